This design comes from an exercise in tuning for small area and a short achievable clock period on the open sky130 flow, not from production work. At most, simulation tests tie the RTL to the original design; equivalence was not proved. The runs stand in the order in which they began. Some may have run side by side, so a run need not build on the results above it, and the first need not be the original design. The series may have gaps, and a smaller design here may also do less where the tests do not look. No functional check of the RTL was part of runs 2 to 7 and 19. The clock port is modelled as an ideal driver; clocking choices that lean on that would not hold on a real chip. Power figures rest on the tool's default switching activity, not on a simulated workload.

File: flow/run.sh
#!/bin/bash
# synth_recipe.tcl (not shown) runs the flow's synth.tcl, then flattens the netlist and writes it again
# the make line also repeats each setting of config.mk as NAME=value (left out here)
make -C /OpenROAD-flow-scripts/flow DESIGN_CONFIG=/design/flow/config.mk WORK_HOME=/design/flow/orfs CLKGATE_MAP_FILE= SYNTH_SCRIPT=/design/flow/synth_recipe.tcl finish
File: flow/config.mk
export PLATFORM = sky130hd
export DESIGN_NAME = adder64
export DESIGN_NICKNAME = adder64
export VERILOG_FILES = /design/flow/design.v
export SDC_FILE = /design/flow/constraint.sdc
export NUM_CORES = 4
export LEC_CHECK = 0
export CAP_MARGIN = 20
export CORE_MARGIN = 2
export CORE_UTILIZATION = 40
export SLEW_MARGIN = 20
File: flow/constraint.sdc
create_clock -name core_clock -period 28.0 [get_ports {clk}]
set_input_delay 5.6000 -clock core_clock [delete_from_list [all_inputs] [get_ports {clk}]]
set_output_delay 5.6000 -clock core_clock [all_outputs]
set_load 0.01 [all_outputs]
File: flow/design.v
module carry_lookahead_adder(x, y, result);
	parameter n = 64;
	input [n-1:0] x, y;
	output [n:0] result;
	wire [n-1:0] p, g;
	wire [n:0] c;
	assign c[0] = 1'b0;
	assign result[n] = c[n];
	genvar i;
    genvar j;
	generate
		for(i = 0; i < n; i=i+1)
		begin
			assign p[i] = x[i]|y[i];
			assign g[i] = x[i]&y[i];
			assign c[i+1] = g[i] | (p[i]&c[i]);
		end
	endgenerate
	generate
		for(j = 0; j < n; j=j+1)
		begin
			assign result[j] = x[j] ^ y[j] ^ c[j];
		end
	endgenerate
endmodule
module adder64 (clk, x, y, result);
    input clk;
    input [63:0] x, y;
    output [64:0] result;
    reg [63:0] x_r, y_r;
    reg [64:0] result_r;
    wire [64:0] sum;
    carry_lookahead_adder #(64) add (.x(x_r), .y(y_r), .result(sum));
    always @(posedge clk) begin
        x_r <= x;
        y_r <= y;
        result_r <= sum;
    end
    assign result = result_r;
endmodule
==> results of run 1 <==
-- worst max-delay path, delay by kind of cell (launching register included) --
family,cells,cell delay [ns]
adders and majority gates,64,26.54
buffers and inverters,2,0.14
DFF,1,0.30
-- cells in the mapped netlist --
cell / count / share of area
dfxtp_1: 193 / 0.75
fa_1: 63 / 0.24
inv_1: 5 / 0.0036
ha_1: 1 / 0.0024
-- cell families (layout without fill, tap and decap cells) --
family,after synthesis,count (layout),synth area share
adders and majority gates,64,64,0.247
DFF,193,193,0.749
buffers and inverters,5,229,0.00364
-- what timing repair did --
item | 4_1_cts | 5_1_grt
hold buffers | 0 | 0
endpoints found under the hold margin | 0 | 0
setup endpoints to repair | 4 | 3
resized for setup | 17 | 11
pin swaps | 0 | 0
-- flip-flops by register name, indices dropped and copies added (netlist names) --
register / count
y_r: 64
x_r: 64
result_r: 65
-- per-stage QoR --
| step | std cells | util | instance area [um^2] | setup WS, ns | setup TNS, ns |
|---|---|---|---|---|---|
| floorplan | 262 | - | 5210 | 0.00380 | 0 |
| global placement | 627 | 0.583 | 7360 | -0.777 | -1.76 |
| detailed placement | 627 | 0.583 | 7360 | -0.958 | -2.45 |
| CTS | 658 | 0.635 | 8010 | 0.0304 | 0 |
| global route | 658 | 0.637 | 8040 | 0.0605 | 0 |
| finish | 658 | 0.637 | 8040 | 0.932 | 0 |
-- worst paths after layout --
check	end	cells past startpoint	slack, ns
worst max-delay path	result_r[63]	66	0.93
worst min-delay path	result_r[0]	1	0.47
worst max register to register	result_r[63]	66	0.93
worst min register to register	result_r[0]	1	0.47
-- layer usage --
layer | GRT usage | vias to the layer above | wire, um
met4 | 0.0715 | 0 | 157
met3 | 0.0848 | 12 | 1030
met5 | 0 | - | 0
met2 | 0.218 | 125 | 4340
met1 | 0.153 | 1211 | 3270
li1 | - | 1220 | -
-- area by class of cell --
| cell class | count | share of cell area |
|---|---|---|
| clock inverter | 9 | 0.0162 |
| sequential | 193 | 0.481 |
| inverter | 5 | 0.00233 |
| clock buffer | 22 | 0.0602 |
| timing repair buffer | 193 | 0.240 |
| tap | 172 | 0.0268 |
| multi-input combinational | 64 | 0.174 |
-- power groups by stage --
stage / Combinational [W] / Clock [W] / Sequential, W
floorplan: 0.0000168 / 0 / 0.000330
global placement: 0.0000890 / 0 / 0.000320
detailed placement: 0.0000899 / 0 / 0.000320
CTS: 0.0000914 / 0.000249 / 0.000315
global route: 0.0000992 / 0.000262 / 0.000317
finish: 0.0000896 / 0.000242 / 0.000314
-- cells in the final DEF (no fill, tap or decap) --
cell type,count
clkinv_2,2
clkdlybuf4s50_1,193
clkbuf_8,4
dfxtp_1,193
bufinv_16,3
clkinvlp_4,4
fa_1,14
inv_1,5
fa_2,49
clkbuf_1,1
ha_1,1
clkbuf_16,17
==> summary.md, run 1 <==
| Metric | Value |
|---|---|
| Area of the multi-input gates | 0.00140 mm^2 |
| Vias in the first global route | slightly below 3000 |
| Drt pass-1 iters | 4 |
| RSZ-0062 raised after global routing | false |
| Root buf cell | clkbuf_16 |
| Setup Skew | 0.00697 ns |
| Net Sw Power | approximately 0.00013 W |
| Clock buffer depth | 2 |
| Per-cell routed wire length | roughly 13 um |
| CTS sink count | about 190 |
| Worst-Skew Late Latency | around 0.42 ns |
| Pwr per Cell Area | 80.4 mW/mm^2 |
| Mean Syn Cell Area | slightly below 20 um^2 |
| Slew Limit Fails | 0 |
| All-Layer GR Usage | 0.141 |
| Status | timing/DRC/antenna clean |
| Crit Path Class | flop to flop |
| Synth Cell Area | a little over 0.005 mm^2 |
| Hold Path Class | flop to flop |
| Element type at the critical path start | flop |
| Yosys warnings | 1 |
| Site row count | 41 |
| Worst slew pin tran | around 0.19 ns |
| Number of synthesized register bits | about 190 |
| Antenna violations before repair | 0 |
| Worst EP required | between 20 and 30 ns |
| Die extent in x | between 100 and 150 um |
| Internal Power | between 0.0005 and 0.0006 W |
| Worst-path clk slew | 0.06 ns |
| Hold Vio Cnt, Final | 0 |
| Chip height | 118 um |
| # H-tree levels | 4 |
| Critical path arrival | 27.43 ns |
| TritonCTS clock tree | yes |
| Post-DP HPWL | between 6 and 7 mm |
| Final period demand of the worst path | roughly 27 ns |
| Post-synth cell types | 4 |
| Total design power | ~0.00065 W |
| Most frequent CP cell | fa_2 |
| Clk pwr share | 0.375 |
| Hold path startpoint | x_r[0] |
| Slowest cell on the critical path | fa_1 |
| Crit Path Max Fanout | 1 |
| FMAX | roughly 37 MHz |
| # diodes | 0 |
| Share of layout cells above drive strength 1 | 0.163 |
| Final hold slack | roughly 0.47 ns |
| Slew margin rel. | 0.875 |
| FF/Latch Area | slightly below 0.004 mm^2 |
| Endpoint class of the critical path | flop |
| IO Pins | about 190 |
| Total gr overflow | 0 |
| CP Launch Point | y_r[0] |
| Fill cells | approximately 950 |
| Nets | 667 |
| Via density | roughly 3.9 |
| Starting DRT DRC Count | 96 |
| Placer Congestion | a little over 0.7 |
| Worst r2r src | y_r[0] |
| Tcrit/Tclk final | 0.967 |
| Comb power frac | 0.139 |
| Die area | about 0.014 mm^2 |
| DRC viols | 0 |
| Pleak | about 3.1 nW |
| Flop pwr share | 0.486 |
| Max-cap violation count | 0 |
| Core area | approximately 0.013 mm^2 |
| Final setup fails | 0 |
| Total CTS buffers | 17 |
| Peak supply drop | about 0.046 mV |
| Largest net degree at the start of global routing | 17 |
| Synthesized instance count | roughly 260 |
| IO buf count | roughly 190 |
| Starting Density | 0.409 |
| Global-route wire length before repair | 14.4 mm |
| Final ANT Viol Nets | 0 |
| Area grow syn2layout | 55.9% |
| CP max stage delay | between 0.4 and 0.5 ns |
| Sequential-to-total area share from yosys stat | 0.749 |
| Via count | 2568 |
| Mapped Nets | approximately 460 |
| Switching Share | 0.208 |
| Setup bufs post-CTS | 0 |
| Final WL | about 8.8 mm |
==> run 2: changes to the inputs <==
==> flow/design.v (replaced) <==
module block_sum2(x, y, s, c);
	parameter n = 64;
	input  [n-1:0] x, y;
	output [n-1:0] s;
	output [n/2-1:0] c;
	genvar j;
	generate
		for (j = 0; j < n/2; j = j + 1)
		begin : blk
			wire c0 = x[2*j] & y[2*j];
			assign s[2*j]   = x[2*j] ^ y[2*j];
			assign s[2*j+1] = x[2*j+1] ^ y[2*j+1] ^ c0;
			assign c[j]     = (x[2*j+1] & y[2*j+1]) | ((x[2*j+1] ^ y[2*j+1]) & c0);
		end
	endgenerate
endmodule
module carry_lookahead_adder(s, c, result);
	parameter n = 64;
	input  [n-1:0] s;
	input  [n/2-1:0] c;
	output [n:0] result;
	wire [n/2:0] ci;    
	assign ci[0] = 1'b0;
	assign result[n] = ci[n/2];
	genvar j;
	generate
		for (j = 0; j < n/2; j = j + 1)
		begin : blk
			assign ci[j+1] = c[j] | (s[2*j] & s[2*j+1] & ci[j]);
			assign result[2*j]   = s[2*j] ^ ci[j];
			assign result[2*j+1] = s[2*j+1] ^ (s[2*j] & ci[j]);
		end
	endgenerate
endmodule
module adder64 (clk, x, y, result);
    input clk;
    input [63:0] x, y;
    output [64:0] result;
    wire [63:0] s;
    wire [31:0] c;
    reg [63:0] s_r;
    reg [31:0] c_r;
    reg [64:0] result_r;
    wire [64:0] sum;
    block_sum2 #(64) pre (.x(x), .y(y), .s(s), .c(c));
    carry_lookahead_adder #(64) add (.s(s_r), .c(c_r), .result(sum));
    always @(posedge clk) begin
        s_r <= s;
        c_r <= c;
        result_r <= sum;
    end
    assign result = result_r;
endmodule
==> summary.md, run 2 <==
| Metric | Value |
|---|---|
| Worst EP required | 22.40 ns (-5.96 ns) |
| Crit Path Class | flop to output pin |
| Slew Limit Fails | 0 (unchanged) |
| Worst-Skew Late Latency | 0.42 ns (about the same) |
| Total CTS buffers | 17 (unchanged) |
| Hold Vio Cnt, Final | 0 (unchanged) |
| Flop pwr share | 0.447 (-0.039) |
| Post-synth top area cell | dfxtp_1 |
| Pleak | 3.58 nW (+14%) |
| Hold Buf Count CTS | 0 (unchanged) |
| Post-synthesis async set-or-reset flop share | 0 (unchanged) |
| Worst slew pin tran | 0.341 ns (+0.154 ns) |
| Number of synthesized register bits | 161 (-17%) |
| Via density | 4.55 (+17%) |
| Mean Syn Cell Area | 14.9 um^2 (-24%) |
| Internal Power | 0.000491 W (-4.0%) |
| All-Layer GR Usage | 0.159 (+0.0173) |
| Synth top area share | 0.572 (-0.178) |
| Top Registers | result_r: 65 flops, s_r: 64 flops, c_r: 32 flops |
| Synth Cell Area | 0.00564 mm^2 (+9.3%) |
| CTS sink count | 161 (-17%) |
| Placed Cells | 752 (+20%) |
| Top reg by flops | result_r |
| Peak supply drop | 0.0431 mV (-7.1%) |
| Nets | 815 (+22%) |
| TritonCTS clock tree | yes |
| Worst-path clk slew | 0.06 ns (about the same) |
| Fill cells | 1098 (+15%) |
| Via count | 3563 (+39%) |
| IO buf count | 193 (unchanged) |
| Share of layout cells above drive strength 1 | 0.0846 (-0.0780) |
| Sequential-to-total area share from yosys stat | 0.572 (-0.178) |
| Chip height | 123 um (+4.4%) |
| Switching Share | 0.238 (+0.0298) |
| Per-cell routed wire length | 14.5 um (+8.6%) |
| Drt pass-1 iters | 3 (-1) |
| Final ANT Viol Nets | 0 (unchanged) |
| Yosys warnings | 1 (unchanged) |
| Most frequent cells in the layout | 193 x clkdlybuf4s50_1, 161 x dfxtp_1, 63 x ha_1, 32 x fa_1, 31 x xor2_1 |
| Setup_tns | 0 ns (unchanged) |
| Synthesized instance count | 379 (+45%) |
| Post-DP HPWL | 9.39 mm (+36%) |
| Global-route wire length before repair | 17.5 mm (+21%) |
| FMAX | 145 MHz (+290%) |
| Site row count | 43 (+4.9%) |
| Largest register FFs | 65 (unchanged) |
| Area grow syn2layout | 48.9% |
| Largest net degree at the start of global routing | 17 (unchanged) |
| # diodes | 0 (unchanged) |
| Most frequent cell after synthesis | dfxtp_1 |
| Die extent in x | 123 um (+4.4%) |
| # H-tree levels | 4 (unchanged) |
| Final period demand of the worst path | 6.90 ns (-20.17 ns) |
| Most common cell after layout, fill and taps aside | clkdlybuf4s50_1 |
| Slew margin rel. | 0.772 (-0.103) |
| Starting Density | 0.408 (-0.000840) |
| Clk pwr share | 0.364 (-0.011) |
| Placer Congestion | 0.732 (+3.1%) |
| Mapped Nets | 603 (+33%) |
| Synth top cells by count | 161 x dfxtp_1, 63 x ha_1, 32 x fa_1 |
| Net Sw Power | 0.000153 W (+14%) |
| Status | timing/DRC/antenna clean |
| Antenna violations before repair | 0 (unchanged) |
| Die area | 0.0151 mm^2 (+9.0%) |
| Crit Path Max Fanout | 1 (unchanged) |
| Root buf cell | clkbuf_16 |
| Critical path buffers and inverters | 1 (-1) |
| Final setup fails | 0 (unchanged) |
| Total gr overflow | 0 (unchanged) |
| Critical path arrival | 1.30 ns (-26.13 ns) |
| Core area | 0.0138 mm^2 (+9.6%) |
| Setup Skew | 0.00668 ns (-0.000287 ns) |
| Pwr per Cell Area | 76.8 mW/mm^2 (-4.4%) |
| Post_cts resized | 0 (-17) |
| Post-synth cell types | 42 (+38) |
| Synth top area cells | dfxtp_1 57%, ha_1 14%, fa_1 11%, xor2_1 4.8%, a31o_1 1.7% |
| DRC viols | 0 (unchanged) |
| Vias in the first global route | 3763 (+30%) |
| RSZ-0062 raised after global routing | false |
| IO Pins | 194 (unchanged) |
| Family with the most delay on the worst path | buffers and inverters |
| Slowest cell on the critical path | clkdlybuf4s50_1 |
| Max-cap violation count | 0 (unchanged) |
| Setup bufs post-CTS | 0 (unchanged) |
| Clock buffer depth | 2 (unchanged) |
| Tcrit/Tclk final | 0.246 (-0.720) |
| Post-synth top flop | dfxtp_1 |
| Number of synthesized flops with an enable pin | 0 (unchanged) |
| Comb power frac | 0.189 (+0.050) |
| Finished Layout Cells | 783 (+19%) |
| Hold Path Class | flop to flop |
| Starting DRT DRC Count | 110 (+15%) |
| Critical path, cell by cell | clkdlybuf4s50_1 |
| Final WL | 11.4 mm (+29%) |
| CP max stage delay | 0.57 ns (+0.10 ns) |
| Element type at the critical path start | flop |
| Endpoint class of the critical path | output pin |
-- run 2: changes by cell type in the layout (fill, tap and decap cells not counted), moves of 9 or more --
cell and delta:
nor2_1 +9, a31o_1 +11, fa_1 +18, fa_2 -49, nand2_1 +9, xor2_1 +31, dfxtp_1 -32, ha_1 +62
-- run 2: metal layers --
metal	vias up	routed length, um	GRT usage
met1	1672	4160	0.153
met3	17	944	0.0776
met4	0	166	0.0575
li1	1763	-	-
met5	-	0	0
met2	111	6090	0.290
-- run 2: kinds of logic (layout without fill, tap and decap cells) --
family          count (synthesis)  after routing  synth area share
fa+ha+maj                      95             95             0.253
compound gates                 55             55            0.0930
simple gates                   36             36            0.0331
flops                         161            161             0.572
xor+xnor                       31             31            0.0482
buf+inv                         1            225          0.000665
-- run 2: final timing paths --
kind	start	to	slack, ns	cells past startpoint
worst max-delay path	result_r[54]	result[54]	21.10	1
worst min-delay path	s_r[1]	result_r[1]	0.33	0
worst max register to register	s_r[20]	result_r[63]	25.45	10
worst min register to register	s_r[1]	result_r[1]	0.33	0
-- run 2: area by class of cell --
type	instances	area [um^2]	area share
repair buffers	193	1930	0.230
clock buffers	19	433	0.0516
clock inverters	12	166	0.0198
multi-input cells	217	2410	0.287
well taps	180	225	0.0268
flip-flops and latches	161	3220	0.384
inverters	1	3.75	0.000447
-- run 2: power groups by stage --
stage	clock, W	combinational [W]	sequential (W)
2_1_floorplan	0	0.0000328	0.000302
3_3_place_gp	0	0.000123	0.000293
3_5_place_dp	0	0.000124	0.000294
4_1_cts	0.000240	0.000125	0.000289
5_1_grt	0.000249	0.000135	0.000293
6_report	0.000235	0.000122	0.000288
-- run 2: stage by stage --
stage          power [W]  hold slack, ns  cell area [um^2]   util  worst slack [ns]
6_report        0.000645           0.325              8390  0.607             21.10
5_1_grt         0.000677           0.335              8390  0.607             21.03
4_1_cts         0.000654           0.327              8390  0.607             21.07
3_5_place_dp    0.000418           0.313              7790  0.564             21.20
3_3_place_gp    0.000416           0.312              7790  0.564             21.19
2_1_floorplan   0.000335           0.310              5640      -             21.68
==> run 3: changes to the inputs <==
==> flow/design.v (replaced) <==
module carry_lookahead_adder(x, y, result);
	parameter n = 64;
	input [n-1:0] x, y;
	output [n:0] result;
	assign result = {1'b0, x} + {1'b0, y};
endmodule
module adder64 (clk, x, y, result);
    input clk;
    input [63:0] x, y;
    output [64:0] result;
    reg [63:0] x_r, y_r;
    reg [64:0] result_r;
    wire [64:0] sum;
    carry_lookahead_adder #(64) add (.x(x_r), .y(y_r), .result(sum));
    always @(posedge clk) begin
        x_r <= x;
        y_r <= y;
        result_r <= sum;
    end
    assign result = result_r;
endmodule
==> summary.md, run 3 <==
| Metric | Value |
|---|---|
| Worst-Skew Late Latency | 0.44 ns (+0.02 ns) |
| Pwr per Cell Area | 67.7 mW/mm^2 (-12%) |
| Chip height | 144 um (+17%) |
| RSZ-0062 raised after global routing | false |
| FMAX | 145 MHz (-0.30%) |
| Site row count | 51 (+19%) |
| Worst slew pin tran | 0.579 ns (+0.238 ns) |
| DP Worst Slack | 21.56 ns (+0.365 ns) |
| Hold Vio Cnt, Final | 0 (unchanged) |
| Core area | 0.0193 mm^2 (+40%) |
| Die extent in x | 144 um (+17%) |
| All-Layer GR Usage | 0.191 (+0.0321) |
| Top Registers | result_r: 65 flops, x_r: 64 flops, y_r: 64 flops |
| Post-synth top flop | dfxtp_1 |
| Tcrit/Tclk final | 0.247 (+0.000750) |
| Final ANT Viol Nets | 0 (unchanged) |
| Peak supply drop | 0.0474 mV (+9.9%) |
| # H-tree levels | 4 (unchanged) |
| Final period demand of the worst path | 6.92 ns (+0.0210 ns) |
| # diodes | 0 (unchanged) |
| Total gr overflow | 0 (unchanged) |
| Post_cts resized | 0 (unchanged) |
| Crit Path Max Fanout | 1 (unchanged) |
| Final WL | 19.5 mm (+71%) |
| IO buf count | 193 (unchanged) |
| Number of synthesized flops with an enable pin | 0 (unchanged) |
| Setup_tns | 0 ns (unchanged) |
| Yosys warnings | 1 (unchanged) |
| CP Launch Point | result_r[30] |
| Area grow syn2layout | 34.0% |
| Per-cell routed wire length | 15.7 um (+8.4%) |
| Hold Path Class | flop to flop |
| Synthesized instance count | 777 (+110%) |
| Mean Syn Cell Area | 10.1 um^2 (-32%) |
| Vias in the first global route | 5997 (+59%) |
| Via density | 5.04 (+11%) |
| Die area | 0.0207 mm^2 (+38%) |
| Clock buffer depth | 2 (unchanged) |
| DRC viols | 0 (unchanged) |
| Drt pass-1 iters | 7 (+4) |
| Largest register FFs | 65 (unchanged) |
| Pleak | 4.37 nW (+22%) |
| Antenna violations before repair | 0 (unchanged) |
| Critical path buffers and inverters | 1 (unchanged) |
| Worst r2r src | y_r[13] |
| Internal Power | 0.000513 W (+4.5%) |
| Worst EP required | 22.40 ns (about the same) |
| Nets | 1154 (+42%) |
| Family with the most delay on the worst path | buffers and inverters |
| Final WS setup | 21.08 ns (-0.0210 ns) |
| Net Sw Power | 0.000198 W (+29%) |
| Hold path startpoint | x_r[0] |
| Final setup fails | 0 (unchanged) |
| Slowest cell on the critical path | clkdlybuf4s50_1 |
| Top reg by flops | result_r |
| Status | timing/DRC/antenna clean |
| Number of synthesized register bits | 193 (+20%) |
| TritonCTS clock tree | yes |
| CTS sink count | 193 (+20%) |
| Most frequent cells in the layout | 193 x clkdlybuf4s50_1, 193 x dfxtp_1, 70 x a21oi_1, 64 x ha_1, 54 x nand2_1 |
| Slew Limit Fails | 0 (unchanged) |
| Placed Instance Area | 0.00996 mm^2 (+28%) |
| Element type at the critical path start | flop |
| Starting DRT DRC Count | 355 (+220%) |
| Critical path, cell by cell | clkdlybuf4s50_1 |
| Starting Density | 0.405 (-0.00226) |
| Synth top area cells | dfxtp_1 49%, ha_1 10%, a21oi_1 4.5%, xnor2_1 3.9%, a21o_1 3.4% |
| Clk pwr share | 0.317 (-0.047) |
| Slew margin rel. | 0.610 (-0.162) |
| Setup Skew | 0.0115 ns (+0.00483 ns) |
| Max-cap violation count | 0 (unchanged) |
| Post-route cell area | 0.0105 mm^2 (+25%) |
| Endpoint class of the critical path | output pin |
| Most frequent cell after synthesis | dfxtp_1 |
| Synth Cell Area | 0.00784 mm^2 (+39%) |
| Comb power frac | 0.241 (+0.052) |
| Post-DP HPWL | 15.4 mm (+64%) |
| Root buf cell | clkbuf_16 |
| Critical path arrival | 1.32 ns (+0.02 ns) |
| Share of layout cells above drive strength 1 | 0.0545 (-0.0301) |
| Mapped Nets | 971 (+61%) |
| Total CTS buffers | 17 (unchanged) |
| CP max stage delay | 0.54 ns (-0.03 ns) |
| Sequential-to-total area share from yosys stat | 0.493 (-0.0789) |
| Hold Buf Count CTS | 0 (unchanged) |
| Global-route wire length before repair | 30.4 mm (+74%) |
| Crit Path Class | flop to output pin |
| Post-synth cell types | 70 (+67%) |
| Post-synth top area cell | dfxtp_1 |
| Largest net degree at the start of global routing | 18 (+1) |
| Flop pwr share | 0.442 (-0.005) |
| Synth top cells by count | 193 x dfxtp_1, 70 x a21oi_1, 64 x ha_1 |
| Final hold slack | 0.452 ns (+0.127 ns) |
| IO Pins | 194 (unchanged) |
| Switching Share | 0.278 (+0.0400) |
| Via count | 6235 (+75%) |
| Placer Congestion | 0.869 (+19%) |
| Synth top area share | 0.493 (-0.0789) |
| Post-synthesis async set-or-reset flop share | 0 (unchanged) |
| Setup bufs post-CTS | 0 (unchanged) |
| Worst-path clk slew | 0.07 ns (about the same) |
| Fill cells | 1724 (+57%) |
==> run 3: cell count changes in the layout (fill, tap and decap cells not counted), moves of 21 or more <==
cell	change
a21oi_1	+66
o21ai_0	+46
nand2_1	+45
nor2_1	+36
xnor2_1	+35
a21o_1	+32
dfxtp_1	+32
fa_1	-31
nand4_1	+21
==> run 3: power by group through the flow <==
| stage | Combinational, W | Sequential [W] | Clock (W) |
|---|---|---|---|
| 6_report | 0.000171 | 0.000314 | 0.000225 |
| 3_3_place_gp | 0.000172 | 0.000320 | 0 |
| 4_1_cts | 0.000172 | 0.000315 | 0.000232 |
| 2_1_floorplan | 0.0000780 | 0.000332 | 0 |
| 3_5_place_dp | 0.000171 | 0.000321 | 0 |
| 5_1_grt | 0.000186 | 0.000318 | 0.000243 |
==> run 3: cell families (layout without fill, tap and decap cells) <==
family	Yosys count	in the layout	share of synthesized area
fa+ha+maj	65	65	0.105
xor+xnor	58	58	0.0648
simple gates	192	192	0.122
compound gates	225	225	0.189
mux	1	1	0.00128
buf+inv	43	239	0.0246
flops	193	193	0.493
==> run 3: final timing paths <==
path | endpoint | slack [ns] | cells past startpoint
setup reg to reg | result_r[63] | 24.88 | 10
setup / recovery | result[30] | 21.08 | 1
hold reg to reg | result_r[0] | 0.45 | 1
hold / removal | result_r[0] | 0.45 | 1
==> run 3: metrics by stage <==
stage          power [W]   util  instances
2_1_floorplan   0.000410      -        777
6_report        0.000711  0.543       1238
4_1_cts         0.000719  0.543       1238
5_1_grt         0.000746  0.543       1238
3_5_place_dp    0.000491  0.515       1206
3_3_place_gp    0.000492  0.515       1206
==> run 3: area by class of cell <==
class	count	area, um^2	area share
repair buffers	193	1930	0.184
multi-input cells	541	3780	0.360
clock buffers	20	447	0.0425
flip-flops and latches	193	3860	0.368
clock inverters	12	97.6	0.00929
well taps	265	332	0.0316
inverters	14	52.6	0.00500
==> run 3: layer usage <==
layer / vias to the layer above / GRT usage / wire length, um
met2: 210 / 0.301 / 8850
met1: 2837 / 0.259 / 9160
met3: 25 / 0.0407 / 1080
li1: 3163 / - / -
met4: 0 / 0.0681 / 384
met5: - / 0 / 0
==> run 4: changes to the inputs <==
==> flow/design.v (replaced) <==
module block_sum2(x, y, s, c);
	parameter n = 64;
	input  [n-1:0] x, y;
	output [n-1:0] s;
	output [n/2-1:0] c;
	genvar j;
	generate
		for (j = 0; j < n/2; j = j + 1)
		begin : blk
			wire c0 = x[2*j] & y[2*j];
			assign s[2*j]   = x[2*j] ^ y[2*j];
			assign s[2*j+1] = x[2*j+1] ^ y[2*j+1] ^ c0;
			assign c[j]     = (x[2*j+1] & y[2*j+1]) | ((x[2*j+1] ^ y[2*j+1]) & c0);
		end
	endgenerate
endmodule
module carry_lookahead_adder(s, c, result);
	parameter n = 64;
	input  [n-1:0] s;
	input  [n/2-1:0] c;
	output [n:0] result;
	wire [n/2:0] ci;    
	assign ci[0] = 1'b0;
	assign result[n] = ci[n/2];
	genvar j;
	generate
		for (j = 0; j < n/2; j = j + 1)
		begin : blk
			assign ci[j+1] = c[j] | (s[2*j] & s[2*j+1] & ci[j]);
			assign result[2*j]   = s[2*j] ^ ci[j];
			assign result[2*j+1] = s[2*j+1] ^ (s[2*j] & ci[j]);
		end
	endgenerate
endmodule
module adder64 (clk, x, y, result);
    input clk;
    input [63:0] x, y;
    output [64:0] result;
    wire [63:0] s;
    wire [31:0] c;
    reg [63:0] s_r;
    reg [31:0] c_r;
    reg [64:0] result_r;
    wire [64:0] sum;
    block_sum2 #(64) pre (.x(x), .y(y), .s(s), .c(c));
    carry_lookahead_adder #(64) add (.s(s_r), .c(c_r), .result(sum));
    always @(posedge clk) begin
        s_r <= s;
        c_r <= c;
        result_r <= sum;
    end
    assign result = result_r;
endmodule
==> flow/flow/run.sh (new file) <==
#!/bin/bash
# Standard layout, with the smallest buffer on every port and no dummy
# clock-tree loads. Full tool output goes to standard.log.
export BUFFER_PORTS_ARGS="-buffer_cell sky130_fd_sc_hd__buf_1"
export CTS_ARGS="-sink_clustering_enable -repair_clock_nets -dont_use_dummy_load"
bash standard.sh > standard.log 2>&1
==> flow/standard.sh (new file) <==
#!/bin/bash
# synth_recipe.tcl (not shown) runs the flow's synth.tcl, then flattens the netlist and writes it again
# the make line also repeats each setting of config.mk as NAME=value (left out here)
make -C /OpenROAD-flow-scripts/flow DESIGN_CONFIG=/design/flow/config.mk WORK_HOME=/design/flow/orfs CLKGATE_MAP_FILE= SYNTH_SCRIPT=/design/flow/synth_recipe.tcl "${@:-finish}"
removed: flow/run.sh
==> summary.md, run 4 <==
| Metric | Value |
|---|---|
| # diodes | 0 (unchanged) |
| Pleak | 2.97 nW (-32%) |
| Crit Path Class | flop to output pin |
| Die extent in x | 123 um (-15%) |
| Synth top area cells | dfxtp_1 57%, ha_1 14%, fa_1 11%, xor2_1 4.8%, a31o_1 1.7% |
| Top Registers | result_r: 65 flops, s_r: 64 flops, c_r: 32 flops |
| Die area | 0.0151 mm^2 (-27%) |
| Share of layout cells above drive strength 1 | 0.0662 (+0.0117) |
| Top reg by flops | result_r |
| Most frequent cells in the layout | 193 x buf_1, 161 x dfxtp_1, 63 x ha_1, 32 x fa_1, 31 x xor2_1 |
| Family with the most delay on the worst path | flip-flops |
| Starting Density | 0.408 (+0.00226) |
| Critical path buffers and inverters | 1 (unchanged) |
| Number of synthesized flops with an enable pin | 0 (unchanged) |
| All-Layer GR Usage | 0.139 (-0.0517) |
| Crit Path Max Fanout | 1 (unchanged) |
| Most frequent cell after synthesis | dfxtp_1 |
| Final hold slack | 0.329 ns (-0.124 ns) |
| Critical path arrival | 0.90 ns (-0.42 ns) |
| RSZ-0062 raised after global routing | false |
| FMAX | 154 MHz (+6.4%) |
| Slew Limit Fails | 0 (unchanged) |
| Via density | 4.55 (-9.7%) |
| Via count | 3499 (-44%) |
| Final WL | 10.0 mm (-49%) |
| TritonCTS clock tree | yes |
| Hold Vio Cnt, Final | 0 (unchanged) |
| Global route hottest layer | met2 |
| Hold Buf Count CTS | 0 (unchanged) |
| Net Sw Power | 0.000141 W (-29%) |
| Worst EP required | 22.40 ns (about the same) |
| Synth top area share | 0.572 (+0.0789) |
| Worst-Skew Late Latency | 0.42 ns (-0.02 ns) |
| Global-route wire length before repair | 15.6 mm (-49%) |
| Chip height | 123 um (-15%) |
| CTS sink count | 161 (-17%) |
| Met1 GRT Util | 0.152 (-0.107) |
| Mapped Nets | 603 (-38%) |
| Worst-path clk slew | 0.06 ns (about the same) |
| Total CTS buffers | 17 (unchanged) |
| Flop pwr share | 0.524 (+0.082) |
| Final ANT Viol Nets | 0 (unchanged) |
| Setup bufs post-CTS | 0 (unchanged) |
| Most common cell after layout, fill and taps aside | buf_1 |
| Post_cts resized | 0 (unchanged) |
| GRT met3 Usage | 0.0576 (+0.0169) |
| Pwr per Cell Area | 78.5 mW/mm^2 (+16%) |
| Setup_tns | 0 ns (unchanged) |
| Setup Skew | 0.0146 ns (+0.00311 ns) |
| Slew margin rel. | 0.774 (+0.164) |
| Clk pwr share | 0.328 (+0.011) |
| Worst path depth | 1 (unchanged) |
| IO Pins | 194 (unchanged) |
| Sequential-to-total area share from yosys stat | 0.572 (+0.0789) |
| Yosys warnings | 1 (unchanged) |
| Placer Congestion | 0.788 (-9.4%) |
| Peak supply drop | 0.0422 mV (-11%) |
| Total gr overflow | 0 (unchanged) |
| IO buf count | 193 (unchanged) |
| Largest register FFs | 65 (unchanged) |
| Starting DRT DRC Count | 106 (-70%) |
| Per-cell routed wire length | 13.0 um (-17%) |
| Post-synth top area cell | dfxtp_1 |
| Comb power frac | 0.147 (-0.094) |
| Worst Reg-to-Reg Cells | 10 (unchanged) |
| Largest net degree at the start of global routing | 17 (-1) |
| Element type at the critical path start | flop |
| Number of synthesized register bits | 161 (-17%) |
| Synth Cell Area | 0.00564 mm^2 (-28%) |
| Core area | 0.0138 mm^2 (-28%) |
| Site row count | 43 (-16%) |
| Root buf cell | clkbuf_16 |
| Slowest cell on the critical path | dfxtp_1 |
| Post-DP HPWL | 8.18 mm (-47%) |
| R2r endpoint | result_r[63] |
| Antenna violations before repair | 0 (unchanged) |
| Worst r2r src | s_r[11] |
| Final setup fails | 0 (unchanged) |
| Synthesized instance count | 379 (-51%) |
| Grt met2 use | 0.230 (-0.0702) |
| CP max stage delay | 0.31 ns (-0.23 ns) |
| Drt pass-1 iters | 4 (-3) |
| Area grow syn2layout | 24.4% |
| # H-tree levels | 4 (unchanged) |
| Switching Share | 0.256 (-0.0219) |
| Post-synth cell types | 42 (-40%) |
| Endpoint class of the critical path | output pin |
| Critical path, cell by cell | buf_1 |
| Max-cap violation count | 0 (unchanged) |
| Worst Hold End | result_r[1] |
| Nets | 815 (-29%) |
| Hold Path Class | flop to flop |
| Clock buffer depth | 2 (unchanged) |
| Internal Power | 0.000409 W (-20%) |
| Final period demand of the worst path | 6.50 ns (-0.417 ns) |
| Setup slack, reg-to-reg | 25.48 ns (+0.60 ns) |
| Worst slew pin tran | 0.336 ns (-0.243 ns) |
| Vias in the first global route | 3551 (-41%) |
| Post-synthesis async set-or-reset flop share | 0 (unchanged) |
| DRC viols | 0 (unchanged) |
| Status | timing/DRC/antenna clean |
| Synth top cells by count | 161 x dfxtp_1, 63 x ha_1, 32 x fa_1 |
| Hold path startpoint | s_r[1] |
| Tcrit/Tclk final | 0.232 (-0.0149) |
| Worst Hold Path Cells | 0 (-1) |
| Post-synth top flop | dfxtp_1 |
| Mean Syn Cell Area | 14.9 um^2 (+47%) |
run 4: through the flow:
stage | cells | worst slack [ns] | util | power [W] | cell area, um^2
3_5_place_dp | 752 | 21.54 | 0.476 | 0.000376 | 6590
6_report | 769 | 21.50 | 0.507 | 0.000550 | 7010
4_1_cts | 769 | 21.45 | 0.507 | 0.000559 | 7010
5_1_grt | 769 | 21.43 | 0.507 | 0.000582 | 7010
2_1_floorplan | 379 | 21.68 | - | 0.000335 | 5640
3_3_place_gp | 752 | 21.54 | 0.476 | 0.000374 | 6590
run 4: cell type report:
class | count | area, um^2
Clock buffer | 17 | 425
Sequential cell | 161 | 3220
Tap cell | 180 | 225
Multi-Input combinational cell | 217 | 2410
Fill cell | 1212 | 6810
Inverter | 1 | 3.75
Timing Repair Buffer | 193 | 724
run 4: power groups by stage:
stage | Combinational, W | Clock (W) | Sequential (W)
global placement | 0.0000810 | 0 | 0.000293
global route | 0.0000927 | 0.000196 | 0.000293
detailed placement | 0.0000826 | 0 | 0.000294
floorplan | 0.0000328 | 0 | 0.000302
CTS | 0.0000836 | 0.000186 | 0.000289
finish | 0.0000810 | 0.000181 | 0.000289
run 4: metal layers:
layer	part of all wire	up-vias
met4	0.023	0
met2	0.51	107
met3	0.066	16
met1	0.41	1632
met5	0	-
li1	-	1744
run 4: cells by family (layout without fill, tap and decap cells):
| logic type | after synthesis | after routing | synth area share |
|---|---|---|---|
| AOI/OAI and AO/OA | 55 | 55 | 0.0930 |
| xor gates and xnor gates | 31 | 31 | 0.0482 |
| adders and majority gates | 95 | 95 | 0.253 |
| buffers and inverters | 1 | 211 | 0.000665 |
| DFF | 161 | 161 | 0.572 |
| and+or+nand+nor | 36 | 36 | 0.0331 |
run 4: how the worst max path moves through the flow:
stage | from | end | slack (ns)
2_1_floorplan | y[10] | s_r[11] | 21.68
3_3_place_gp | y[38] | s_r[39] | 21.54
3_5_place_dp | y[14] | s_r[15] | 21.54
4_1_cts | result_r[5] | result[5] | 21.45
5_1_grt | result_r[5] | result[5] | 21.43
6_report | result_r[5] | result[5] | 21.50
==> run 5: changes to the inputs <==
==> flow/flow/run.sh (replaced) <==
#!/bin/bash
# Standard layout, with the smallest buffer on every port and a lighter
# clock tree. Full tool output goes to standard.log.
export BUFFER_PORTS_ARGS="-buffer_cell sky130_fd_sc_hd__buf_1"
export CTS_ARGS="-sink_clustering_enable -repair_clock_nets -dont_use_dummy_load -buf_list sky130_fd_sc_hd__clkbuf_4 -sink_clustering_size 20"
bash standard.sh > standard.log 2>&1
==> summary.md, run 5 <==
| Metric | Value |
|---|---|
| Slew Limit Fails | 0 (unchanged) |
| Hold Vio Cnt, Final | 0 (unchanged) |
| Hold Path Class | flop to flop |
| Post-synth top flop | dfxtp_1 |
| Synth top area cells | dfxtp_1 57%, ha_1 14%, fa_1 11%, xor2_1 4.8%, a31o_1 1.7% |
| Share of layout cells above drive strength 1 | 0.0662 (unchanged) |
| Root buf cell | clkbuf_4 |
| Pwr per Cell Area | 68.6 mW/mm^2 (-13%) |
| Status | timing/DRC/antenna clean |
| Element type at the critical path start | flop |
| Top Registers | result_r: 65 flops, s_r: 64 flops, c_r: 32 flops |
| Die extent in x | 123 um (unchanged) |
| Worst-Skew Late Latency | 0.54 ns (+0.12 ns) |
| Mean Syn Cell Area | 14.9 um^2 (unchanged) |
| Area grow syn2layout | 19.2% |
| Worst Hold Path Cells | 0 (unchanged) |
| Total CTS buffers | 17 (unchanged) |
| R2r endpoint | result_r[33] |
| Number of synthesized register bits | 161 (unchanged) |
| Top reg by flops | result_r |
| Worst-path clk slew | 0.12 ns (+0.06 ns) |
| Post-synth top area cell | dfxtp_1 |
| Post-synthesis async set-or-reset flop share | 0 (unchanged) |
| Core area | 0.0138 mm^2 (unchanged) |
| Synthesized instance count | 379 (unchanged) |
| Synth top cells by count | 161 x dfxtp_1, 63 x ha_1, 32 x fa_1 |
| Yosys warnings | 1 (unchanged) |
| Hold path startpoint | s_r[1] |
| Vias in the first global route | 3536 (-0.42%) |
| Most frequent cell after synthesis | dfxtp_1 |
| Endpoint class of the critical path | output pin |
| Starting Density | 0.408 (unchanged) |
| Per-cell routed wire length | 12.9 um (-1.1%) |
| Synth top area share | 0.572 (unchanged) |
| Post-synth cell types | 42 (unchanged) |
| Finished Layout Cells | 770 (+0.13%) |
| Critical path arrival | 1.04 ns (+0.14 ns) |
| Crit Path Max Fanout | 1 (unchanged) |
| Family with the most delay on the worst path | flip-flops |
| # H-tree levels | 4 (unchanged) |
| Critical path buffers and inverters | 1 (unchanged) |
| Worst EP required | 22.40 ns (about the same) |
| Synth Cell Area | 0.00564 mm^2 (unchanged) |
| Setup slack, reg-to-reg | 25.48 ns (about the same) |
| Worst r2r src | s_r[4] |
| Largest net degree at the start of global routing | 17 (unchanged) |
| DRC viols | 0 (unchanged) |
| Largest register FFs | 65 (unchanged) |
| IO Pins | 194 (unchanged) |
| Final WL | 9.90 mm (-0.96%) |
| Setup_tns | 0 ns (unchanged) |
| Total gr overflow | 0 (unchanged) |
| Setup bufs post-CTS | 0 (unchanged) |
| Final ANT Viol Nets | 0 (unchanged) |
| Drt pass-1 iters | 4 (unchanged) |
| Die area | 0.0151 mm^2 (unchanged) |
| All-Layer GR Usage | 0.137 (-0.00178) |
| Via density | 4.56 (+0.16%) |
| Clock buffer depth | 2 (unchanged) |
| Utilization after layout | 0.486 (-0.0214) |
| Nets | 815 (unchanged) |
| Setup Skew | 0.0325 ns (+0.0179 ns) |
| Pleak | 2.84 nW (-4.4%) |
| Antenna violations before repair | 1 (+1) |
| IO buf count | 193 (unchanged) |
| Placer Congestion | 0.788 (unchanged) |
| FMAX | 151 MHz (-2.1%) |
| Final period demand of the worst path | 6.64 ns (+0.143 ns) |
| Slew margin rel. | 0.775 (+0.00169) |
| Worst Reg-to-Reg Cells | 10 (unchanged) |
| Hold Buf Count CTS | 0 (unchanged) |
| Tcrit/Tclk final | 0.237 (+0.00509) |
| Sequential-to-total area share from yosys stat | 0.572 (unchanged) |
| Slowest cell on the critical path | dfxtp_1 |
| Site row count | 43 (unchanged) |
| Via count | 3509 (+0.29%) |
| Critical path, cell by cell | buf_1 |
| Post_cts resized | 0 (unchanged) |
| CTS sink count | 161 (unchanged) |
| Post-DP HPWL | 8.18 mm (unchanged) |
| Crit Path Class | flop to output pin |
| CP max stage delay | 0.33 ns (+0.02 ns) |
| Most common cell after layout, fill and taps aside | buf_1 |
| TritonCTS clock tree | yes |
| Mapped Nets | 603 (unchanged) |
| Chip height | 123 um (unchanged) |
| Final setup fails | 0 (unchanged) |
| Peak supply drop | 0.0401 mV (-4.9%) |
| Global-route wire length before repair | 15.5 mm (-0.70%) |
| Most frequent cells in the layout | 193 x buf_1, 161 x dfxtp_1, 63 x ha_1, 32 x fa_1, 31 x xor2_1 |
| Max-cap violation count | 0 (unchanged) |
| Placed Cells | 752 (unchanged) |
| Worst Hold End | result_r[1] |
| Number of synthesized flops with an enable pin | 0 (unchanged) |
| RSZ-0062 raised after global routing | false |
| Worst slew pin tran | 0.334 ns (-0.00250 ns) |
| Starting DRT DRC Count | 107 (+0.94%) |
==> run 5: cell counts after synthesis <==
Identical to the previous run, type by type.
==> run 5: area by class of cell <==
class / count / area [um^2]
diodes: 1 / 2.50
clock buffers: 17 / 128
fillers: 1250 / 7110
inverters: 1 / 3.75
multi-input cells: 217 / 2410
flip-flops and latches: 161 / 3220
well taps: 180 / 225
repair buffers: 193 / 724
==> run 5: worst max path at each step <==
stage	from	end	slack, ns	cells past startpoint
floorplan	y[10]	s_r[11]	21.68	2
global route	result_r[4]	result[4]	21.23	1
CTS	result_r[5]	result[5]	21.28	1
detailed placement	y[14]	s_r[15]	21.54	3
global placement	y[38]	s_r[39]	21.54	3
finish	result_r[4]	result[4]	21.36	1
==> run 5: cells by family (layout without fill, tap and decap cells) <==
group	Yosys count	count (layout)	synth area share
flops	161	161	0.572
fa+ha+maj	95	95	0.253
compound gates	55	55	0.0930
simple gates	36	36	0.0331
xor+xnor	31	31	0.0482
buf+inv	1	211	0.000665
other cells	0	1	0
==> run 5: power breakdown <==
part           switching [W]  internal [W]
Combinational      0.0000457     0.0000351
Clock              0.0000645     0.0000278
Sequential         0.0000193      0.000269
==> run 5: metrics by stage <==
step           hold WS [ns]  total power (W)  worst slack (ns)  instance area [um^2]
5_1_grt               0.349         0.000492             21.23                  6720
3_3_place_gp          0.312         0.000374             21.54                  6590
3_5_place_dp          0.320         0.000376             21.54                  6590
2_1_floorplan         0.310         0.000335             21.68                  5640
6_report              0.344         0.000461             21.36                  6720
4_1_cts               0.344         0.000469             21.28                  6720
==> run 5: layer usage <==
layer	global-route usage	vias up	part of all wire
met5	0	-	0
met4	0.0704	0	0.019
met3	0.0548	15	0.070
met2	0.226	109	0.50
met1	0.153	1638	0.41
li1	-	1747	-
==> run 6: changes to the inputs <==
==> flow/flow/run.sh (replaced) <==
#!/bin/bash
# Standard layout, with the smallest buffer on every port and a lighter
# clock tree. Full tool output goes to standard.log.
export BUFFER_PORTS_ARGS="-buffer_cell sky130_fd_sc_hd__buf_1"
export CTS_ARGS="-sink_clustering_enable -repair_clock_nets -dont_use_dummy_load -buf_list sky130_fd_sc_hd__clkbuf_8 -root_buf sky130_fd_sc_hd__clkbuf_16 -sink_clustering_size 25 -sink_clustering_max_diameter 80"
bash standard.sh > standard.log 2>&1
--- a/flow/config.mk
+++ b/flow/config.mk
@@ -7,5 +7,5 @@
 export LEC_CHECK = 0
 export CAP_MARGIN = 20
 export CORE_MARGIN = 2
-export CORE_UTILIZATION = 40
+export CORE_UTILIZATION = 60
 export SLEW_MARGIN = 20
==> summary.md, run 6 <==
| Metric | Value |
|---|---|
| Clock buffer depth | 2 (unchanged) |
| Synth top area cells | dfxtp_1 57%, ha_1 14%, fa_1 11%, xor2_1 4.8%, a31o_1 1.7% |
| Chip height | 101 um (-18%) |
| Synth Area in Simple Gates | 0.0331 (unchanged) |
| Via density | 5.00 (+9.7%) |
| Synth Area in XOR/XNOR | 0.0482 (unchanged) |
| Largest net degree at the start of global routing | 17 (unchanged) |
| Final WL | 9.52 mm (-3.8%) |
| Total CTS buffers | 17 (unchanged) |
| Final ANT Viol Nets | 0 (unchanged) |
| Pleak | 2.89 nW (+1.7%) |
| # diodes | 0 (-1) |
| Mapped Nets | 603 (unchanged) |
| Placer Congestion | 0.796 (+1.1%) |
| Critical path buffers and inverters | 1 (unchanged) |
| Sequential-to-total area share from yosys stat | 0.572 (unchanged) |
| Worst r2r src | s_r[4] |
| FMAX | 155 MHz (+3.0%) |
| Critical path arrival | 0.85 ns (-0.19 ns) |
| Site row count | 35 (-19%) |
| Crit Path Class | flop to output pin |
| CP max stage delay | 0.33 ns (about the same) |
| Crit Path Max Fanout | 1 (unchanged) |
| Yosys warnings | 1 (unchanged) |
| # H-tree levels | 4 (unchanged) |
| Vias in the first global route | 3540 (+0.11%) |
| Die area | 0.0102 mm^2 (-32%) |
| Nets | 815 (unchanged) |
| Synth top area share | 0.572 (unchanged) |
| Antenna violations before repair | 0 (-1) |
| IO Pins | 194 (unchanged) |
| Setup slack, reg-to-reg | 25.53 ns (+0.05 ns) |
| Hold Path Class | flop to flop |
| Post-synthesis async set-or-reset flop share | 0 (unchanged) |
| Per-cell routed wire length | 13.6 um (+5.8%) |
| Endpoint class of the critical path | output pin |
| Tcrit/Tclk final | 0.230 (-0.00689) |
| Worst-path clk slew | 0.09 ns (-0.03 ns) |
| Area grow syn2layout | 19.7% |
| Most frequent cells in the layout | 193 x buf_1, 161 x dfxtp_1, 63 x ha_1, 32 x fa_1, 31 x xor2_1 |
| R2r endpoint | result_r[33] |
| Number of synthesized flops with an enable pin | 0 (unchanged) |
| Slew Limit Fails | 0 (unchanged) |
| Mean Syn Cell Area | 14.9 um^2 (unchanged) |
| Setup bufs post-CTS | 0 (unchanged) |
| Top Registers | result_r: 65 flops, s_r: 64 flops, c_r: 32 flops |
| Post-synth top flop | dfxtp_1 |
| DRC viols | 0 (unchanged) |
| Worst-Skew Late Latency | 0.37 ns (-0.17 ns) |
| Hold Buf Count CTS | 0 (unchanged) |
| CTS sink count | 161 (unchanged) |
| Adder-cell share of the synthesized area | 0.253 (unchanged) |
| Worst Hold Path Cells | 0 (unchanged) |
| Family with the most delay on the worst path | flip-flops |
| Most frequent cell after synthesis | dfxtp_1 |
| Max-cap violation count | 0 (unchanged) |
| Post-synthesis mux area share | 0 (unchanged) |
| Final hold slack | 0.335 ns (-0.00889 ns) |
| Setup_tns | 0 ns (unchanged) |
| Drt pass-1 iters | 4 (unchanged) |
| Synth top cells by count | 161 x dfxtp_1, 63 x ha_1, 32 x fa_1 |
| Starting DRT DRC Count | 49 (-54%) |
| Hold Vio Cnt, Final | 0 (unchanged) |
| Slowest cell on the critical path | dfxtp_1 |
| Root buf cell | clkbuf_16 |
| Worst EP required | 22.40 ns (about the same) |
| Fill cells | 702 (-44%) |
| Element type at the critical path start | flop |
| Worst Hold End | result_r[1] |
| Most common cell after layout, fill and taps aside | buf_1 |
| Post-synth top area cell | dfxtp_1 |
| Pwr per Cell Area | 73.0 mW/mm^2 (+6.4%) |
| Final period demand of the worst path | 6.45 ns (-0.193 ns) |
| Via count | 3501 (-0.23%) |
| Top reg by flops | result_r |
| Share of layout cells above drive strength 1 | 0.0662 (unchanged) |
| Final setup fails | 0 (unchanged) |
| Post_cts resized | 0 (unchanged) |
| Core area | 0.00920 mm^2 (-33%) |
| All-Layer GR Usage | 0.196 (+0.0591) |
| Worst slew pin tran | 0.334 ns (+0.000212 ns) |
| Largest family of logic cells by synthesized area | adder cells |
| Total gr overflow | 0 (unchanged) |
| Setup Skew | 0.0356 ns (+0.00310 ns) |
| IO buf count | 193 (unchanged) |
| Compound-Gate Fraction of Synth Area | 0.0930 (unchanged) |
| Hold path startpoint | s_r[1] |
| Synthesized instance count | 379 (unchanged) |
| Worst Reg-to-Reg Cells | 10 (unchanged) |
| Die extent in x | 101 um (-18%) |
| Synth Cell Area | 0.00564 mm^2 (unchanged) |
| Starting Density | 0.613 (+0.205) |
| Peak supply drop | 0.0466 mV (+16%) |
| TritonCTS clock tree | yes |
| Global-route wire length before repair | 15.2 mm (-1.8%) |
| Utilization after layout | 0.734 (+0.248) |
| Largest register FFs | 65 (unchanged) |
| Post-synth cell types | 42 (unchanged) |
| Post-DP HPWL | 7.88 mm (-3.7%) |
| Slew margin rel. | 0.775 (about the same) |
| RSZ-0062 raised after global routing | false |
| Critical path, cell by cell | buf_1 |
| Number of synthesized register bits | 161 (unchanged) |
| Status | timing/DRC/antenna clean |
==> run 6: changes by cell type in the layout (fill, tap and decap cells not counted), sizes merged <==
cell and delta:
diode -1
==> run 6: per-layer routing <==
layer / part of all wire / GRT usage / vias to the layer above
met1: 0.39 / 0.214 / 1635
met4: 0.016 / 0.0634 / 0
met2: 0.52 / 0.352 / 116
li1: - / - / 1737
met3: 0.074 / 0.0742 / 13
met5: 0 / 0 / -
==> run 6: worst max path at each step <==
stage / cells after the start / end / slack, ns / startpoint
6_report: 1 / result[63] / 21.55 / result_r[63]
5_1_grt: 1 / result[11] / 21.50 / result_r[11]
4_1_cts: 1 / result[63] / 21.53 / result_r[63]
3_5_place_dp: 3 / s_r[41] / 21.54 / y[40]
3_3_place_gp: 3 / s_r[35] / 21.54 / y[34]
2_1_floorplan: 2 / s_r[11] / 21.68 / y[10]
==> run 6: cell families after synthesis <==
kind of cell	Yosys count
flops	161
compound gates	55
xor+xnor	31
simple gates	36
buf+inv	1
fa+ha+maj	95
==> run 6: layout make-up <==
type                    instances  area, um^2  area share
multi-input cells             217        2410       0.357
flip-flops and latches        161        3220       0.478
inverters                       1        3.75    0.000556
well taps                     111         139      0.0206
repair buffers                193         724       0.107
clock buffers                  17         245      0.0364
==> run 6: stage by stage <==
stage	std cells	worst slack (ns)	power [W]	cell area (um^2)
floorplan	379	21.68	0.000335	5640
global placement	683	21.54	0.000372	6500
detailed placement	683	21.54	0.000376	6500
CTS	700	21.53	0.000499	6750
global route	700	21.50	0.000522	6750
finish	700	21.55	0.000492	6750
==> run 6: report_power, final <==
group	internal [W]	leakage [nW]	total (W)	switching [W]
sequential	0.000269	1.36	0.000288	0.0000193
combinational	0.0000352	1.40	0.0000809	0.0000457
clock	0.0000573	0.127	0.000123	0.0000661
==> run 7: changes to the inputs <==
==> flow/flow/run.sh (replaced) <==
#!/bin/bash
# Standard layout, with the smallest buffer on every port and a lighter
# clock tree. Full tool output goes to standard.log.
export BUFFER_PORTS_ARGS="-buffer_cell sky130_fd_sc_hd__buf_1"
export CTS_ARGS="-sink_clustering_enable -repair_clock_nets -dont_use_dummy_load -buf_list sky130_fd_sc_hd__clkbuf_8 -root_buf sky130_fd_sc_hd__clkbuf_16 -sink_clustering_size 40 -sink_clustering_max_diameter 150"
bash standard.sh > standard.log 2>&1
==> summary.md, run 7 <==
| Metric | Value |
|---|---|
| Status | timing/DRC/antenna clean |
| IO buf count | 193 (unchanged) |
| Most frequent cells in the layout | 193 x buf_1, 161 x dfxtp_1, 63 x ha_1, 32 x fa_1, 31 x xor2_1 |
| Adder-cell share of the synthesized area | 0.253 (unchanged) |
| Chip height | 101 um (unchanged) |
| Top Registers | result_r: 65 flops, s_r: 64 flops, c_r: 32 flops |
| Most frequent cell after synthesis | dfxtp_1 |
| Slowest cell on the critical path | dfxtp_1 |
| Total CTS buffers | 17 (unchanged) |
| Antenna violations before repair | 0 (unchanged) |
| FMAX | 155 MHz (unchanged) |
| Internal Power | 0.000361 W (unchanged) |
| Synth top area share | 0.572 (unchanged) |
| Post-synth cell types | 42 (unchanged) |
| Slew Limit Fails | 0 (unchanged) |
| Final WL | 9.52 mm (unchanged) |
| Net Sw Power | 0.000131 W (unchanged) |
| Yosys warnings | 1 (unchanged) |
| Post-synthesis async set-or-reset flop share | 0 (unchanged) |
| Worst slew pin tran | 0.334 ns (unchanged) |
| Setup slack, reg-to-reg | 25.53 ns (about the same) |
| Post-synth top area cell | dfxtp_1 |
| Family with the most delay on the worst path | flip-flops |
| Worst-Skew Late Latency | 0.37 ns (about the same) |
| Utilization after layout | 0.734 (unchanged) |
| Synth Area in XOR/XNOR | 0.0482 (unchanged) |
| Post-DP HPWL | 7.88 mm (unchanged) |
| Starting DRT DRC Count | 49 (unchanged) |
| Sequential-to-total area share from yosys stat | 0.572 (unchanged) |
| Worst-path clk slew | 0.09 ns (about the same) |
| CP max stage delay | 0.33 ns (about the same) |
| Crit Path Max Fanout | 1 (unchanged) |
| Mapped Nets | 603 (unchanged) |
| Synth Cell Area | 0.00564 mm^2 (unchanged) |
| Worst EP required | 22.40 ns (about the same) |
| Nets | 815 (unchanged) |
| Total design power | 0.000492 W (unchanged) |
| Via density | 5.00 (unchanged) |
| Switching Share | 0.266 (unchanged) |
| Comb power frac | 0.164 (about the same) |
| Number of synthesized flops with an enable pin | 0 (unchanged) |
| Total gr overflow | 0 (unchanged) |
| All-Layer GR Usage | 0.196 (unchanged) |
| Final setup fails | 0 (unchanged) |
| Setup Skew | 0.0356 ns (unchanged) |
| Pwr per Cell Area | 73.0 mW/mm^2 (unchanged) |
| Clock buffer depth | 2 (unchanged) |
| Slew margin rel. | 0.775 (unchanged) |
| CTS sink count | 161 (unchanged) |
| DRC viols | 0 (unchanged) |
| Via count | 3501 (unchanged) |
| Compound-Gate Fraction of Synth Area | 0.0930 (unchanged) |
| Critical path, cell by cell | buf_1 |
| Final period demand of the worst path | 6.45 ns (unchanged) |
| Post-synthesis mux area share | 0 (unchanged) |
| Element type at the critical path start | flop |
| Number of synthesized register bits | 161 (unchanged) |
| Hold Vio Cnt, Final | 0 (unchanged) |
| Clk pwr share | 0.251 (about the same) |
| Area grow syn2layout | 19.7% (unchanged) |
| Root buf cell | clkbuf_16 |
| Hold Path Class | flop to flop |
| Max-cap violation count | 0 (unchanged) |
| Synth Area in Simple Gates | 0.0331 (unchanged) |
| Placer Congestion | 0.796 (unchanged) |
| Flop pwr share | 0.585 (about the same) |
| Post-route cell area | 0.00675 mm^2 (unchanged) |
| Pleak | 2.89 nW (unchanged) |
| Synth top cells by count | 161 x dfxtp_1, 63 x ha_1, 32 x fa_1 |
| Peak supply drop | 0.0466 mV (unchanged) |
| Final ANT Viol Nets | 0 (unchanged) |
| Largest register FFs | 65 (unchanged) |
| Share of layout cells above drive strength 1 | 0.0662 (unchanged) |
| TritonCTS clock tree | yes |
| Final WS setup | 21.55 ns (unchanged) |
| Mean Syn Cell Area | 14.9 um^2 (unchanged) |
| Post-synth top flop | dfxtp_1 |
| RSZ-0062 raised after global routing | false |
| Critical path buffers and inverters | 1 (unchanged) |
| Starting Density | 0.613 (unchanged) |
| Setup bufs post-CTS | 0 (unchanged) |
| Die extent in x | 101 um (unchanged) |
| # H-tree levels | 4 (unchanged) |
| Post_cts resized | 0 (unchanged) |
| Tcrit/Tclk final | 0.230 (unchanged) |
| # diodes | 0 (unchanged) |
| Vias in the first global route | 3540 (unchanged) |
| Synthesized instance count | 379 (unchanged) |
| Largest family of logic cells by synthesized area | adder cells |
| Global-route wire length before repair | 15.2 mm (unchanged) |
| Critical path arrival | 0.85 ns (about the same) |
| Core area | 0.00920 mm^2 (unchanged) |
| Die area | 0.0102 mm^2 (unchanged) |
| Site row count | 35 (unchanged) |
| Crit Path Class | flop to output pin |
| Top reg by flops | result_r |
| Endpoint class of the critical path | output pin |
| IO Pins | 194 (unchanged) |
| Per-cell routed wire length | 13.6 um (unchanged) |
| Largest net degree at the start of global routing | 17 (unchanged) |
| Synth top area cells | dfxtp_1 57%, ha_1 14%, fa_1 11%, xor2_1 4.8%, a31o_1 1.7% |
| Setup_tns | 0 ns (unchanged) |
| DP Worst Slack | 21.54 ns (unchanged) |
| Most common cell after layout, fill and taps aside | buf_1 |
| Placed Instance Area | 0.00650 mm^2 (unchanged) |
| Drt pass-1 iters | 4 (unchanged) |
| Hold Buf Count CTS | 0 (unchanged) |
## run 7: final cells by class
type                            count  area, um^2
Clock buffer                       17         245
Fill cell                         702        2450
Inverter                            1        3.75
Multi-Input combinational cell    217        2410
Sequential cell                   161        3220
Tap cell                          111         139
Timing Repair Buffer              193         724
## run 7: power by group through the flow
stage                     combinational, W  clock [W]  sequential [W]
after floorplan                  0.0000328          0        0.000302
after global placement           0.0000799          0        0.000292
after detailed placement         0.0000826          0        0.000293
after CTS                        0.0000832   0.000127        0.000288
after global routing             0.0000933   0.000136        0.000292
final                            0.0000809   0.000123        0.000288
## run 7: logic make-up after synthesis
family                   after synthesis
XOR/XNOR                              31
adder cells (fa/ha/maj)               95
AND/OR/NAND/NOR                       36
flip-flops                           161
buffers and inverters                  1
AO/OA/AOI/OAI                         55
## run 7: worst paths after layout
check                                    end          from  cells after the start
worst max-delay path              result[63]  result_r[63]                      1
worst max register to register  result_r[33]        s_r[4]                     10
worst min-delay path             result_r[1]        s_r[1]                      0
worst min register to register   result_r[1]        s_r[1]                      0
## run 7: per-stage QoR
step / std cells / hold slack, ns
4_1_cts: 700 / 0.331
3_3_place_gp: 683 / 0.312
3_5_place_dp: 683 / 0.318
2_1_floorplan: 379 / 0.310
6_report: 700 / 0.335
5_1_grt: 700 / 0.339
## run 7: routing by layer
layer	vias up	wire, um	GRT usage
li1	1737	-	-
met1	1635	3720	0.214
met4	0	150	0.0634
met2	116	4950	0.352
met5	-	0	0
met3	13	700	0.0742
==> run 8: changes to the inputs <==
==> flow/design.v (replaced) <==
module half_adder(a, b, s, co);
	input a, b;
	output s, co;
	assign s = a ^ b;
	assign co = a & b;
endmodule
module full_adder(a, b, ci, s, co);
	input a, b, ci;
	output s, co;
	assign s = a ^ b ^ ci;
	assign co = (a & b) | ((a ^ b) & ci);
endmodule
module block_sum(x, y, s, c);
	parameter n = 64;
	parameter K = 3;
	localparam NB = (n + K - 1) / K;
	input  [n-1:0] x, y;
	output [n-1:0] s;
	output [NB-1:0] c;
	wire [n:0] cc;      
	genvar i;
	generate
		for (i = 0; i < n; i = i + 1)
		begin : bit_
			if (i % K == 0)
			begin : h
				half_adder ha (.a(x[i]), .b(y[i]), .s(s[i]), .co(cc[i+1]));
			end
			else
			begin : f
				full_adder fa (.a(x[i]), .b(y[i]), .ci(cc[i]), .s(s[i]), .co(cc[i+1]));
			end
			if ((i % K == K - 1) || (i == n - 1))
			begin : out_
				assign c[i / K] = cc[i+1];
			end
		end
	endgenerate
endmodule
module carry_lookahead_adder(s, c, result);
	parameter n = 64;
	parameter K = 3;
	localparam NB = (n + K - 1) / K;
	input  [n-1:0] s;
	input  [NB-1:0] c;
	output [n:0] result;
	wire [NB:0] ci;     
	wire [n-1:0] t;     
	assign ci[0] = 1'b0;
	assign result[n] = ci[NB];
	genvar i, b;
	generate
		for (i = 0; i < n; i = i + 1)
		begin : bit_
			if (i % K == 0)
			begin : first
				assign t[i] = ci[i / K];
			end
			else
			begin : rest
				assign t[i] = t[i-1] & s[i-1];
			end
			assign result[i] = s[i] ^ t[i];
		end
		for (b = 0; b < NB; b = b + 1)
		begin : blk
			localparam LO = b * K;
			localparam HI = (b * K + K - 1 < n - 1) ? b * K + K - 1 : n - 1;
			assign ci[b+1] = c[b] | (&s[HI:LO] & ci[b]);
		end
	endgenerate
endmodule
module adder64 (clk, x, y, result);
    input clk;
    input [63:0] x, y;
    output [64:0] result;
    localparam K = 3;
    localparam NB = (64 + K - 1) / K;
    wire [63:0] s;
    wire [NB-1:0] c;
    reg [63:0] s_r;
    reg [NB-1:0] c_r;
    reg [64:0] result_r;
    wire [64:0] sum;
    block_sum #(64, K) pre (.x(x), .y(y), .s(s), .c(c));
    carry_lookahead_adder #(64, K) add (.s(s_r), .c(c_r), .result(sum));
    always @(posedge clk) begin
        s_r <= s;
        c_r <= c;
        result_r <= sum;
    end
    assign result = result_r;
endmodule
==> flow/flow/run.sh (replaced) <==
#!/bin/bash
# Standard layout, with the smallest buffer on every port and a lighter
# clock tree. Full tool output goes to standard.log.
export BUFFER_PORTS_ARGS="-buffer_cell sky130_fd_sc_hd__buf_1"
export CTS_ARGS="-sink_clustering_enable -repair_clock_nets -dont_use_dummy_load -buf_list sky130_fd_sc_hd__clkbuf_8 -root_buf sky130_fd_sc_hd__clkbuf_16 -sink_clustering_size 25 -sink_clustering_max_diameter 80"
bash standard.sh > standard.log 2>&1
--- a/flow/config.mk
+++ b/flow/config.mk
@@ -9,3 +9,5 @@
 export CORE_MARGIN = 2
 export CORE_UTILIZATION = 60
 export SLEW_MARGIN = 20
+export SYNTH_HIERARCHICAL = 1
+export SYNTH_MINIMUM_KEEP_SIZE = 0
==> summary.md, run 8 <==
| Metric | Value |
|---|---|
| Slowest cell on the critical path | fa_1 |
| Hold Buf Count CTS | 0 (unchanged) |
| Worst Hold End | result_r[2] |
| Largest register FFs | 65 (unchanged) |
| Via count | 3204 (-8.5%) |
| Post-synth top flop | dfxtp_1 |
| Switching Share | 0.264 (-0.00217) |
| Post-synth top area cell | dfxtp_1 |
| CP max stage delay | 0.46 ns (+0.13 ns) |
| Synth top area cells | dfxtp_1 55%, fa_1 15%, ha_1 14%, buf_4 3.4%, xor2_1 3.2% |
| Worst r2r src | c_r[0] |
| Post-route cell area | 0.00638 mm^2 (-5.5%) |
| Post-synthesis mux area share | 0 (unchanged) |
| Post_cts resized | 0 (unchanged) |
| Final WL | 9.01 mm (-5.4%) |
| Most frequent cells in the layout | 193 x buf_1, 151 x dfxtp_1, 63 x ha_1, 42 x fa_1, 20 x xor2_1 |
| Post-synth cell types | 29 (-31%) |
| Adder-cell share of the synthesized area | 0.298 (+0.0448) |
| Synth top area share | 0.553 (-0.0182) |
| IO Pins | 194 (unchanged) |
| Post-synthesis async set-or-reset flop share | 0 (unchanged) |
| Hold Vio Cnt, Final | 0 (unchanged) |
| Clk pwr share | 0.253 (+0.002) |
| Internal Power | 0.000346 W (-4.3%) |
| TritonCTS clock tree | yes |
| Flop pwr share | 0.582 (-0.003) |
| Final setup fails | 0 (unchanged) |
| Finished Layout Cells | 660 (-5.7%) |
| Setup slack, reg-to-reg | 25.20 ns (-0.33 ns) |
| Most common cell after layout, fill and taps aside | buf_1 |
| Area grow syn2layout | 16.8% |
| # diodes | 0 (unchanged) |
| Global-route wire length before repair | 14.7 mm (-3.1%) |
| Per-cell routed wire length | 13.7 um (+0.37%) |
| Crit Path Class | primary input to flop |
| Largest family of logic cells by synthesized area | adder cells |
| Placed Instance Area | 0.00613 mm^2 (-5.7%) |
| Worst-path clk slew | 0.06 ns (-0.03 ns) |
| Share of layout cells above drive strength 1 | 0.0399 (-0.0264) |
| Yosys warnings | 7 (+6) |
| Mapped Nets | 601 (-0.33%) |
| Worst-Skew Late Latency | 0.36 ns (about the same) |
| Placer Congestion | 0.722 (-9.4%) |
| Nets | 788 (-3.3%) |
| Placed Cells | 643 (-5.9%) |
| Setup_tns | 0 ns (unchanged) |
| Top Registers | result_r: 65 flops, s_r: 64 flops, c_r: 22 flops |
| Vias in the first global route | 3371 (-4.8%) |
| Drt pass-1 iters | 4 (unchanged) |
| FMAX | 153 MHz (-1.1%) |
| Core area | 0.00876 mm^2 (-4.7%) |
| Sequential-to-total area share from yosys stat | 0.553 (-0.0182) |
| Synth Area in XOR/XNOR | 0.0321 (-0.0161) |
| All-Layer GR Usage | 0.195 (-0.000951) |
| Pleak | 2.77 nW (-4.2%) |
| Worst Reg-to-Reg Cells | 11 (+1) |
| Post-DP HPWL | 7.43 mm (-5.7%) |
| Element type at the critical path start | primary input |
| Chip height | 99.4 um (-1.5%) |
| Worst EP required | 28.20 ns (+5.80 ns) |
| Peak supply drop | 0.0327 mV (-30%) |
| Worst slew pin tran | 0.374 ns (+0.0401 ns) |
| Via density | 4.85 (-2.9%) |
| Site row count | 34 (-2.9%) |
| Max-cap violation count | 0 (unchanged) |
| Largest net degree at the start of global routing | 17 (unchanged) |
| Crit Path Max Fanout | 1 (unchanged) |
| Compound-Gate Fraction of Synth Area | 0.0465 (-0.0465) |
| Clock buffer depth | 2 (unchanged) |
| Starting DRT DRC Count | 43 (-12%) |
| Most frequent CP cell | fa_1 |
| IO buf count | 193 (unchanged) |
| Setup bufs post-CTS | 0 (unchanged) |
| Die extent in x | 99.4 um (-1.5%) |
| Most frequent cell after synthesis | dfxtp_1 |
| Slew margin rel. | 0.748 (-0.0267) |
| CTS sink count | 151 (-6.2%) |
| Total CTS buffers | 17 (unchanged) |
| # H-tree levels | 4 (unchanged) |
| Total gr overflow | 0 (unchanged) |
| Top reg by flops | result_r |
| Critical path arrival | 6.72 ns (+5.87 ns) |
| Synthesized instance count | 367 (-3.2%) |
| Hold path startpoint | s_r[2] |
| Setup Skew | 0.0305 ns (-0.00510 ns) |
| Hold Path Class | flop to flop |
| Starting Density | 0.623 (+0.0102) |
| Status | timing/DRC/antenna clean |
| Die area | 0.00988 mm^2 (-3.0%) |
| Tcrit/Tclk final | 0.233 (+0.00255) |
| Mean Syn Cell Area | 14.9 um^2 (about the same) |
| Synth Area in Simple Gates | 0.0318 (-0.00122) |
| Synth Cell Area | 0.00546 mm^2 (-3.1%) |
| Synth top cells by count | 151 x dfxtp_1, 63 x ha_1, 42 x fa_1 |
| Fill cells | 669 (-4.7%) |
| Slew Limit Fails | 0 (unchanged) |
| Worst Hold Path Cells | 0 (unchanged) |
| Endpoint class of the critical path | flop |
| Final ANT Viol Nets | 0 (unchanged) |
| DRC viols | 0 (unchanged) |
| Critical path, cell by cell | buf_1 -> ha_1 -> fa_1 -> fa_1 |
| Number of synthesized register bits | 151 (-6.2%) |
| Pwr per Cell Area | 73.7 mW/mm^2 (+0.91%) |
| RSZ-0062 raised after global routing | false |
| Net Sw Power | 0.000124 W (-5.4%) |
| Antenna violations before repair | 0 (unchanged) |
| Number of synthesized flops with an enable pin | 0 (unchanged) |
| R2r endpoint | result_r[62] |
| Root buf cell | clkbuf_16 |
| Comb power frac | 0.165 (about the same) |
| Final period demand of the worst path | 6.52 ns (+0.0713 ns) |
[run 8: changes by cell type in the layout (fill, tap and decap cells not counted), moves of 3 or more]
cell / before / now
a31oi_1: 6 / 1
nor2_1: 9 / 4
nand2_1: 9 / 1
a41oi_1: 0 / 4
xor2_1: 31 / 20
nand4_1: 4 / 0
fa_1: 32 / 42
dfxtp_1: 161 / 151
inv_1: 1 / 5
a31o_2: 7 / 0
nand3_1: 0 / 14
a21oi_1: 4 / 1
a31o_1: 11 / 1
a41o_1: 2 / 11
[run 8: power groups by stage]
stage,clock network (W),registers (W),logic [W]
after detailed placement,0,0.000278,0.0000788
final,0.000119,0.000273,0.0000775
after CTS,0.000124,0.000274,0.0000802
after global routing,0.000132,0.000278,0.0000891
after floorplan,0,0.000288,0.0000315
after global placement,0,0.000277,0.0000765
[run 8: layout make-up]
| cell class | instances | area, um^2 | share of cell area |
|---|---|---|---|
| Tap cell | 108 | 135 | 0.0212 |
| Inverter | 5 | 18.8 | 0.00294 |
| Sequential cell | 151 | 3020 | 0.474 |
| Clock buffer | 17 | 245 | 0.0384 |
| Multi-Input combinational cell | 186 | 2230 | 0.350 |
| Timing Repair Buffer | 193 | 724 | 0.114 |
[run 8: worst max-delay path, delay by kind of cell]
family | cells | cell delay (ns)
adder cells (fa/ha/maj) | 3 | 1.05
buffers and inverters | 1 | 0.07
[run 8: kinds of logic after synthesis]
family                   Yosys count
AND/OR/NAND/NOR                   32
flip-flops                       151
adder cells (fa/ha/maj)          105
buffers and inverters             30
AO/OA/AOI/OAI                     29
XOR/XNOR                          20
[run 8: worst max path at each step]
stage | cells after the start | slack (ns) | start | end
after floorplan | 4 | 21.25 | x[0] | c_r[0]
after global routing | 4 | 21.46 | x[6] | s_r[8]
after CTS | 4 | 21.50 | x[36] | s_r[38]
final | 4 | 21.48 | x[36] | s_r[38]
after detailed placement | 4 | 21.12 | x[6] | s_r[8]
after global placement | 4 | 21.15 | x[6] | s_r[8]
[run 8: Yosys stat by module, one instance, submodules excluded, a selection]
module      copies in the design  cells inside  area (um^2)
half_adder                    22             1         12.5
adder64                        1           151         3020
full_adder                    42             1         20.0
[run 8: layer usage]
layer | global-route usage | vias to the layer above | part of all wire
met5 | 0 | - | 0
met1 | 0.227 | 1464 | 0.40
met2 | 0.337 | 127 | 0.51
li1 | - | 1603 | -
met3 | 0.0647 | 10 | 0.081
met4 | 0.0727 | 0 | 0.0091
[run 8: through the flow]
step	power (W)	hold slack, ns	utilization	worst slack (ns)
floorplan	0.000319	0.389	-	21.25
global placement	0.000354	0.313	0.700	21.15
detailed placement	0.000357	0.312	0.700	21.12
CTS	0.000477	0.331	0.728	21.50
global route	0.000500	0.343	0.728	21.46
finish	0.000470	0.330	0.728	21.48
==> run 9: changes to the inputs <==
==> flow/flow/run.sh (replaced) <==
#!/bin/bash
# Standard layout, with the smallest buffer on every port and a lighter
# clock tree. Full tool output goes to standard.log.
export BUFFER_PORTS_ARGS="-buffer_cell sky130_fd_sc_hd__buf_1"
export CTS_ARGS="-sink_clustering_enable -repair_clock_nets -dont_use_dummy_load -buf_list {sky130_fd_sc_hd__clkbuf_4 sky130_fd_sc_hd__clkbuf_8} -root_buf sky130_fd_sc_hd__clkbuf_16"
bash standard.sh > standard.log 2>&1
==> summary.md, run 9 <==
| Metric | Value |
|---|---|
| Status | timing/DRC/antenna clean |
| Placer Congestion | 0.722 (unchanged) |
| Core area | 0.00876 mm^2 (unchanged) |
| Worst-Skew Late Latency | 0.36 ns (about the same) |
| Root buf cell | clkbuf_16 |
| Area of the multi-input gates | 0.00223 mm^2 (unchanged) |
| Critical path, cell by cell | buf_1 -> ha_1 -> fa_1 -> fa_1 |
| Mean Syn Cell Area | 14.9 um^2 (unchanged) |
| Top reg by flops | result_r |
| Number of synthesized register bits | 151 (unchanged) |
| Slew margin rel. | 0.748 (unchanged) |
| Worst EP required | 28.20 ns (about the same) |
| Peak supply drop | 0.0327 mV (unchanged) |
| Post-synth cell types | 29 (unchanged) |
| Largest register FFs | 65 (unchanged) |
| Final ANT Viol Nets | 0 (unchanged) |
| Final WL | 9.01 mm (unchanged) |
| Worst r2r src | c_r[0] |
| RSZ-0062 raised after global routing | false |
| Via density | 4.85 (unchanged) |
| Clock buffer depth | 2 (unchanged) |
| Setup Skew | 0.0305 ns (unchanged) |
| Number of synthesized flops with an enable pin | 0 (unchanged) |
| Slew Limit Fails | 0 (unchanged) |
| Post-synthesis async set-or-reset flop share | 0 (unchanged) |
| DRC viols | 0 (unchanged) |
| Max-cap violation count | 0 (unchanged) |
| Hold Vio Cnt, Final | 0 (unchanged) |
| Crit Path Class | primary input to flop |
| Mapped Nets | 601 (unchanged) |
| # H-tree levels | 4 (unchanged) |
| Most common cell after layout, fill and taps aside | buf_1 |
| Final hold slack | 0.330 ns (unchanged) |
| TritonCTS clock tree | yes |
| FF/Latch Area | 0.00302 mm^2 (unchanged) |
| Top Registers | result_r: 65 flops, s_r: 64 flops, c_r: 22 flops |
| Pleak | 2.77 nW (unchanged) |
| Hold Path Class | flop to flop |
| Vias in the first global route | 3371 (unchanged) |
| Post-synth top area cell | dfxtp_1 |
| Synth top area share | 0.553 (unchanged) |
| Pwr per Cell Area | 73.7 mW/mm^2 (unchanged) |
| Most frequent CP cell | fa_1 |
| # diodes | 0 (unchanged) |
| Total gr overflow | 0 (unchanged) |
| Endpoint class of the critical path | flop |
| Final period demand of the worst path | 6.52 ns (unchanged) |
| Setup_tns | 0 ns (unchanged) |
| CP max stage delay | 0.46 ns (about the same) |
| Synth top area cells | dfxtp_1 55%, fa_1 15%, ha_1 14%, buf_4 3.4%, xor2_1 3.2% |
| Sequential-to-total area share from yosys stat | 0.553 (unchanged) |
| Post-DP HPWL | 7.43 mm (unchanged) |
| IO buf count | 193 (unchanged) |
| Via count | 3204 (unchanged) |
| Worst-path clk slew | 0.06 ns (about the same) |
| Hold path startpoint | s_r[2] |
| Share of layout cells above drive strength 1 | 0.0399 (unchanged) |
| Most frequent cells in the layout | 193 x buf_1, 151 x dfxtp_1, 63 x ha_1, 42 x fa_1, 20 x xor2_1 |
| Synth top cells by count | 151 x dfxtp_1, 63 x ha_1, 42 x fa_1 |
| Largest net degree at the start of global routing | 17 (unchanged) |
| Setup slack, reg-to-reg | 25.20 ns (about the same) |
| All-Layer GR Usage | 0.195 (unchanged) |
| Most frequent cell after synthesis | dfxtp_1 |
| Post-synth top flop | dfxtp_1 |
| Worst slew pin tran | 0.374 ns (unchanged) |
| Tcrit/Tclk final | 0.233 (unchanged) |
| Global-route wire length before repair | 14.7 mm (unchanged) |
| FMAX | 153 MHz (unchanged) |
| Antenna violations before repair | 0 (unchanged) |
| Yosys warnings | 7 (unchanged) |
| Synth Cell Area | 0.00546 mm^2 (unchanged) |
| Drt pass-1 iters | 4 (unchanged) |
| CTS sink count | 151 (unchanged) |
| Worst Reg-to-Reg Cells | 11 (unchanged) |
| Total CTS buffers | 17 (unchanged) |
| Die extent in x | 99.4 um (unchanged) |
| Per-cell routed wire length | 13.7 um (unchanged) |
| Synthesized instance count | 367 (unchanged) |
| Critical path arrival | 6.72 ns (about the same) |
| Starting Density | 0.623 (unchanged) |
| Hold Buf Count CTS | 0 (unchanged) |
| Area grow syn2layout | 16.8% (unchanged) |
| Nets | 788 (unchanged) |
| Final setup fails | 0 (unchanged) |
| R2r endpoint | result_r[62] |
| IO Pins | 194 (unchanged) |
| Crit Path Max Fanout | 1 (unchanged) |
| Chip height | 99.4 um (unchanged) |
| Starting DRT DRC Count | 43 (unchanged) |
| Worst Hold End | result_r[2] |
| Post_cts resized | 0 (unchanged) |
| Worst Hold Path Cells | 0 (unchanged) |
| Site row count | 34 (unchanged) |
| Die area | 0.00988 mm^2 (unchanged) |
| Setup bufs post-CTS | 0 (unchanged) |
| Fill cells | 669 (unchanged) |
| Slowest cell on the critical path | fa_1 |
| Element type at the critical path start | primary input |
==> run 9: cell counts after synthesis <==
Identical to the previous run, type by type.
==> run 9: power by group <==
part	internal, W	total, W	switching, W
sequential	0.000256	0.000273	0.0000174
clock	0.0000571	0.000119	0.0000619
combinational	0.0000327	0.0000775	0.0000448
==> run 9: how the worst max path moves through the flow <==
stage / endpoint / cells after the start / startpoint / slack [ns]
finish: s_r[38] / 4 / x[36] / 21.48
global route: s_r[8] / 4 / x[6] / 21.46
CTS: s_r[38] / 4 / x[36] / 21.50
global placement: s_r[8] / 4 / x[6] / 21.15
detailed placement: s_r[8] / 4 / x[6] / 21.12
floorplan: c_r[0] / 4 / x[0] / 21.25
==> run 9: per-stage QoR <==
| stage | std cells | setup WS [ns] | utilization | area [um^2] | power (W) |
|---|---|---|---|---|---|
| 3_3_place_gp | 643 | 21.15 | 0.700 | 6130 | 0.000354 |
| 3_5_place_dp | 643 | 21.12 | 0.700 | 6130 | 0.000357 |
| 5_1_grt | 660 | 21.46 | 0.728 | 6380 | 0.000500 |
| 6_report | 660 | 21.48 | 0.728 | 6380 | 0.000470 |
| 4_1_cts | 660 | 21.50 | 0.728 | 6380 | 0.000477 |
| 2_1_floorplan | 367 | 21.25 | - | 5460 | 0.000319 |
==> run 9: layout make-up <==
type	instances	share of cell area
clock buffers	17	0.0384
inverters	5	0.00294
multi-input cells	186	0.350
flip-flops and latches	151	0.474
well taps	108	0.0212
repair buffers	193	0.114
==> run 9: metal layers <==
| metal | global-route usage | wire length [um] | share of wire | vias to the layer above |
|---|---|---|---|---|
| li1 | - | - | - | 1603 |
| met1 | 0.227 | 3580 | 0.40 | 1464 |
| met2 | 0.337 | 4620 | 0.51 | 127 |
| met3 | 0.0647 | 731 | 0.081 | 10 |
| met4 | 0.0727 | 82 | 0.0091 | 0 |
| met5 | 0 | 0 | 0 | - |
==> run 9: kinds of logic after synthesis <==
logic type,Yosys count,synth area share
buf+inv,30,0.0378
flops,151,0.553
compound gates,29,0.0465
fa+ha+maj,105,0.298
xor+xnor,20,0.0321
simple gates,32,0.0318
==> run 9: worst max-delay path, delay by kind of cell <==
kind                     cells  cell delay [ns]
adder cells (fa/ha/maj)      3             1.05
buffers and inverters        1             0.07
==> run 9: per-module statistics from Yosys (local to each module, per instance), a selection <==
module      cells inside  times used
adder64              151           1
full_adder             1          42
half_adder             1          22
==> run 10: changes to the inputs <==
==> flow/flow/run.sh (replaced) <==
#!/bin/bash
# Standard layout, with the smallest buffer on every port and a lighter
# clock tree. Full tool output goes to standard.log.
export BUFFER_PORTS_ARGS="-buffer_cell sky130_fd_sc_hd__buf_1"
export CTS_ARGS="-sink_clustering_enable -repair_clock_nets -dont_use_dummy_load -buf_list sky130_fd_sc_hd__clkbuf_4 -root_buf sky130_fd_sc_hd__clkbuf_16"
bash standard.sh > standard.log 2>&1
--- a/flow/config.mk
+++ b/flow/config.mk
@@ -7,7 +7,8 @@
 export LEC_CHECK = 0
 export CAP_MARGIN = 20
 export CORE_MARGIN = 2
-export CORE_UTILIZATION = 60
+export CORE_UTILIZATION = 80
+export PLACE_DENSITY = 0.85
 export SLEW_MARGIN = 20
 export SYNTH_HIERARCHICAL = 1
 export SYNTH_MINIMUM_KEEP_SIZE = 0
==> summary.md, run 10 <==
| Metric | Value |
|---|---|
| Status | timing/DRC/antenna clean |
| Worst-path clk slew | 0.09 ns (+0.03 ns) |
| IO buf count | 193 (unchanged) |
| Area grow syn2layout | 14.3% |
| Mapped Nets | 601 (unchanged) |
| Element type at the critical path start | primary input |
| Synth top area cells | dfxtp_1 55%, fa_1 15%, ha_1 14%, buf_4 3.4%, xor2_1 3.2% |
| Comb power frac | 0.183 (+0.018) |
| Largest register FFs | 65 (unchanged) |
| Tcrit/Tclk final | 0.236 (+0.00286) |
| Net Sw Power | 0.000128 W (+3.4%) |
| Setup Skew | 0.0424 ns (+0.0119 ns) |
| Sequential-to-total area share from yosys stat | 0.553 (unchanged) |
| Die extent in x | 86.6 um (-13%) |
| Placed Instance Area | 0.00610 mm^2 (-0.57%) |
| Number of synthesized register bits | 151 (unchanged) |
| Internal Power | 0.000322 W (-6.7%) |
| Worst EP required | 28.20 ns (about the same) |
| Final setup fails | 0 (unchanged) |
| Crit Path Max Fanout | 1 (unchanged) |
| DRC viols | 0 (unchanged) |
| Post-route cell area | 0.00624 mm^2 (-2.1%) |
| IO Pins | 194 (unchanged) |
| Site row count | 30 (-12%) |
| Setup_tns | 0 ns (unchanged) |
| Hold path startpoint | s_r[2] |
| Via density | 5.63 (+16%) |
| Total CTS buffers | 17 (unchanged) |
| Hold Buf Count CTS | 0 (unchanged) |
| FF/Latch Area | 0.00302 mm^2 (unchanged) |
| Final period demand of the worst path | 6.60 ns (+0.0801 ns) |
| Top reg by flops | result_r |
| Area of the multi-input gates | 0.00223 mm^2 (unchanged) |
| Pleak | 2.72 nW (-1.5%) |
| Nets | 788 (unchanged) |
| Most frequent cell after synthesis | dfxtp_1 |
| Post-synth top flop | dfxtp_1 |
| Post-DP HPWL | 9.11 mm (+23%) |
| RSZ-0062 raised after global routing | false |
| Critical path arrival | 6.81 ns (+0.09 ns) |
| Per-cell routed wire length | 18.4 um (+35%) |
| Synth top cells by count | 151 x dfxtp_1, 63 x ha_1, 42 x fa_1 |
| Share of layout cells above drive strength 1 | 0.0399 (unchanged) |
| Top Registers | result_r: 65 flops, s_r: 64 flops, c_r: 22 flops |
| Worst r2r src | s_r[5] |
| # diodes | 0 (unchanged) |
| Worst slew pin tran | 0.462 ns (+0.0880 ns) |
| Post-synth cell types | 29 (unchanged) |
| Most common cell after layout, fill and taps aside | buf_1 |
| Root buf cell | clkbuf_16 |
| TritonCTS clock tree | yes |
| Flop pwr share | 0.613 (+0.031) |
| Post-synthesis async set-or-reset flop share | 0 (unchanged) |
| Max-cap violation count | 0 (unchanged) |
| Global-route wire length before repair | 17.9 mm (+21%) |
| Switching Share | 0.285 (+0.0205) |
| CTS sink count | 151 (unchanged) |
| CP Launch Point | x[54] |
| Synth Cell Area | 0.00546 mm^2 (unchanged) |
| Starting DRT DRC Count | 150 (+250%) |
| Pwr per Cell Area | 72.2 mW/mm^2 (-2.0%) |
| Hold Path Class | flop to flop |
| Slew Limit Fails | 0 (unchanged) |
| Peak supply drop | 0.0446 mV (+37%) |
| Hold Vio Cnt, Final | 0 (unchanged) |
| FMAX | 151 MHz (-1.2%) |
| Drt pass-1 iters | 4 (unchanged) |
| Post_cts resized | 0 (unchanged) |
| Endpoint class of the critical path | flop |
| Fill cells | 225 (-66%) |
| All-Layer GR Usage | 0.329 (+0.134) |
| Crit Path Class | primary input to flop |
| # H-tree levels | 4 (unchanged) |
| Total gr overflow | 0 (unchanged) |
| Starting Density | 0.817 (+0.194) |
| Most frequent cells in the layout | 193 x buf_1, 151 x dfxtp_1, 63 x ha_1, 42 x fa_1, 20 x xor2_1 |
| Number of synthesized flops with an enable pin | 0 (unchanged) |
| Clock buffer depth | 2 (unchanged) |
| Final WL | 11.6 mm (+29%) |
| Setup bufs post-CTS | 0 (unchanged) |
| Synthesized instance count | 367 (unchanged) |
| Largest net degree at the start of global routing | 17 (unchanged) |
| Chip height | 86.6 um (-13%) |
| Core area | 0.00668 mm^2 (-24%) |
| Yosys warnings | 7 (unchanged) |
| Mean Syn Cell Area | 14.9 um^2 (unchanged) |
| Synth top area share | 0.553 (unchanged) |
| Post-synth top area cell | dfxtp_1 |
| Slew margin rel. | 0.689 (-0.0592) |
| Die area | 0.00750 mm^2 (-24%) |
| Worst-Skew Late Latency | 0.37 ns (about the same) |
| Clk pwr share | 0.204 (-0.049) |
| Placer Congestion | 0.822 (+14%) |
| Via count | 3560 (+11%) |
| Vias in the first global route | 3977 (+18%) |
| Antenna violations before repair | 0 (unchanged) |
| Final ANT Viol Nets | 0 (unchanged) |
-- run 10: kinds of logic (layout without fill, tap and decap cells) --
| logic type | Yosys count | in the layout | synth area share |
|---|---|---|---|
| flops | 151 | 151 | 0.553 |
| fa+ha+maj | 105 | 105 | 0.298 |
| simple gates | 32 | 32 | 0.0318 |
| buf+inv | 30 | 215 | 0.0378 |
| compound gates | 29 | 29 | 0.0465 |
| xor+xnor | 20 | 20 | 0.0321 |
-- run 10: worst max-delay path, cell delays in order --
cell	delay, ns
buf_1	0.08
ha_1	0.22
fa_1	0.42
fa_1	0.49
-- run 10: area by class of cell --
cell class / count / area share
Inverter: 5 / 0.00301
Multi-Input combinational cell: 186 / 0.358
Tap cell: 80 / 0.0160
Clock buffer: 17 / 0.0232
Sequential cell: 151 / 0.484
Timing Repair Buffer: 193 / 0.116
-- run 10: per-module statistics from Yosys (local to each module, per instance), excerpt --
module      flops+latches  cell area [um^2]  copies in the design  cells
half_adder              0              12.5                    22      1
adder64               151              3020                     1    151
full_adder              0              20.0                    42      1
-- run 10: path summary, 6_finish.rpt --
| check | endpoint | slack [ns] | depth (start not counted) |
|---|---|---|---|
| hold reg to reg | result_r[2] | 0.34 | 0 |
| setup / recovery | s_r[56] | 21.40 | 4 |
| setup reg to reg | result_r[62] | 24.99 | 11 |
| hold / removal | result_r[2] | 0.34 | 0 |
-- run 10: routing by layer --
metal / vias to the layer above / wire length (um) / share of wire / GRT usage
met3: 54 / 850 / 0.073 / 0.113
li1: 1609 / - / - / -
met1: 1671 / 3890 / 0.33 / 0.306
met5: - / 0 / 0 / 0
met4: 0 / 647 / 0.056 / 0.212
met2: 226 / 6250 / 0.54 / 0.602
-- run 10: stage by stage --
| stage | hold WS [ns] | power [W] | worst slack [ns] | std cells | util |
|---|---|---|---|---|---|
| after floorplan | 0.389 | 0.000319 | 21.25 | 367 | - |
| after global placement | 0.312 | 0.000351 | 21.17 | 615 | 0.913 |
| after detailed placement | 0.316 | 0.000361 | 21.12 | 615 | 0.913 |
| after CTS | 0.337 | 0.000453 | 21.44 | 632 | 0.934 |
| after global routing | 0.351 | 0.000474 | 21.43 | 632 | 0.934 |
| final | 0.335 | 0.000451 | 21.40 | 632 | 0.934 |
-- run 10: power by group through the flow --
stage | sequential (W) | clock, W | combinational, W
floorplan | 0.000288 | 0 | 0.0000315
global placement | 0.000278 | 0 | 0.0000734
detailed placement | 0.000280 | 0 | 0.0000810
CTS | 0.000276 | 0.0000941 | 0.0000828
global route | 0.000280 | 0.000103 | 0.0000921
finish | 0.000276 | 0.0000920 | 0.0000824
==> run 11: changes to the inputs <==
--- a/flow/design.v
+++ b/flow/design.v
@@ -37,6 +37,13 @@
 		end
 	endgenerate
 endmodule
+module carry_cell(p, g, ci, co);
+	parameter W = 3;
+	input [W-1:0] p;
+	input g, ci;
+	output co;
+	assign co = g | (&p & ci);
+endmodule
 module carry_lookahead_adder(s, c, result);
 	parameter n = 64;
 	parameter K = 3;
@@ -66,7 +73,7 @@
 		begin : blk
 			localparam LO = b * K;
 			localparam HI = (b * K + K - 1 < n - 1) ? b * K + K - 1 : n - 1;
-			assign ci[b+1] = c[b] | (&s[HI:LO] & ci[b]);
+			carry_cell #(HI - LO + 1) cc (.p(s[HI:LO]), .g(c[b]), .ci(ci[b]), .co(ci[b+1]));
 		end
 	endgenerate
 endmodule
==> flow/flow/run.sh (replaced) <==
#!/bin/bash
# Standard layout, with the smallest buffer on every port and a lighter
# clock tree. Full tool output goes to standard.log.
export BUFFER_PORTS_ARGS="-buffer_cell sky130_fd_sc_hd__buf_1"
export CTS_ARGS="-sink_clustering_enable -repair_clock_nets -dont_use_dummy_load -buf_list sky130_fd_sc_hd__clkbuf_8 -root_buf sky130_fd_sc_hd__clkbuf_16"
bash standard.sh > standard.log 2>&1
--- a/flow/config.mk
+++ b/flow/config.mk
@@ -7,8 +7,7 @@
 export LEC_CHECK = 0
 export CAP_MARGIN = 20
 export CORE_MARGIN = 2
-export CORE_UTILIZATION = 80
-export PLACE_DENSITY = 0.85
+export CORE_UTILIZATION = 60
 export SLEW_MARGIN = 20
 export SYNTH_HIERARCHICAL = 1
 export SYNTH_MINIMUM_KEEP_SIZE = 0
==> summary.md, run 11 <==
| Metric | Value |
|---|---|
| Root buf cell | clkbuf_16 |
| TritonCTS clock tree | yes |
| IO Pins | 194 (unchanged) |
| IO buf count | 193 (unchanged) |
| Placed Cells | 600 (-2.4%) |
| Total gr overflow | 0 (unchanged) |
| Sequential-to-total area share from yosys stat | 0.577 (+0.0234) |
| Top reg by flops | result_r |
| Synthesized instance count | 325 (-11%) |
| Die extent in x | 97.5 um (+12%) |
| Net Sw Power | 0.000118 W (-8.0%) |
| DRC viols | 0 (unchanged) |
| Most frequent cells in the layout | 193 x buf_1, 151 x dfxtp_1, 62 x ha_1, 42 x fa_1 |
| Synth Cell Area | 0.00524 mm^2 (-4.1%) |
| Tcrit/Tclk final | 0.233 (-0.00302) |
| Utilization after layout | 0.716 (-0.219) |
| # diodes | 0 (unchanged) |
| R2r endpoint | result_r[62] |
| Switching Share | 0.255 (-0.0292) |
| Largest register FFs | 65 (unchanged) |
| Site row count | 34 (+13%) |
| Nets | 744 (-5.6%) |
| Worst Hold End | result_r[2] |
| Mean Syn Cell Area | 16.1 um^2 (+8.3%) |
| Synth top area cells | dfxtp_1 58%, fa_1 16%, ha_1 15%, a41o_1 4.0%, buf_4 3.7% |
| CP max stage delay | 0.46 ns (-0.03 ns) |
| Number of synthesized register bits | 151 (unchanged) |
| Internal Power | 0.000344 W (+6.6%) |
| Crit Path Class | primary input to flop |
| Status | timing/DRC/antenna clean |
| Mapped Nets | 558 (-7.2%) |
| Core area | 0.00859 mm^2 (+29%) |
| Number of synthesized flops with an enable pin | 0 (unchanged) |
| Most common cell after layout, fill and taps aside | buf_1 |
| Total CTS buffers | 17 (unchanged) |
| RSZ-0062 raised after global routing | false |
| Drt pass-1 iters | 4 (unchanged) |
| Total design power | 0.000462 W (+2.5%) |
| Setup_tns | 0 ns (unchanged) |
| Placer Congestion | 0.737 (-10%) |
| Die area | 0.00950 mm^2 (+27%) |
| Synth top cells by count | 151 x dfxtp_1, 62 x ha_1, 42 x fa_1 |
| Chip height | 97.5 um (+12%) |
| Largest net degree at the start of global routing | 17 (unchanged) |
| Final setup fails | 0 (unchanged) |
| Endpoint class of the critical path | flop |
| Max-cap violation count | 0 (unchanged) |
| Pleak | 2.74 nW (+0.61%) |
| Final period demand of the worst path | 6.52 ns (-0.0846 ns) |
| Antenna violations before repair | 0 (unchanged) |
| Share of layout cells above drive strength 1 | 0.0334 (-0.00646) |
| Worst EP required | 28.20 ns (about the same) |
| Critical path, cell by cell | buf_1 -> ha_1 -> fa_1 -> fa_1 |
| Top Registers | result_r: 65 flops, s_r: 64 flops, c_r: 22 flops |
| Final WS setup | 21.48 ns (+0.0846 ns) |
| Crit Path Max Fanout | 1 (unchanged) |
| Hold Path Class | flop to flop |
| Area grow syn2layout | 17.4% |
| CTS sink count | 151 (unchanged) |
| Starting Density | 0.610 (-0.208) |
| Worst r2r src | c_r[0] |
| Setup bufs post-CTS | 0 (unchanged) |
| Comb power frac | 0.158 (-0.025) |
| Yosys warnings | 7 (unchanged) |
| Synth top area share | 0.577 (+0.0234) |
| Hold Buf Count CTS | 0 (unchanged) |
| All-Layer GR Usage | 0.185 (-0.144) |
| Most frequent cell after synthesis | dfxtp_1 |
| Slowest cell on the critical path | fa_1 |
| Critical path arrival | 6.72 ns (-0.09 ns) |
| Setup Skew | 0.0247 ns (-0.0177 ns) |
| Final WL | 8.06 mm (-31%) |
| Post_cts resized | 0 (unchanged) |
| Post-DP HPWL | 6.81 mm (-25%) |
| Global-route wire length before repair | 13.6 mm (-24%) |
| Worst Hold Path Cells | 0 (unchanged) |
| Most frequent CP cell | fa_1 |
| Setup slack, reg-to-reg | 21.99 ns (-3.00 ns) |
| Critical path buffers and inverters | 1 (unchanged) |
| Element type at the critical path start | primary input |
| Finished Layout Cells | 617 (-2.4%) |
| Family with the most delay on the worst path | adder cells |
| Flop pwr share | 0.586 (-0.027) |
| Post-synth top area cell | dfxtp_1 |
| Per-cell routed wire length | 13.1 um (-29%) |
| DP Worst Slack | 21.15 ns (+0.0256 ns) |
| Slew Limit Fails | 0 (unchanged) |
| Via count | 2905 (-18%) |
| Clock buffer depth | 2 (unchanged) |
| Pwr per Cell Area | 75.1 mW/mm^2 (+4.0%) |
| Post-synth cell types | 8 (-72%) |
| Vias in the first global route | 3169 (-20%) |
| Post-synthesis async set-or-reset flop share | 0 (unchanged) |
| Worst-Skew Late Latency | 0.35 ns (-0.02 ns) |
| # H-tree levels | 4 (unchanged) |
| Post-synth top flop | dfxtp_1 |
| Hold Vio Cnt, Final | 0 (unchanged) |
| Worst Reg-to-Reg Cells | 23 (+12) |
| Worst-path clk slew | 0.07 ns (-0.02 ns) |
| Peak supply drop | 0.0327 mV (-27%) |
| Hold path startpoint | s_r[2] |
| FMAX | 153 MHz (+1.3%) |
| Via density | 4.71 (-16%) |
| Clk pwr share | 0.256 (+0.052) |
| Final ANT Viol Nets | 0 (unchanged) |
| Starting DRT DRC Count | 29 (-81%) |
run 11: changes by cell type after synthesis, moves of 2 or more:
cell      previous run  this run
a41o_1              11        21
a41oi_1              4         0
inv_1                5         0
nand3_1             14         0
nor2_1               4         0
nor3_1               4         0
o21ai_0              2         0
o21bai_1             2         0
o31ai_1              2         0
or3_1                3         0
run 11: how the worst max path moves through the flow:
stage                     startpoint  slack (ns)  endpoint  depth (start not counted)
final                          x[33]       21.48   s_r[35]                          4
after global routing            x[9]       21.47   s_r[11]                          4
after CTS                      x[33]       21.51   s_r[35]                          4
after detailed placement       x[42]       21.15   s_r[44]                          4
after global placement         x[33]       21.16   s_r[35]                          4
after floorplan                 x[0]       21.25    c_r[0]                          4
run 11: kinds of logic after synthesis:
family                     after synthesis  synth area share
DFF                                    151             0.577
adders and majority gates              104             0.309
buffers and inverters                   26            0.0372
AOI/OAI and AO/OA                       22            0.0415
xor gates and xnor gates                21            0.0351
other                                    1          0.000716
run 11: stage by stage:
| stage | area, um^2 | hold WS [ns] |
|---|---|---|
| 2_1_floorplan | 5240 | 0.423 |
| 3_3_place_gp | 5900 | 0.336 |
| 3_5_place_dp | 5900 | 0.343 |
| 4_1_cts | 6150 | 0.356 |
| 5_1_grt | 6150 | 0.361 |
| 6_report | 6150 | 0.354 |
run 11: power groups by stage:
stage	registers, W	logic, W	clock network [W]
2_1_floorplan	0.000286	0.0000286	0
3_3_place_gp	0.000275	0.0000726	0
3_5_place_dp	0.000276	0.0000747	0
4_1_cts	0.000271	0.0000756	0.000123
5_1_grt	0.000275	0.0000845	0.000130
6_report	0.000271	0.0000732	0.000118
run 11: cell type report:
class,count,area (um^2)
multi-input combinational,148,2020
timing repair buffer,193,724
tap,108,135
clock buffer,17,245
fill,654,2440
sequential,151,3020
run 11: worst register-to-register path: stages, from the launching register on:
cell	delay, ns
dfxtp_1	0.30
a41o_1	0.22
a41o_1	0.26
a41o_1	0.25
a41o_1	0.25
a41o_1	0.25
a41o_1	0.26
a41o_1	0.26
a41o_1	0.27
a41o_1	0.26
a41o_1	0.26
a41o_1	0.25
a41o_1	0.25
a41o_1	0.25
a41o_1	0.25
a41o_1	0.26
a41o_1	0.26
a41o_1	0.27
a41o_1	0.26
a41o_1	0.25
a41o_1	0.26
ha_1	0.19
ha_1	0.18
xor2_1	0.15
run 11: metal layers:
layer	track usage	share of wire	up-vias
li1	-	-	1446
met1	0.206	0.40	1324
met2	0.312	0.49	125
met3	0.0770	0.099	10
met4	0.0780	0.010	0
met5	0	0	-
run 11: per-module statistics from Yosys (local to each module, per instance), a selection:
module | area, um^2 | times used | cells inside
half_adder | 12.5 | 22 | 1
adder64 | 3020 | 1 | 151
full_adder | 20.0 | 42 | 1
==> run 12: changes to the inputs <==
==> flow/flow/run.sh (replaced) <==
#!/bin/bash
# Standard layout, with the smallest buffer on every port and a lighter
# clock tree. Full tool output goes to standard.log.
export BUFFER_PORTS_ARGS="-buffer_cell sky130_fd_sc_hd__buf_1"
export CTS_ARGS="-sink_clustering_enable -repair_clock_nets -dont_use_dummy_load -buf_list sky130_fd_sc_hd__clkbuf_8 -root_buf sky130_fd_sc_hd__clkbuf_8"
bash standard.sh > standard.log 2>&1
==> summary.md, run 12 <==
| Metric | Value |
|---|---|
| Pleak | 2.74 nW (-0.19%) |
| Largest register FFs | 65 (unchanged) |
| Hold Buf Count CTS | 0 (unchanged) |
| Most frequent cell after synthesis | dfxtp_1 |
| Hold Path Class | flop to flop |
| Area of the multi-input gates | 0.00202 mm^2 (unchanged) |
| Final hold slack | 0.354 ns (+0.000130 ns) |
| All-Layer GR Usage | 0.185 (unchanged) |
| Critical path, cell by cell | buf_1 |
| Yosys warnings | 7 (unchanged) |
| Chip height | 97.5 um (unchanged) |
| Net Sw Power | 0.000118 W (+0.20%) |
| Most frequent cells in the layout | 193 x buf_1, 151 x dfxtp_1, 62 x ha_1, 42 x fa_1 |
| DRC viols | 0 (unchanged) |
| Mapped Nets | 558 (unchanged) |
| Number of synthesized register bits | 151 (unchanged) |
| Post-synth cell types | 8 (unchanged) |
| Element type at the critical path start | flop |
| Tcrit/Tclk final | 0.232 (-0.00106) |
| Global-route wire length before repair | 13.6 mm (+0.10%) |
| CP max stage delay | 0.31 ns (-0.15 ns) |
| Synth top area cells | dfxtp_1 58%, fa_1 16%, ha_1 15%, a41o_1 4.0%, buf_4 3.7% |
| Switching Share | 0.258 (+0.00241) |
| Family with the most delay on the worst path | flip-flops |
| Clock buffer depth | 2 (unchanged) |
| Via count | 2913 (+0.28%) |
| Starting Density | 0.610 (unchanged) |
| Fill cells | 654 (unchanged) |
| Placer Congestion | 0.737 (unchanged) |
| Worst-path clk slew | 0.07 ns (about the same) |
| # diodes | 0 (unchanged) |
| Critical path buffers and inverters | 1 (unchanged) |
| Internal Power | 0.000340 W (-1.1%) |
| Most common cell after layout, fill and taps aside | buf_1 |
| Final ANT Viol Nets | 0 (unchanged) |
| Synthesized instance count | 325 (unchanged) |
| IO buf count | 193 (unchanged) |
| Synth top area share | 0.577 (unchanged) |
| Total design power | 0.000458 W (-0.74%) |
| Share of layout cells above drive strength 1 | 0.0334 (unchanged) |
| Root buf cell | clkbuf_8 |
| Utilization after layout | 0.714 (-0.00131) |
| Vias in the first global route | 3171 (+0.063%) |
| RSZ-0062 raised after global routing | false |
| Per-cell routed wire length | 13.1 um (+0.20%) |
| Top Registers | result_r: 65 flops, s_r: 64 flops, c_r: 22 flops |
| Top reg by flops | result_r |
| Slew Limit Fails | 0 (unchanged) |
| Area grow syn2layout | 17.1% |
| Antenna violations before repair | 0 (unchanged) |
| Comb power frac | 0.160 (+0.002) |
| Final period demand of the worst path | 6.49 ns (-0.0296 ns) |
| Site row count | 34 (unchanged) |
| Starting DRT DRC Count | 36 (+24%) |
| # H-tree levels | 4 (unchanged) |
| Final setup fails | 0 (unchanged) |
| CTS sink count | 151 (unchanged) |
| Sequential-to-total area share from yosys stat | 0.577 (unchanged) |
| Post-synth top flop | dfxtp_1 |
| Nets | 744 (unchanged) |
| Endpoint class of the critical path | output pin |
| Setup_tns | 0 ns (unchanged) |
| Total CTS buffers | 17 (unchanged) |
| Post-DP HPWL | 6.81 mm (unchanged) |
| Final WL | 8.07 mm (+0.20%) |
| Placed Instance Area | 0.00590 mm^2 (unchanged) |
| Flop pwr share | 0.590 (+0.004) |
| Hold Vio Cnt, Final | 0 (unchanged) |
| Core area | 0.00859 mm^2 (unchanged) |
| Status | timing/DRC/antenna clean |
| Synth top cells by count | 151 x dfxtp_1, 62 x ha_1, 42 x fa_1 |
| Crit Path Max Fanout | 1 (unchanged) |
| Worst EP required | 22.40 ns (-5.80 ns) |
| Slowest cell on the critical path | dfxtp_1 |
| TritonCTS clock tree | yes |
| Pwr per Cell Area | 74.7 mW/mm^2 (-0.56%) |
| Largest net degree at the start of global routing | 17 (unchanged) |
| Total gr overflow | 0 (unchanged) |
| Clk pwr share | 0.250 (-0.006) |
| Post-synth top area cell | dfxtp_1 |
| FF/Latch Area | 0.00302 mm^2 (unchanged) |
| Mean Syn Cell Area | 16.1 um^2 (unchanged) |
| Worst-Skew Late Latency | 0.41 ns (+0.06 ns) |
| Number of synthesized flops with an enable pin | 0 (unchanged) |
| Crit Path Class | flop to output pin |
| Die area | 0.00950 mm^2 (unchanged) |
| Critical path arrival | 0.89 ns (-5.83 ns) |
| Via density | 4.72 (+0.28%) |
| Setup Skew | 0.0241 ns (-0.000672 ns) |
| IO Pins | 194 (unchanged) |
| Peak supply drop | 0.0333 mV (+2.0%) |
| Post-synthesis async set-or-reset flop share | 0 (unchanged) |
| FMAX | 154 MHz (+0.45%) |
| Post-route cell area | 0.00614 mm^2 (-0.18%) |
| Max-cap violation count | 0 (unchanged) |
| Synth Cell Area | 0.00524 mm^2 (unchanged) |
| Drt pass-1 iters | 4 (unchanged) |
| Setup bufs post-CTS | 0 (unchanged) |
| Post_cts resized | 0 (unchanged) |
| Die extent in x | 97.5 um (unchanged) |
==> run 12: through the flow <==
step	setup WS, ns	instances
after detailed placement	21.15	600
after global routing	21.43	617
after CTS	21.46	617
after global placement	21.16	600
after floorplan	21.25	325
final	21.51	617
==> run 12: layout make-up <==
type | instances | share of cell area
clock buffers | 17 | 0.0381
multi-input cells | 148 | 0.329
well taps | 108 | 0.0220
flip-flops and latches | 151 | 0.492
repair buffers | 193 | 0.118
==> run 12: path summary, 6_finish.rpt <==
| path | start | end | slack, ns | cells past startpoint |
|---|---|---|---|---|
| worst max-delay path | result_r[33] | result[33] | 21.51 | 1 |
| worst min-delay path | s_r[2] | result_r[2] | 0.35 | 0 |
| worst max register to register | c_r[0] | result_r[62] | 22.00 | 23 |
| worst min register to register | s_r[2] | result_r[2] | 0.35 | 0 |
==> run 12: metal layers <==
layer	vias up	GRT usage	routed length (um)
met4	0	0.0716	78
li1	1446	-	-
met2	129	0.312	3940
met1	1327	0.206	3250
met3	11	0.0813	805
met5	-	0	0
==> run 12: power groups by stage <==
stage	sequential [W]	clock (W)	combinational, W
after CTS	0.000271	0.000119	0.0000756
after global placement	0.000275	0	0.0000726
final	0.000271	0.000115	0.0000733
after floorplan	0.000286	0	0.0000286
after detailed placement	0.000276	0	0.0000747
after global routing	0.000275	0.000126	0.0000845
==> run 12: kinds of logic after synthesis <==
kind of cell / Yosys count / synth area share
compound gates: 22 / 0.0415
xor+xnor: 21 / 0.0351
fa+ha+maj: 104 / 0.309
buf+inv: 26 / 0.0372
flops: 151 / 0.577
other cells: 1 / 0.000716
==> run 12: modules after synthesis, one instance, submodules excluded, a selection <==
module / flip-flops and latches / area [um^2]
adder64: 151 / 3020
half_adder: 0 / 12.5
full_adder: 0 / 20.0
==> run 13: changes to the inputs <==
--- a/flow/config.mk
+++ b/flow/config.mk
@@ -7,7 +7,8 @@
 export LEC_CHECK = 0
 export CAP_MARGIN = 20
 export CORE_MARGIN = 2
-export CORE_UTILIZATION = 60
+export CORE_UTILIZATION = 75
+export PLACE_DENSITY = 0.8
 export SLEW_MARGIN = 20
 export SYNTH_HIERARCHICAL = 1
 export SYNTH_MINIMUM_KEEP_SIZE = 0
==> summary.md, run 13 <==
| Metric | Value |
|---|---|
| Status | timing/DRC/antenna clean |
| Post-synthesis async set-or-reset flop share | 0 (unchanged) |
| Grt met2 use | 0.520 (+0.208) |
| Most frequent cell after synthesis | dfxtp_1 |
| Core area | 0.00679 mm^2 (-21%) |
| Largest register FFs | 65 (unchanged) |
| Hold Vio Cnt, Final | 0 (unchanged) |
| Via density | 5.17 (+9.4%) |
| Post-synth cell types | 8 (unchanged) |
| FMAX | 153 MHz (-0.78%) |
| Comb power frac | 0.167 (+0.007) |
| Root buf cell | clkbuf_8 |
| Per-cell routed wire length | 16.9 um (+29%) |
| Clk pwr share | 0.248 (-0.002) |
| Post_cts resized | 0 (unchanged) |
| Starting DRT DRC Count | 74 (+110%) |
| Global route hottest layer | met2 |
| Final setup fails | 0 (unchanged) |
| Chip height | 87.6 um (-10%) |
| Slew Limit Fails | 0 (unchanged) |
| Site row count | 30 (-12%) |
| All-Layer GR Usage | 0.282 (+0.0975) |
| Slowest cell on the critical path | dfxtp_1 |
| CP max stage delay | 0.34 ns (+0.03 ns) |
| Vias in the first global route | 3412 (+7.6%) |
| CTS sink count | 151 (unchanged) |
| Global-route wire length before repair | 15.6 mm (+15%) |
| # H-tree levels | 4 (unchanged) |
| Final ANT Viol Nets | 0 (unchanged) |
| Crit Path Class | flop to output pin |
| Synthesized instance count | 325 (unchanged) |
| Worst-Skew Late Latency | 0.43 ns (+0.02 ns) |
| Synth top area share | 0.577 (unchanged) |
| Clock buffer depth | 2 (unchanged) |
| Critical path buffers and inverters | 1 (unchanged) |
| Antenna violations before repair | 0 (unchanged) |
| Top reg by flops | result_r |
| Fill cells | 286 (-56%) |
| Post-route cell area | 0.00612 mm^2 (-0.24%) |
| Post-DP HPWL | 7.74 mm (+14%) |
| Peak supply drop | 0.0488 mV (+46%) |
| Utilization after layout | 0.901 (+0.187) |
| DRC viols | 0 (unchanged) |
| Setup bufs post-CTS | 0 (unchanged) |
| Pleak | 2.74 nW (unchanged) |
| Via count | 3126 (+7.3%) |
| Synth Cell Area | 0.00524 mm^2 (unchanged) |
| Die area | 0.00767 mm^2 (-19%) |
| Top Registers | result_r: 65 flops, s_r: 64 flops, c_r: 22 flops |
| Number of synthesized flops with an enable pin | 0 (unchanged) |
| Hold Buf Count CTS | 0 (unchanged) |
| Family with the most delay on the worst path | flip-flops |
| Setup Skew | 0.0302 ns (+0.00619 ns) |
| Endpoint class of the critical path | output pin |
| Worst-path clk slew | 0.08 ns (about the same) |
| Final period demand of the worst path | 6.54 ns (+0.0510 ns) |
| Total design power | 0.000467 W (+1.8%) |
| Starting Density | 0.771 (+0.161) |
| Flop pwr share | 0.584 (-0.006) |
| Yosys warnings | 7 (unchanged) |
| Final WL | 10.2 mm (+27%) |
| TritonCTS clock tree | yes |
| Placer Congestion | 0.786 (+6.7%) |
| Tcrit/Tclk final | 0.234 (+0.00182) |
| Worst EP required | 22.40 ns (about the same) |
| Critical path arrival | 0.94 ns (+0.05 ns) |
| Drt pass-1 iters | 4 (unchanged) |
| Synth top cells by count | 151 x dfxtp_1, 62 x ha_1, 42 x fa_1 |
| Net Sw Power | 0.000125 W (+6.1%) |
| Element type at the critical path start | flop |
| Placed Instance Area | 0.00589 mm^2 (-0.25%) |
| Largest net degree at the start of global routing | 17 (unchanged) |
| IO Pins | 194 (unchanged) |
| Synth top area cells | dfxtp_1 58%, fa_1 16%, ha_1 15%, a41o_1 4.0%, buf_4 3.7% |
| RSZ-0062 raised after global routing | false |
| Area grow syn2layout | 16.9% |
| IO buf count | 193 (unchanged) |
| Total gr overflow | 0 (unchanged) |
| Nets | 744 (unchanged) |
| # diodes | 0 (unchanged) |
| Max-cap violation count | 0 (unchanged) |
| Internal Power | 0.000341 W (+0.31%) |
| Crit Path Max Fanout | 1 (unchanged) |
| Most frequent cells in the layout | 193 x buf_1, 151 x dfxtp_1, 62 x ha_1, 42 x fa_1 |
| Critical path, cell by cell | buf_1 |
| Sequential-to-total area share from yosys stat | 0.577 (unchanged) |
| Hold Path Class | flop to flop |
| Mapped Nets | 558 (unchanged) |
| Number of synthesized register bits | 151 (unchanged) |
| Met1 GRT Util | 0.277 (+0.0708) |
| Total CTS buffers | 17 (unchanged) |
| Setup_tns | 0 ns (unchanged) |
| Pwr per Cell Area | 76.2 mW/mm^2 (+2.1%) |
| Switching Share | 0.269 (+0.0110) |
| Die extent in x | 87.6 um (-10%) |
| GRT met3 Usage | 0.0905 (+0.00919) |
| Share of layout cells above drive strength 1 | 0.0334 (unchanged) |
| Post-synth top area cell | dfxtp_1 |
| Mean Syn Cell Area | 16.1 um^2 (unchanged) |
| Post-synth top flop | dfxtp_1 |
| Most common cell after layout, fill and taps aside | buf_1 |
==> run 13: cell families (layout without fill, tap and decap cells) <==
family          Yosys count  in the layout  synth area share
other cells               1              1          0.000716
buf+inv                  26            210            0.0372
flops                   151            151             0.577
compound gates           22             22            0.0415
xor+xnor                 21             21            0.0351
fa+ha+maj               104            104             0.309
==> run 13: Yosys stat by module (local to each module, per instance), a selection <==
module | area, um^2 | cells | flip-flops and latches | times used
full_adder | 20.0 | 1 | 0 | 42
adder64 | 3020 | 151 | 151 | 1
half_adder | 12.5 | 1 | 0 | 22
==> run 13: through the flow <==
stage               setup slack (ns)  instances  hold WS (ns)
global placement               21.17        588         0.335
global route                   21.44        605         0.366
CTS                            21.45        605         0.354
finish                         21.46        605         0.353
detailed placement             21.13        588         0.338
floorplan                      21.25        325         0.423
==> run 13: final timing paths <==
kind	start	depth (start not counted)	to	slack (ns)
setup / recovery	result_r[31]	1	result[31]	21.46
hold / removal	s_r[2]	0	result_r[2]	0.35
setup reg to reg	c_r[0]	23	result_r[62]	21.83
hold reg to reg	s_r[2]	0	result_r[2]	0.35
==> run 13: power groups by stage <==
stage	combinational (W)	clock, W	sequential (W)
floorplan	0.0000286	0	0.000286
global placement	0.0000707	0	0.000275
detailed placement	0.0000759	0	0.000277
CTS	0.0000786	0.000117	0.000273
global route	0.0000873	0.000125	0.000276
finish	0.0000781	0.000116	0.000273
==> run 13: area by class of cell <==
cell class | instances | area [um^2] | share of cell area
clock buffer | 17 | 234 | 0.0382
sequential | 151 | 3020 | 0.494
timing repair buffer | 193 | 724 | 0.118
tap | 96 | 120 | 0.0196
multi-input combinational | 148 | 2020 | 0.330
==> run 13: layer usage <==
| metal | part of all wire | vias up |
|---|---|---|
| met4 | 0.037 | 0 |
| met5 | 0 | - |
| li1 | - | 1450 |
| met2 | 0.54 | 160 |
| met3 | 0.075 | 39 |
| met1 | 0.35 | 1477 |
==> run 14: changes to the inputs <==
==> flow/flow/run.sh (replaced) <==
#!/bin/bash
# Standard layout, with the smallest buffer on every port and a lighter
# clock tree. Full tool output goes to standard.log.
export BUFFER_PORTS_ARGS="-buffer_cell sky130_fd_sc_hd__buf_1"
export CTS_ARGS="-sink_clustering_enable -repair_clock_nets -dont_use_dummy_load -buf_list sky130_fd_sc_hd__clkbuf_8 -root_buf sky130_fd_sc_hd__clkbuf_4"
bash standard.sh > standard.log 2>&1
--- a/flow/config.mk
+++ b/flow/config.mk
@@ -7,8 +7,7 @@
 export LEC_CHECK = 0
 export CAP_MARGIN = 20
 export CORE_MARGIN = 2
-export CORE_UTILIZATION = 75
-export PLACE_DENSITY = 0.8
+export CORE_UTILIZATION = 60
 export SLEW_MARGIN = 20
 export SYNTH_HIERARCHICAL = 1
 export SYNTH_MINIMUM_KEEP_SIZE = 0
==> summary.md, run 14 <==
| Metric | Value |
|---|---|
| Synth Cell Area | 0.00524 mm^2 (unchanged) |
| FMAX | 151 MHz (-1.1%) |
| IO buf count | 193 (unchanged) |
| Starting Density | 0.610 (-0.161) |
| Setup bufs post-CTS | 0 (unchanged) |
| Number of synthesized flops with an enable pin | 0 (unchanged) |
| Hold Buf Count CTS | 0 (unchanged) |
| Critical path buffers and inverters | 1 (unchanged) |
| Hold Vio Cnt, Final | 0 (unchanged) |
| Area grow syn2layout | 17.0% |
| Pleak | 2.73 nW (about the same) |
| CP max stage delay | 0.31 ns (-0.03 ns) |
| Per-cell routed wire length | 13.1 um (-23%) |
| IO Pins | 194 (unchanged) |
| Met1 GRT Util | 0.206 (-0.0708) |
| Core area | 0.00859 mm^2 (+26%) |
| Grt met2 use | 0.312 (-0.208) |
| Max-cap violation count | 0 (unchanged) |
| TritonCTS clock tree | yes |
| Global-route wire length before repair | 13.6 mm (-13%) |
| Endpoint class of the critical path | output pin |
| Worst-path clk slew | 0.07 ns (about the same) |
| Worst EP required | 22.40 ns (about the same) |
| Most frequent cell after synthesis | dfxtp_1 |
| All-Layer GR Usage | 0.185 (-0.0975) |
| Pwr per Cell Area | 74.4 mW/mm^2 (-2.4%) |
| Post-synth top flop | dfxtp_1 |
| Final WL | 8.07 mm (-21%) |
| Site row count | 34 (+13%) |
| Worst-Skew Late Latency | 0.54 ns (+0.11 ns) |
| Setup Skew | 0.0258 ns (-0.00446 ns) |
| Post-synth cell types | 8 (unchanged) |
| Nets | 744 (unchanged) |
| GRT met3 Usage | 0.0813 (-0.00919) |
| Total design power | 0.000456 W (-2.3%) |
| DRC viols | 0 (unchanged) |
| Via count | 2910 (-6.9%) |
| Post-route cell area | 0.00613 mm^2 (+0.14%) |
| Crit Path Class | flop to output pin |
| Total CTS buffers | 17 (unchanged) |
| Slew Limit Fails | 0 (unchanged) |
| Root buf cell | clkbuf_4 |
| Critical path, cell by cell | buf_1 |
| Post-synthesis async set-or-reset flop share | 0 (unchanged) |
| Post-synth top area cell | dfxtp_1 |
| Via density | 4.72 (-8.7%) |
| Synth top area cells | dfxtp_1 58%, fa_1 16%, ha_1 15%, a41o_1 4.0%, buf_4 3.7% |
| Final ANT Viol Nets | 0 (unchanged) |
| Tcrit/Tclk final | 0.236 (+0.00268) |
| Placed Cells | 600 (+2.0%) |
| Mean Syn Cell Area | 16.1 um^2 (unchanged) |
| # H-tree levels | 4 (unchanged) |
| Sequential-to-total area share from yosys stat | 0.577 (unchanged) |
| Placer Congestion | 0.737 (-6.3%) |
| # diodes | 0 (unchanged) |
| Top Registers | result_r: 65 flops, s_r: 64 flops, c_r: 22 flops |
| Chip height | 97.5 um (+11%) |
| Synthesized instance count | 325 (unchanged) |
| Drt pass-1 iters | 5 (+1) |
| Crit Path Max Fanout | 1 (unchanged) |
| Most frequent cells in the layout | 193 x buf_1, 151 x dfxtp_1, 62 x ha_1, 42 x fa_1 |
| Element type at the critical path start | flop |
| Mapped Nets | 558 (unchanged) |
| Critical path arrival | 1.01 ns (+0.07 ns) |
| Final period demand of the worst path | 6.61 ns (+0.0750 ns) |
| Finished Layout Cells | 617 (+2.0%) |
| Fill cells | 655 (+130%) |
| Antenna violations before repair | 0 (unchanged) |
| Most common cell after layout, fill and taps aside | buf_1 |
| Synth top cells by count | 151 x dfxtp_1, 62 x ha_1, 42 x fa_1 |
| RSZ-0062 raised after global routing | false |
| Synth top area share | 0.577 (unchanged) |
| Die extent in x | 97.5 um (+11%) |
| Final setup fails | 0 (unchanged) |
| Top reg by flops | result_r |
| Setup_tns | 0 ns (unchanged) |
| Total gr overflow | 0 (unchanged) |
| Global route hottest layer | met2 |
| Share of layout cells above drive strength 1 | 0.0334 (unchanged) |
| Placed Instance Area | 0.00590 mm^2 (+0.25%) |
| Die area | 0.00950 mm^2 (+24%) |
| Hold Path Class | flop to flop |
| Largest register FFs | 65 (unchanged) |
| Number of synthesized register bits | 151 (unchanged) |
| Yosys warnings | 7 (unchanged) |
| Status | timing/DRC/antenna clean |
| Starting DRT DRC Count | 40 (-46%) |
| Peak supply drop | 0.0314 mV (-36%) |
| Slowest cell on the critical path | dfxtp_1 |
| Vias in the first global route | 3168 (-7.2%) |
| Largest net degree at the start of global routing | 17 (unchanged) |
| Post-DP HPWL | 6.81 mm (-12%) |
| CTS sink count | 151 (unchanged) |
| Post_cts resized | 0 (unchanged) |
| Family with the most delay on the worst path | flip-flops |
| Clock buffer depth | 2 (unchanged) |
==> run 14: final cells by class <==
type,instances,area [um^2],share of cell area
flip-flops and latches,151,3020,0.493
multi-input cells,148,2020,0.330
repair buffers,193,724,0.118
clock buffers,17,228,0.0371
well taps,108,135,0.0220
==> run 14: per-stage QoR <==
step	setup slack [ns]	util	hold slack, ns
final	21.39	0.714	0.354
after global routing	21.29	0.714	0.361
after CTS	21.32	0.714	0.357
after detailed placement	21.15	0.687	0.343
after global placement	21.16	0.687	0.336
after floorplan	21.25	-	0.423
==> run 14: logic make-up (layout without fill, tap and decap cells) <==
logic type,Yosys count,count (layout),share of synthesized area
flops,151,151,0.577
buf+inv,26,210,0.0372
other cells,1,1,0.000716
fa+ha+maj,104,104,0.309
xor+xnor,21,21,0.0351
compound gates,22,22,0.0415
==> run 14: per-module statistics from Yosys, one instance, submodules excluded, excerpt <==
module      copies in the design  flip-flops and latches
full_adder                    42                       0
half_adder                    22                       0
adder64                        1                     151
==> run 14: per-layer routing <==
| metal | share of wire | up-vias |
|---|---|---|
| met4 | 0.011 | 0 |
| li1 | - | 1446 |
| met5 | 0 | - |
| met1 | 0.40 | 1325 |
| met2 | 0.49 | 129 |
| met3 | 0.10 | 10 |
==> run 14: worst paths after layout <==
path | startpoint | endpoint | slack [ns] | cells after the start
setup / recovery | result_r[33] | result[33] | 21.39 | 1
hold / removal | s_r[2] | result_r[2] | 0.35 | 0
setup reg to reg | c_r[0] | result_r[62] | 21.99 | 23
hold reg to reg | s_r[2] | result_r[2] | 0.35 | 0
==> run 14: power breakdown <==
| group | internal (W) | total (W) | switching (W) |
|---|---|---|---|
| sequential | 0.000256 | 0.000271 | 0.0000148 |
| clock | 0.0000514 | 0.000112 | 0.0000610 |
| combinational | 0.0000309 | 0.0000732 | 0.0000423 |
==> run 15: changes to the inputs <==
==> flow/flow/run.sh (replaced) <==
#!/bin/bash
# Standard layout, with the smallest buffer on every port and a lighter
# clock tree. Full tool output goes to standard.log.
export BUFFER_PORTS_ARGS="-buffer_cell sky130_fd_sc_hd__buf_1"
export CTS_ARGS="-sink_clustering_enable -repair_clock_nets -dont_use_dummy_load -buf_list sky130_fd_sc_hd__clkbuf_8 -root_buf sky130_fd_sc_hd__clkbuf_8"
export SETUP_SLACK_MARGIN=21.65
bash standard.sh > standard.log 2>&1
==> summary.md, run 15 <==
| Metric | Value |
|---|---|
| Placed Cells | 600 (unchanged) |
| Nets | 744 (unchanged) |
| Number of synthesized register bits | 151 (unchanged) |
| Total gr overflow | 0 (unchanged) |
| Post-synth cell types | 8 (unchanged) |
| Critical path arrival | 0.87 ns (-0.14 ns) |
| Number of synthesized flops with an enable pin | 0 (unchanged) |
| Clk pwr share | 0.235 (-0.011) |
| Via count | 3041 (+4.5%) |
| Total CTS buffers | 17 (unchanged) |
| Site row count | 34 (unchanged) |
| Comb power frac | 0.203 (+0.042) |
| IO Pins | 194 (unchanged) |
| Setup Skew | 0.0262 ns (+0.000391 ns) |
| Final ANT Viol Nets | 0 (unchanged) |
| Switching Share | 0.254 (-0.00493) |
| Mean Syn Cell Area | 16.1 um^2 (unchanged) |
| Clock buffer depth | 2 (unchanged) |
| Hold Path Class | flop to flop |
| Die area | 0.00950 mm^2 (unchanged) |
| Post-synthesis async set-or-reset flop share | 0 (unchanged) |
| Root buf cell | clkbuf_8 |
| Via density | 4.93 (+4.5%) |
| Final WL | 9.36 mm (+16%) |
| Critical path, cell by cell | buf_6 |
| Total design power | 0.000492 W (+7.8%) |
| Final setup fails | 0 (unchanged) |
| Synth Cell Area | 0.00524 mm^2 (unchanged) |
| Synth top area cells | dfxtp_1 58%, fa_1 16%, ha_1 15%, a41o_1 4.0%, buf_4 3.7% |
| Synth top cells by count | 151 x dfxtp_1, 62 x ha_1, 42 x fa_1 |
| Endpoint class of the critical path | output pin |
| Starting Density | 0.610 (unchanged) |
| Final period demand of the worst path | 6.47 ns (-0.142 ns) |
| # H-tree levels | 4 (unchanged) |
| Largest register FFs | 65 (unchanged) |
| Most common cell after layout, fill and taps aside | dfxtp_1 |
| Utilization after layout | 0.817 (+0.104) |
| Post-DP HPWL | 7.08 mm (+4.1%) |
| Area grow syn2layout | 34.0% |
| Most frequent cells in the layout | 121 x dfxtp_1, 96 x buf_1, 57 x buf_6, 42 x fa_2, 41 x ha_1 |
| Max-cap violation count | 0 (unchanged) |
| Net Sw Power | 0.000125 W (+5.7%) |
| Element type at the critical path start | flop |
| Slew Limit Fails | 0 (unchanged) |
| Crit Path Class | flop to output pin |
| RSZ-0062 raised after global routing | true |
| # diodes | 0 (unchanged) |
| Top Registers | result_r: 65 flops, s_r: 64 flops, c_r: 22 flops |
| Global-route wire length before repair | 14.6 mm (+7.9%) |
| Worst-path clk slew | 0.07 ns (about the same) |
| TritonCTS clock tree | yes |
| DRC viols | 0 (unchanged) |
| Slowest cell on the critical path | dfxtp_2 |
| Placer Congestion | 0.729 (-1.0%) |
| Synth top area share | 0.577 (unchanged) |
| Mapped Nets | 558 (unchanged) |
| Internal Power | 0.000367 W (+8.5%) |
| Setup_tns | 0 ns (unchanged) |
| Starting DRT DRC Count | 26 (-35%) |
| Finished Layout Cells | 617 (unchanged) |
| Die extent in x | 97.5 um (unchanged) |
| Tcrit/Tclk final | 0.231 (-0.00508) |
| Post-synth top area cell | dfxtp_1 |
| Share of layout cells above drive strength 1 | 0.407 (+0.373) |
| Hold Vio Cnt, Final | 0 (unchanged) |
| Pwr per Cell Area | 70.0 mW/mm^2 (-5.9%) |
| Crit Path Max Fanout | 1 (unchanged) |
| Most frequent cell after synthesis | dfxtp_1 |
| Critical path buffers and inverters | 1 (unchanged) |
| Drt pass-1 iters | 4 (-1) |
| CP max stage delay | 0.35 ns (+0.04 ns) |
| Chip height | 97.5 um (unchanged) |
| Yosys warnings | 7 (unchanged) |
| CTS sink count | 151 (unchanged) |
| Pleak | 3.08 nW (+13%) |
| FMAX | 154 MHz (+2.2%) |
| Antenna violations before repair | 0 (unchanged) |
| Worst-Skew Late Latency | 0.42 ns (-0.12 ns) |
| Sequential-to-total area share from yosys stat | 0.577 (unchanged) |
| Largest net degree at the start of global routing | 17 (unchanged) |
| Synthesized instance count | 325 (unchanged) |
| Vias in the first global route | 3294 (+4.0%) |
| Per-cell routed wire length | 15.2 um (+16%) |
| Worst EP required | 22.40 ns (about the same) |
| Core area | 0.00859 mm^2 (unchanged) |
| Status | timing/DRC/antenna clean |
| Setup bufs post-CTS | 0 (unchanged) |
| Family with the most delay on the worst path | flip-flops |
| Flop pwr share | 0.561 (-0.032) |
| Top reg by flops | result_r |
| All-Layer GR Usage | 0.202 (+0.0172) |
| IO buf count | 193 (unchanged) |
| Peak supply drop | 0.0385 mV (+23%) |
| Post-synth top flop | dfxtp_1 |
| Hold Buf Count CTS | 0 (unchanged) |
-- run 15: cell count changes in the layout (fill, tap and decap cells not counted), moves of 2 or more --
cell	previous run	this run
buf_1	193	96
buf_6	0	57
fa_1	42	0
fa_2	0	42
buf_2	0	38
dfxtp_1	151	121
dfxtp_2	0	30
ha_1	62	41
ha_4	0	21
clkbuf_2	0	2
-- run 15: layout make-up --
class	count	area, um^2
timing repair buffer	193	1200
clock buffer	17	234
fill	466	1570
multi-input combinational	148	2390
tap	108	135
sequential	151	3060
-- run 15: Yosys stat by module, one instance, submodules excluded, a selection --
module / flops+latches / cells inside / copies in the design
full_adder: 0 / 1 / 42
adder64: 151 / 151 / 1
half_adder: 0 / 1 / 22
-- run 15: worst paths after layout --
kind | end | slack [ns] | startpoint | depth (start not counted)
max reg2reg | result_r[62] | 21.95 | c_r[0] | 23
max | result[52] | 21.53 | result_r[52] | 1
min reg2reg | result_r[0] | 0.35 | s_r[0] | 0
min | result_r[0] | 0.35 | s_r[0] | 0
-- run 15: metrics by stage --
step,hold slack [ns],instance area (um^2),setup slack [ns]
after floorplan,0.423,5670,21.33
after global placement,0.335,6270,21.20
after detailed placement,0.342,6270,21.15
after CTS,0.346,6830,21.50
after global routing,0.353,7020,21.48
final,0.346,7020,21.53
-- run 15: power groups by stage --
| stage | clock network (W) | registers [W] | logic, W |
|---|---|---|---|
| after floorplan | 0 | 0.000286 | 0.0000334 |
| after global placement | 0 | 0.000275 | 0.0000756 |
| after detailed placement | 0 | 0.000276 | 0.0000791 |
| after CTS | 0.000120 | 0.000273 | 0.0000934 |
| after global routing | 0.000128 | 0.000280 | 0.000111 |
| final | 0.000116 | 0.000276 | 0.0000998 |
-- run 15: logic make-up after synthesis --
group | share of synthesized area
compound gates | 0.0415
xor+xnor | 0.0351
fa+ha+maj | 0.309
buf+inv | 0.0372
flops | 0.577
other cells | 0.000716
-- run 15: timing repair --
action / in CTS / in global routing
hold endpoints to repair: 0 / 0
endpoints found under the setup margin: 79 / 79
resized for setup: 128 / 62
pin swaps: 37 / 22
-- run 15: routing by layer --
metal  global-route usage  part of all wire
met1                0.213              0.35
met2                0.352              0.54
met3               0.0813             0.077
met4               0.0940             0.028
met5                    0                 0
==> run 16: changes to the inputs <==
==> flow/flow/run.sh (replaced) <==
#!/bin/bash
# Standard layout, with the smallest buffer on every port and a lighter
# clock tree. Full tool output goes to standard.log.
export BUFFER_PORTS_ARGS="-buffer_cell sky130_fd_sc_hd__buf_1"
export CTS_ARGS="-repair_clock_nets -dont_use_dummy_load -buf_list sky130_fd_sc_hd__clkbuf_4 -root_buf sky130_fd_sc_hd__clkbuf_8"
bash standard.sh > standard.log 2>&1
==> summary.md, run 16 <==
| Metric | Value |
|---|---|
| Synth Area in XOR/XNOR | 0.0351 (unchanged) |
| Worst-path clk slew | 0.12 ns (+0.05 ns) |
| CP max stage delay | 0.34 ns (about the same) |
| Peak supply drop | 0.0368 mV (-4.4%) |
| Final period demand of the worst path | 6.50 ns (+0.0271 ns) |
| Compound-Gate Fraction of Synth Area | 0.0415 (unchanged) |
| Pleak | 2.69 nW (-13%) |
| Final setup fails | 0 (unchanged) |
| Share of layout cells above drive strength 1 | 0.0334 (-0.373) |
| FMAX | 154 MHz (-0.42%) |
| Pwr per Cell Area | 71.5 mW/mm^2 (+2.1%) |
| Post-DP HPWL | 6.81 mm (-3.9%) |
| Setup slack, reg-to-reg | 21.98 ns (+0.03 ns) |
| Hold Vio Cnt, Final | 0 (unchanged) |
| Post-synth cell types | 8 (unchanged) |
| Critical path arrival | 0.90 ns (+0.03 ns) |
| Mapped Nets | 558 (unchanged) |
| Area grow syn2layout | 15.2% |
| Most frequent cell after synthesis | dfxtp_1 |
| All-Layer GR Usage | 0.185 (-0.0168) |
| Chip height | 97.5 um (unchanged) |
| Status | timing/DRC/antenna clean |
| Element type at the critical path start | flop |
| Endpoint class of the critical path | output pin |
| Mean Syn Cell Area | 16.1 um^2 (unchanged) |
| Synth top area cells | dfxtp_1 58%, fa_1 16%, ha_1 15%, a41o_1 4.0%, buf_4 3.7% |
| Final WL | 8.10 mm (-14%) |
| Post-synthesis mux area share | 0 (unchanged) |
| Post-synth top flop | dfxtp_1 |
| Synth Area in Simple Gates | 0 (unchanged) |
| Site row count | 34 (unchanged) |
| Final hold slack | 0.359 ns (+0.0123 ns) |
| Max-cap violation count | 0 (unchanged) |
| Worst-Skew Late Latency | 0.41 ns (about the same) |
| Per-cell routed wire length | 13.1 um (-14%) |
| Root buf cell | clkbuf_8 |
| Slew Limit Fails | 0 (unchanged) |
| Number of synthesized register bits | 151 (unchanged) |
| Tcrit/Tclk final | 0.232 (+0.000968) |
| CTS sink count | 151 (unchanged) |
| Top reg by flops | result_r |
| Synthesized instance count | 325 (unchanged) |
| Most frequent cells in the layout | 193 x buf_1, 151 x dfxtp_1, 62 x ha_1, 42 x fa_1 |
| Post-route cell area | 0.00604 mm^2 (-14%) |
| Final ANT Viol Nets | 0 (unchanged) |
| Placer Congestion | 0.737 (+1.1%) |
| Nets | 744 (unchanged) |
| Adder-cell share of the synthesized area | 0.309 (unchanged) |
| Worst r2r src | c_r[0] |
| Family with the most delay on the worst path | flip-flops |
| Most common cell after layout, fill and taps aside | buf_1 |
| Die area | 0.00950 mm^2 (unchanged) |
| Largest register FFs | 65 (unchanged) |
| Setup Skew | 0.0400 ns (+0.0138 ns) |
| Worst Hold End | result_r[2] |
| TritonCTS clock tree | yes |
| Sequential-to-total area share from yosys stat | 0.577 (unchanged) |
| Hold path startpoint | s_r[2] |
| Hold Path Class | flop to flop |
| IO buf count | 193 (unchanged) |
| Utilization after layout | 0.703 (-0.114) |
| Synth Cell Area | 0.00524 mm^2 (unchanged) |
| Area of the multi-input gates | 0.00202 mm^2 (-15%) |
| Crit Path Max Fanout | 1 (unchanged) |
| Synth top area share | 0.577 (unchanged) |
| Post_cts resized | 0 (-100%) |
| Worst Reg-to-Reg Cells | 23 (unchanged) |
| Yosys warnings | 7 (unchanged) |
| Slowest cell on the critical path | dfxtp_1 |
| R2r endpoint | result_r[62] |
| Hold Buf Count CTS | 0 (unchanged) |
| Synth top cells by count | 151 x dfxtp_1, 62 x ha_1, 42 x fa_1 |
| Setup bufs post-CTS | 0 (unchanged) |
| Global-route wire length before repair | 13.6 mm (-7.2%) |
| Fill cells | 667 (+43%) |
| FF/Latch Area | 0.00302 mm^2 (-1.2%) |
| Total gr overflow | 0 (unchanged) |
| Antenna violations before repair | 0 (unchanged) |
| Core area | 0.00859 mm^2 (unchanged) |
| Total CTS buffers | 17 (unchanged) |
| Post-synthesis async set-or-reset flop share | 0 (unchanged) |
| Vias in the first global route | 3181 (-3.4%) |
| # H-tree levels | 4 (unchanged) |
| Drt pass-1 iters | 4 (unchanged) |
| Post-synth top area cell | dfxtp_1 |
| Number of synthesized flops with an enable pin | 0 (unchanged) |
| Worst Hold Path Cells | 0 (unchanged) |
| Placed Instance Area | 0.00590 mm^2 (-5.9%) |
| Die extent in x | 97.5 um (unchanged) |
| Via count | 2909 (-4.3%) |
| IO Pins | 194 (unchanged) |
| # diodes | 0 (unchanged) |
| RSZ-0062 raised after global routing | false |
| Setup_tns | 0 ns (unchanged) |
| Clock buffer depth | 2 (unchanged) |
| Worst EP required | 22.40 ns (about the same) |
| DRC viols | 0 (unchanged) |
| Critical path buffers and inverters | 1 (unchanged) |
| Starting Density | 0.610 (unchanged) |
| Critical path, cell by cell | buf_1 |
| Total design power | 0.000431 W (-12%) |
| Via density | 4.71 (-4.3%) |
| Top Registers | result_r: 65 flops, s_r: 64 flops, c_r: 22 flops |
| Largest net degree at the start of global routing | 17 (unchanged) |
| Starting DRT DRC Count | 28 (+7.7%) |
| Largest family of logic cells by synthesized area | adder cells |
| Crit Path Class | flop to output pin |
[run 16: final cells by class]
class,count,share of cell area
Clock buffer,17,0.0222
Multi-Input combinational cell,148,0.335
Sequential cell,151,0.501
Tap cell,108,0.0224
Timing Repair Buffer,193,0.120
[run 16: logic make-up (layout without fill, tap and decap cells)]
kind of cell               count (synthesis)  count (layout)
DFF                                      151             151
xor gates and xnor gates                  21              21
AOI/OAI and AO/OA                         22              22
buffers and inverters                     26             210
other                                      1               1
adders and majority gates                104             104
[run 16: metrics by stage]
| step | instances | setup slack, ns |
|---|---|---|
| 2_1_floorplan | 325 | 21.25 |
| 3_3_place_gp | 600 | 21.16 |
| 3_5_place_dp | 600 | 21.15 |
| 4_1_cts | 617 | 21.45 |
| 5_1_grt | 617 | 21.41 |
| 6_report | 617 | 21.50 |
[run 16: Yosys stat by module (local to each module, per instance), excerpt]
module	times used	flip-flops and latches
full_adder	42	0
half_adder	22	0
adder64	1	151
[run 16: worst max path at each step]
| stage | slack (ns) | to | depth (start not counted) | start |
|---|---|---|---|---|
| 6_report | 21.50 | result[48] | 1 | result_r[48] |
| 5_1_grt | 21.41 | result[48] | 1 | result_r[48] |
| 4_1_cts | 21.45 | result[48] | 1 | result_r[48] |
| 3_5_place_dp | 21.15 | s_r[44] | 4 | x[42] |
| 3_3_place_gp | 21.16 | s_r[35] | 4 | x[33] |
| 2_1_floorplan | 21.25 | c_r[0] | 4 | x[0] |
[run 16: where the power goes]
part	switching (W)	internal, W	leakage (nW)
Clock	0.0000580	0.0000299	0.0808
Combinational	0.0000424	0.0000309	1.34
Sequential	0.0000148	0.000255	1.27
Total	0.000115	0.000316	2.69
[run 16: per-layer routing]
metal / GRT usage / up-vias / routed length, um / part of all wire
met4: 0.0684 / 0 / 78 / 0.0096
met2: 0.311 / 126 / 3890 / 0.48
met3: 0.0856 / 9 / 867 / 0.11
met1: 0.207 / 1323 / 3270 / 0.40
li1: - / 1451 / - / -
met5: 0 / - / 0 / 0
==> run 17: changes to the inputs <==
==> flow/flow/run.sh (replaced) <==
#!/bin/bash
# Standard layout, with the smallest buffer on every port and a lighter
# clock tree. Full tool output goes to standard.log.
export BUFFER_PORTS_ARGS="-buffer_cell sky130_fd_sc_hd__buf_1"
export CTS_ARGS="-sink_clustering_enable -repair_clock_nets -dont_use_dummy_load -buf_list sky130_fd_sc_hd__clkbuf_4 -root_buf sky130_fd_sc_hd__clkbuf_8 -sink_buffer_max_cap_derate 0.6"
bash standard.sh > standard.log 2>&1
==> summary.md, run 17 <==
| Metric | Value |
|---|---|
| Mean Syn Cell Area | 16.1 um^2 (unchanged) |
| Total CTS buffers | 17 (unchanged) |
| Via count | 2909 (unchanged) |
| Vias in the first global route | 3181 (unchanged) |
| Antenna violations before repair | 0 (unchanged) |
| DP Worst Slack | 21.15 ns (unchanged) |
| Area grow syn2layout | 15.2% (unchanged) |
| Synth top area cells | dfxtp_1 58%, fa_1 16%, ha_1 15%, a41o_1 4.0%, buf_4 3.7% |
| Worst path depth | 1 (unchanged) |
| All-Layer GR Usage | 0.185 (unchanged) |
| Hold Vio Cnt, Final | 0 (unchanged) |
| Synth Cell Area | 0.00524 mm^2 (unchanged) |
| Crit Path Class | flop to output pin |
| GRT met3 Usage | 0.0856 (unchanged) |
| Element type at the critical path start | flop |
| CTS sink count | 151 (unchanged) |
| Per-cell routed wire length | 13.1 um (unchanged) |
| # diodes | 0 (unchanged) |
| Max-cap violation count | 0 (unchanged) |
| TritonCTS clock tree | yes |
| Total gr overflow | 0 (unchanged) |
| Post-synth top flop | dfxtp_1 |
| Worst Reg-to-Reg Cells | 23 (unchanged) |
| Post_cts resized | 0 (unchanged) |
| Synthesized instance count | 325 (unchanged) |
| IO Pins | 194 (unchanged) |
| Crit Path Max Fanout | 1 (unchanged) |
| # H-tree levels | 4 (unchanged) |
| Setup bufs post-CTS | 0 (unchanged) |
| Post-route cell area | 0.00604 mm^2 (unchanged) |
| Site row count | 34 (unchanged) |
| Worst r2r src | c_r[0] |
| Critical path arrival | 0.90 ns (about the same) |
| Setup Skew | 0.0400 ns (unchanged) |
| Drt pass-1 iters | 4 (unchanged) |
| Grt met2 use | 0.311 (unchanged) |
| Placer Congestion | 0.737 (unchanged) |
| Final period demand of the worst path | 6.50 ns (unchanged) |
| Final WS setup | 21.50 ns (unchanged) |
| Most frequent cells in the layout | 193 x buf_1, 151 x dfxtp_1, 62 x ha_1, 42 x fa_1 |
| Total design power | 0.000431 W (unchanged) |
| Final ANT Viol Nets | 0 (unchanged) |
| Critical path, cell by cell | buf_1 |
| Endpoint class of the critical path | output pin |
| Synth top cells by count | 151 x dfxtp_1, 62 x ha_1, 42 x fa_1 |
| RSZ-0062 raised after global routing | false |
| Slew Limit Fails | 0 (unchanged) |
| CP Launch Point | result_r[48] |
| Utilization after layout | 0.703 (unchanged) |
| Largest register FFs | 65 (unchanged) |
| Pwr per Cell Area | 71.5 mW/mm^2 (unchanged) |
| Worst Hold Path Cells | 0 (unchanged) |
| Core area | 0.00859 mm^2 (unchanged) |
| Yosys warnings | 7 (unchanged) |
| Tcrit/Tclk final | 0.232 (unchanged) |
| Starting DRT DRC Count | 28 (unchanged) |
| Most common cell after layout, fill and taps aside | buf_1 |
| Chip height | 97.5 um (unchanged) |
| IO buf count | 193 (unchanged) |
| Status | timing/DRC/antenna clean |
| Die area | 0.00950 mm^2 (unchanged) |
| Post-synthesis async set-or-reset flop share | 0 (unchanged) |
| Pleak | 2.69 nW (unchanged) |
| Placed Instance Area | 0.00590 mm^2 (unchanged) |
| Hold Buf Count CTS | 0 (unchanged) |
| Most frequent cell after synthesis | dfxtp_1 |
| Worst EP required | 22.40 ns (about the same) |
| Top Registers | result_r: 65 flops, s_r: 64 flops, c_r: 22 flops |
| Clock buffer depth | 2 (unchanged) |
| Hold path startpoint | s_r[2] |
| Synth top area share | 0.577 (unchanged) |
| Critical path buffers and inverters | 1 (unchanged) |
| Final setup fails | 0 (unchanged) |
| Hold Path Class | flop to flop |
| FMAX | 154 MHz (unchanged) |
| Family with the most delay on the worst path | flip-flops |
| Post-DP HPWL | 6.81 mm (unchanged) |
| Starting Density | 0.610 (unchanged) |
| Global-route wire length before repair | 13.6 mm (unchanged) |
| Sequential-to-total area share from yosys stat | 0.577 (unchanged) |
| Mapped Nets | 558 (unchanged) |
| Peak supply drop | 0.0368 mV (unchanged) |
| DRC viols | 0 (unchanged) |
| Largest net degree at the start of global routing | 17 (unchanged) |
| Root buf cell | clkbuf_8 |
| Setup_tns | 0 ns (unchanged) |
| Number of synthesized flops with an enable pin | 0 (unchanged) |
| Die extent in x | 97.5 um (unchanged) |
| Worst-Skew Late Latency | 0.41 ns (about the same) |
| Met1 GRT Util | 0.207 (unchanged) |
| Fill cells | 667 (unchanged) |
| CP max stage delay | 0.34 ns (about the same) |
| Nets | 744 (unchanged) |
| Top reg by flops | result_r |
| Slowest cell on the critical path | dfxtp_1 |
| Post-synth top area cell | dfxtp_1 |
| Share of layout cells above drive strength 1 | 0.0334 (unchanged) |
| Via density | 4.71 (unchanged) |
| Global route hottest layer | met2 |
| Worst-path clk slew | 0.12 ns (about the same) |
| Post-synth cell types | 8 (unchanged) |
| Final WL | 8.10 mm (unchanged) |
| Number of synthesized register bits | 151 (unchanged) |
run 17: power by group:
part / switching, W / internal (W) / leakage [nW]
Combinational: 0.0000424 / 0.0000309 / 1.34
Clock: 0.0000580 / 0.0000299 / 0.0808
Sequential: 0.0000148 / 0.000255 / 1.27
run 17: modules after synthesis (local to each module, per instance), a selection:
module,cells inside,cell area [um^2]
adder64,151,3020
full_adder,1,20.0
half_adder,1,12.5
run 17: final cells by class:
class | count | area (um^2) | share of cell area
Tap cell | 108 | 135 | 0.0224
Multi-Input combinational cell | 148 | 2020 | 0.335
Clock buffer | 17 | 134 | 0.0222
Sequential cell | 151 | 3020 | 0.501
Timing Repair Buffer | 193 | 724 | 0.120
run 17: cell families after synthesis:
kind of cell / after synthesis / share of synthesized area
buffers and inverters: 26 / 0.0372
adder cells (fa/ha/maj): 104 / 0.309
other: 1 / 0.000716
flip-flops: 151 / 0.577
XOR/XNOR: 21 / 0.0351
AO/OA/AOI/OAI: 22 / 0.0415
run 17: final timing paths:
kind                   to  slack [ns]
max            result[48]       21.50
min           result_r[2]        0.36
max reg2reg  result_r[62]       21.98
min reg2reg   result_r[2]        0.36
run 17: per-stage QoR:
step	instances	hold slack, ns
6_report	617	0.359
5_1_grt	617	0.367
4_1_cts	617	0.362
3_5_place_dp	600	0.343
3_3_place_gp	600	0.336
2_1_floorplan	325	0.423
run 17: worst register-to-register path: stages, from the launching register on:
cell     delay, ns
dfxtp_1       0.32
a41o_1        0.22
a41o_1        0.26
a41o_1        0.25
a41o_1        0.25
a41o_1        0.25
a41o_1        0.26
a41o_1        0.26
a41o_1        0.27
a41o_1        0.26
a41o_1        0.25
a41o_1        0.25
a41o_1        0.25
a41o_1        0.25
a41o_1        0.25
a41o_1        0.26
a41o_1        0.26
a41o_1        0.27
a41o_1        0.26
a41o_1        0.25
a41o_1        0.26
ha_1          0.19
ha_1          0.18
xor2_1        0.15
run 17: layer usage:
| metal | part of all wire | vias up |
|---|---|---|
| met5 | 0 | - |
| met1 | 0.40 | 1323 |
| met3 | 0.11 | 9 |
| li1 | - | 1451 |
| met2 | 0.48 | 126 |
| met4 | 0.0096 | 0 |
==> run 18: changes to the inputs <==
==> flow/flow/run.sh (replaced) <==
#!/bin/bash
# Standard layout, with the smallest buffer on every port and a lighter
# clock tree (clkbuf_4 leaves, widened where they drive many flip-flops).
# Full tool output goes to standard.log.
export BUFFER_PORTS_ARGS="-buffer_cell sky130_fd_sc_hd__buf_1"
export CTS_ARGS="-sink_clustering_enable -repair_clock_nets -dont_use_dummy_load -buf_list sky130_fd_sc_hd__clkbuf_4 -root_buf sky130_fd_sc_hd__clkbuf_8"
export POST_CTS_TCL="$(pwd)/flow/post_cts.tcl"
bash standard.sh > standard.log 2>&1
==> flow/flow/post_cts.tcl (new file) <==
# After CTS: a leaf clock buffer that drives many flip-flops is widened to
# clkbuf_8, to keep the slew at the flip-flop clock pins low.
set n_up 0
foreach inst [get_cells clkbuf_*] {
  set out [get_pins -of_objects $inst -filter "direction==output"]
  set fo [llength [get_pins -of_objects [get_nets -of_objects $out] -filter "direction==input"]]
  set cell [get_property [get_lib_cells -of_objects $inst] name]
  if { $cell == "sky130_fd_sc_hd__clkbuf_4" && $fo >= 11 } {
    replace_cell $inst sky130_fd_sc_hd__clkbuf_8
    incr n_up
  }
}
puts "post_cts: widened $n_up leaf clock buffers"
detailed_placement
check_placement -verbose
estimate_parasitics -placement
==> summary.md, run 18 <==
| Metric | Value |
|---|---|
| Antenna violations before repair | 0 (unchanged) |
| Global-route wire length before repair | 13.6 mm (unchanged) |
| Worst Hold End | result_r[2] |
| Core area | 0.00859 mm^2 (unchanged) |
| Final ANT Viol Nets | 0 (unchanged) |
| Worst r2r src | c_r[0] |
| Element type at the critical path start | flop |
| FMAX | 154 MHz (+0.12%) |
| RSZ-0062 raised after global routing | false |
| Placer Congestion | 0.737 (unchanged) |
| Largest net degree at the start of global routing | 17 (unchanged) |
| Crit Path Max Fanout | 1 (unchanged) |
| Pwr per Cell Area | 72.2 mW/mm^2 (+1.0%) |
| Hold Vio Cnt, Final | 0 (unchanged) |
| Critical path buffers and inverters | 1 (unchanged) |
| CP max stage delay | 0.34 ns (about the same) |
| Worst EP required | 22.40 ns (about the same) |
| Slowest cell on the critical path | dfxtp_1 |
| Post-DP HPWL | 6.81 mm (unchanged) |
| Site row count | 34 (unchanged) |
| TritonCTS clock tree | yes |
| CTS sink count | 151 (unchanged) |
| Synth top cells by count | 151 x dfxtp_1, 62 x ha_1, 42 x fa_1 |
| Nets | 744 (unchanged) |
| Chip height | 97.5 um (unchanged) |
| DRC viols | 0 (unchanged) |
| Post-synthesis async set-or-reset flop share | 0 (unchanged) |
| Setup_tns | 0 ns (unchanged) |
| Setup Skew | 0.0284 ns (-0.0117 ns) |
| Yosys warnings | 7 (unchanged) |
| Vias in the first global route | 3180 (-0.031%) |
| Number of synthesized register bits | 151 (unchanged) |
| Crit Path Class | flop to output pin |
| Post-synth top flop | dfxtp_1 |
| Peak supply drop | 0.0384 mV (+4.3%) |
| Via count | 2905 (-0.14%) |
| Placed Cells | 600 (unchanged) |
| Post-synth top area cell | dfxtp_1 |
| Die extent in x | 97.5 um (unchanged) |
| Worst-Skew Late Latency | 0.40 ns (about the same) |
| Final setup fails | 0 (unchanged) |
| Pleak | 2.71 nW (+0.38%) |
| Total gr overflow | 0 (unchanged) |
| Worst Hold Path Cells | 0 (unchanged) |
| R2r endpoint | result_r[62] |
| Synth Cell Area | 0.00524 mm^2 (unchanged) |
| Top reg by flops | result_r |
| # diodes | 0 (unchanged) |
| Number of synthesized flops with an enable pin | 0 (unchanged) |
| Max-cap violation count | 0 (unchanged) |
| Total design power | 0.000438 W (+1.5%) |
| Family with the most delay on the worst path | flip-flops |
| Mean Syn Cell Area | 16.1 um^2 (unchanged) |
| Final WL | 8.07 mm (-0.38%) |
| All-Layer GR Usage | 0.185 (unchanged) |
| Finished Layout Cells | 617 (unchanged) |
| Synth top area cells | dfxtp_1 58%, fa_1 16%, ha_1 15%, a41o_1 4.0%, buf_4 3.7% |
| Share of layout cells above drive strength 1 | 0.0334 (unchanged) |
| Top Registers | result_r: 65 flops, s_r: 64 flops, c_r: 22 flops |
| Setup slack, reg-to-reg | 21.99 ns (about the same) |
| Starting Density | 0.610 (unchanged) |
| Tcrit/Tclk final | 0.232 (-0.000271) |
| Hold path startpoint | s_r[2] |
| Endpoint class of the critical path | output pin |
| Largest register FFs | 65 (unchanged) |
| Die area | 0.00950 mm^2 (unchanged) |
| Drt pass-1 iters | 4 (unchanged) |
| Final period demand of the worst path | 6.49 ns (-0.00760 ns) |
| Most frequent cell after synthesis | dfxtp_1 |
| Most common cell after layout, fill and taps aside | buf_1 |
| Per-cell routed wire length | 13.1 um (-0.38%) |
| Worst Reg-to-Reg Cells | 23 (unchanged) |
| Slew Limit Fails | 0 (unchanged) |
| Critical path arrival | 0.89 ns (about the same) |
| Worst-path clk slew | 0.10 ns (-0.02 ns) |
| Status | timing/DRC/antenna clean |
| Post-synth cell types | 8 (unchanged) |
| Starting DRT DRC Count | 30 (+7.1%) |
| IO buf count | 193 (unchanged) |
| Critical path, cell by cell | buf_1 |
| Area grow syn2layout | 15.7% |
| Hold Path Class | flop to flop |
| Most frequent cells in the layout | 193 x buf_1, 151 x dfxtp_1, 62 x ha_1, 42 x fa_1 |
| Final hold slack | 0.354 ns (-0.00465 ns) |
| Synthesized instance count | 325 (unchanged) |
| Via density | 4.71 (-0.14%) |
| Synth top area share | 0.577 (unchanged) |
| Mapped Nets | 558 (unchanged) |
| IO Pins | 194 (unchanged) |
| Sequential-to-total area share from yosys stat | 0.577 (unchanged) |
==> run 18: cell type report <==
type | instances | area [um^2]
tap | 108 | 135
multi-input combinational | 148 | 2020
clock buffer | 17 | 159
timing repair buffer | 193 | 724
sequential | 151 | 3020
fill | 661 | 2530
==> run 18: cells by family after synthesis <==
kind of cell,synth area share
compound gates,0.0415
xor+xnor,0.0351
fa+ha+maj,0.309
flops,0.577
other cells,0.000716
buf+inv,0.0372
==> run 18: per-stage QoR <==
| step | utilization | area (um^2) | setup WS [ns] |
|---|---|---|---|
| 2_1_floorplan | - | 5240 | 21.25 |
| 3_3_place_gp | 0.687 | 5900 | 21.16 |
| 3_5_place_dp | 0.687 | 5900 | 21.15 |
| 5_1_grt | 0.706 | 6060 | 21.43 |
| 6_report | 0.706 | 6060 | 21.51 |
==> run 18: worst register-to-register path: cells and delay by family, from the launching register on <==
kind | cells | cell delay [ns]
fa+ha+maj | 2 | 0.37
flops | 1 | 0.30
compound gates | 20 | 5.09
xor+xnor | 1 | 0.15
==> run 18: routing by layer <==
layer | vias to the layer above | GRT usage | part of all wire
met2 | 124 | 0.311 | 0.49
met5 | - | 0 | 0
met4 | 0 | 0.0652 | 0.0071
met3 | 6 | 0.0878 | 0.10
li1 | 1448 | - | -
met1 | 1327 | 0.207 | 0.40
==> run 18: worst max-delay path by stage <==
stage	startpoint	end	slack, ns	depth (start not counted)
2_1_floorplan	x[0]	c_r[0]	21.25	4
3_3_place_gp	x[33]	s_r[35]	21.16	4
3_5_place_dp	x[42]	s_r[44]	21.15	4
5_1_grt	result_r[55]	result[55]	21.43	1
6_report	result_r[26]	result[26]	21.51	1
==> run 18: power breakdown <==
group	total (W)	internal (W)	leakage (nW)	switching (W)
clock	0.0000941	0.0000359	0.0912	0.0000583
sequential	0.000270	0.000255	1.27	0.0000148
combinational	0.0000733	0.0000309	1.34	0.0000424
total	0.000438	0.000322	2.71	0.000115
==> run 18: modules after synthesis (local to each module, per instance), a selection <==
| module | flip-flops and latches | copies in the design |
|---|---|---|
| adder64 | 151 | 1 |
| full_adder | 0 | 42 |
| half_adder | 0 | 22 |
==> run 19: changes to the inputs <==
--- a/flow/design.v
+++ b/flow/design.v
@@ -73,7 +73,14 @@
 		begin : blk
 			localparam LO = b * K;
 			localparam HI = (b * K + K - 1 < n - 1) ? b * K + K - 1 : n - 1;
-			carry_cell #(HI - LO + 1) cc (.p(s[HI:LO]), .g(c[b]), .ci(ci[b]), .co(ci[b+1]));
+			if (b == 0)
+			begin : first
+				assign ci[b+1] = c[b];
+			end
+			else
+			begin : rest
+				carry_cell #(HI - LO + 1) cc (.p(s[HI:LO]), .g(c[b]), .ci(ci[b]), .co(ci[b+1]));
+			end
 		end
 	endgenerate
 endmodule
==> summary.md, run 19 <==
| Metric | Value |
|---|---|
| Status | timing/DRC/antenna clean |
| DRC viols | 0 (unchanged) |
| Synth top cells by count | 151 x dfxtp_1, 62 x ha_1, 42 x fa_1 |
| Family with the most delay on the worst path | flip-flops |
| Critical path, cell by cell | buf_1 |
| Largest register FFs | 65 (unchanged) |
| Antenna violations before repair | 0 (unchanged) |
| Share of layout cells above drive strength 1 | 0.0335 (+0.000132) |
| CTS sink count | 151 (unchanged) |
| All-Layer GR Usage | 0.193 (+0.00731) |
| Post-synth cell types | 7 (-1) |
| Mean Syn Cell Area | 16.2 um^2 (+0.35%) |
| Starting DRT DRC Count | 17 (-43%) |
| Crit Path Max Fanout | 1 (unchanged) |
| Utilization after layout | 0.705 (-0.000873) |
| Final period demand of the worst path | 6.51 ns (+0.0132 ns) |
| Top reg by flops | result_r |
| Max-cap violation count | 0 (unchanged) |
| CP max stage delay | 0.32 ns (-0.02 ns) |
| Slew margin rel. | 0.870 |
| Die extent in x | 97.3 um (-0.12%) |
| IO Pins | 194 (unchanged) |
| Vias in the first global route | 3136 (-1.4%) |
| Post-synthesis async set-or-reset flop share | 0 (unchanged) |
| Most frequent cells in the layout | 193 x buf_1, 151 x dfxtp_1, 62 x ha_1, 42 x fa_1, 21 x xor2_1 |
| Synth Cell Area | 0.00523 mm^2 (-0.26%) |
| Total gr overflow | 0 (unchanged) |
| Mapped Nets | 556 (-0.36%) |
| Post-synth top area cell | dfxtp_1 |
| Nets | 742 (-0.27%) |
| IO buf count | 193 (unchanged) |
| Synth top area cells | dfxtp_1 58%, fa_1 16%, ha_1 15%, a41o_1 3.8%, buf_4 3.7% |
| Site row count | 34 (unchanged) |
| Area grow syn2layout | 15.9% |
| Global-route wire length before repair | 14.0 mm (+2.8%) |
| TritonCTS clock tree | yes |
| Via density | 4.77 (+1.2%) |
| Starting Density | 0.608 (-0.00160) |
| Number of synthesized register bits | 151 (unchanged) |
| Final WL | 8.11 mm (+0.60%) |
| Most frequent cell after synthesis | dfxtp_1 |
| Synthesized instance count | 323 (-0.62%) |
| Endpoint class of the critical path | output pin |
| Sequential-to-total area share from yosys stat | 0.578 (+0.00152) |
| Worst-Skew Late Latency | 0.41 ns (about the same) |
| Via count | 2931 (+0.90%) |
| Critical path arrival | 0.91 ns (+0.02 ns) |
| Peak supply drop | 0.0403 mV (+5.0%) |
| Core area | 0.00859 mm^2 (unchanged) |
| FMAX | 154 MHz (-0.20%) |
| Pleak | 2.70 nW (-0.28%) |
| Drt pass-1 iters | 4 (unchanged) |
| Slew Limit Fails | 0 (unchanged) |
| # diodes | 0 (unchanged) |
| Crit Path Class | flop to output pin |
| Post-synth top flop | dfxtp_1 |
| Top Registers | result_r: 65 flops, s_r: 64 flops, c_r: 22 flops |
| Element type at the critical path start | flop |
| Worst-path clk slew | 0.08 ns (-0.02 ns) |
| Largest net degree at the start of global routing | 17 (unchanged) |
| Per-cell routed wire length | 13.2 um (+0.92%) |
| Synth top area share | 0.578 (+0.00152) |
| Yosys warnings | 7 (unchanged) |
| Die area | 0.00947 mm^2 (-0.25%) |
| RSZ-0062 raised after global routing | false |
| Worst EP required | 22.40 ns (about the same) |
| Hold Path Class | flop to flop |
| Pwr per Cell Area | 72.5 mW/mm^2 (+0.43%) |
| Post-DP HPWL | 6.77 mm (-0.55%) |
| Setup Skew | 0.0307 ns (+0.00230 ns) |
| Slowest cell on the critical path | dfxtp_1 |
| Setup_tns | 0 ns (unchanged) |
| Number of synthesized flops with an enable pin | 0 (unchanged) |
| Worst slew pin tran | roughly 0.20 ns |
| Tcrit/Tclk final | 0.232 (+0.000471) |
| Hold Vio Cnt, Final | 0 (unchanged) |
| Placer Congestion | 0.776 (+5.3%) |
| Most common cell after layout, fill and taps aside | buf_1 |
| Critical path buffers and inverters | 1 (unchanged) |
| Final setup fails | 0 (unchanged) |
| Final ANT Viol Nets | 0 (unchanged) |
| Chip height | 97.3 um (-0.12%) |
run 19: per-layer routing:
layer / up-vias / wire (um) / GRT usage
li1: 1444 / - / -
met3: 18 / 714 / 0.0755
met1: 1345 / 3060 / 0.210
met4: 0 / 180 / 0.0919
met2: 124 / 4160 / 0.329
met5: - / 0 / 0
run 19: kinds of logic (layout without fill, tap and decap cells):
group / Yosys count / in the layout / synth area share
xor+xnor: 21 / 21 / 0.0352
flops: 151 / 151 / 0.578
fa+ha+maj: 104 / 104 / 0.309
compound gates: 21 / 21 / 0.0397
buf+inv: 26 / 210 / 0.0373
run 19: power breakdown:
part / leakage [nW] / total [W] / switching, W / internal [W]
combinational: 1.33 / 0.0000719 / 0.0000413 / 0.0000305
clock: 0.0937 / 0.0000966 / 0.0000593 / 0.0000374
sequential: 1.27 / 0.000271 / 0.0000152 / 0.000255
total: 2.70 / 0.000439 / 0.000116 / 0.000323
run 19: stage by stage:
step                      setup slack, ns  hold slack [ns]  power, W  area (um^2)  std cells
final                               21.49            0.330  0.000439         6060        615
after global routing                21.42            0.343  0.000468         6060        615
after floorplan                     21.25            0.400  0.000314         5230        323
after global placement              21.17            0.310  0.000346         5890        598
after detailed placement            21.14            0.314  0.000349         5890        598
run 19: cell type report:
| class | instances | area, um^2 |
|---|---|---|
| Sequential cell | 151 | 3020 |
| Fill cell | 668 | 2540 |
| Multi-Input combinational cell | 146 | 2010 |
| Timing Repair Buffer | 193 | 724 |
| Clock buffer | 17 | 165 |
| Tap cell | 108 | 135 |
run 19: final timing paths:
check | from | endpoint | slack [ns] | cells past startpoint
worst min-delay path | s_r[2] | result_r[2] | 0.33 | 0
worst max register to register | s_r[5] | result_r[62] | 22.17 | 22
worst min register to register | s_r[2] | result_r[2] | 0.33 | 0
worst max-delay path | result_r[30] | result[30] | 21.49 | 1
run 19: Yosys stat by module (local to each module, per instance), excerpt:
module | cells | flops+latches
adder64 | 151 | 151
full_adder | 1 | 0
half_adder | 1 | 0

## re-timing with driven ports
How much do the figures lean on ideal ports? The routed layouts below were timed once more, with nothing changed but the port constraints.
Step 1: set_driving_cell puts a clkbuf_16 on clk and a buf_2 on each other input, an assumption about the parent block.
Step 2, shift: input delay + t, output delay - t, t = (earliest + latest rising clock arrival at the registers) / 2. This alone moves slack from input paths to output paths.
a / b / c = ideal / step 1 / step 2; a / b = the first two.
| run | t (ns) | setup WS [ns] | hold slack, ns | worst register clock-pin slew, ns |
|---|---|---|---|---|
| run 1 | 0.449 | 0.932 / 0.932 / 0.932 | 0.469 / 0.469 / 0.469 | 0.06 / 0.06 |
| run 2 | 0.457 | 21.102 / 21.062 / 21.176 | 0.325 / 0.325 / 0.325 | 0.06 / 0.06 |
| run 3 | 0.478 | 21.081 / 21.035 / 21.513 | 0.452 / 0.452 / 0.452 | 0.07 / 0.07 |
| run 4 | 0.452 | 21.498 / 21.457 / 21.518 | 0.329 / 0.329 / 0.329 | 0.06 / 0.06 |
| run 5 | 0.558 | 21.356 / 21.320 / 21.527 | 0.344 / 0.344 / 0.344 | 0.12 / 0.12 |
| run 6 | 0.384 | 21.548 / 21.513 / 21.508 | 0.335 / 0.335 / 0.335 | 0.09 / 0.09 |
| run 7 | 0.384 | 21.548 / 21.513 / 21.508 | 0.335 / 0.335 / 0.335 | 0.09 / 0.09 |
| run 8 | 0.379 | 21.477 / 21.489 / 21.110 | 0.330 / 0.330 / 0.330 | 0.08 / 0.08 |
| run 9 | 0.379 | 21.477 / 21.489 / 21.110 | 0.330 / 0.330 / 0.330 | 0.08 / 0.08 |
| run 10 | 0.382 | 21.397 / 21.397 / 21.015 | 0.335 / 0.335 / 0.335 | 0.12 / 0.12 |
| run 11 | 0.377 | 21.482 / 21.498 / 21.121 | 0.354 / 0.354 / 0.354 | 0.08 / 0.08 |
| run 12 | 0.433 | 21.511 / 21.480 / 21.123 | 0.354 / 0.354 / 0.354 | 0.08 / 0.08 |
| run 13 | 0.443 | 21.460 / 21.431 / 21.111 | 0.353 / 0.353 / 0.353 | 0.09 / 0.09 |
| run 14 | 0.558 | 21.385 / 21.355 / 21.122 | 0.354 / 0.354 / 0.354 | 0.08 / 0.08 |
| run 15 | 0.443 | 21.527 / 21.494 / 21.161 | 0.346 / 0.346 / 0.346 | 0.08 / 0.08 |
| run 16 | 0.420 | 21.500 / 21.469 / 21.122 | 0.359 / 0.359 / 0.359 | 0.12 / 0.12 |
| run 17 | 0.420 | 21.500 / 21.469 / 21.122 | 0.359 / 0.359 / 0.359 | 0.12 / 0.12 |
| run 18 | 0.414 | 21.508 / 21.477 / 21.134 | 0.354 / 0.354 / 0.354 | 0.10 / 0.10 |
| run 19 | 0.423 | 21.495 / 21.462 / 21.123 | 0.330 / 0.330 / 0.330 | 0.10 / 0.10 |
After both steps setup and hold are still met in every run listed. For run 12, which loses most, drivers alone change the setup slack by -0.031 ns; drivers and shift together by -0.388 ns.
